Background: an optimization exercise with open tools, aiming at small area. Do not read the settings as production practice. The RTL was checked by simulation tests, not by an equivalence proof against the original design. The runs stand in the order in which they began. Some may have run side by side, so a run need not build on the results above it, and the first need not be the original design. Some runs may be left out. An edit can pass the tests and still lose a function that they never use. Power figures rest on the tool's default switching activity, not on a simulated workload.

==> design/flow/design.v <==
module bfsk_mod ( clk, rst, msg, dout, delay_cnt, ph1, ph2);
input  wire clk;
input  wire rst;
input  wire        [95:0] msg;
output wire signed [7:0]  dout;
output wire        [15:0] delay_cnt;
output wire        [31:0] ph1;
output wire        [31:0] ph2;
reg [15:0] sin_table1 [0:4095];
initial $readmemh("sin2.hex", sin_table1);
reg [15:0] sin_table2 [0:4095];
initial $readmemh("sin2.hex", sin_table2);
reg [31:0]  count;
reg [3:0]   state_fsk;
reg [95:0]  shift_reg;
reg         data_bit;
reg [7:0]   cnt_bits;
reg [31:0]  delay_bit;
reg         tx_en;
reg [7:0]   bitpos;
reg [7:0]   DAC_r;
reg [31:0]  ph1_1k2;
reg [31:0]  ph2_2k2;
reg [31:0]  ph1_inc;
reg [31:0]  ph2_inc;
reg [15:0]  sine1;
reg [15:0]  sine2;
assign dout      = DAC_r;
assign delay_cnt = delay_bit[15:0];
assign ph1       = ph1_1k2;
assign ph2       = ph2_2k2;
always@(posedge clk) begin
  if (rst) begin
    state_fsk   <=4'd0;
    shift_reg   <=96'd0;
    data_bit    <=1'b0;
    cnt_bits    <=8'd0;
    delay_bit   <=32'd0;
    bitpos      <=8'd0;
    tx_en       <=1'b0;
    count       <=32'd0;
    DAC_r       <=8'd128;
    ph1_1k2      <=0;
    ph2_2k2      <=0;
    ph1_inc      <=0;
    ph2_inc      <=0;
  end
  else begin
    count <=count+32'd1;
    case (count)
        32'd12000: begin
            count       <=32'd0;
            state_fsk   <=4'd2;
        end
    endcase
    case(state_fsk)
        4'd0: begin  
            DAC_r       <=8'd0;
            cnt_bits    <=8'd0;
            delay_bit   <=32'd0;
            bitpos      <=8'd0;
            tx_en       <=1'b0;
            shift_reg   <=msg;
            ph1_1k2     <=0;
            ph2_2k2     <=0;
            ph1_inc     <=32'd0;
            ph2_inc     <=32'd0;
        end
        4'd1: begin
            state_fsk <=4'd2;
        end
        4'd2: begin  
            case(shift_reg[95])
                1: begin
                    ph1_1k2 <=ph1_1k2 + 32'd10737418;  
                    if(delay_bit<32'd1599) begin
                        delay_bit   <=delay_bit+1'b1;
                    end
                    else begin
                        cnt_bits  <=cnt_bits+1'b1;
                        delay_bit <=0;
                        shift_reg <= {shift_reg[94:0],1'b0};
                        if(cnt_bits >= 8'd96)
                            state_fsk<=4'd0;
                    end
                    DAC_r <=sin_table2[ph1_1k2[31-:12]][15-:8]+128;
                end
                0: begin
                    ph2_2k2 <=ph2_2k2 + 32'd21474836;  
                    if(delay_bit<32'd1599) begin
                        delay_bit <=delay_bit+1'b1;
                    end
                    else begin
                        cnt_bits  <=cnt_bits+1'b1;
                        delay_bit <=0;
                        shift_reg <={shift_reg[94:0],1'b0};
                        if(cnt_bits >= 8'd96)
                            state_fsk<=4'd0;
                    end
                    DAC_r <=sin_table2[ph2_2k2[31-:12]][15-:8]-128;
                end
            endcase
        end
        4'd15: begin
        end
        default:state_fsk<=4'd0;
    endcase
  end
end
endmodule
==> design/flow/sin2.hex <==
8000
8032
8064
8096
80c9
80fb
812d
815f
8192
81c4
81f6
8229
825b
828d
82bf
82f2
8324
8356
8388
83bb
83ed
841f
8451
8484
84b6
84e8
851a
854d
857f
85b1
85e3
8615
8648
867a
86ac
86de
8711
8743
8775
87a7
87d9
880b
883e
8870
88a2
88d4
8906
8938
896b
899d
89cf
8a01
8a33
8a65
8a97
8ac9
8afc
8b2e
8b60
8b92
8bc4
8bf6
8c28
8c5a
8c8c
8cbe
8cf0
8d22
8d54
8d86
8db8
8dea
8e1c
8e4e
8e80
8eb2
8ee4
8f16
8f48
8f7a
8fac
8fdd
900f
9041
9073
90a5
90d7
9109
913a
916c
919e
91d0
9202
9233
9265
9297
92c9
92fa
932c
935e
938f
93c1
93f3
9425
9456
9488
94b9
94eb
951d
954e
9580
95b1
95e3
9614
9646
9677
96a9
96da
970c
973d
976f
97a0
97d2
9803
9834
9866
9897
98c8
98fa
992b
995c
998e
99bf
99f0
9a21
9a52
9a84
9ab5
9ae6
9b17
9b48
9b79
9baa
9bdc
9c0d
9c3e
9c6f
9ca0
9cd1
9d02
9d33
9d64
9d95
9dc5
9df6
9e27
9e58
9e89
9eba
9eea
9f1b
9f4c
9f7d
9fad
9fde
a00f
a040
a070
a0a1
a0d1
a102
a133
a163
a194
a1c4
a1f5
a225
a256
a286
a2b6
a2e7
a317
a347
a378
a3a8
a3d8
a409
a439
a469
a499
a4c9
a4fa
a52a
a55a
a58a
a5ba
a5ea
a61a
a64a
a67a
a6aa
a6da
a70a
a739
a769
a799
a7c9
a7f9
a828
a858
a888
a8b8
a8e7
a917
a946
a976
a9a6
a9d5
aa05
aa34
aa64
aa93
aac2
aaf2
ab21
ab50
ab80
abaf
abde
ac0d
ac3d
ac6c
ac9b
acca
acf9
ad28
ad57
ad86
adb5
ade4
ae13
ae42
ae71
aea0
aecf
aefd
af2c
af5b
af89
afb8
afe7
b015
b044
b073
b0a1
b0d0
b0fe
b12c
b15b
b189
b1b8
b1e6
b214
b242
b271
b29f
b2cd
b2fb
b329
b357
b385
b3b3
b3e1
b40f
b43d
b46b
b499
b4c7
b4f5
b522
b550
b57e
b5ab
b5d9
b607
b634
b662
b68f
b6bd
b6ea
b717
b745
b772
b79f
b7cd
b7fa
b827
b854
b881
b8af
b8dc
b909
b936
b963
b98f
b9bc
b9e9
ba16
ba43
ba70
ba9c
bac9
baf6
bb22
bb4f
bb7b
bba8
bbd4
bc01
bc2d
bc59
bc86
bcb2
bcde
bd0b
bd37
bd63
bd8f
bdbb
bde7
be13
be3f
be6b
be97
bec3
beee
bf1a
bf46
bf72
bf9d
bfc9
bff4
c020
c04b
c077
c0a2
c0ce
c0f9
c124
c150
c17b
c1a6
c1d1
c1fc
c227
c252
c27d
c2a8
c2d3
c2fe
c329
c354
c37e
c3a9
c3d4
c3fe
c429
c453
c47e
c4a8
c4d3
c4fd
c527
c552
c57c
c5a6
c5d0
c5fa
c624
c64f
c679
c6a2
c6cc
c6f6
c720
c74a
c774
c79d
c7c7
c7f1
c81a
c844
c86d
c897
c8c0
c8e9
c913
c93c
c965
c98e
c9b7
c9e0
ca09
ca32
ca5b
ca84
caad
cad6
caff
cb27
cb50
cb79
cba1
cbca
cbf2
cc1b
cc43
cc6c
cc94
ccbc
cce4
cd0c
cd35
cd5d
cd85
cdad
cdd5
cdfd
ce24
ce4c
ce74
ce9c
cec3
ceeb
cf12
cf3a
cf61
cf89
cfb0
cfd8
cfff
d026
d04d
d074
d09b
d0c2
d0e9
d110
d137
d15e
d185
d1ac
d1d2
d1f9
d220
d246
d26d
d293
d2b9
d2e0
d306
d32c
d352
d379
d39f
d3c5
d3eb
d411
d437
d45c
d482
d4a8
d4ce
d4f3
d519
d53e
d564
d589
d5af
d5d4
d5f9
d61e
d644
d669
d68e
d6b3
d6d8
d6fd
d721
d746
d76b
d790
d7b4
d7d9
d7fe
d822
d846
d86b
d88f
d8b3
d8d8
d8fc
d920
d944
d968
d98c
d9b0
d9d4
d9f7
da1b
da3f
da62
da86
daaa
dacd
daf0
db14
db37
db5a
db7e
dba1
dbc4
dbe7
dc0a
dc2d
dc50
dc72
dc95
dcb8
dcda
dcfd
dd1f
dd42
dd64
dd87
dda9
ddcb
dded
de10
de32
de54
de76
de97
deb9
dedb
defd
df1e
df40
df62
df83
dfa5
dfc6
dfe7
e009
e02a
e04b
e06c
e08d
e0ae
e0cf
e0f0
e111
e131
e152
e173
e193
e1b4
e1d4
e1f5
e215
e235
e255
e276
e296
e2b6
e2d6
e2f6
e315
e335
e355
e375
e394
e3b4
e3d3
e3f3
e412
e431
e451
e470
e48f
e4ae
e4cd
e4ec
e50b
e52a
e549
e567
e586
e5a5
e5c3
e5e2
e600
e61e
e63d
e65b
e679
e697
e6b5
e6d3
e6f1
e70f
e72d
e74a
e768
e786
e7a3
e7c1
e7de
e7fb
e819
e836
e853
e870
e88d
e8aa
e8c7
e8e4
e901
e91d
e93a
e957
e973
e990
e9ac
e9c8
e9e5
ea01
ea1d
ea39
ea55
ea71
ea8d
eaa9
eac5
eae0
eafc
eb17
eb33
eb4e
eb6a
eb85
eba0
ebbb
ebd7
ebf2
ec0d
ec28
ec42
ec5d
ec78
ec93
ecad
ecc8
ece2
ecfd
ed17
ed31
ed4b
ed65
ed80
ed9a
edb3
edcd
ede7
ee01
ee1b
ee34
ee4e
ee67
ee81
ee9a
eeb3
eecc
eee6
eeff
ef18
ef31
ef49
ef62
ef7b
ef94
efac
efc5
efdd
eff6
f00e
f026
f03e
f057
f06f
f087
f09f
f0b6
f0ce
f0e6
f0fe
f115
f12d
f144
f15c
f173
f18a
f1a1
f1b8
f1cf
f1e6
f1fd
f214
f22b
f242
f258
f26f
f285
f29c
f2b2
f2c8
f2df
f2f5
f30b
f321
f337
f34d
f362
f378
f38e
f3a3
f3b9
f3ce
f3e4
f3f9
f40e
f423
f438
f44e
f462
f477
f48c
f4a1
f4b6
f4ca
f4df
f4f3
f508
f51c
f530
f544
f558
f56d
f581
f594
f5a8
f5bc
f5d0
f5e3
f5f7
f60a
f61e
f631
f644
f658
f66b
f67e
f691
f6a4
f6b6
f6c9
f6dc
f6ee
f701
f714
f726
f738
f74a
f75d
f76f
f781
f793
f7a5
f7b7
f7c8
f7da
f7ec
f7fd
f80f
f820
f831
f843
f854
f865
f876
f887
f898
f8a9
f8b9
f8ca
f8db
f8eb
f8fc
f90c
f91c
f92c
f93d
f94d
f95d
f96d
f97d
f98c
f99c
f9ac
f9bb
f9cb
f9da
f9ea
f9f9
fa08
fa17
fa26
fa35
fa44
fa53
fa62
fa70
fa7f
fa8e
fa9c
faaa
fab9
fac7
fad5
fae3
faf1
faff
fb0d
fb1b
fb29
fb36
fb44
fb51
fb5f
fb6c
fb79
fb87
fb94
fba1
fbae
fbbb
fbc8
fbd4
fbe1
fbee
fbfa
fc07
fc13
fc1f
fc2c
fc38
fc44
fc50
fc5c
fc68
fc73
fc7f
fc8b
fc96
fca2
fcad
fcb9
fcc4
fccf
fcda
fce5
fcf0
fcfb
fd06
fd11
fd1b
fd26
fd30
fd3b
fd45
fd4f
fd5a
fd64
fd6e
fd78
fd82
fd8c
fd95
fd9f
fda9
fdb2
fdbc
fdc5
fdce
fdd7
fde1
fdea
fdf3
fdfc
fe04
fe0d
fe16
fe1e
fe27
fe30
fe38
fe40
fe48
fe51
fe59
fe61
fe69
fe70
fe78
fe80
fe88
fe8f
fe97
fe9e
fea5
fead
feb4
febb
fec2
fec9
fed0
fed6
fedd
fee4
feea
fef1
fef7
fefe
ff04
ff0a
ff10
ff16
ff1c
ff22
ff28
ff2d
ff33
ff39
ff3e
ff44
ff49
ff4e
ff53
ff58
ff5d
ff62
ff67
ff6c
ff71
ff75
ff7a
ff7e
ff83
ff87
ff8b
ff90
ff94
ff98
ff9c
ffa0
ffa3
ffa7
ffab
ffae
ffb2
ffb5
ffb9
ffbc
ffbf
ffc2
ffc5
ffc8
ffcb
ffce
ffd0
ffd3
ffd6
ffd8
ffdb
ffdd
ffdf
ffe1
ffe3
ffe5
ffe7
ffe9
ffeb
ffed
ffee
fff0
fff1
fff3
fff4
fff5
fff7
fff8
fff9
fffa
fffb
fffb
fffc
fffd
fffd
fffe
fffe
fffe
ffff
ffff
ffff
ffff
ffff
ffff
ffff
fffe
fffe
fffd
fffd
fffc
fffc
fffb
fffa
fff9
fff8
fff7
fff6
fff5
fff4
fff2
fff1
ffef
ffee
ffec
ffea
ffe8
ffe6
ffe4
ffe2
ffe0
ffde
ffdc
ffd9
ffd7
ffd4
ffd2
ffcf
ffcc
ffc9
ffc7
ffc4
ffc1
ffbd
ffba
ffb7
ffb4
ffb0
ffad
ffa9
ffa5
ffa1
ff9e
ff9a
ff96
ff92
ff8e
ff89
ff85
ff81
ff7c
ff78
ff73
ff6e
ff6a
ff65
ff60
ff5b
ff56
ff51
ff4b
ff46
ff41
ff3b
ff36
ff30
ff2b
ff25
ff1f
ff19
ff13
ff0d
ff07
ff01
fefa
fef4
feee
fee7
fee0
feda
fed3
fecc
fec5
febe
feb7
feb0
fea9
fea2
fe9a
fe93
fe8b
fe84
fe7c
fe74
fe6d
fe65
fe5d
fe55
fe4d
fe44
fe3c
fe34
fe2b
fe23
fe1a
fe12
fe09
fe00
fdf7
fdee
fde5
fddc
fdd3
fdca
fdc0
fdb7
fdad
fda4
fd9a
fd90
fd87
fd7d
fd73
fd69
fd5f
fd55
fd4a
fd40
fd36
fd2b
fd21
fd16
fd0b
fd00
fcf6
fceb
fce0
fcd5
fcc9
fcbe
fcb3
fca8
fc9c
fc91
fc85
fc79
fc6e
fc62
fc56
fc4a
fc3e
fc32
fc25
fc19
fc0d
fc00
fbf4
fbe7
fbdb
fbce
fbc1
fbb4
fba7
fb9a
fb8d
fb80
fb73
fb65
fb58
fb4b
fb3d
fb2f
fb22
fb14
fb06
faf8
faea
fadc
face
fac0
fab2
faa3
fa95
fa86
fa78
fa69
fa5a
fa4c
fa3d
fa2e
fa1f
fa10
fa00
f9f1
f9e2
f9d2
f9c3
f9b3
f9a4
f994
f984
f975
f965
f955
f945
f935
f924
f914
f904
f8f3
f8e3
f8d2
f8c2
f8b1
f8a0
f88f
f87e
f86d
f85c
f84b
f83a
f829
f817
f806
f7f4
f7e3
f7d1
f7bf
f7ae
f79c
f78a
f778
f766
f754
f741
f72f
f71d
f70a
f6f8
f6e5
f6d3
f6c0
f6ad
f69a
f687
f674
f661
f64e
f63b
f627
f614
f601
f5ed
f5da
f5c6
f5b2
f59e
f58a
f577
f563
f54e
f53a
f526
f512
f4fd
f4e9
f4d4
f4c0
f4ab
f497
f482
f46d
f458
f443
f42e
f419
f404
f3ee
f3d9
f3c4
f3ae
f399
f383
f36d
f357
f342
f32c
f316
f300
f2ea
f2d3
f2bd
f2a7
f290
f27a
f263
f24d
f236
f220
f209
f1f2
f1db
f1c4
f1ad
f196
f17e
f167
f150
f138
f121
f109
f0f2
f0da
f0c2
f0aa
f093
f07b
f063
f04b
f032
f01a
f002
efe9
efd1
efb9
efa0
ef87
ef6f
ef56
ef3d
ef24
ef0b
eef2
eed9
eec0
eea7
ee8d
ee74
ee5a
ee41
ee27
ee0e
edf4
edda
edc0
eda7
ed8d
ed73
ed58
ed3e
ed24
ed0a
ecef
ecd5
ecba
eca0
ec85
ec6b
ec50
ec35
ec1a
ebff
ebe4
ebc9
ebae
eb93
eb77
eb5c
eb41
eb25
eb0a
eaee
ead2
eab7
ea9b
ea7f
ea63
ea47
ea2b
ea0f
e9f3
e9d7
e9ba
e99e
e981
e965
e948
e92c
e90f
e8f2
e8d5
e8b9
e89c
e87f
e862
e844
e827
e80a
e7ed
e7cf
e7b2
e794
e777
e759
e73b
e71e
e700
e6e2
e6c4
e6a6
e688
e66a
e64c
e62d
e60f
e5f1
e5d2
e5b4
e595
e577
e558
e539
e51a
e4fc
e4dd
e4be
e49f
e480
e460
e441
e422
e402
e3e3
e3c4
e3a4
e384
e365
e345
e325
e306
e2e6
e2c6
e2a6
e286
e266
e245
e225
e205
e1e4
e1c4
e1a4
e183
e162
e142
e121
e100
e0df
e0bf
e09e
e07d
e05b
e03a
e019
dff8
dfd7
dfb5
df94
df72
df51
df2f
df0e
deec
deca
dea8
de87
de65
de43
de21
ddfe
dddc
ddba
dd98
dd76
dd53
dd31
dd0e
dcec
dcc9
dca6
dc84
dc61
dc3e
dc1b
dbf8
dbd5
dbb2
db8f
db6c
db49
db25
db02
dadf
dabb
da98
da74
da51
da2d
da09
d9e6
d9c2
d99e
d97a
d956
d932
d90e
d8ea
d8c6
d8a1
d87d
d859
d834
d810
d7eb
d7c7
d7a2
d77d
d759
d734
d70f
d6ea
d6c5
d6a0
d67b
d656
d631
d60c
d5e7
d5c1
d59c
d576
d551
d52c
d506
d4e0
d4bb
d495
d46f
d449
d424
d3fe
d3d8
d3b2
d38c
d366
d33f
d319
d2f3
d2cd
d2a6
d280
d259
d233
d20c
d1e6
d1bf
d198
d171
d14b
d124
d0fd
d0d6
d0af
d088
d061
d03a
d012
cfeb
cfc4
cf9d
cf75
cf4e
cf26
ceff
ced7
ceaf
ce88
ce60
ce38
ce10
cde9
cdc1
cd99
cd71
cd49
cd21
ccf8
ccd0
cca8
cc80
cc57
cc2f
cc07
cbde
cbb6
cb8d
cb64
cb3c
cb13
caea
cac2
ca99
ca70
ca47
ca1e
c9f5
c9cc
c9a3
c97a
c950
c927
c8fe
c8d5
c8ab
c882
c858
c82f
c805
c7dc
c7b2
c788
c75f
c735
c70b
c6e1
c6b7
c68e
c664
c63a
c60f
c5e5
c5bb
c591
c567
c53d
c512
c4e8
c4be
c493
c469
c43e
c414
c3e9
c3be
c394
c369
c33e
c313
c2e9
c2be
c293
c268
c23d
c212
c1e7
c1bc
c190
c165
c13a
c10f
c0e3
c0b8
c08d
c061
c036
c00a
bfdf
bfb3
bf87
bf5c
bf30
bf04
bed8
bead
be81
be55
be29
bdfd
bdd1
bda5
bd79
bd4d
bd21
bcf4
bcc8
bc9c
bc70
bc43
bc17
bbea
bbbe
bb92
bb65
bb38
bb0c
badf
bab3
ba86
ba59
ba2c
ba00
b9d3
b9a6
b979
b94c
b91f
b8f2
b8c5
b898
b86b
b83e
b811
b7e3
b7b6
b789
b75b
b72e
b701
b6d3
b6a6
b678
b64b
b61d
b5f0
b5c2
b595
b567
b539
b50b
b4de
b4b0
b482
b454
b426
b3f8
b3ca
b39c
b36e
b340
b312
b2e4
b2b6
b288
b25a
b22b
b1fd
b1cf
b1a0
b172
b144
b115
b0e7
b0b8
b08a
b05b
b02d
affe
afcf
afa1
af72
af43
af15
aee6
aeb7
ae88
ae59
ae2b
adfc
adcd
ad9e
ad6f
ad40
ad11
ace2
acb3
ac83
ac54
ac25
abf6
abc7
ab97
ab68
ab39
ab09
aada
aaab
aa7b
aa4c
aa1c
a9ed
a9bd
a98e
a95e
a92f
a8ff
a8cf
a8a0
a870
a840
a811
a7e1
a7b1
a781
a751
a722
a6f2
a6c2
a692
a662
a632
a602
a5d2
a5a2
a572
a542
a512
a4e1
a4b1
a481
a451
a421
a3f0
a3c0
a390
a360
a32f
a2ff
a2cf
a29e
a26e
a23d
a20d
a1dc
a1ac
a17b
a14b
a11a
a0ea
a0b9
a088
a058
a027
9ff7
9fc6
9f95
9f64
9f34
9f03
9ed2
9ea1
9e70
9e40
9e0f
9dde
9dad
9d7c
9d4b
9d1a
9ce9
9cb8
9c87
9c56
9c25
9bf4
9bc3
9b92
9b61
9b30
9aff
9acd
9a9c
9a6b
9a3a
9a09
99d7
99a6
9975
9944
9912
98e1
98b0
987e
984d
981c
97ea
97b9
9787
9756
9725
96f3
96c2
9690
965f
962d
95fc
95ca
9599
9567
9535
9504
94d2
94a1
946f
943d
940c
93da
93a8
9377
9345
9313
92e2
92b0
927e
924c
921b
91e9
91b7
9185
9153
9122
90f0
90be
908c
905a
9028
8ff6
8fc5
8f93
8f61
8f2f
8efd
8ecb
8e99
8e67
8e35
8e03
8dd1
8d9f
8d6d
8d3b
8d09
8cd7
8ca5
8c73
8c41
8c0f
8bdd
8bab
8b79
8b47
8b15
8ae3
8ab0
8a7e
8a4c
8a1a
89e8
89b6
8984
8952
891f
88ed
88bb
8889
8857
8825
87f2
87c0
878e
875c
872a
86f7
86c5
8693
8661
862f
85fc
85ca
8598
8566
8533
8501
84cf
849d
846b
8438
8406
83d4
83a1
836f
833d
830b
82d8
82a6
8274
8242
820f
81dd
81ab
8179
8146
8114
80e2
80af
807d
804b
8019
7fe6
7fb4
7f82
7f50
7f1d
7eeb
7eb9
7e86
7e54
7e22
7df0
7dbd
7d8b
7d59
7d27
7cf4
7cc2
7c90
7c5e
7c2b
7bf9
7bc7
7b94
7b62
7b30
7afe
7acc
7a99
7a67
7a35
7a03
79d0
799e
796c
793a
7908
78d5
78a3
7871
783f
780d
77da
77a8
7776
7744
7712
76e0
76ad
767b
7649
7617
75e5
75b3
7581
754f
751c
74ea
74b8
7486
7454
7422
73f0
73be
738c
735a
7328
72f6
72c4
7292
7260
722e
71fc
71ca
7198
7166
7134
7102
70d0
709e
706c
703a
7009
6fd7
6fa5
6f73
6f41
6f0f
6edd
6eac
6e7a
6e48
6e16
6de4
6db3
6d81
6d4f
6d1d
6cec
6cba
6c88
6c57
6c25
6bf3
6bc2
6b90
6b5e
6b2d
6afb
6aca
6a98
6a66
6a35
6a03
69d2
69a0
696f
693d
690c
68da
68a9
6878
6846
6815
67e3
67b2
6781
674f
671e
66ed
66bb
668a
6659
6628
65f6
65c5
6594
6563
6532
6500
64cf
649e
646d
643c
640b
63da
63a9
6378
6347
6316
62e5
62b4
6283
6252
6221
61f0
61bf
618f
615e
612d
60fc
60cb
609b
606a
6039
6008
5fd8
5fa7
5f77
5f46
5f15
5ee5
5eb4
5e84
5e53
5e23
5df2
5dc2
5d91
5d61
5d30
5d00
5cd0
5c9f
5c6f
5c3f
5c0f
5bde
5bae
5b7e
5b4e
5b1e
5aed
5abd
5a8d
5a5d
5a2d
59fd
59cd
599d
596d
593d
590d
58dd
58ae
587e
584e
581e
57ee
57bf
578f
575f
5730
5700
56d0
56a1
5671
5642
5612
55e3
55b3
5584
5554
5525
54f6
54c6
5497
5468
5438
5409
53da
53ab
537c
534c
531d
52ee
52bf
5290
5261
5232
5203
51d4
51a6
5177
5148
5119
50ea
50bc
508d
505e
5030
5001
4fd2
4fa4
4f75
4f47
4f18
4eea
4ebb
4e8d
4e5f
4e30
4e02
4dd4
4da5
4d77
4d49
4d1b
4ced
4cbf
4c91
4c63
4c35
4c07
4bd9
4bab
4b7d
4b4f
4b21
4af4
4ac6
4a98
4a6a
4a3d
4a0f
49e2
49b4
4987
4959
492c
48fe
48d1
48a4
4876
4849
481c
47ee
47c1
4794
4767
473a
470d
46e0
46b3
4686
4659
462c
45ff
45d3
45a6
4579
454c
4520
44f3
44c7
449a
446d
4441
4415
43e8
43bc
438f
4363
4337
430b
42de
42b2
4286
425a
422e
4202
41d6
41aa
417e
4152
4127
40fb
40cf
40a3
4078
404c
4020
3ff5
3fc9
3f9e
3f72
3f47
3f1c
3ef0
3ec5
3e9a
3e6f
3e43
3e18
3ded
3dc2
3d97
3d6c
3d41
3d16
3cec
3cc1
3c96
3c6b
3c41
3c16
3beb
3bc1
3b96
3b6c
3b41
3b17
3aed
3ac2
3a98
3a6e
3a44
3a1a
39f0
39c5
399b
3971
3948
391e
38f4
38ca
38a0
3877
384d
3823
37fa
37d0
37a7
377d
3754
372a
3701
36d8
36af
3685
365c
3633
360a
35e1
35b8
358f
3566
353d
3515
34ec
34c3
349b
3472
3449
3421
33f8
33d0
33a8
337f
3357
332f
3307
32de
32b6
328e
3266
323e
3216
31ef
31c7
319f
3177
3150
3128
3100
30d9
30b1
308a
3062
303b
3014
2fed
2fc5
2f9e
2f77
2f50
2f29
2f02
2edb
2eb4
2e8e
2e67
2e40
2e19
2df3
2dcc
2da6
2d7f
2d59
2d32
2d0c
2ce6
2cc0
2c99
2c73
2c4d
2c27
2c01
2bdb
2bb6
2b90
2b6a
2b44
2b1f
2af9
2ad3
2aae
2a89
2a63
2a3e
2a18
29f3
29ce
29a9
2984
295f
293a
2915
28f0
28cb
28a6
2882
285d
2838
2814
27ef
27cb
27a6
2782
275e
2739
2715
26f1
26cd
26a9
2685
2661
263d
2619
25f6
25d2
25ae
258b
2567
2544
2520
24fd
24da
24b6
2493
2470
244d
242a
2407
23e4
23c1
239e
237b
2359
2336
2313
22f1
22ce
22ac
2289
2267
2245
2223
2201
21de
21bc
219a
2178
2157
2135
2113
20f1
20d0
20ae
208d
206b
204a
2028
2007
1fe6
1fc5
1fa4
1f82
1f61
1f40
1f20
1eff
1ede
1ebd
1e9d
1e7c
1e5b
1e3b
1e1b
1dfa
1dda
1dba
1d99
1d79
1d59
1d39
1d19
1cf9
1cda
1cba
1c9a
1c7b
1c5b
1c3b
1c1c
1bfd
1bdd
1bbe
1b9f
1b7f
1b60
1b41
1b22
1b03
1ae5
1ac6
1aa7
1a88
1a6a
1a4b
1a2d
1a0e
19f0
19d2
19b3
1995
1977
1959
193b
191d
18ff
18e1
18c4
18a6
1888
186b
184d
1830
1812
17f5
17d8
17bb
179d
1780
1763
1746
172a
170d
16f0
16d3
16b7
169a
167e
1661
1645
1628
160c
15f0
15d4
15b8
159c
1580
1564
1548
152d
1511
14f5
14da
14be
14a3
1488
146c
1451
1436
141b
1400
13e5
13ca
13af
1394
137a
135f
1345
132a
1310
12f5
12db
12c1
12a7
128c
1272
1258
123f
1225
120b
11f1
11d8
11be
11a5
118b
1172
1158
113f
1126
110d
10f4
10db
10c2
10a9
1090
1078
105f
1046
102e
1016
ffd
fe5
fcd
fb4
f9c
f84
f6c
f55
f3d
f25
f0d
ef6
ede
ec7
eaf
e98
e81
e69
e52
e3b
e24
e0d
df6
ddf
dc9
db2
d9c
d85
d6f
d58
d42
d2c
d15
cff
ce9
cd3
cbd
ca8
c92
c7c
c66
c51
c3b
c26
c11
bfb
be6
bd1
bbc
ba7
b92
b7d
b68
b54
b3f
b2b
b16
b02
aed
ad9
ac5
ab1
a9c
a88
a75
a61
a4d
a39
a25
a12
9fe
9eb
9d8
9c4
9b1
99e
98b
978
965
952
93f
92c
91a
907
8f5
8e2
8d0
8be
8ab
899
887
875
863
851
840
82e
81c
80b
7f9
7e8
7d6
7c5
7b4
7a3
792
781
770
75f
74e
73d
72d
71c
70c
6fb
6eb
6db
6ca
6ba
6aa
69a
68a
67b
66b
65b
64c
63c
62d
61d
60e
5ff
5ef
5e0
5d1
5c2
5b3
5a5
596
587
579
56a
55c
54d
53f
531
523
515
507
4f9
4eb
4dd
4d0
4c2
4b4
4a7
49a
48c
47f
472
465
458
44b
43e
431
424
418
40b
3ff
3f2
3e6
3da
3cd
3c1
3b5
3a9
39d
391
386
37a
36e
363
357
34c
341
336
32a
31f
314
309
2ff
2f4
2e9
2de
2d4
2c9
2bf
2b5
2aa
2a0
296
28c
282
278
26f
265
25b
252
248
23f
235
22c
223
21a
211
208
1ff
1f6
1ed
1e5
1dc
1d4
1cb
1c3
1bb
1b2
1aa
1a2
19a
192
18b
183
17b
174
16c
165
15d
156
14f
148
141
13a
133
12c
125
11f
118
111
10b
105
fe
f8
f2
ec
e6
e0
da
d4
cf
c9
c4
be
b9
b4
ae
a9
a4
9f
9a
95
91
8c
87
83
7e
7a
76
71
6d
69
65
61
5e
5a
56
52
4f
4b
48
45
42
3e
3b
38
36
33
30
2d
2b
28
26
23
21
1f
1d
1b
19
17
15
13
11
10
e
d
b
a
9
8
7
6
5
4
3
3
2
2
1
1
0
0
0
0
0
0
0
1
1
1
2
2
3
4
4
5
6
7
8
a
b
c
e
f
11
12
14
16
18
1a
1c
1e
20
22
24
27
29
2c
2f
31
34
37
3a
3d
40
43
46
4a
4d
51
54
58
5c
5f
63
67
6b
6f
74
78
7c
81
85
8a
8e
93
98
9d
a2
a7
ac
b1
b6
bb
c1
c6
cc
d2
d7
dd
e3
e9
ef
f5
fb
101
108
10e
115
11b
122
129
12f
136
13d
144
14b
152
15a
161
168
170
177
17f
187
18f
196
19e
1a6
1ae
1b7
1bf
1c7
1cf
1d8
1e1
1e9
1f2
1fb
203
20c
215
21e
228
231
23a
243
24d
256
260
26a
273
27d
287
291
29b
2a5
2b0
2ba
2c4
2cf
2d9
2e4
2ee
2f9
304
30f
31a
325
330
33b
346
352
35d
369
374
380
38c
397
3a3
3af
3bb
3c7
3d3
3e0
3ec
3f8
405
411
41e
42b
437
444
451
45e
46b
478
486
493
4a0
4ae
4bb
4c9
4d6
4e4
4f2
500
50e
51c
52a
538
546
555
563
571
580
58f
59d
5ac
5bb
5ca
5d9
5e8
5f7
606
615
625
634
644
653
663
673
682
692
6a2
6b2
6c2
6d3
6e3
6f3
703
714
724
735
746
756
767
778
789
79a
7ab
7bc
7ce
7df
7f0
802
813
825
837
848
85a
86c
87e
890
8a2
8b5
8c7
8d9
8eb
8fe
911
923
936
949
95b
96e
981
994
9a7
9bb
9ce
9e1
9f5
a08
a1c
a2f
a43
a57
a6b
a7e
a92
aa7
abb
acf
ae3
af7
b0c
b20
b35
b49
b5e
b73
b88
b9d
bb1
bc7
bdc
bf1
c06
c1b
c31
c46
c5c
c71
c87
c9d
cb2
cc8
cde
cf4
d0a
d20
d37
d4d
d63
d7a
d90
da7
dbd
dd4
deb
e02
e19
e30
e47
e5e
e75
e8c
ea3
ebb
ed2
eea
f01
f19
f31
f49
f60
f78
f90
fa8
fc1
fd9
ff1
1009
1022
103a
1053
106b
1084
109d
10b6
10ce
10e7
1100
1119
1133
114c
1165
117e
1198
11b1
11cb
11e4
11fe
1218
1232
124c
1265
127f
129a
12b4
12ce
12e8
1302
131d
1337
1352
136c
1387
13a2
13bd
13d7
13f2
140d
1428
1444
145f
147a
1495
14b1
14cc
14e8
1503
151f
153a
1556
1572
158e
15aa
15c6
15e2
15fe
161a
1637
1653
166f
168c
16a8
16c5
16e2
16fe
171b
1738
1755
1772
178f
17ac
17c9
17e6
1804
1821
183e
185c
1879
1897
18b5
18d2
18f0
190e
192c
194a
1968
1986
19a4
19c2
19e1
19ff
1a1d
1a3c
1a5a
1a79
1a98
1ab6
1ad5
1af4
1b13
1b32
1b51
1b70
1b8f
1bae
1bce
1bed
1c0c
1c2c
1c4b
1c6b
1c8a
1caa
1cca
1cea
1d09
1d29
1d49
1d69
1d89
1daa
1dca
1dea
1e0a
1e2b
1e4b
1e6c
1e8c
1ead
1ece
1eee
1f0f
1f30
1f51
1f72
1f93
1fb4
1fd5
1ff6
2018
2039
205a
207c
209d
20bf
20e1
2102
2124
2146
2168
2189
21ab
21cd
21ef
2212
2234
2256
2278
229b
22bd
22e0
2302
2325
2347
236a
238d
23af
23d2
23f5
2418
243b
245e
2481
24a5
24c8
24eb
250f
2532
2555
2579
259d
25c0
25e4
2608
262b
264f
2673
2697
26bb
26df
2703
2727
274c
2770
2794
27b9
27dd
2801
2826
284b
286f
2894
28b9
28de
2902
2927
294c
2971
2996
29bb
29e1
2a06
2a2b
2a50
2a76
2a9b
2ac1
2ae6
2b0c
2b31
2b57
2b7d
2ba3
2bc8
2bee
2c14
2c3a
2c60
2c86
2cad
2cd3
2cf9
2d1f
2d46
2d6c
2d92
2db9
2ddf
2e06
2e2d
2e53
2e7a
2ea1
2ec8
2eef
2f16
2f3d
2f64
2f8b
2fb2
2fd9
3000
3027
304f
3076
309e
30c5
30ed
3114
313c
3163
318b
31b3
31db
3202
322a
3252
327a
32a2
32ca
32f3
331b
3343
336b
3393
33bc
33e4
340d
3435
345e
3486
34af
34d8
3500
3529
3552
357b
35a4
35cd
35f6
361f
3648
3671
369a
36c3
36ec
3716
373f
3768
3792
37bb
37e5
380e
3838
3862
388b
38b5
38df
3909
3933
395d
3986
39b0
39db
3a05
3a2f
3a59
3a83
3aad
3ad8
3b02
3b2c
3b57
3b81
3bac
3bd6
3c01
3c2b
3c56
3c81
3cab
3cd6
3d01
3d2c
3d57
3d82
3dad
3dd8
3e03
3e2e
3e59
3e84
3eaf
3edb
3f06
3f31
3f5d
3f88
3fb4
3fdf
400b
4036
4062
408d
40b9
40e5
4111
413c
4168
4194
41c0
41ec
4218
4244
4270
429c
42c8
42f4
4321
434d
4379
43a6
43d2
43fe
442b
4457
4484
44b0
44dd
4509
4536
4563
458f
45bc
45e9
4616
4643
4670
469c
46c9
46f6
4723
4750
477e
47ab
47d8
4805
4832
4860
488d
48ba
48e8
4915
4942
4970
499d
49cb
49f8
4a26
4a54
4a81
4aaf
4add
4b0a
4b38
4b66
4b94
4bc2
4bf0
4c1e
4c4c
4c7a
4ca8
4cd6
4d04
4d32
4d60
4d8e
4dbd
4deb
4e19
4e47
4e76
4ea4
4ed3
4f01
4f2f
4f5e
4f8c
4fbb
4fea
5018
5047
5076
50a4
50d3
5102
5130
515f
518e
51bd
51ec
521b
524a
5279
52a8
52d7
5306
5335
5364
5393
53c2
53f2
5421
5450
547f
54af
54de
550d
553d
556c
559b
55cb
55fa
562a
5659
5689
56b9
56e8
5718
5747
5777
57a7
57d7
5806
5836
5866
5896
58c6
58f5
5925
5955
5985
59b5
59e5
5a15
5a45
5a75
5aa5
5ad5
5b05
5b36
5b66
5b96
5bc6
5bf6
5c27
5c57
5c87
5cb8
5ce8
5d18
5d49
5d79
5da9
5dda
5e0a
5e3b
5e6b
5e9c
5ecc
5efd
5f2e
5f5e
5f8f
5fbf
5ff0
6021
6052
6082
60b3
60e4
6115
6145
6176
61a7
61d8
6209
623a
626a
629b
62cc
62fd
632e
635f
6390
63c1
63f2
6423
6455
6486
64b7
64e8
6519
654a
657b
65ad
65de
660f
6640
6671
66a3
66d4
6705
6737
6768
6799
67cb
67fc
682d
685f
6890
68c2
68f3
6925
6956
6988
69b9
69eb
6a1c
6a4e
6a7f
6ab1
6ae2
6b14
6b46
6b77
6ba9
6bda
6c0c
6c3e
6c70
6ca1
6cd3
6d05
6d36
6d68
6d9a
6dcc
6dfd
6e2f
6e61
6e93
6ec5
6ef6
6f28
6f5a
6f8c
6fbe
6ff0
7022
7053
7085
70b7
70e9
711b
714d
717f
71b1
71e3
7215
7247
7279
72ab
72dd
730f
7341
7373
73a5
73d7
7409
743b
746d
749f
74d1
7503
7536
7568
759a
75cc
75fe
7630
7662
7694
76c7
76f9
772b
775d
778f
77c1
77f4
7826
7858
788a
78bc
78ee
7921
7953
7985
79b7
79ea
7a1c
7a4e
7a80
7ab2
7ae5
7b17
7b49
7b7b
7bae
7be0
7c12
7c44
7c77
7ca9
7cdb
7d0d
7d40
7d72
7da4
7dd6
7e09
7e3b
7e6d
7ea0
7ed2
7f04
7f36
7f69
7f9b
7fcd
8000
==> design/flow/run.sh <==
#!/bin/bash
# synth_recipe.tcl (not shown) runs the flow's synth.tcl, then flattens the netlist and writes it again
# the make line also repeats each setting of config.mk as NAME=value (left out here)
make -C /OpenROAD-flow-scripts/flow DESIGN_CONFIG=/design/flow/config.mk WORK_HOME=/design/flow/orfs CLKGATE_MAP_FILE= SYNTH_SCRIPT=/design/flow/synth_recipe.tcl finish
==> design/flow/config.mk <==
export PLATFORM = sky130hd
export DESIGN_NAME = bfsk_mod
export DESIGN_NICKNAME = bfsk_mod
export VERILOG_FILES = /design/flow/design.v
export SDC_FILE = /design/flow/constraint.sdc
export NUM_CORES = 4
export LEC_CHECK = 0
export CAP_MARGIN = 20
export CORE_MARGIN = 2
export CORE_UTILIZATION = 40
export SLEW_MARGIN = 20
export SYNTH_MEMORY_MAX_BITS = 131072
==> design/flow/constraint.sdc <==
create_clock -name core_clock -period 8.0 [get_ports {clk}]
set_input_delay 1.6000 -clock core_clock [delete_from_list [all_inputs] [get_ports {clk}]]
set_output_delay 1.6000 -clock core_clock [all_outputs]
set_load 0.01 [all_outputs]
==> flow_summary.json, run 1 <==
{
  "critPathSlowestCell": "a2111oi_0",
  "final_util_pct": 45.71,
  "finalNonFillerCells": 4534,
  "grt_antenna_before_repair": 9,
  "placed_cells": 4468,
  "hold_path_end": "delay_bit[19]",
  "yosysWarnings": 1,
  "holdBufCountCts": 0,
  "synth_area_per_cell_um2": 6.598,
  "grt_remaining_overflow": 0,
  "worst_endpoint_required_time_ns": 8.43,
  "ant_nets": 0,
  "worst-slew-pin-transition_ns": 1.218,
  "detail_route.wirelength_um": 142600,
  "path_class": "flip-flop to flip-flop",
  "groute.usage.overall_pct": 42.54,
  "first_pass_iters": 11,
  "n_fill_cell": 6485,
  "number_of_maximum_capacitance_violations": 0,
  "timing.reg2reg.setup_slack_ns": 1.85,
  "commonest_register_cell_after_synthesis": "dfxtp_1",
  "post_cts.repair.setup_buffers": 0,
  "cts.htree.levels": 1,
  "netlist-cell-type-count": 112,
  "holdCritPathClass": "flip-flop to flip-flop",
  "num_cts_buffers": 31,
  "routabilityCongestion": 1.103,
  "worst_case_clock_buffer_depth": 3,
  "initial_core_util_pct": 40.31,
  "setup_viol": 0,
  "hold_path.startpoint": "delay_bit[19]",
  "crit_path_frequent_cell": "a21oi_1",
  "cp_cell_sequence": "or3_4 > nor2_1 > a41oi_1 > o211ai_4 > inv_2 > a21oi_2 > a21oi_1 > a2111oi_0 > nor4_1 > o21ai_0 > a21oi_1 > a32oi_1",
  "ys_ff_latch": 257,
  "fraction_of_final_layout_cells_with_drive_strength_greater_than_1_pct": 8.405,
  "critical_path.reg2reg.startpoint": "state_fsk[0]",
  "largest_register_ff_count": 96,
  "holdPathStages": 1,
  "report.final.slew_viol_count": 0,
  "timing.clock.skew_ns": 0.06500,
  "design.final.nets": 3827,
  "dr.first_iter.drc_count": 6154,
  "first_global_vias": 30350,
  "final_period_minus_worst_setup_slack_ns": 6.152,
  "dpl.hpwl_um": 97000,
  "flow.area_growth_from_synthesis_pct": 13.41,
  "crit_path_start_kind": "flip-flop",
  "synth_edf_count": 0,
  "synth_top_cell_by_area": "dfxtp_1",
  "worstSkewPairLatency_ns": 0.64,
  "crit_path_max_fanout": 48,
  "timing.critical_path.arrival_ns": 6.58,
  "number_of_rows_created_at_floorplan": 91,
  "synth.yosys.seq_area_share_pct": 20.80,
  "run_status": "no timing/DRC/antenna violations",
  "port_buffers": 182,
  "yosys.cell_count.top_type": "nor2_1",
  "via_per_inst": 7.297,
  "timing.reg2reg.worst_path_depth": 12,
  "grt_pass1_wl_um": 206600,
  "floorplan.io_pins": 186,
  "mappedNetlistArea_um2": 24740,
  "largest_net_degree_at_the_start_of_global_routing": 118,
  "drt_drc_violations_left": 0,
  "yosys-top-cells-count": "nor2_1, a21oi_1, nand2_1, o21ai_0, dfxtp_1",
  "grt_setup_unrepaired": "false",
  "final.setup.tns_ns": 0,
  "fmax_mhz": 162.5,
  "post_synth_main_area_contributors": "dfxtp_1, nor2_1, a21oi_1",
  "cts_tree": "yes",
  "synthArstFlopShare_pct": 0,
  "synthesized_instance_count": 3749,
  "core_area_um2": 61370,
  "dieArea_um2": 63840,
  "clk_pin_slew_ns": 0.07,
  "tritoncts_num_sinks": 257,
  "die_width_um": 252.7,
  "clock-root-buffer": "clkbuf_16",
  "worst_setup_path_end_kind": "flip-flop",
  "vias": 33090,
  "per_cell_routed_wire_length_um": 31.45,
  "cp_slowest_stage_delay_ns": 0.87,
  "slew_headroom_pct": 18.38,
  "die_height_um": 252.7,
  "yosysTopAreaCellShare_pct": 20.80,
  "cts_repair_resize_count": 0,
  "final_cycle_utilization_of_the_critical_path_pct": 76.91,
  "hold_violations": 0
}
==> metrics by stage <==
stage / instance area (um2) / hold WS (ns) / setup WS, ns
3_3_place_gp: 27010 / 0.4419 / 1.900
6_report: 28050 / 0.4624 / 1.848
2_1_floorplan: 24740 / 0.4302 / 3.464
5_1_grt: 28030 / 0.4682 / 1.751
4_1_cts: 27990 / 0.4622 / 2.263
3_5_place_dp: 27010 / 0.4469 / 1.909
==> cell usage in the layout (no fill, tap or decap), types with 22 or more instances in the layout <==
master           count
nor2_1             628
a21oi_1            413
o21ai_0            288
nand2_1            288
dfxtp_1            256
clkdlybuf4s50_1    181
o22ai_1            141
buf_4              140
nand3_1            128
nor3_1             103
o211ai_1            82
a211oi_1            76
a31oi_1             65
nand4_1             47
a221oi_1            47
o221ai_1            41
xnor2_1             39
nor4_1              38
xor2_1              37
inv_1               35
o31ai_1             32
a311oi_1            32
clkbuf_16           31
o2111ai_1           28
and2_1              26
a22oi_1             24
and3_1              23
o311ai_0            22
==> per-layer routing <==
layer | GRT usage [%] | up-vias | part of all wire, %
li1 | - | 14090 | -
met1 | 55.15 | 15380 | 39
met2 | 59.59 | 2875 | 39
met3 | 17.87 | 726 | 16
met4 | 21.84 | 8 | 6.2
met5 | 0.1544 | - | 0.081
==> cells by family (layout without fill, tap and decap cells) <==
kind of cell    count (synthesis)  in the layout  share of synthesized area (%)
compound gates               1544           1544                          41.26
xor+xnor                       78             78                          2.822
fa+ha+maj                      15             15                         0.7587
buf+inv                       445            430                          7.972
flops                         257            257                          20.80
mux                            26             26                          1.163
other cells                     1             11                        0.01516
simple gates                 1383           1383                          25.20
==> worst max path at each step <==
stage / start / to / depth (start not counted)
3_3_place_gp: rst / flip-flop / 14
3_5_place_dp: rst / flip-flop / 14
2_1_floorplan: rst / flip-flop / 15
6_report: state_fsk[0] / flip-flop / 12
4_1_cts: state_fsk[0] / flip-flop / 14
5_1_grt: state_fsk[0] / flip-flop / 12
==> critical path: cells and delay by family, from the launching register on <==
family / cells / cell delay [ns]
AND/OR/NAND/NOR: 3 / 1.53
buffers and inverters: 1 / 0.43
flip-flops: 1 / 0.38
AO/OA/AOI/OAI: 8 / 3.60
==> area by class of cell <==
cell class                 count  area, um2  area share (%)
inverter                      48      182.7          0.6511
clock buffer                  41      843.3           3.006
multi-input combinational   3049      17760           63.29
clock inverter                14      136.4          0.4861
antenna                        8      20.02         0.07136
sequential                   257       5149           18.35
tap                          790      988.4           3.523
timing repair buffer         327       2978           10.61
Power of run 1 is not shown: the default activity estimate is doubtful for this run.
==> run 2, diff against run 1 <==
==> design/flow/design.v (replaced) <==
module bfsk_mod ( clk, rst, msg, dout, delay_cnt, ph1, ph2);
input  wire clk;
input  wire rst;
input  wire        [95:0] msg;
output wire signed [7:0]  dout;
output wire        [15:0] delay_cnt;
output wire        [31:0] ph1;
output wire        [31:0] ph2;
reg  [13:0] lf;          
reg         tx;          
reg  [95:0] shift_reg;
reg  [10:0] delay_bit;   
reg  [7:0]  DAC_r;
reg  [31:1] ph1_r;       
reg  [31:2] ph2_r;       
assign dout      = DAC_r;
assign delay_cnt = {5'd0, delay_bit};
assign ph1       = {ph1_r, 1'b0};
assign ph2       = {ph2_r, 2'b00};
wire t_wrap = ~lf[13] & lf[12] & ~lf[11] & ~lf[10] & lf[8] & lf[7] & ~lf[6] & lf[5] & ~lf[4] & lf[3] & lf[2] & lf[1] & lf[0];
wire d_last = &{delay_bit[10:9], delay_bit[5:0]};
wire f_last = ~lf[7] & ~lf[4] & lf[2] & ~lf[1] & ~lf[0];
wire lf_fb  = ~(lf[13] ^ lf[1] ^ lf[0]);
wire        bit_cur = shift_reg[95];
wire [11:0] addr = bit_cur ? ph1_r[31:20] : ph2_r[31:20];
wire [10:0] fa   = addr[11] ? ~addr[10:0] : addr[10:0];
wire        hs   = fa[10];
wire [9:0]  hc   = hs ? ~fa[9:0] : fa[9:0];
wire [10:0] hx   = {hc, hs};
reg  [6:0]  hb2;
reg  [1:0]  he2;
reg  [0:0]  hdd;
always @* begin
  case (hx[10:5])
    6'd0: hb2 = 7'd0;
    6'd1: hb2 = 7'd3;
    6'd2: hb2 = 7'd6;
    6'd3: hb2 = 7'd9;
    6'd4: hb2 = 7'd12;
    6'd5: hb2 = 7'd15;
    6'd6: hb2 = 7'd18;
    6'd7: hb2 = 7'd21;
    6'd8: hb2 = 7'd24;
    6'd9: hb2 = 7'd28;
    6'd10: hb2 = 7'd31;
    6'd11: hb2 = 7'd34;
    6'd12: hb2 = 7'd37;
    6'd13: hb2 = 7'd40;
    6'd14: hb2 = 7'd43;
    6'd15: hb2 = 7'd46;
    6'd16: hb2 = 7'd48;
    6'd17: hb2 = 7'd51;
    6'd18: hb2 = 7'd54;
    6'd19: hb2 = 7'd57;
    6'd20: hb2 = 7'd60;
    6'd21: hb2 = 7'd63;
    6'd22: hb2 = 7'd65;
    6'd23: hb2 = 7'd68;
    6'd24: hb2 = 7'd71;
    6'd25: hb2 = 7'd73;
    6'd26: hb2 = 7'd76;
    6'd27: hb2 = 7'd78;
    6'd28: hb2 = 7'd81;
    6'd29: hb2 = 7'd83;
    6'd30: hb2 = 7'd85;
    6'd31: hb2 = 7'd88;
    6'd32: hb2 = 7'd90;
    6'd33: hb2 = 7'd92;
    6'd34: hb2 = 7'd94;
    6'd35: hb2 = 7'd96;
    6'd36: hb2 = 7'd98;
    6'd37: hb2 = 7'd100;
    6'd38: hb2 = 7'd102;
    6'd39: hb2 = 7'd104;
    6'd40: hb2 = 7'd106;
    6'd41: hb2 = 7'd108;
    6'd42: hb2 = 7'd109;
    6'd43: hb2 = 7'd111;
    6'd44: hb2 = 7'd112;
    6'd45: hb2 = 7'd114;
    6'd46: hb2 = 7'd115;
    6'd47: hb2 = 7'd117;
    6'd48: hb2 = 7'd118;
    6'd49: hb2 = 7'd119;
    6'd50: hb2 = 7'd120;
    6'd51: hb2 = 7'd121;
    6'd52: hb2 = 7'd122;
    6'd53: hb2 = 7'd123;
    6'd54: hb2 = 7'd124;
    6'd55: hb2 = 7'd124;
    6'd56: hb2 = 7'd125;
    6'd57: hb2 = 7'd126;
    6'd58: hb2 = 7'd126;
    6'd59: hb2 = 7'd127;
    6'd60: hb2 = 7'd127;
    6'd61: hb2 = 7'd127;
    6'd62: hb2 = 7'd127;
    6'd63: hb2 = 7'd127;
    default: hb2 = 7'd0;
  endcase
end
always @* begin
  case (hx[10:3])
    8'd0: he2 = 2'd0;
    8'd1: he2 = 2'd0;
    8'd2: he2 = 2'd1;
    8'd3: he2 = 2'd2;
    8'd4: he2 = 2'd0;
    8'd5: he2 = 2'd0;
    8'd6: he2 = 2'd1;
    8'd7: he2 = 2'd2;
    8'd8: he2 = 2'd0;
    8'd9: he2 = 2'd1;
    8'd10: he2 = 2'd1;
    8'd11: he2 = 2'd2;
    8'd12: he2 = 2'd0;
    8'd13: he2 = 2'd1;
    8'd14: he2 = 2'd1;
    8'd15: he2 = 2'd2;
    8'd16: he2 = 2'd0;
    8'd17: he2 = 2'd1;
    8'd18: he2 = 2'd2;
    8'd19: he2 = 2'd2;
    8'd20: he2 = 2'd0;
    8'd21: he2 = 2'd1;
    8'd22: he2 = 2'd2;
    8'd23: he2 = 2'd3;
    8'd24: he2 = 2'd0;
    8'd25: he2 = 2'd1;
    8'd26: he2 = 2'd2;
    8'd27: he2 = 2'd3;
    8'd28: he2 = 2'd0;
    8'd29: he2 = 2'd1;
    8'd30: he2 = 2'd2;
    8'd31: he2 = 2'd3;
    8'd32: he2 = 2'd0;
    8'd33: he2 = 2'd1;
    8'd34: he2 = 2'd2;
    8'd35: he2 = 2'd3;
    8'd36: he2 = 2'd0;
    8'd37: he2 = 2'd0;
    8'd38: he2 = 2'd1;
    8'd39: he2 = 2'd2;
    8'd40: he2 = 2'd0;
    8'd41: he2 = 2'd0;
    8'd42: he2 = 2'd1;
    8'd43: he2 = 2'd2;
    8'd44: he2 = 2'd0;
    8'd45: he2 = 2'd0;
    8'd46: he2 = 2'd1;
    8'd47: he2 = 2'd2;
    8'd48: he2 = 2'd0;
    8'd49: he2 = 2'd0;
    8'd50: he2 = 2'd1;
    8'd51: he2 = 2'd2;
    8'd52: he2 = 2'd0;
    8'd53: he2 = 2'd0;
    8'd54: he2 = 2'd1;
    8'd55: he2 = 2'd2;
    8'd56: he2 = 2'd0;
    8'd57: he2 = 2'd0;
    8'd58: he2 = 2'd1;
    8'd59: he2 = 2'd2;
    8'd60: he2 = 2'd0;
    8'd61: he2 = 2'd0;
    8'd62: he2 = 2'd1;
    8'd63: he2 = 2'd2;
    8'd64: he2 = 2'd0;
    8'd65: he2 = 2'd1;
    8'd66: he2 = 2'd2;
    8'd67: he2 = 2'd3;
    8'd68: he2 = 2'd0;
    8'd69: he2 = 2'd1;
    8'd70: he2 = 2'd2;
    8'd71: he2 = 2'd3;
    8'd72: he2 = 2'd0;
    8'd73: he2 = 2'd1;
    8'd74: he2 = 2'd2;
    8'd75: he2 = 2'd2;
    8'd76: he2 = 2'd0;
    8'd77: he2 = 2'd1;
    8'd78: he2 = 2'd1;
    8'd79: he2 = 2'd2;
    8'd80: he2 = 2'd0;
    8'd81: he2 = 2'd1;
    8'd82: he2 = 2'd1;
    8'd83: he2 = 2'd2;
    8'd84: he2 = 2'd0;
    8'd85: he2 = 2'd0;
    8'd86: he2 = 2'd1;
    8'd87: he2 = 2'd2;
    8'd88: he2 = 2'd0;
    8'd89: he2 = 2'd1;
    8'd90: he2 = 2'd2;
    8'd91: he2 = 2'd2;
    8'd92: he2 = 2'd0;
    8'd93: he2 = 2'd1;
    8'd94: he2 = 2'd1;
    8'd95: he2 = 2'd2;
    8'd96: he2 = 2'd0;
    8'd97: he2 = 2'd0;
    8'd98: he2 = 2'd1;
    8'd99: he2 = 2'd2;
    8'd100: he2 = 2'd0;
    8'd101: he2 = 2'd1;
    8'd102: he2 = 2'd1;
    8'd103: he2 = 2'd2;
    8'd104: he2 = 2'd0;
    8'd105: he2 = 2'd0;
    8'd106: he2 = 2'd1;
    8'd107: he2 = 2'd2;
    8'd108: he2 = 2'd0;
    8'd109: he2 = 2'd1;
    8'd110: he2 = 2'd1;
    8'd111: he2 = 2'd2;
    8'd112: he2 = 2'd0;
    8'd113: he2 = 2'd0;
    8'd114: he2 = 2'd1;
    8'd115: he2 = 2'd2;
    8'd116: he2 = 2'd0;
    8'd117: he2 = 2'd1;
    8'd118: he2 = 2'd1;
    8'd119: he2 = 2'd2;
    8'd120: he2 = 2'd0;
    8'd121: he2 = 2'd1;
    8'd122: he2 = 2'd2;
    8'd123: he2 = 2'd2;
    8'd124: he2 = 2'd0;
    8'd125: he2 = 2'd0;
    8'd126: he2 = 2'd1;
    8'd127: he2 = 2'd1;
    8'd128: he2 = 2'd0;
    8'd129: he2 = 2'd1;
    8'd130: he2 = 2'd1;
    8'd131: he2 = 2'd2;
    8'd132: he2 = 2'd0;
    8'd133: he2 = 2'd1;
    8'd134: he2 = 2'd1;
    8'd135: he2 = 2'd2;
    8'd136: he2 = 2'd0;
    8'd137: he2 = 2'd1;
    8'd138: he2 = 2'd1;
    8'd139: he2 = 2'd2;
    8'd140: he2 = 2'd0;
    8'd141: he2 = 2'd1;
    8'd142: he2 = 2'd1;
    8'd143: he2 = 2'd2;
    8'd144: he2 = 2'd0;
    8'd145: he2 = 2'd1;
    8'd146: he2 = 2'd1;
    8'd147: he2 = 2'd2;
    8'd148: he2 = 2'd0;
    8'd149: he2 = 2'd1;
    8'd150: he2 = 2'd1;
    8'd151: he2 = 2'd2;
    8'd152: he2 = 2'd0;
    8'd153: he2 = 2'd1;
    8'd154: he2 = 2'd1;
    8'd155: he2 = 2'd2;
    8'd156: he2 = 2'd0;
    8'd157: he2 = 2'd1;
    8'd158: he2 = 2'd1;
    8'd159: he2 = 2'd2;
    8'd160: he2 = 2'd0;
    8'd161: he2 = 2'd0;
    8'd162: he2 = 2'd1;
    8'd163: he2 = 2'd1;
    8'd164: he2 = 2'd0;
    8'd165: he2 = 2'd0;
    8'd166: he2 = 2'd0;
    8'd167: he2 = 2'd1;
    8'd168: he2 = 2'd0;
    8'd169: he2 = 2'd1;
    8'd170: he2 = 2'd1;
    8'd171: he2 = 2'd1;
    8'd172: he2 = 2'd0;
    8'd173: he2 = 2'd0;
    8'd174: he2 = 2'd1;
    8'd175: he2 = 2'd1;
    8'd176: he2 = 2'd0;
    8'd177: he2 = 2'd1;
    8'd178: he2 = 2'd1;
    8'd179: he2 = 2'd1;
    8'd180: he2 = 2'd0;
    8'd181: he2 = 2'd0;
    8'd182: he2 = 2'd1;
    8'd183: he2 = 2'd1;
    8'd184: he2 = 2'd0;
    8'd185: he2 = 2'd1;
    8'd186: he2 = 2'd1;
    8'd187: he2 = 2'd1;
    8'd188: he2 = 2'd0;
    8'd189: he2 = 2'd0;
    8'd190: he2 = 2'd0;
    8'd191: he2 = 2'd0;
    8'd192: he2 = 2'd0;
    8'd193: he2 = 2'd0;
    8'd194: he2 = 2'd0;
    8'd195: he2 = 2'd1;
    8'd196: he2 = 2'd0;
    8'd197: he2 = 2'd0;
    8'd198: he2 = 2'd0;
    8'd199: he2 = 2'd1;
    8'd200: he2 = 2'd0;
    8'd201: he2 = 2'd0;
    8'd202: he2 = 2'd1;
    8'd203: he2 = 2'd1;
    8'd204: he2 = 2'd0;
    8'd205: he2 = 2'd0;
    8'd206: he2 = 2'd1;
    8'd207: he2 = 2'd1;
    8'd208: he2 = 2'd0;
    8'd209: he2 = 2'd0;
    8'd210: he2 = 2'd0;
    8'd211: he2 = 2'd1;
    8'd212: he2 = 2'd0;
    8'd213: he2 = 2'd0;
    8'd214: he2 = 2'd0;
    8'd215: he2 = 2'd0;
    8'd216: he2 = 2'd0;
    8'd217: he2 = 2'd0;
    8'd218: he2 = 2'd0;
    8'd219: he2 = 2'd0;
    8'd220: he2 = 2'd0;
    8'd221: he2 = 2'd1;
    8'd222: he2 = 2'd1;
    8'd223: he2 = 2'd1;
    8'd224: he2 = 2'd0;
    8'd225: he2 = 2'd0;
    8'd226: he2 = 2'd0;
    8'd227: he2 = 2'd0;
    8'd228: he2 = 2'd0;
    8'd229: he2 = 2'd0;
    8'd230: he2 = 2'd0;
    8'd231: he2 = 2'd0;
    8'd232: he2 = 2'd0;
    8'd233: he2 = 2'd0;
    8'd234: he2 = 2'd0;
    8'd235: he2 = 2'd0;
    8'd236: he2 = 2'd0;
    8'd237: he2 = 2'd0;
    8'd238: he2 = 2'd0;
    8'd239: he2 = 2'd0;
    8'd240: he2 = 2'd0;
    8'd241: he2 = 2'd0;
    8'd242: he2 = 2'd0;
    8'd243: he2 = 2'd0;
    8'd244: he2 = 2'd0;
    8'd245: he2 = 2'd0;
    8'd246: he2 = 2'd0;
    8'd247: he2 = 2'd0;
    8'd248: he2 = 2'd0;
    8'd249: he2 = 2'd0;
    8'd250: he2 = 2'd0;
    8'd251: he2 = 2'd0;
    8'd252: he2 = 2'd0;
    8'd253: he2 = 2'd0;
    8'd254: he2 = 2'd0;
    8'd255: he2 = 2'd0;
    default: he2 = 2'd0;
  endcase
end
always @* begin
  case (hx)
    11'd0: hdd = 1'd0;
    11'd1: hdd = 1'd0;
    11'd2: hdd = 1'd0;
    11'd3: hdd = 1'd0;
    11'd4: hdd = 1'd0;
    11'd5: hdd = 1'd0;
    11'd6: hdd = 1'd0;
    11'd7: hdd = 1'd0;
    11'd8: hdd = 1'd0;
    11'd9: hdd = 1'd0;
    11'd10: hdd = 1'd0;
    11'd11: hdd = 1'd1;
    11'd12: hdd = 1'd1;
    11'd13: hdd = 1'd1;
    11'd14: hdd = 1'd1;
    11'd15: hdd = 1'd1;
    11'd16: hdd = 1'd0;
    11'd17: hdd = 1'd0;
    11'd18: hdd = 1'd0;
    11'd19: hdd = 1'd0;
    11'd20: hdd = 1'd0;
    11'd21: hdd = 1'd1;
    11'd22: hdd = 1'd1;
    11'd23: hdd = 1'd1;
    11'd24: hdd = 1'd0;
    11'd25: hdd = 1'd0;
    11'd26: hdd = 1'd0;
    11'd27: hdd = 1'd0;
    11'd28: hdd = 1'd0;
    11'd29: hdd = 1'd0;
    11'd30: hdd = 1'd0;
    11'd31: hdd = 1'd1;
    11'd32: hdd = 1'd0;
    11'd33: hdd = 1'd0;
    11'd34: hdd = 1'd0;
    11'd35: hdd = 1'd0;
    11'd36: hdd = 1'd0;
    11'd37: hdd = 1'd0;
    11'd38: hdd = 1'd0;
    11'd39: hdd = 1'd0;
    11'd40: hdd = 1'd0;
    11'd41: hdd = 1'd1;
    11'd42: hdd = 1'd1;
    11'd43: hdd = 1'd1;
    11'd44: hdd = 1'd1;
    11'd45: hdd = 1'd1;
    11'd46: hdd = 1'd1;
    11'd47: hdd = 1'd1;
    11'd48: hdd = 1'd0;
    11'd49: hdd = 1'd0;
    11'd50: hdd = 1'd0;
    11'd51: hdd = 1'd1;
    11'd52: hdd = 1'd1;
    11'd53: hdd = 1'd1;
    11'd54: hdd = 1'd1;
    11'd55: hdd = 1'd1;
    11'd56: hdd = 1'd0;
    11'd57: hdd = 1'd0;
    11'd58: hdd = 1'd0;
    11'd59: hdd = 1'd0;
    11'd60: hdd = 1'd0;
    11'd61: hdd = 1'd0;
    11'd62: hdd = 1'd1;
    11'd63: hdd = 1'd1;
    11'd64: hdd = 1'd0;
    11'd65: hdd = 1'd0;
    11'd66: hdd = 1'd0;
    11'd67: hdd = 1'd0;
    11'd68: hdd = 1'd0;
    11'd69: hdd = 1'd0;
    11'd70: hdd = 1'd0;
    11'd71: hdd = 1'd0;
    11'd72: hdd = 1'd0;
    11'd73: hdd = 1'd0;
    11'd74: hdd = 1'd0;
    11'd75: hdd = 1'd0;
    11'd76: hdd = 1'd0;
    11'd77: hdd = 1'd0;
    11'd78: hdd = 1'd0;
    11'd79: hdd = 1'd0;
    11'd80: hdd = 1'd0;
    11'd81: hdd = 1'd0;
    11'd82: hdd = 1'd1;
    11'd83: hdd = 1'd1;
    11'd84: hdd = 1'd1;
    11'd85: hdd = 1'd1;
    11'd86: hdd = 1'd1;
    11'd87: hdd = 1'd1;
    11'd88: hdd = 1'd0;
    11'd89: hdd = 1'd0;
    11'd90: hdd = 1'd0;
    11'd91: hdd = 1'd0;
    11'd92: hdd = 1'd1;
    11'd93: hdd = 1'd1;
    11'd94: hdd = 1'd1;
    11'd95: hdd = 1'd1;
    11'd96: hdd = 1'd0;
    11'd97: hdd = 1'd0;
    11'd98: hdd = 1'd0;
    11'd99: hdd = 1'd0;
    11'd100: hdd = 1'd0;
    11'd101: hdd = 1'd0;
    11'd102: hdd = 1'd1;
    11'd103: hdd = 1'd1;
    11'd104: hdd = 1'd0;
    11'd105: hdd = 1'd0;
    11'd106: hdd = 1'd0;
    11'd107: hdd = 1'd0;
    11'd108: hdd = 1'd0;
    11'd109: hdd = 1'd0;
    11'd110: hdd = 1'd0;
    11'd111: hdd = 1'd0;
    11'd112: hdd = 1'd0;
    11'd113: hdd = 1'd1;
    11'd114: hdd = 1'd1;
    11'd115: hdd = 1'd1;
    11'd116: hdd = 1'd1;
    11'd117: hdd = 1'd1;
    11'd118: hdd = 1'd1;
    11'd119: hdd = 1'd1;
    11'd120: hdd = 1'd0;
    11'd121: hdd = 1'd0;
    11'd122: hdd = 1'd0;
    11'd123: hdd = 1'd1;
    11'd124: hdd = 1'd1;
    11'd125: hdd = 1'd1;
    11'd126: hdd = 1'd1;
    11'd127: hdd = 1'd1;
    11'd128: hdd = 1'd0;
    11'd129: hdd = 1'd0;
    11'd130: hdd = 1'd0;
    11'd131: hdd = 1'd0;
    11'd132: hdd = 1'd0;
    11'd133: hdd = 1'd1;
    11'd134: hdd = 1'd1;
    11'd135: hdd = 1'd1;
    11'd136: hdd = 1'd0;
    11'd137: hdd = 1'd0;
    11'd138: hdd = 1'd0;
    11'd139: hdd = 1'd0;
    11'd140: hdd = 1'd0;
    11'd141: hdd = 1'd0;
    11'd142: hdd = 1'd0;
    11'd143: hdd = 1'd1;
    11'd144: hdd = 1'd0;
    11'd145: hdd = 1'd0;
    11'd146: hdd = 1'd0;
    11'd147: hdd = 1'd0;
    11'd148: hdd = 1'd0;
    11'd149: hdd = 1'd0;
    11'd150: hdd = 1'd0;
    11'd151: hdd = 1'd0;
    11'd152: hdd = 1'd0;
    11'd153: hdd = 1'd0;
    11'd154: hdd = 1'd1;
    11'd155: hdd = 1'd1;
    11'd156: hdd = 1'd1;
    11'd157: hdd = 1'd1;
    11'd158: hdd = 1'd1;
    11'd159: hdd = 1'd1;
    11'd160: hdd = 1'd0;
    11'd161: hdd = 1'd0;
    11'd162: hdd = 1'd0;
    11'd163: hdd = 1'd0;
    11'd164: hdd = 1'd1;
    11'd165: hdd = 1'd1;
    11'd166: hdd = 1'd1;
    11'd167: hdd = 1'd1;
    11'd168: hdd = 1'd0;
    11'd169: hdd = 1'd0;
    11'd170: hdd = 1'd0;
    11'd171: hdd = 1'd0;
    11'd172: hdd = 1'd0;
    11'd173: hdd = 1'd0;
    11'd174: hdd = 1'd1;
    11'd175: hdd = 1'd1;
    11'd176: hdd = 1'd0;
    11'd177: hdd = 1'd0;
    11'd178: hdd = 1'd0;
    11'd179: hdd = 1'd0;
    11'd180: hdd = 1'd0;
    11'd181: hdd = 1'd0;
    11'd182: hdd = 1'd0;
    11'd183: hdd = 1'd0;
    11'd184: hdd = 1'd0;
    11'd185: hdd = 1'd0;
    11'd186: hdd = 1'd0;
    11'd187: hdd = 1'd0;
    11'd188: hdd = 1'd0;
    11'd189: hdd = 1'd0;
    11'd190: hdd = 1'd0;
    11'd191: hdd = 1'd0;
    11'd192: hdd = 1'd0;
    11'd193: hdd = 1'd0;
    11'd194: hdd = 1'd0;
    11'd195: hdd = 1'd1;
    11'd196: hdd = 1'd1;
    11'd197: hdd = 1'd1;
    11'd198: hdd = 1'd1;
    11'd199: hdd = 1'd1;
    11'd200: hdd = 1'd0;
    11'd201: hdd = 1'd0;
    11'd202: hdd = 1'd0;
    11'd203: hdd = 1'd0;
    11'd204: hdd = 1'd0;
    11'd205: hdd = 1'd1;
    11'd206: hdd = 1'd1;
    11'd207: hdd = 1'd1;
    11'd208: hdd = 1'd0;
    11'd209: hdd = 1'd0;
    11'd210: hdd = 1'd0;
    11'd211: hdd = 1'd0;
    11'd212: hdd = 1'd0;
    11'd213: hdd = 1'd0;
    11'd214: hdd = 1'd0;
    11'd215: hdd = 1'd1;
    11'd216: hdd = 1'd0;
    11'd217: hdd = 1'd0;
    11'd218: hdd = 1'd0;
    11'd219: hdd = 1'd0;
    11'd220: hdd = 1'd0;
    11'd221: hdd = 1'd0;
    11'd222: hdd = 1'd0;
    11'd223: hdd = 1'd0;
    11'd224: hdd = 1'd0;
    11'd225: hdd = 1'd0;
    11'd226: hdd = 1'd1;
    11'd227: hdd = 1'd1;
    11'd228: hdd = 1'd1;
    11'd229: hdd = 1'd1;
    11'd230: hdd = 1'd1;
    11'd231: hdd = 1'd1;
    11'd232: hdd = 1'd0;
    11'd233: hdd = 1'd0;
    11'd234: hdd = 1'd0;
    11'd235: hdd = 1'd0;
    11'd236: hdd = 1'd1;
    11'd237: hdd = 1'd1;
    11'd238: hdd = 1'd1;
    11'd239: hdd = 1'd1;
    11'd240: hdd = 1'd0;
    11'd241: hdd = 1'd0;
    11'd242: hdd = 1'd0;
    11'd243: hdd = 1'd0;
    11'd244: hdd = 1'd0;
    11'd245: hdd = 1'd0;
    11'd246: hdd = 1'd1;
    11'd247: hdd = 1'd1;
    11'd248: hdd = 1'd0;
    11'd249: hdd = 1'd0;
    11'd250: hdd = 1'd0;
    11'd251: hdd = 1'd0;
    11'd252: hdd = 1'd0;
    11'd253: hdd = 1'd0;
    11'd254: hdd = 1'd0;
    11'd255: hdd = 1'd0;
    11'd256: hdd = 1'd0;
    11'd257: hdd = 1'd1;
    11'd258: hdd = 1'd1;
    11'd259: hdd = 1'd1;
    11'd260: hdd = 1'd1;
    11'd261: hdd = 1'd1;
    11'd262: hdd = 1'd1;
    11'd263: hdd = 1'd1;
    11'd264: hdd = 1'd0;
    11'd265: hdd = 1'd0;
    11'd266: hdd = 1'd0;
    11'd267: hdd = 1'd1;
    11'd268: hdd = 1'd1;
    11'd269: hdd = 1'd1;
    11'd270: hdd = 1'd1;
    11'd271: hdd = 1'd1;
    11'd272: hdd = 1'd0;
    11'd273: hdd = 1'd0;
    11'd274: hdd = 1'd0;
    11'd275: hdd = 1'd0;
    11'd276: hdd = 1'd0;
    11'd277: hdd = 1'd0;
    11'd278: hdd = 1'd1;
    11'd279: hdd = 1'd1;
    11'd280: hdd = 1'd0;
    11'd281: hdd = 1'd0;
    11'd282: hdd = 1'd0;
    11'd283: hdd = 1'd0;
    11'd284: hdd = 1'd0;
    11'd285: hdd = 1'd0;
    11'd286: hdd = 1'd0;
    11'd287: hdd = 1'd0;
    11'd288: hdd = 1'd0;
    11'd289: hdd = 1'd0;
    11'd290: hdd = 1'd0;
    11'd291: hdd = 1'd0;
    11'd292: hdd = 1'd0;
    11'd293: hdd = 1'd0;
    11'd294: hdd = 1'd0;
    11'd295: hdd = 1'd0;
    11'd296: hdd = 1'd0;
    11'd297: hdd = 1'd0;
    11'd298: hdd = 1'd1;
    11'd299: hdd = 1'd1;
    11'd300: hdd = 1'd1;
    11'd301: hdd = 1'd1;
    11'd302: hdd = 1'd1;
    11'd303: hdd = 1'd1;
    11'd304: hdd = 1'd0;
    11'd305: hdd = 1'd0;
    11'd306: hdd = 1'd0;
    11'd307: hdd = 1'd0;
    11'd308: hdd = 1'd0;
    11'd309: hdd = 1'd1;
    11'd310: hdd = 1'd1;
    11'd311: hdd = 1'd1;
    11'd312: hdd = 1'd0;
    11'd313: hdd = 1'd0;
    11'd314: hdd = 1'd0;
    11'd315: hdd = 1'd0;
    11'd316: hdd = 1'd0;
    11'd317: hdd = 1'd0;
    11'd318: hdd = 1'd0;
    11'd319: hdd = 1'd1;
    11'd320: hdd = 1'd0;
    11'd321: hdd = 1'd0;
    11'd322: hdd = 1'd0;
    11'd323: hdd = 1'd0;
    11'd324: hdd = 1'd0;
    11'd325: hdd = 1'd0;
    11'd326: hdd = 1'd0;
    11'd327: hdd = 1'd0;
    11'd328: hdd = 1'd0;
    11'd329: hdd = 1'd0;
    11'd330: hdd = 1'd1;
    11'd331: hdd = 1'd1;
    11'd332: hdd = 1'd1;
    11'd333: hdd = 1'd1;
    11'd334: hdd = 1'd1;
    11'd335: hdd = 1'd1;
    11'd336: hdd = 1'd0;
    11'd337: hdd = 1'd0;
    11'd338: hdd = 1'd0;
    11'd339: hdd = 1'd0;
    11'd340: hdd = 1'd1;
    11'd341: hdd = 1'd1;
    11'd342: hdd = 1'd1;
    11'd343: hdd = 1'd1;
    11'd344: hdd = 1'd0;
    11'd345: hdd = 1'd0;
    11'd346: hdd = 1'd0;
    11'd347: hdd = 1'd0;
    11'd348: hdd = 1'd0;
    11'd349: hdd = 1'd0;
    11'd350: hdd = 1'd0;
    11'd351: hdd = 1'd1;
    11'd352: hdd = 1'd0;
    11'd353: hdd = 1'd0;
    11'd354: hdd = 1'd0;
    11'd355: hdd = 1'd0;
    11'd356: hdd = 1'd0;
    11'd357: hdd = 1'd0;
    11'd358: hdd = 1'd0;
    11'd359: hdd = 1'd0;
    11'd360: hdd = 1'd0;
    11'd361: hdd = 1'd0;
    11'd362: hdd = 1'd1;
    11'd363: hdd = 1'd1;
    11'd364: hdd = 1'd1;
    11'd365: hdd = 1'd1;
    11'd366: hdd = 1'd1;
    11'd367: hdd = 1'd1;
    11'd368: hdd = 1'd0;
    11'd369: hdd = 1'd0;
    11'd370: hdd = 1'd0;
    11'd371: hdd = 1'd0;
    11'd372: hdd = 1'd1;
    11'd373: hdd = 1'd1;
    11'd374: hdd = 1'd1;
    11'd375: hdd = 1'd1;
    11'd376: hdd = 1'd0;
    11'd377: hdd = 1'd0;
    11'd378: hdd = 1'd0;
    11'd379: hdd = 1'd0;
    11'd380: hdd = 1'd0;
    11'd381: hdd = 1'd0;
    11'd382: hdd = 1'd0;
    11'd383: hdd = 1'd1;
    11'd384: hdd = 1'd0;
    11'd385: hdd = 1'd0;
    11'd386: hdd = 1'd0;
    11'd387: hdd = 1'd0;
    11'd388: hdd = 1'd0;
    11'd389: hdd = 1'd0;
    11'd390: hdd = 1'd0;
    11'd391: hdd = 1'd0;
    11'd392: hdd = 1'd0;
    11'd393: hdd = 1'd1;
    11'd394: hdd = 1'd1;
    11'd395: hdd = 1'd1;
    11'd396: hdd = 1'd1;
    11'd397: hdd = 1'd1;
    11'd398: hdd = 1'd1;
    11'd399: hdd = 1'd1;
    11'd400: hdd = 1'd0;
    11'd401: hdd = 1'd0;
    11'd402: hdd = 1'd0;
    11'd403: hdd = 1'd0;
    11'd404: hdd = 1'd1;
    11'd405: hdd = 1'd1;
    11'd406: hdd = 1'd1;
    11'd407: hdd = 1'd1;
    11'd408: hdd = 1'd0;
    11'd409: hdd = 1'd0;
    11'd410: hdd = 1'd0;
    11'd411: hdd = 1'd0;
    11'd412: hdd = 1'd0;
    11'd413: hdd = 1'd0;
    11'd414: hdd = 1'd0;
    11'd415: hdd = 1'd1;
    11'd416: hdd = 1'd0;
    11'd417: hdd = 1'd0;
    11'd418: hdd = 1'd0;
    11'd419: hdd = 1'd0;
    11'd420: hdd = 1'd0;
    11'd421: hdd = 1'd0;
    11'd422: hdd = 1'd0;
    11'd423: hdd = 1'd0;
    11'd424: hdd = 1'd0;
    11'd425: hdd = 1'd0;
    11'd426: hdd = 1'd1;
    11'd427: hdd = 1'd1;
    11'd428: hdd = 1'd1;
    11'd429: hdd = 1'd1;
    11'd430: hdd = 1'd1;
    11'd431: hdd = 1'd1;
    11'd432: hdd = 1'd0;
    11'd433: hdd = 1'd0;
    11'd434: hdd = 1'd0;
    11'd435: hdd = 1'd0;
    11'd436: hdd = 1'd1;
    11'd437: hdd = 1'd1;
    11'd438: hdd = 1'd1;
    11'd439: hdd = 1'd1;
    11'd440: hdd = 1'd0;
    11'd441: hdd = 1'd0;
    11'd442: hdd = 1'd0;
    11'd443: hdd = 1'd0;
    11'd444: hdd = 1'd0;
    11'd445: hdd = 1'd0;
    11'd446: hdd = 1'd0;
    11'd447: hdd = 1'd1;
    11'd448: hdd = 1'd0;
    11'd449: hdd = 1'd0;
    11'd450: hdd = 1'd0;
    11'd451: hdd = 1'd0;
    11'd452: hdd = 1'd0;
    11'd453: hdd = 1'd0;
    11'd454: hdd = 1'd0;
    11'd455: hdd = 1'd0;
    11'd456: hdd = 1'd0;
    11'd457: hdd = 1'd0;
    11'd458: hdd = 1'd1;
    11'd459: hdd = 1'd1;
    11'd460: hdd = 1'd1;
    11'd461: hdd = 1'd1;
    11'd462: hdd = 1'd1;
    11'd463: hdd = 1'd1;
    11'd464: hdd = 1'd0;
    11'd465: hdd = 1'd0;
    11'd466: hdd = 1'd0;
    11'd467: hdd = 1'd0;
    11'd468: hdd = 1'd0;
    11'd469: hdd = 1'd1;
    11'd470: hdd = 1'd1;
    11'd471: hdd = 1'd1;
    11'd472: hdd = 1'd0;
    11'd473: hdd = 1'd0;
    11'd474: hdd = 1'd0;
    11'd475: hdd = 1'd0;
    11'd476: hdd = 1'd0;
    11'd477: hdd = 1'd0;
    11'd478: hdd = 1'd0;
    11'd479: hdd = 1'd0;
    11'd480: hdd = 1'd0;
    11'd481: hdd = 1'd0;
    11'd482: hdd = 1'd0;
    11'd483: hdd = 1'd0;
    11'd484: hdd = 1'd0;
    11'd485: hdd = 1'd0;
    11'd486: hdd = 1'd0;
    11'd487: hdd = 1'd0;
    11'd488: hdd = 1'd0;
    11'd489: hdd = 1'd0;
    11'd490: hdd = 1'd0;
    11'd491: hdd = 1'd1;
    11'd492: hdd = 1'd1;
    11'd493: hdd = 1'd1;
    11'd494: hdd = 1'd1;
    11'd495: hdd = 1'd1;
    11'd496: hdd = 1'd0;
    11'd497: hdd = 1'd0;
    11'd498: hdd = 1'd0;
    11'd499: hdd = 1'd0;
    11'd500: hdd = 1'd0;
    11'd501: hdd = 1'd0;
    11'd502: hdd = 1'd1;
    11'd503: hdd = 1'd1;
    11'd504: hdd = 1'd0;
    11'd505: hdd = 1'd0;
    11'd506: hdd = 1'd0;
    11'd507: hdd = 1'd0;
    11'd508: hdd = 1'd0;
    11'd509: hdd = 1'd0;
    11'd510: hdd = 1'd0;
    11'd511: hdd = 1'd0;
    11'd512: hdd = 1'd0;
    11'd513: hdd = 1'd1;
    11'd514: hdd = 1'd1;
    11'd515: hdd = 1'd1;
    11'd516: hdd = 1'd1;
    11'd517: hdd = 1'd1;
    11'd518: hdd = 1'd1;
    11'd519: hdd = 1'd1;
    11'd520: hdd = 1'd0;
    11'd521: hdd = 1'd0;
    11'd522: hdd = 1'd0;
    11'd523: hdd = 1'd0;
    11'd524: hdd = 1'd1;
    11'd525: hdd = 1'd1;
    11'd526: hdd = 1'd1;
    11'd527: hdd = 1'd1;
    11'd528: hdd = 1'd0;
    11'd529: hdd = 1'd0;
    11'd530: hdd = 1'd0;
    11'd531: hdd = 1'd0;
    11'd532: hdd = 1'd0;
    11'd533: hdd = 1'd0;
    11'd534: hdd = 1'd0;
    11'd535: hdd = 1'd1;
    11'd536: hdd = 1'd0;
    11'd537: hdd = 1'd0;
    11'd538: hdd = 1'd0;
    11'd539: hdd = 1'd0;
    11'd540: hdd = 1'd0;
    11'd541: hdd = 1'd0;
    11'd542: hdd = 1'd0;
    11'd543: hdd = 1'd0;
    11'd544: hdd = 1'd0;
    11'd545: hdd = 1'd0;
    11'd546: hdd = 1'd1;
    11'd547: hdd = 1'd1;
    11'd548: hdd = 1'd1;
    11'd549: hdd = 1'd1;
    11'd550: hdd = 1'd1;
    11'd551: hdd = 1'd1;
    11'd552: hdd = 1'd0;
    11'd553: hdd = 1'd0;
    11'd554: hdd = 1'd0;
    11'd555: hdd = 1'd0;
    11'd556: hdd = 1'd0;
    11'd557: hdd = 1'd1;
    11'd558: hdd = 1'd1;
    11'd559: hdd = 1'd1;
    11'd560: hdd = 1'd0;
    11'd561: hdd = 1'd0;
    11'd562: hdd = 1'd0;
    11'd563: hdd = 1'd0;
    11'd564: hdd = 1'd0;
    11'd565: hdd = 1'd0;
    11'd566: hdd = 1'd0;
    11'd567: hdd = 1'd0;
    11'd568: hdd = 1'd0;
    11'd569: hdd = 1'd0;
    11'd570: hdd = 1'd0;
    11'd571: hdd = 1'd0;
    11'd572: hdd = 1'd0;
    11'd573: hdd = 1'd0;
    11'd574: hdd = 1'd0;
    11'd575: hdd = 1'd0;
    11'd576: hdd = 1'd0;
    11'd577: hdd = 1'd0;
    11'd578: hdd = 1'd0;
    11'd579: hdd = 1'd1;
    11'd580: hdd = 1'd1;
    11'd581: hdd = 1'd1;
    11'd582: hdd = 1'd1;
    11'd583: hdd = 1'd1;
    11'd584: hdd = 1'd0;
    11'd585: hdd = 1'd0;
    11'd586: hdd = 1'd0;
    11'd587: hdd = 1'd0;
    11'd588: hdd = 1'd0;
    11'd589: hdd = 1'd0;
    11'd590: hdd = 1'd0;
    11'd591: hdd = 1'd1;
    11'd592: hdd = 1'd0;
    11'd593: hdd = 1'd0;
    11'd594: hdd = 1'd0;
    11'd595: hdd = 1'd0;
    11'd596: hdd = 1'd0;
    11'd597: hdd = 1'd0;
    11'd598: hdd = 1'd0;
    11'd599: hdd = 1'd0;
    11'd600: hdd = 1'd0;
    11'd601: hdd = 1'd0;
    11'd602: hdd = 1'd1;
    11'd603: hdd = 1'd1;
    11'd604: hdd = 1'd1;
    11'd605: hdd = 1'd1;
    11'd606: hdd = 1'd1;
    11'd607: hdd = 1'd1;
    11'd608: hdd = 1'd0;
    11'd609: hdd = 1'd0;
    11'd610: hdd = 1'd0;
    11'd611: hdd = 1'd0;
    11'd612: hdd = 1'd0;
    11'd613: hdd = 1'd1;
    11'd614: hdd = 1'd1;
    11'd615: hdd = 1'd1;
    11'd616: hdd = 1'd0;
    11'd617: hdd = 1'd0;
    11'd618: hdd = 1'd0;
    11'd619: hdd = 1'd0;
    11'd620: hdd = 1'd0;
    11'd621: hdd = 1'd0;
    11'd622: hdd = 1'd0;
    11'd623: hdd = 1'd0;
    11'd624: hdd = 1'd0;
    11'd625: hdd = 1'd1;
    11'd626: hdd = 1'd1;
    11'd627: hdd = 1'd1;
    11'd628: hdd = 1'd1;
    11'd629: hdd = 1'd1;
    11'd630: hdd = 1'd1;
    11'd631: hdd = 1'd1;
    11'd632: hdd = 1'd0;
    11'd633: hdd = 1'd0;
    11'd634: hdd = 1'd0;
    11'd635: hdd = 1'd0;
    11'd636: hdd = 1'd1;
    11'd637: hdd = 1'd1;
    11'd638: hdd = 1'd1;
    11'd639: hdd = 1'd1;
    11'd640: hdd = 1'd0;
    11'd641: hdd = 1'd0;
    11'd642: hdd = 1'd0;
    11'd643: hdd = 1'd0;
    11'd644: hdd = 1'd0;
    11'd645: hdd = 1'd0;
    11'd646: hdd = 1'd0;
    11'd647: hdd = 1'd0;
    11'd648: hdd = 1'd0;
    11'd649: hdd = 1'd0;
    11'd650: hdd = 1'd0;
    11'd651: hdd = 1'd0;
    11'd652: hdd = 1'd0;
    11'd653: hdd = 1'd0;
    11'd654: hdd = 1'd0;
    11'd655: hdd = 1'd0;
    11'd656: hdd = 1'd0;
    11'd657: hdd = 1'd0;
    11'd658: hdd = 1'd0;
    11'd659: hdd = 1'd0;
    11'd660: hdd = 1'd1;
    11'd661: hdd = 1'd1;
    11'd662: hdd = 1'd1;
    11'd663: hdd = 1'd1;
    11'd664: hdd = 1'd0;
    11'd665: hdd = 1'd0;
    11'd666: hdd = 1'd0;
    11'd667: hdd = 1'd0;
    11'd668: hdd = 1'd0;
    11'd669: hdd = 1'd0;
    11'd670: hdd = 1'd0;
    11'd671: hdd = 1'd1;
    11'd672: hdd = 1'd0;
    11'd673: hdd = 1'd0;
    11'd674: hdd = 1'd0;
    11'd675: hdd = 1'd0;
    11'd676: hdd = 1'd0;
    11'd677: hdd = 1'd0;
    11'd678: hdd = 1'd0;
    11'd679: hdd = 1'd0;
    11'd680: hdd = 1'd0;
    11'd681: hdd = 1'd0;
    11'd682: hdd = 1'd0;
    11'd683: hdd = 1'd1;
    11'd684: hdd = 1'd1;
    11'd685: hdd = 1'd1;
    11'd686: hdd = 1'd1;
    11'd687: hdd = 1'd1;
    11'd688: hdd = 1'd0;
    11'd689: hdd = 1'd0;
    11'd690: hdd = 1'd0;
    11'd691: hdd = 1'd0;
    11'd692: hdd = 1'd0;
    11'd693: hdd = 1'd0;
    11'd694: hdd = 1'd0;
    11'd695: hdd = 1'd1;
    11'd696: hdd = 1'd0;
    11'd697: hdd = 1'd0;
    11'd698: hdd = 1'd0;
    11'd699: hdd = 1'd0;
    11'd700: hdd = 1'd0;
    11'd701: hdd = 1'd0;
    11'd702: hdd = 1'd0;
    11'd703: hdd = 1'd0;
    11'd704: hdd = 1'd0;
    11'd705: hdd = 1'd0;
    11'd706: hdd = 1'd0;
    11'd707: hdd = 1'd1;
    11'd708: hdd = 1'd1;
    11'd709: hdd = 1'd1;
    11'd710: hdd = 1'd1;
    11'd711: hdd = 1'd1;
    11'd712: hdd = 1'd0;
    11'd713: hdd = 1'd0;
    11'd714: hdd = 1'd0;
    11'd715: hdd = 1'd0;
    11'd716: hdd = 1'd0;
    11'd717: hdd = 1'd0;
    11'd718: hdd = 1'd0;
    11'd719: hdd = 1'd1;
    11'd720: hdd = 1'd0;
    11'd721: hdd = 1'd0;
    11'd722: hdd = 1'd0;
    11'd723: hdd = 1'd0;
    11'd724: hdd = 1'd0;
    11'd725: hdd = 1'd0;
    11'd726: hdd = 1'd0;
    11'd727: hdd = 1'd0;
    11'd728: hdd = 1'd0;
    11'd729: hdd = 1'd0;
    11'd730: hdd = 1'd0;
    11'd731: hdd = 1'd1;
    11'd732: hdd = 1'd1;
    11'd733: hdd = 1'd1;
    11'd734: hdd = 1'd1;
    11'd735: hdd = 1'd1;
    11'd736: hdd = 1'd0;
    11'd737: hdd = 1'd0;
    11'd738: hdd = 1'd0;
    11'd739: hdd = 1'd0;
    11'd740: hdd = 1'd0;
    11'd741: hdd = 1'd0;
    11'd742: hdd = 1'd0;
    11'd743: hdd = 1'd1;
    11'd744: hdd = 1'd0;
    11'd745: hdd = 1'd0;
    11'd746: hdd = 1'd0;
    11'd747: hdd = 1'd0;
    11'd748: hdd = 1'd0;
    11'd749: hdd = 1'd0;
    11'd750: hdd = 1'd0;
    11'd751: hdd = 1'd0;
    11'd752: hdd = 1'd0;
    11'd753: hdd = 1'd0;
    11'd754: hdd = 1'd0;
    11'd755: hdd = 1'd1;
    11'd756: hdd = 1'd1;
    11'd757: hdd = 1'd1;
    11'd758: hdd = 1'd1;
    11'd759: hdd = 1'd1;
    11'd760: hdd = 1'd0;
    11'd761: hdd = 1'd0;
    11'd762: hdd = 1'd0;
    11'd763: hdd = 1'd0;
    11'd764: hdd = 1'd0;
    11'd765: hdd = 1'd0;
    11'd766: hdd = 1'd0;
    11'd767: hdd = 1'd1;
    11'd768: hdd = 1'd0;
    11'd769: hdd = 1'd0;
    11'd770: hdd = 1'd0;
    11'd771: hdd = 1'd0;
    11'd772: hdd = 1'd0;
    11'd773: hdd = 1'd0;
    11'd774: hdd = 1'd0;
    11'd775: hdd = 1'd0;
    11'd776: hdd = 1'd0;
    11'd777: hdd = 1'd0;
    11'd778: hdd = 1'd0;
    11'd779: hdd = 1'd1;
    11'd780: hdd = 1'd1;
    11'd781: hdd = 1'd1;
    11'd782: hdd = 1'd1;
    11'd783: hdd = 1'd1;
    11'd784: hdd = 1'd0;
    11'd785: hdd = 1'd0;
    11'd786: hdd = 1'd0;
    11'd787: hdd = 1'd0;
    11'd788: hdd = 1'd0;
    11'd789: hdd = 1'd0;
    11'd790: hdd = 1'd0;
    11'd791: hdd = 1'd0;
    11'd792: hdd = 1'd0;
    11'd793: hdd = 1'd0;
    11'd794: hdd = 1'd0;
    11'd795: hdd = 1'd0;
    11'd796: hdd = 1'd0;
    11'd797: hdd = 1'd0;
    11'd798: hdd = 1'd0;
    11'd799: hdd = 1'd0;
    11'd800: hdd = 1'd0;
    11'd801: hdd = 1'd0;
    11'd802: hdd = 1'd0;
    11'd803: hdd = 1'd0;
    11'd804: hdd = 1'd1;
    11'd805: hdd = 1'd1;
    11'd806: hdd = 1'd1;
    11'd807: hdd = 1'd1;
    11'd808: hdd = 1'd0;
    11'd809: hdd = 1'd0;
    11'd810: hdd = 1'd0;
    11'd811: hdd = 1'd0;
    11'd812: hdd = 1'd0;
    11'd813: hdd = 1'd0;
    11'd814: hdd = 1'd0;
    11'd815: hdd = 1'd0;
    11'd816: hdd = 1'd0;
    11'd817: hdd = 1'd1;
    11'd818: hdd = 1'd1;
    11'd819: hdd = 1'd1;
    11'd820: hdd = 1'd1;
    11'd821: hdd = 1'd1;
    11'd822: hdd = 1'd1;
    11'd823: hdd = 1'd1;
    11'd824: hdd = 1'd0;
    11'd825: hdd = 1'd0;
    11'd826: hdd = 1'd0;
    11'd827: hdd = 1'd0;
    11'd828: hdd = 1'd0;
    11'd829: hdd = 1'd1;
    11'd830: hdd = 1'd1;
    11'd831: hdd = 1'd1;
    11'd832: hdd = 1'd0;
    11'd833: hdd = 1'd0;
    11'd834: hdd = 1'd0;
    11'd835: hdd = 1'd0;
    11'd836: hdd = 1'd0;
    11'd837: hdd = 1'd0;
    11'd838: hdd = 1'd0;
    11'd839: hdd = 1'd0;
    11'd840: hdd = 1'd0;
    11'd841: hdd = 1'd0;
    11'd842: hdd = 1'd1;
    11'd843: hdd = 1'd1;
    11'd844: hdd = 1'd1;
    11'd845: hdd = 1'd1;
    11'd846: hdd = 1'd1;
    11'd847: hdd = 1'd1;
    11'd848: hdd = 1'd0;
    11'd849: hdd = 1'd0;
    11'd850: hdd = 1'd0;
    11'd851: hdd = 1'd0;
    11'd852: hdd = 1'd0;
    11'd853: hdd = 1'd0;
    11'd854: hdd = 1'd0;
    11'd855: hdd = 1'd1;
    11'd856: hdd = 1'd0;
    11'd857: hdd = 1'd0;
    11'd858: hdd = 1'd0;
    11'd859: hdd = 1'd0;
    11'd860: hdd = 1'd0;
    11'd861: hdd = 1'd0;
    11'd862: hdd = 1'd0;
    11'd863: hdd = 1'd0;
    11'd864: hdd = 1'd0;
    11'd865: hdd = 1'd0;
    11'd866: hdd = 1'd0;
    11'd867: hdd = 1'd0;
    11'd868: hdd = 1'd1;
    11'd869: hdd = 1'd1;
    11'd870: hdd = 1'd1;
    11'd871: hdd = 1'd1;
    11'd872: hdd = 1'd0;
    11'd873: hdd = 1'd0;
    11'd874: hdd = 1'd0;
    11'd875: hdd = 1'd0;
    11'd876: hdd = 1'd0;
    11'd877: hdd = 1'd0;
    11'd878: hdd = 1'd0;
    11'd879: hdd = 1'd0;
    11'd880: hdd = 1'd0;
    11'd881: hdd = 1'd1;
    11'd882: hdd = 1'd1;
    11'd883: hdd = 1'd1;
    11'd884: hdd = 1'd1;
    11'd885: hdd = 1'd1;
    11'd886: hdd = 1'd1;
    11'd887: hdd = 1'd1;
    11'd888: hdd = 1'd0;
    11'd889: hdd = 1'd0;
    11'd890: hdd = 1'd0;
    11'd891: hdd = 1'd0;
    11'd892: hdd = 1'd0;
    11'd893: hdd = 1'd0;
    11'd894: hdd = 1'd1;
    11'd895: hdd = 1'd1;
    11'd896: hdd = 1'd0;
    11'd897: hdd = 1'd0;
    11'd898: hdd = 1'd0;
    11'd899: hdd = 1'd0;
    11'd900: hdd = 1'd0;
    11'd901: hdd = 1'd0;
    11'd902: hdd = 1'd0;
    11'd903: hdd = 1'd0;
    11'd904: hdd = 1'd0;
    11'd905: hdd = 1'd0;
    11'd906: hdd = 1'd0;
    11'd907: hdd = 1'd1;
    11'd908: hdd = 1'd1;
    11'd909: hdd = 1'd1;
    11'd910: hdd = 1'd1;
    11'd911: hdd = 1'd1;
    11'd912: hdd = 1'd0;
    11'd913: hdd = 1'd0;
    11'd914: hdd = 1'd0;
    11'd915: hdd = 1'd0;
    11'd916: hdd = 1'd0;
    11'd917: hdd = 1'd0;
    11'd918: hdd = 1'd0;
    11'd919: hdd = 1'd0;
    11'd920: hdd = 1'd0;
    11'd921: hdd = 1'd0;
    11'd922: hdd = 1'd0;
    11'd923: hdd = 1'd0;
    11'd924: hdd = 1'd0;
    11'd925: hdd = 1'd0;
    11'd926: hdd = 1'd0;
    11'd927: hdd = 1'd0;
    11'd928: hdd = 1'd0;
    11'd929: hdd = 1'd0;
    11'd930: hdd = 1'd0;
    11'd931: hdd = 1'd0;
    11'd932: hdd = 1'd0;
    11'd933: hdd = 1'd0;
    11'd934: hdd = 1'd1;
    11'd935: hdd = 1'd1;
    11'd936: hdd = 1'd0;
    11'd937: hdd = 1'd0;
    11'd938: hdd = 1'd0;
    11'd939: hdd = 1'd0;
    11'd940: hdd = 1'd0;
    11'd941: hdd = 1'd0;
    11'd942: hdd = 1'd0;
    11'd943: hdd = 1'd0;
    11'd944: hdd = 1'd0;
    11'd945: hdd = 1'd0;
    11'd946: hdd = 1'd0;
    11'd947: hdd = 1'd1;
    11'd948: hdd = 1'd1;
    11'd949: hdd = 1'd1;
    11'd950: hdd = 1'd1;
    11'd951: hdd = 1'd1;
    11'd952: hdd = 1'd0;
    11'd953: hdd = 1'd0;
    11'd954: hdd = 1'd0;
    11'd955: hdd = 1'd0;
    11'd956: hdd = 1'd0;
    11'd957: hdd = 1'd0;
    11'd958: hdd = 1'd0;
    11'd959: hdd = 1'd0;
    11'd960: hdd = 1'd0;
    11'd961: hdd = 1'd1;
    11'd962: hdd = 1'd1;
    11'd963: hdd = 1'd1;
    11'd964: hdd = 1'd1;
    11'd965: hdd = 1'd1;
    11'd966: hdd = 1'd1;
    11'd967: hdd = 1'd1;
    11'd968: hdd = 1'd0;
    11'd969: hdd = 1'd0;
    11'd970: hdd = 1'd0;
    11'd971: hdd = 1'd0;
    11'd972: hdd = 1'd0;
    11'd973: hdd = 1'd0;
    11'd974: hdd = 1'd0;
    11'd975: hdd = 1'd1;
    11'd976: hdd = 1'd0;
    11'd977: hdd = 1'd0;
    11'd978: hdd = 1'd0;
    11'd979: hdd = 1'd0;
    11'd980: hdd = 1'd0;
    11'd981: hdd = 1'd0;
    11'd982: hdd = 1'd0;
    11'd983: hdd = 1'd0;
    11'd984: hdd = 1'd0;
    11'd985: hdd = 1'd0;
    11'd986: hdd = 1'd0;
    11'd987: hdd = 1'd0;
    11'd988: hdd = 1'd0;
    11'd989: hdd = 1'd1;
    11'd990: hdd = 1'd1;
    11'd991: hdd = 1'd1;
    11'd992: hdd = 1'd0;
    11'd993: hdd = 1'd0;
    11'd994: hdd = 1'd0;
    11'd995: hdd = 1'd0;
    11'd996: hdd = 1'd0;
    11'd997: hdd = 1'd0;
    11'd998: hdd = 1'd0;
    11'd999: hdd = 1'd0;
    11'd1000: hdd = 1'd0;
    11'd1001: hdd = 1'd0;
    11'd1002: hdd = 1'd0;
    11'd1003: hdd = 1'd1;
    11'd1004: hdd = 1'd1;
    11'd1005: hdd = 1'd1;
    11'd1006: hdd = 1'd1;
    11'd1007: hdd = 1'd1;
    11'd1008: hdd = 1'd0;
    11'd1009: hdd = 1'd0;
    11'd1010: hdd = 1'd0;
    11'd1011: hdd = 1'd0;
    11'd1012: hdd = 1'd0;
    11'd1013: hdd = 1'd0;
    11'd1014: hdd = 1'd0;
    11'd1015: hdd = 1'd0;
    11'd1016: hdd = 1'd0;
    11'd1017: hdd = 1'd1;
    11'd1018: hdd = 1'd1;
    11'd1019: hdd = 1'd1;
    11'd1020: hdd = 1'd1;
    11'd1021: hdd = 1'd1;
    11'd1022: hdd = 1'd1;
    11'd1023: hdd = 1'd1;
    11'd1024: hdd = 1'd0;
    11'd1025: hdd = 1'd0;
    11'd1026: hdd = 1'd0;
    11'd1027: hdd = 1'd0;
    11'd1028: hdd = 1'd0;
    11'd1029: hdd = 1'd0;
    11'd1030: hdd = 1'd0;
    11'd1031: hdd = 1'd1;
    11'd1032: hdd = 1'd0;
    11'd1033: hdd = 1'd0;
    11'd1034: hdd = 1'd0;
    11'd1035: hdd = 1'd0;
    11'd1036: hdd = 1'd0;
    11'd1037: hdd = 1'd0;
    11'd1038: hdd = 1'd0;
    11'd1039: hdd = 1'd0;
    11'd1040: hdd = 1'd0;
    11'd1041: hdd = 1'd0;
    11'd1042: hdd = 1'd0;
    11'd1043: hdd = 1'd0;
    11'd1044: hdd = 1'd0;
    11'd1045: hdd = 1'd0;
    11'd1046: hdd = 1'd1;
    11'd1047: hdd = 1'd1;
    11'd1048: hdd = 1'd0;
    11'd1049: hdd = 1'd0;
    11'd1050: hdd = 1'd0;
    11'd1051: hdd = 1'd0;
    11'd1052: hdd = 1'd0;
    11'd1053: hdd = 1'd0;
    11'd1054: hdd = 1'd0;
    11'd1055: hdd = 1'd0;
    11'd1056: hdd = 1'd0;
    11'd1057: hdd = 1'd0;
    11'd1058: hdd = 1'd0;
    11'd1059: hdd = 1'd0;
    11'd1060: hdd = 1'd0;
    11'd1061: hdd = 1'd1;
    11'd1062: hdd = 1'd1;
    11'd1063: hdd = 1'd1;
    11'd1064: hdd = 1'd0;
    11'd1065: hdd = 1'd0;
    11'd1066: hdd = 1'd0;
    11'd1067: hdd = 1'd0;
    11'd1068: hdd = 1'd0;
    11'd1069: hdd = 1'd0;
    11'd1070: hdd = 1'd0;
    11'd1071: hdd = 1'd0;
    11'd1072: hdd = 1'd0;
    11'd1073: hdd = 1'd0;
    11'd1074: hdd = 1'd0;
    11'd1075: hdd = 1'd0;
    11'd1076: hdd = 1'd1;
    11'd1077: hdd = 1'd1;
    11'd1078: hdd = 1'd1;
    11'd1079: hdd = 1'd1;
    11'd1080: hdd = 1'd0;
    11'd1081: hdd = 1'd0;
    11'd1082: hdd = 1'd0;
    11'd1083: hdd = 1'd0;
    11'd1084: hdd = 1'd0;
    11'd1085: hdd = 1'd0;
    11'd1086: hdd = 1'd0;
    11'd1087: hdd = 1'd0;
    11'd1088: hdd = 1'd0;
    11'd1089: hdd = 1'd0;
    11'd1090: hdd = 1'd0;
    11'd1091: hdd = 1'd1;
    11'd1092: hdd = 1'd1;
    11'd1093: hdd = 1'd1;
    11'd1094: hdd = 1'd1;
    11'd1095: hdd = 1'd1;
    11'd1096: hdd = 1'd0;
    11'd1097: hdd = 1'd0;
    11'd1098: hdd = 1'd0;
    11'd1099: hdd = 1'd0;
    11'd1100: hdd = 1'd0;
    11'd1101: hdd = 1'd0;
    11'd1102: hdd = 1'd0;
    11'd1103: hdd = 1'd0;
    11'd1104: hdd = 1'd0;
    11'd1105: hdd = 1'd0;
    11'd1106: hdd = 1'd1;
    11'd1107: hdd = 1'd1;
    11'd1108: hdd = 1'd1;
    11'd1109: hdd = 1'd1;
    11'd1110: hdd = 1'd1;
    11'd1111: hdd = 1'd1;
    11'd1112: hdd = 1'd0;
    11'd1113: hdd = 1'd0;
    11'd1114: hdd = 1'd0;
    11'd1115: hdd = 1'd0;
    11'd1116: hdd = 1'd0;
    11'd1117: hdd = 1'd0;
    11'd1118: hdd = 1'd0;
    11'd1119: hdd = 1'd0;
    11'd1120: hdd = 1'd0;
    11'd1121: hdd = 1'd1;
    11'd1122: hdd = 1'd1;
    11'd1123: hdd = 1'd1;
    11'd1124: hdd = 1'd1;
    11'd1125: hdd = 1'd1;
    11'd1126: hdd = 1'd1;
    11'd1127: hdd = 1'd1;
    11'd1128: hdd = 1'd0;
    11'd1129: hdd = 1'd0;
    11'd1130: hdd = 1'd0;
    11'd1131: hdd = 1'd0;
    11'd1132: hdd = 1'd0;
    11'd1133: hdd = 1'd0;
    11'd1134: hdd = 1'd0;
    11'd1135: hdd = 1'd0;
    11'd1136: hdd = 1'd0;
    11'd1137: hdd = 1'd1;
    11'd1138: hdd = 1'd1;
    11'd1139: hdd = 1'd1;
    11'd1140: hdd = 1'd1;
    11'd1141: hdd = 1'd1;
    11'd1142: hdd = 1'd1;
    11'd1143: hdd = 1'd1;
    11'd1144: hdd = 1'd0;
    11'd1145: hdd = 1'd0;
    11'd1146: hdd = 1'd0;
    11'd1147: hdd = 1'd0;
    11'd1148: hdd = 1'd0;
    11'd1149: hdd = 1'd0;
    11'd1150: hdd = 1'd0;
    11'd1151: hdd = 1'd0;
    11'd1152: hdd = 1'd0;
    11'd1153: hdd = 1'd1;
    11'd1154: hdd = 1'd1;
    11'd1155: hdd = 1'd1;
    11'd1156: hdd = 1'd1;
    11'd1157: hdd = 1'd1;
    11'd1158: hdd = 1'd1;
    11'd1159: hdd = 1'd1;
    11'd1160: hdd = 1'd0;
    11'd1161: hdd = 1'd0;
    11'd1162: hdd = 1'd0;
    11'd1163: hdd = 1'd0;
    11'd1164: hdd = 1'd0;
    11'd1165: hdd = 1'd0;
    11'd1166: hdd = 1'd0;
    11'd1167: hdd = 1'd0;
    11'd1168: hdd = 1'd0;
    11'd1169: hdd = 1'd1;
    11'd1170: hdd = 1'd1;
    11'd1171: hdd = 1'd1;
    11'd1172: hdd = 1'd1;
    11'd1173: hdd = 1'd1;
    11'd1174: hdd = 1'd1;
    11'd1175: hdd = 1'd1;
    11'd1176: hdd = 1'd0;
    11'd1177: hdd = 1'd0;
    11'd1178: hdd = 1'd0;
    11'd1179: hdd = 1'd0;
    11'd1180: hdd = 1'd0;
    11'd1181: hdd = 1'd0;
    11'd1182: hdd = 1'd0;
    11'd1183: hdd = 1'd0;
    11'd1184: hdd = 1'd0;
    11'd1185: hdd = 1'd0;
    11'd1186: hdd = 1'd1;
    11'd1187: hdd = 1'd1;
    11'd1188: hdd = 1'd1;
    11'd1189: hdd = 1'd1;
    11'd1190: hdd = 1'd1;
    11'd1191: hdd = 1'd1;
    11'd1192: hdd = 1'd0;
    11'd1193: hdd = 1'd0;
    11'd1194: hdd = 1'd0;
    11'd1195: hdd = 1'd0;
    11'd1196: hdd = 1'd0;
    11'd1197: hdd = 1'd0;
    11'd1198: hdd = 1'd0;
    11'd1199: hdd = 1'd0;
    11'd1200: hdd = 1'd0;
    11'd1201: hdd = 1'd0;
    11'd1202: hdd = 1'd1;
    11'd1203: hdd = 1'd1;
    11'd1204: hdd = 1'd1;
    11'd1205: hdd = 1'd1;
    11'd1206: hdd = 1'd1;
    11'd1207: hdd = 1'd1;
    11'd1208: hdd = 1'd0;
    11'd1209: hdd = 1'd0;
    11'd1210: hdd = 1'd0;
    11'd1211: hdd = 1'd0;
    11'd1212: hdd = 1'd0;
    11'd1213: hdd = 1'd0;
    11'd1214: hdd = 1'd0;
    11'd1215: hdd = 1'd0;
    11'd1216: hdd = 1'd0;
    11'd1217: hdd = 1'd0;
    11'd1218: hdd = 1'd0;
    11'd1219: hdd = 1'd1;
    11'd1220: hdd = 1'd1;
    11'd1221: hdd = 1'd1;
    11'd1222: hdd = 1'd1;
    11'd1223: hdd = 1'd1;
    11'd1224: hdd = 1'd0;
    11'd1225: hdd = 1'd0;
    11'd1226: hdd = 1'd0;
    11'd1227: hdd = 1'd0;
    11'd1228: hdd = 1'd0;
    11'd1229: hdd = 1'd0;
    11'd1230: hdd = 1'd0;
    11'd1231: hdd = 1'd0;
    11'd1232: hdd = 1'd0;
    11'd1233: hdd = 1'd0;
    11'd1234: hdd = 1'd0;
    11'd1235: hdd = 1'd0;
    11'd1236: hdd = 1'd0;
    11'd1237: hdd = 1'd1;
    11'd1238: hdd = 1'd1;
    11'd1239: hdd = 1'd1;
    11'd1240: hdd = 1'd0;
    11'd1241: hdd = 1'd0;
    11'd1242: hdd = 1'd0;
    11'd1243: hdd = 1'd0;
    11'd1244: hdd = 1'd0;
    11'd1245: hdd = 1'd0;
    11'd1246: hdd = 1'd0;
    11'd1247: hdd = 1'd0;
    11'd1248: hdd = 1'd0;
    11'd1249: hdd = 1'd0;
    11'd1250: hdd = 1'd0;
    11'd1251: hdd = 1'd0;
    11'd1252: hdd = 1'd0;
    11'd1253: hdd = 1'd0;
    11'd1254: hdd = 1'd1;
    11'd1255: hdd = 1'd1;
    11'd1256: hdd = 1'd0;
    11'd1257: hdd = 1'd0;
    11'd1258: hdd = 1'd0;
    11'd1259: hdd = 1'd0;
    11'd1260: hdd = 1'd0;
    11'd1261: hdd = 1'd0;
    11'd1262: hdd = 1'd0;
    11'd1263: hdd = 1'd0;
    11'd1264: hdd = 1'd0;
    11'd1265: hdd = 1'd0;
    11'd1266: hdd = 1'd0;
    11'd1267: hdd = 1'd0;
    11'd1268: hdd = 1'd0;
    11'd1269: hdd = 1'd0;
    11'd1270: hdd = 1'd0;
    11'd1271: hdd = 1'd0;
    11'd1272: hdd = 1'd0;
    11'd1273: hdd = 1'd0;
    11'd1274: hdd = 1'd0;
    11'd1275: hdd = 1'd0;
    11'd1276: hdd = 1'd0;
    11'd1277: hdd = 1'd0;
    11'd1278: hdd = 1'd0;
    11'd1279: hdd = 1'd0;
    11'd1280: hdd = 1'd0;
    11'd1281: hdd = 1'd0;
    11'd1282: hdd = 1'd0;
    11'd1283: hdd = 1'd0;
    11'd1284: hdd = 1'd0;
    11'd1285: hdd = 1'd0;
    11'd1286: hdd = 1'd0;
    11'd1287: hdd = 1'd0;
    11'd1288: hdd = 1'd0;
    11'd1289: hdd = 1'd0;
    11'd1290: hdd = 1'd0;
    11'd1291: hdd = 1'd1;
    11'd1292: hdd = 1'd1;
    11'd1293: hdd = 1'd1;
    11'd1294: hdd = 1'd1;
    11'd1295: hdd = 1'd1;
    11'd1296: hdd = 1'd0;
    11'd1297: hdd = 1'd0;
    11'd1298: hdd = 1'd0;
    11'd1299: hdd = 1'd0;
    11'd1300: hdd = 1'd0;
    11'd1301: hdd = 1'd0;
    11'd1302: hdd = 1'd0;
    11'd1303: hdd = 1'd0;
    11'd1304: hdd = 1'd0;
    11'd1305: hdd = 1'd0;
    11'd1306: hdd = 1'd0;
    11'd1307: hdd = 1'd0;
    11'd1308: hdd = 1'd0;
    11'd1309: hdd = 1'd0;
    11'd1310: hdd = 1'd1;
    11'd1311: hdd = 1'd1;
    11'd1312: hdd = 1'd0;
    11'd1313: hdd = 1'd0;
    11'd1314: hdd = 1'd0;
    11'd1315: hdd = 1'd0;
    11'd1316: hdd = 1'd0;
    11'd1317: hdd = 1'd0;
    11'd1318: hdd = 1'd0;
    11'd1319: hdd = 1'd0;
    11'd1320: hdd = 1'd0;
    11'd1321: hdd = 1'd0;
    11'd1322: hdd = 1'd0;
    11'd1323: hdd = 1'd0;
    11'd1324: hdd = 1'd0;
    11'd1325: hdd = 1'd0;
    11'd1326: hdd = 1'd0;
    11'd1327: hdd = 1'd0;
    11'd1328: hdd = 1'd0;
    11'd1329: hdd = 1'd1;
    11'd1330: hdd = 1'd1;
    11'd1331: hdd = 1'd1;
    11'd1332: hdd = 1'd1;
    11'd1333: hdd = 1'd1;
    11'd1334: hdd = 1'd1;
    11'd1335: hdd = 1'd1;
    11'd1336: hdd = 1'd0;
    11'd1337: hdd = 1'd0;
    11'd1338: hdd = 1'd0;
    11'd1339: hdd = 1'd0;
    11'd1340: hdd = 1'd0;
    11'd1341: hdd = 1'd0;
    11'd1342: hdd = 1'd0;
    11'd1343: hdd = 1'd0;
    11'd1344: hdd = 1'd0;
    11'd1345: hdd = 1'd0;
    11'd1346: hdd = 1'd0;
    11'd1347: hdd = 1'd0;
    11'd1348: hdd = 1'd1;
    11'd1349: hdd = 1'd1;
    11'd1350: hdd = 1'd1;
    11'd1351: hdd = 1'd1;
    11'd1352: hdd = 1'd0;
    11'd1353: hdd = 1'd0;
    11'd1354: hdd = 1'd0;
    11'd1355: hdd = 1'd0;
    11'd1356: hdd = 1'd0;
    11'd1357: hdd = 1'd0;
    11'd1358: hdd = 1'd0;
    11'd1359: hdd = 1'd0;
    11'd1360: hdd = 1'd0;
    11'd1361: hdd = 1'd0;
    11'd1362: hdd = 1'd0;
    11'd1363: hdd = 1'd0;
    11'd1364: hdd = 1'd0;
    11'd1365: hdd = 1'd0;
    11'd1366: hdd = 1'd0;
    11'd1367: hdd = 1'd0;
    11'd1368: hdd = 1'd0;
    11'd1369: hdd = 1'd1;
    11'd1370: hdd = 1'd1;
    11'd1371: hdd = 1'd1;
    11'd1372: hdd = 1'd1;
    11'd1373: hdd = 1'd1;
    11'd1374: hdd = 1'd1;
    11'd1375: hdd = 1'd1;
    11'd1376: hdd = 1'd0;
    11'd1377: hdd = 1'd0;
    11'd1378: hdd = 1'd0;
    11'd1379: hdd = 1'd0;
    11'd1380: hdd = 1'd0;
    11'd1381: hdd = 1'd0;
    11'd1382: hdd = 1'd0;
    11'd1383: hdd = 1'd0;
    11'd1384: hdd = 1'd0;
    11'd1385: hdd = 1'd0;
    11'd1386: hdd = 1'd0;
    11'd1387: hdd = 1'd0;
    11'd1388: hdd = 1'd0;
    11'd1389: hdd = 1'd1;
    11'd1390: hdd = 1'd1;
    11'd1391: hdd = 1'd1;
    11'd1392: hdd = 1'd0;
    11'd1393: hdd = 1'd0;
    11'd1394: hdd = 1'd0;
    11'd1395: hdd = 1'd0;
    11'd1396: hdd = 1'd0;
    11'd1397: hdd = 1'd0;
    11'd1398: hdd = 1'd0;
    11'd1399: hdd = 1'd0;
    11'd1400: hdd = 1'd0;
    11'd1401: hdd = 1'd0;
    11'd1402: hdd = 1'd0;
    11'd1403: hdd = 1'd0;
    11'd1404: hdd = 1'd0;
    11'd1405: hdd = 1'd0;
    11'd1406: hdd = 1'd0;
    11'd1407: hdd = 1'd0;
    11'd1408: hdd = 1'd0;
    11'd1409: hdd = 1'd0;
    11'd1410: hdd = 1'd0;
    11'd1411: hdd = 1'd1;
    11'd1412: hdd = 1'd1;
    11'd1413: hdd = 1'd1;
    11'd1414: hdd = 1'd1;
    11'd1415: hdd = 1'd1;
    11'd1416: hdd = 1'd0;
    11'd1417: hdd = 1'd0;
    11'd1418: hdd = 1'd0;
    11'd1419: hdd = 1'd0;
    11'd1420: hdd = 1'd0;
    11'd1421: hdd = 1'd0;
    11'd1422: hdd = 1'd0;
    11'd1423: hdd = 1'd0;
    11'd1424: hdd = 1'd0;
    11'd1425: hdd = 1'd0;
    11'd1426: hdd = 1'd0;
    11'd1427: hdd = 1'd0;
    11'd1428: hdd = 1'd0;
    11'd1429: hdd = 1'd0;
    11'd1430: hdd = 1'd0;
    11'd1431: hdd = 1'd0;
    11'd1432: hdd = 1'd0;
    11'd1433: hdd = 1'd1;
    11'd1434: hdd = 1'd1;
    11'd1435: hdd = 1'd1;
    11'd1436: hdd = 1'd1;
    11'd1437: hdd = 1'd1;
    11'd1438: hdd = 1'd1;
    11'd1439: hdd = 1'd1;
    11'd1440: hdd = 1'd0;
    11'd1441: hdd = 1'd0;
    11'd1442: hdd = 1'd0;
    11'd1443: hdd = 1'd0;
    11'd1444: hdd = 1'd0;
    11'd1445: hdd = 1'd0;
    11'd1446: hdd = 1'd0;
    11'd1447: hdd = 1'd0;
    11'd1448: hdd = 1'd0;
    11'd1449: hdd = 1'd0;
    11'd1450: hdd = 1'd0;
    11'd1451: hdd = 1'd0;
    11'd1452: hdd = 1'd0;
    11'd1453: hdd = 1'd0;
    11'd1454: hdd = 1'd0;
    11'd1455: hdd = 1'd1;
    11'd1456: hdd = 1'd0;
    11'd1457: hdd = 1'd0;
    11'd1458: hdd = 1'd0;
    11'd1459: hdd = 1'd0;
    11'd1460: hdd = 1'd0;
    11'd1461: hdd = 1'd0;
    11'd1462: hdd = 1'd0;
    11'd1463: hdd = 1'd0;
    11'd1464: hdd = 1'd0;
    11'd1465: hdd = 1'd0;
    11'd1466: hdd = 1'd0;
    11'd1467: hdd = 1'd0;
    11'd1468: hdd = 1'd0;
    11'd1469: hdd = 1'd0;
    11'd1470: hdd = 1'd0;
    11'd1471: hdd = 1'd0;
    11'd1472: hdd = 1'd0;
    11'd1473: hdd = 1'd0;
    11'd1474: hdd = 1'd0;
    11'd1475: hdd = 1'd0;
    11'd1476: hdd = 1'd0;
    11'd1477: hdd = 1'd0;
    11'd1478: hdd = 1'd0;
    11'd1479: hdd = 1'd1;
    11'd1480: hdd = 1'd0;
    11'd1481: hdd = 1'd0;
    11'd1482: hdd = 1'd0;
    11'd1483: hdd = 1'd0;
    11'd1484: hdd = 1'd0;
    11'd1485: hdd = 1'd0;
    11'd1486: hdd = 1'd0;
    11'd1487: hdd = 1'd0;
    11'd1488: hdd = 1'd0;
    11'd1489: hdd = 1'd0;
    11'd1490: hdd = 1'd0;
    11'd1491: hdd = 1'd0;
    11'd1492: hdd = 1'd0;
    11'd1493: hdd = 1'd0;
    11'd1494: hdd = 1'd0;
    11'd1495: hdd = 1'd0;
    11'd1496: hdd = 1'd0;
    11'd1497: hdd = 1'd0;
    11'd1498: hdd = 1'd0;
    11'd1499: hdd = 1'd0;
    11'd1500: hdd = 1'd0;
    11'd1501: hdd = 1'd0;
    11'd1502: hdd = 1'd0;
    11'd1503: hdd = 1'd0;
    11'd1504: hdd = 1'd0;
    11'd1505: hdd = 1'd0;
    11'd1506: hdd = 1'd0;
    11'd1507: hdd = 1'd0;
    11'd1508: hdd = 1'd0;
    11'd1509: hdd = 1'd0;
    11'd1510: hdd = 1'd0;
    11'd1511: hdd = 1'd0;
    11'd1512: hdd = 1'd0;
    11'd1513: hdd = 1'd0;
    11'd1514: hdd = 1'd0;
    11'd1515: hdd = 1'd0;
    11'd1516: hdd = 1'd0;
    11'd1517: hdd = 1'd0;
    11'd1518: hdd = 1'd0;
    11'd1519: hdd = 1'd0;
    11'd1520: hdd = 1'd0;
    11'd1521: hdd = 1'd0;
    11'd1522: hdd = 1'd0;
    11'd1523: hdd = 1'd0;
    11'd1524: hdd = 1'd0;
    11'd1525: hdd = 1'd0;
    11'd1526: hdd = 1'd0;
    11'd1527: hdd = 1'd0;
    11'd1528: hdd = 1'd0;
    11'd1529: hdd = 1'd1;
    11'd1530: hdd = 1'd1;
    11'd1531: hdd = 1'd1;
    11'd1532: hdd = 1'd1;
    11'd1533: hdd = 1'd1;
    11'd1534: hdd = 1'd1;
    11'd1535: hdd = 1'd1;
    11'd1536: hdd = 1'd0;
    11'd1537: hdd = 1'd0;
    11'd1538: hdd = 1'd0;
    11'd1539: hdd = 1'd0;
    11'd1540: hdd = 1'd0;
    11'd1541: hdd = 1'd0;
    11'd1542: hdd = 1'd0;
    11'd1543: hdd = 1'd0;
    11'd1544: hdd = 1'd0;
    11'd1545: hdd = 1'd0;
    11'd1546: hdd = 1'd0;
    11'd1547: hdd = 1'd0;
    11'd1548: hdd = 1'd0;
    11'd1549: hdd = 1'd0;
    11'd1550: hdd = 1'd0;
    11'd1551: hdd = 1'd0;
    11'd1552: hdd = 1'd0;
    11'd1553: hdd = 1'd0;
    11'd1554: hdd = 1'd0;
    11'd1555: hdd = 1'd0;
    11'd1556: hdd = 1'd1;
    11'd1557: hdd = 1'd1;
    11'd1558: hdd = 1'd1;
    11'd1559: hdd = 1'd1;
    11'd1560: hdd = 1'd0;
    11'd1561: hdd = 1'd0;
    11'd1562: hdd = 1'd0;
    11'd1563: hdd = 1'd0;
    11'd1564: hdd = 1'd0;
    11'd1565: hdd = 1'd0;
    11'd1566: hdd = 1'd0;
    11'd1567: hdd = 1'd0;
    11'd1568: hdd = 1'd0;
    11'd1569: hdd = 1'd0;
    11'd1570: hdd = 1'd0;
    11'd1571: hdd = 1'd0;
    11'd1572: hdd = 1'd0;
    11'd1573: hdd = 1'd0;
    11'd1574: hdd = 1'd0;
    11'd1575: hdd = 1'd0;
    11'd1576: hdd = 1'd0;
    11'd1577: hdd = 1'd0;
    11'd1578: hdd = 1'd0;
    11'd1579: hdd = 1'd0;
    11'd1580: hdd = 1'd0;
    11'd1581: hdd = 1'd0;
    11'd1582: hdd = 1'd0;
    11'd1583: hdd = 1'd0;
    11'd1584: hdd = 1'd0;
    11'd1585: hdd = 1'd1;
    11'd1586: hdd = 1'd1;
    11'd1587: hdd = 1'd1;
    11'd1588: hdd = 1'd1;
    11'd1589: hdd = 1'd1;
    11'd1590: hdd = 1'd1;
    11'd1591: hdd = 1'd1;
    11'd1592: hdd = 1'd0;
    11'd1593: hdd = 1'd0;
    11'd1594: hdd = 1'd0;
    11'd1595: hdd = 1'd0;
    11'd1596: hdd = 1'd0;
    11'd1597: hdd = 1'd0;
    11'd1598: hdd = 1'd0;
    11'd1599: hdd = 1'd0;
    11'd1600: hdd = 1'd0;
    11'd1601: hdd = 1'd0;
    11'd1602: hdd = 1'd0;
    11'd1603: hdd = 1'd0;
    11'd1604: hdd = 1'd0;
    11'd1605: hdd = 1'd0;
    11'd1606: hdd = 1'd0;
    11'd1607: hdd = 1'd0;
    11'd1608: hdd = 1'd0;
    11'd1609: hdd = 1'd0;
    11'd1610: hdd = 1'd0;
    11'd1611: hdd = 1'd0;
    11'd1612: hdd = 1'd0;
    11'd1613: hdd = 1'd0;
    11'd1614: hdd = 1'd0;
    11'd1615: hdd = 1'd1;
    11'd1616: hdd = 1'd0;
    11'd1617: hdd = 1'd0;
    11'd1618: hdd = 1'd0;
    11'd1619: hdd = 1'd0;
    11'd1620: hdd = 1'd0;
    11'd1621: hdd = 1'd0;
    11'd1622: hdd = 1'd0;
    11'd1623: hdd = 1'd0;
    11'd1624: hdd = 1'd0;
    11'd1625: hdd = 1'd0;
    11'd1626: hdd = 1'd0;
    11'd1627: hdd = 1'd0;
    11'd1628: hdd = 1'd0;
    11'd1629: hdd = 1'd0;
    11'd1630: hdd = 1'd0;
    11'd1631: hdd = 1'd0;
    11'd1632: hdd = 1'd0;
    11'd1633: hdd = 1'd0;
    11'd1634: hdd = 1'd0;
    11'd1635: hdd = 1'd0;
    11'd1636: hdd = 1'd0;
    11'd1637: hdd = 1'd0;
    11'd1638: hdd = 1'd0;
    11'd1639: hdd = 1'd0;
    11'd1640: hdd = 1'd0;
    11'd1641: hdd = 1'd0;
    11'd1642: hdd = 1'd0;
    11'd1643: hdd = 1'd0;
    11'd1644: hdd = 1'd0;
    11'd1645: hdd = 1'd0;
    11'd1646: hdd = 1'd0;
    11'd1647: hdd = 1'd1;
    11'd1648: hdd = 1'd0;
    11'd1649: hdd = 1'd0;
    11'd1650: hdd = 1'd0;
    11'd1651: hdd = 1'd0;
    11'd1652: hdd = 1'd0;
    11'd1653: hdd = 1'd0;
    11'd1654: hdd = 1'd0;
    11'd1655: hdd = 1'd0;
    11'd1656: hdd = 1'd0;
    11'd1657: hdd = 1'd0;
    11'd1658: hdd = 1'd0;
    11'd1659: hdd = 1'd0;
    11'd1660: hdd = 1'd0;
    11'd1661: hdd = 1'd0;
    11'd1662: hdd = 1'd0;
    11'd1663: hdd = 1'd0;
    11'd1664: hdd = 1'd0;
    11'd1665: hdd = 1'd0;
    11'd1666: hdd = 1'd0;
    11'd1667: hdd = 1'd0;
    11'd1668: hdd = 1'd0;
    11'd1669: hdd = 1'd0;
    11'd1670: hdd = 1'd0;
    11'd1671: hdd = 1'd0;
    11'd1672: hdd = 1'd0;
    11'd1673: hdd = 1'd0;
    11'd1674: hdd = 1'd0;
    11'd1675: hdd = 1'd0;
    11'd1676: hdd = 1'd0;
    11'd1677: hdd = 1'd0;
    11'd1678: hdd = 1'd0;
    11'd1679: hdd = 1'd0;
    11'd1680: hdd = 1'd0;
    11'd1681: hdd = 1'd0;
    11'd1682: hdd = 1'd0;
    11'd1683: hdd = 1'd1;
    11'd1684: hdd = 1'd1;
    11'd1685: hdd = 1'd1;
    11'd1686: hdd = 1'd1;
    11'd1687: hdd = 1'd1;
    11'd1688: hdd = 1'd0;
    11'd1689: hdd = 1'd0;
    11'd1690: hdd = 1'd0;
    11'd1691: hdd = 1'd0;
    11'd1692: hdd = 1'd0;
    11'd1693: hdd = 1'd0;
    11'd1694: hdd = 1'd0;
    11'd1695: hdd = 1'd0;
    11'd1696: hdd = 1'd0;
    11'd1697: hdd = 1'd0;
    11'd1698: hdd = 1'd0;
    11'd1699: hdd = 1'd0;
    11'd1700: hdd = 1'd0;
    11'd1701: hdd = 1'd0;
    11'd1702: hdd = 1'd0;
    11'd1703: hdd = 1'd0;
    11'd1704: hdd = 1'd0;
    11'd1705: hdd = 1'd0;
    11'd1706: hdd = 1'd0;
    11'd1707: hdd = 1'd0;
    11'd1708: hdd = 1'd0;
    11'd1709: hdd = 1'd0;
    11'd1710: hdd = 1'd0;
    11'd1711: hdd = 1'd0;
    11'd1712: hdd = 1'd0;
    11'd1713: hdd = 1'd0;
    11'd1714: hdd = 1'd0;
    11'd1715: hdd = 1'd0;
    11'd1716: hdd = 1'd0;
    11'd1717: hdd = 1'd0;
    11'd1718: hdd = 1'd0;
    11'd1719: hdd = 1'd0;
    11'd1720: hdd = 1'd0;
    11'd1721: hdd = 1'd1;
    11'd1722: hdd = 1'd1;
    11'd1723: hdd = 1'd1;
    11'd1724: hdd = 1'd1;
    11'd1725: hdd = 1'd1;
    11'd1726: hdd = 1'd1;
    11'd1727: hdd = 1'd1;
    11'd1728: hdd = 1'd0;
    11'd1729: hdd = 1'd0;
    11'd1730: hdd = 1'd0;
    11'd1731: hdd = 1'd0;
    11'd1732: hdd = 1'd0;
    11'd1733: hdd = 1'd0;
    11'd1734: hdd = 1'd0;
    11'd1735: hdd = 1'd0;
    11'd1736: hdd = 1'd0;
    11'd1737: hdd = 1'd0;
    11'd1738: hdd = 1'd0;
    11'd1739: hdd = 1'd0;
    11'd1740: hdd = 1'd0;
    11'd1741: hdd = 1'd0;
    11'd1742: hdd = 1'd0;
    11'd1743: hdd = 1'd0;
    11'd1744: hdd = 1'd0;
    11'd1745: hdd = 1'd0;
    11'd1746: hdd = 1'd0;
    11'd1747: hdd = 1'd0;
    11'd1748: hdd = 1'd0;
    11'd1749: hdd = 1'd0;
    11'd1750: hdd = 1'd0;
    11'd1751: hdd = 1'd0;
    11'd1752: hdd = 1'd0;
    11'd1753: hdd = 1'd0;
    11'd1754: hdd = 1'd0;
    11'd1755: hdd = 1'd0;
    11'd1756: hdd = 1'd0;
    11'd1757: hdd = 1'd0;
    11'd1758: hdd = 1'd0;
    11'd1759: hdd = 1'd0;
    11'd1760: hdd = 1'd0;
    11'd1761: hdd = 1'd0;
    11'd1762: hdd = 1'd0;
    11'd1763: hdd = 1'd0;
    11'd1764: hdd = 1'd0;
    11'd1765: hdd = 1'd1;
    11'd1766: hdd = 1'd1;
    11'd1767: hdd = 1'd1;
    11'd1768: hdd = 1'd0;
    11'd1769: hdd = 1'd0;
    11'd1770: hdd = 1'd0;
    11'd1771: hdd = 1'd0;
    11'd1772: hdd = 1'd0;
    11'd1773: hdd = 1'd0;
    11'd1774: hdd = 1'd0;
    11'd1775: hdd = 1'd0;
    11'd1776: hdd = 1'd0;
    11'd1777: hdd = 1'd0;
    11'd1778: hdd = 1'd0;
    11'd1779: hdd = 1'd0;
    11'd1780: hdd = 1'd0;
    11'd1781: hdd = 1'd0;
    11'd1782: hdd = 1'd0;
    11'd1783: hdd = 1'd0;
    11'd1784: hdd = 1'd0;
    11'd1785: hdd = 1'd0;
    11'd1786: hdd = 1'd0;
    11'd1787: hdd = 1'd0;
    11'd1788: hdd = 1'd0;
    11'd1789: hdd = 1'd0;
    11'd1790: hdd = 1'd0;
    11'd1791: hdd = 1'd0;
    11'd1792: hdd = 1'd0;
    11'd1793: hdd = 1'd0;
    11'd1794: hdd = 1'd0;
    11'd1795: hdd = 1'd0;
    11'd1796: hdd = 1'd0;
    11'd1797: hdd = 1'd0;
    11'd1798: hdd = 1'd0;
    11'd1799: hdd = 1'd0;
    11'd1800: hdd = 1'd0;
    11'd1801: hdd = 1'd0;
    11'd1802: hdd = 1'd0;
    11'd1803: hdd = 1'd0;
    11'd1804: hdd = 1'd0;
    11'd1805: hdd = 1'd0;
    11'd1806: hdd = 1'd0;
    11'd1807: hdd = 1'd0;
    11'd1808: hdd = 1'd0;
    11'd1809: hdd = 1'd0;
    11'd1810: hdd = 1'd0;
    11'd1811: hdd = 1'd0;
    11'd1812: hdd = 1'd0;
    11'd1813: hdd = 1'd0;
    11'd1814: hdd = 1'd0;
    11'd1815: hdd = 1'd0;
    11'd1816: hdd = 1'd0;
    11'd1817: hdd = 1'd1;
    11'd1818: hdd = 1'd1;
    11'd1819: hdd = 1'd1;
    11'd1820: hdd = 1'd1;
    11'd1821: hdd = 1'd1;
    11'd1822: hdd = 1'd1;
    11'd1823: hdd = 1'd1;
    11'd1824: hdd = 1'd0;
    11'd1825: hdd = 1'd0;
    11'd1826: hdd = 1'd0;
    11'd1827: hdd = 1'd0;
    11'd1828: hdd = 1'd0;
    11'd1829: hdd = 1'd0;
    11'd1830: hdd = 1'd0;
    11'd1831: hdd = 1'd0;
    11'd1832: hdd = 1'd0;
    11'd1833: hdd = 1'd0;
    11'd1834: hdd = 1'd0;
    11'd1835: hdd = 1'd0;
    11'd1836: hdd = 1'd0;
    11'd1837: hdd = 1'd0;
    11'd1838: hdd = 1'd0;
    11'd1839: hdd = 1'd0;
    11'd1840: hdd = 1'd0;
    11'd1841: hdd = 1'd0;
    11'd1842: hdd = 1'd0;
    11'd1843: hdd = 1'd0;
    11'd1844: hdd = 1'd0;
    11'd1845: hdd = 1'd0;
    11'd1846: hdd = 1'd0;
    11'd1847: hdd = 1'd0;
    11'd1848: hdd = 1'd0;
    11'd1849: hdd = 1'd0;
    11'd1850: hdd = 1'd0;
    11'd1851: hdd = 1'd0;
    11'd1852: hdd = 1'd0;
    11'd1853: hdd = 1'd0;
    11'd1854: hdd = 1'd0;
    11'd1855: hdd = 1'd0;
    11'd1856: hdd = 1'd0;
    11'd1857: hdd = 1'd0;
    11'd1858: hdd = 1'd0;
    11'd1859: hdd = 1'd0;
    11'd1860: hdd = 1'd0;
    11'd1861: hdd = 1'd0;
    11'd1862: hdd = 1'd0;
    11'd1863: hdd = 1'd0;
    11'd1864: hdd = 1'd0;
    11'd1865: hdd = 1'd0;
    11'd1866: hdd = 1'd0;
    11'd1867: hdd = 1'd0;
    11'd1868: hdd = 1'd0;
    11'd1869: hdd = 1'd0;
    11'd1870: hdd = 1'd0;
    11'd1871: hdd = 1'd0;
    11'd1872: hdd = 1'd0;
    11'd1873: hdd = 1'd0;
    11'd1874: hdd = 1'd0;
    11'd1875: hdd = 1'd0;
    11'd1876: hdd = 1'd0;
    11'd1877: hdd = 1'd0;
    11'd1878: hdd = 1'd0;
    11'd1879: hdd = 1'd0;
    11'd1880: hdd = 1'd0;
    11'd1881: hdd = 1'd0;
    11'd1882: hdd = 1'd0;
    11'd1883: hdd = 1'd0;
    11'd1884: hdd = 1'd0;
    11'd1885: hdd = 1'd1;
    11'd1886: hdd = 1'd1;
    11'd1887: hdd = 1'd1;
    11'd1888: hdd = 1'd0;
    11'd1889: hdd = 1'd0;
    11'd1890: hdd = 1'd0;
    11'd1891: hdd = 1'd0;
    11'd1892: hdd = 1'd0;
    11'd1893: hdd = 1'd0;
    11'd1894: hdd = 1'd0;
    11'd1895: hdd = 1'd0;
    11'd1896: hdd = 1'd0;
    11'd1897: hdd = 1'd0;
    11'd1898: hdd = 1'd0;
    11'd1899: hdd = 1'd0;
    11'd1900: hdd = 1'd0;
    11'd1901: hdd = 1'd0;
    11'd1902: hdd = 1'd0;
    11'd1903: hdd = 1'd0;
    11'd1904: hdd = 1'd0;
    11'd1905: hdd = 1'd0;
    11'd1906: hdd = 1'd0;
    11'd1907: hdd = 1'd0;
    11'd1908: hdd = 1'd0;
    11'd1909: hdd = 1'd0;
    11'd1910: hdd = 1'd0;
    11'd1911: hdd = 1'd0;
    11'd1912: hdd = 1'd0;
    11'd1913: hdd = 1'd0;
    11'd1914: hdd = 1'd0;
    11'd1915: hdd = 1'd0;
    11'd1916: hdd = 1'd0;
    11'd1917: hdd = 1'd0;
    11'd1918: hdd = 1'd0;
    11'd1919: hdd = 1'd0;
    11'd1920: hdd = 1'd0;
    11'd1921: hdd = 1'd0;
    11'd1922: hdd = 1'd0;
    11'd1923: hdd = 1'd0;
    11'd1924: hdd = 1'd0;
    11'd1925: hdd = 1'd0;
    11'd1926: hdd = 1'd0;
    11'd1927: hdd = 1'd0;
    11'd1928: hdd = 1'd0;
    11'd1929: hdd = 1'd0;
    11'd1930: hdd = 1'd0;
    11'd1931: hdd = 1'd0;
    11'd1932: hdd = 1'd0;
    11'd1933: hdd = 1'd0;
    11'd1934: hdd = 1'd0;
    11'd1935: hdd = 1'd0;
    11'd1936: hdd = 1'd0;
    11'd1937: hdd = 1'd0;
    11'd1938: hdd = 1'd0;
    11'd1939: hdd = 1'd0;
    11'd1940: hdd = 1'd0;
    11'd1941: hdd = 1'd0;
    11'd1942: hdd = 1'd0;
    11'd1943: hdd = 1'd0;
    11'd1944: hdd = 1'd0;
    11'd1945: hdd = 1'd0;
    11'd1946: hdd = 1'd0;
    11'd1947: hdd = 1'd0;
    11'd1948: hdd = 1'd0;
    11'd1949: hdd = 1'd0;
    11'd1950: hdd = 1'd0;
    11'd1951: hdd = 1'd0;
    11'd1952: hdd = 1'd0;
    11'd1953: hdd = 1'd0;
    11'd1954: hdd = 1'd0;
    11'd1955: hdd = 1'd0;
    11'd1956: hdd = 1'd0;
    11'd1957: hdd = 1'd0;
    11'd1958: hdd = 1'd0;
    11'd1959: hdd = 1'd0;
    11'd1960: hdd = 1'd0;
    11'd1961: hdd = 1'd0;
    11'd1962: hdd = 1'd0;
    11'd1963: hdd = 1'd0;
    11'd1964: hdd = 1'd0;
    11'd1965: hdd = 1'd0;
    11'd1966: hdd = 1'd0;
    11'd1967: hdd = 1'd0;
    11'd1968: hdd = 1'd0;
    11'd1969: hdd = 1'd0;
    11'd1970: hdd = 1'd0;
    11'd1971: hdd = 1'd0;
    11'd1972: hdd = 1'd0;
    11'd1973: hdd = 1'd0;
    11'd1974: hdd = 1'd0;
    11'd1975: hdd = 1'd0;
    11'd1976: hdd = 1'd0;
    11'd1977: hdd = 1'd0;
    11'd1978: hdd = 1'd0;
    11'd1979: hdd = 1'd0;
    11'd1980: hdd = 1'd0;
    11'd1981: hdd = 1'd0;
    11'd1982: hdd = 1'd0;
    11'd1983: hdd = 1'd0;
    11'd1984: hdd = 1'd0;
    11'd1985: hdd = 1'd0;
    11'd1986: hdd = 1'd0;
    11'd1987: hdd = 1'd0;
    11'd1988: hdd = 1'd0;
    11'd1989: hdd = 1'd0;
    11'd1990: hdd = 1'd0;
    11'd1991: hdd = 1'd0;
    11'd1992: hdd = 1'd0;
    11'd1993: hdd = 1'd0;
    11'd1994: hdd = 1'd0;
    11'd1995: hdd = 1'd0;
    11'd1996: hdd = 1'd0;
    11'd1997: hdd = 1'd0;
    11'd1998: hdd = 1'd0;
    11'd1999: hdd = 1'd0;
    11'd2000: hdd = 1'd0;
    11'd2001: hdd = 1'd0;
    11'd2002: hdd = 1'd0;
    11'd2003: hdd = 1'd0;
    11'd2004: hdd = 1'd0;
    11'd2005: hdd = 1'd0;
    11'd2006: hdd = 1'd0;
    11'd2007: hdd = 1'd0;
    11'd2008: hdd = 1'd0;
    11'd2009: hdd = 1'd0;
    11'd2010: hdd = 1'd0;
    11'd2011: hdd = 1'd0;
    11'd2012: hdd = 1'd0;
    11'd2013: hdd = 1'd0;
    11'd2014: hdd = 1'd0;
    11'd2015: hdd = 1'd0;
    11'd2016: hdd = 1'd0;
    11'd2017: hdd = 1'd0;
    11'd2018: hdd = 1'd0;
    11'd2019: hdd = 1'd0;
    11'd2020: hdd = 1'd0;
    11'd2021: hdd = 1'd0;
    11'd2022: hdd = 1'd0;
    11'd2023: hdd = 1'd0;
    11'd2024: hdd = 1'd0;
    11'd2025: hdd = 1'd0;
    11'd2026: hdd = 1'd0;
    11'd2027: hdd = 1'd0;
    11'd2028: hdd = 1'd0;
    11'd2029: hdd = 1'd0;
    11'd2030: hdd = 1'd0;
    11'd2031: hdd = 1'd0;
    11'd2032: hdd = 1'd0;
    11'd2033: hdd = 1'd0;
    11'd2034: hdd = 1'd0;
    11'd2035: hdd = 1'd0;
    11'd2036: hdd = 1'd0;
    11'd2037: hdd = 1'd0;
    11'd2038: hdd = 1'd0;
    11'd2039: hdd = 1'd0;
    11'd2040: hdd = 1'd0;
    11'd2041: hdd = 1'd0;
    11'd2042: hdd = 1'd0;
    11'd2043: hdd = 1'd0;
    11'd2044: hdd = 1'd0;
    11'd2045: hdd = 1'd0;
    11'd2046: hdd = 1'd0;
    11'd2047: hdd = 1'd0;
    default: hdd = 1'd0;
  endcase
end
wire [6:0] hq     = hb2 + he2 + hdd;
wire [7:0] sample = (&addr) ? 8'h00 : (addr[11] ? ~{1'b0, hq} : {1'b0, hq});
always @(posedge clk) begin
  if (rst) begin
    lf        <= 14'd0;
    tx        <= 1'b0;
    delay_bit <= 11'd0;
    DAC_r     <= 8'h80;
    ph1_r     <= 31'd0;
    ph2_r     <= 30'd0;
  end else begin
    lf <= t_wrap ? 14'd0 : {lf[12:0], lf_fb};
    if (!tx) begin
      tx        <= t_wrap;
      DAC_r     <= 8'd0;
      delay_bit <= 11'd0;
      ph1_r     <= 31'd0;
      ph2_r     <= 30'd0;
    end else begin
      DAC_r     <= sample;
      delay_bit <= d_last ? 11'd0 : delay_bit + 11'd1;
      if (d_last && f_last) tx <= 1'b0;
      if (bit_cur) ph1_r <= ph1_r + 31'd5368709;    
      else         ph2_r <= ph2_r + 30'd5368709;    
    end
  end
end
wire sr_load  = ~tx;
wire sr_shift = tx & d_last;
wire sr_hold  = tx & ~d_last;
always @(posedge clk)
  shift_reg <= ({96{sr_load}}  & msg)
             | ({96{sr_shift}} & {shift_reg[94:0], 1'b0})
             | ({96{sr_hold}}  & shift_reg);
endmodule
==> design/flow/flow/run.sh (new file) <==
#!/bin/bash
# Own flow: the standard layout, with synthesis mapping the logic through
# an area-oriented ABC script (flow/abc_area.script) in place of ORFS's.
set -euo pipefail
W=$PWD
export OWN_FLOW_DIR=$W/flow
sed "s|SYNTH_SCRIPT=[^ ]*|SYNTH_SCRIPT=$W/flow/synth.tcl|" standard.sh > $W/standard_own.sh
bash $W/standard_own.sh > $W/flow_make.log 2>&1
==> design/flow/flow/abc_area.script (new file) <==
strash
dc2
dch
amap
topo
==> design/flow/flow/synth.tcl (new file) <==
# Same synthesis as synth_recipe.tcl, but every abc call uses flow/abc_area.script.
proc abc {args} {
  set i [lsearch -exact $args -script]
  if { $i >= 0 } {
    lset args [expr { $i + 1 }] $::env(OWN_FLOW_DIR)/abc_area.script
  }
  puts "own abc: $args"
  yosys abc {*}$args
}
source $::env(OWN_FLOW_DIR)/../synth_recipe.tcl
==> design/flow/standard.sh (new file) <==
#!/bin/bash
# synth_recipe.tcl (not shown) runs the flow's synth.tcl, then flattens the netlist and writes it again
# the make line also repeats each setting of config.mk as NAME=value (left out here)
make -C /OpenROAD-flow-scripts/flow DESIGN_CONFIG=/design/flow/config.mk WORK_HOME=/design/flow/orfs CLKGATE_MAP_FILE= SYNTH_SCRIPT=/design/flow/synth_recipe.tcl "${@:-finish}"
removed: design/flow/sin2.hex
removed: design/flow/run.sh
==> run 2 against run 1 <==
- count of clock-buffer cells in the layout fell by 22
- sequential cell count fell by 66
- design area fell by 58%
- via count down 72%
- critical path depth up 15
- highest routed layer is now met4
- first-iteration DRC count down 80%
- critical path type unchanged
- utilization rose by 8.2 points
- hold slack worse by 0.039 ns
- die area decreased by 63%
- non-clock buffer count decreased by 133
- still clean on timing, DRC and antenna
- global-route usage fell by 20 points
==> flow_summary.json, run 2 <==
{
  "dieArea_um2": 23750,
  "placed_cells": 1599,
  "via_per_inst": 5.691,
  "critical_path.reg2reg.startpoint": "shift_reg[95]",
  "drt_drc_violations_left": 0,
  "dr.first_iter.drc_count": 1204,
  "die_width_um": 154.1,
  "critPathTopFamily": "buffers and inverters",
  "grt_antenna_before_repair": 1,
  "finalInstanceArea_um2": 11830,
  "flow.area_growth_from_synthesis_pct": 31.23,
  "hold_violations": 0,
  "post_synth_main_area_contributors": "dfxtp_1, a222oi_1, nor2_1",
  "cellPowerDensity_nw_per_um2": 185.0,
  "cp-startpoint": "shift_reg[95]",
  "worst_setup_path_end_kind": "flip-flop",
  "leakagePower_nw": 4.146,
  "netlist-cell-type-count": 44,
  "report.final.slew_viol_count": 0,
  "ir_drop_uv": 113.6,
  "clk_pin_slew_ns": 0.07,
  "setup_viol": 0,
  "timing.critical_path.arrival_ns": 7.28,
  "grt_pass1_wl_um": 43960,
  "cts.htree.levels": 4,
  "finalNonFillerCells": 1632,
  "largest_register_ff_count": 96,
  "design.final.nets": 1452,
  "tritoncts_num_sinks": 191,
  "number_of_rows_created_at_floorplan": 54,
  "num_cts_buffers": 17,
  "synth_edf_count": 0,
  "final_cycle_utilization_of_the_critical_path_pct": 86.76,
  "detail_route.wirelength_um": 28070,
  "multiInputGateArea_um2": 4477,
  "n_fill_cell": 2097,
  "run_status": "no timing/DRC/antenna violations",
  "synth_top_cell_by_area": "dfxtp_1",
  "floorplan.io_pins": 186,
  "dpl.hpwl_um": 19810,
  "clock-root-buffer": "clkbuf_16",
  "largest_net_degree_at_the_start_of_global_routing": 98,
  "final_common_cell": "nor2_1",
  "die_height_um": 154.1,
  "per_cell_routed_wire_length_um": 17.20,
  "first_global_vias": 8341,
  "yosys-top-cells-count": "nor2_1, dfxtp_1, clkinv_1, a222oi_1, o21ai_0",
  "core_area_um2": 21960,
  "synth.yosys.seq_area_share_pct": 42.41,
  "timing.clock.skew_ns": 0.01793,
  "groute.usage.overall_pct": 22.87,
  "fraction_of_final_layout_cells_with_drive_strength_greater_than_1_pct": 3.923,
  "synth_area_per_cell_um2": 8.006,
  "holdBufCountCts": 0,
  "path_class": "flip-flop to flip-flop",
  "synthesized_instance_count": 1126,
  "critPathSlowestCell": "dfxtp_1",
  "yosys.cell_count.top_type": "nor2_1",
  "commonest_register_cell_after_synthesis": "dfxtp_1",
  "routabilityCongestion": 0.9772,
  "yosysTopAreaCellShare_pct": 42.41,
  "final-seq-area_um2": 3824,
  "worstSkewPairLatency_ns": 0.43,
  "cts_repair_resize_count": 0,
  "crit_path_start_kind": "flip-flop",
  "post_cts.repair.setup_buffers": 0,
  "postPlaceCellArea_um2": 11250,
  "ant_nets": 0,
  "vias": 9288,
  "synthArstFlopShare_pct": 0,
  "grt_setup_unrepaired": "false",
  "crit_path_frequent_cell": "nor2_1",
  "final_period_minus_worst_setup_slack_ns": 6.941,
  "crit_path_max_fanout": 31,
  "grt_remaining_overflow": 0,
  "port_buffers": 177,
  "first_pass_iters": 7,
  "worst-slew-pin-transition_ns": 1.052,
  "ys_ff_latch": 191,
  "worst_endpoint_required_time_ns": 8.34,
  "yosysWarnings": 1,
  "fmax_mhz": 144.1,
  "number_of_maximum_capacitance_violations": 0,
  "worst_case_clock_buffer_depth": 2,
  "final_cell_mix": "nor2_1, dfxtp_1, clkinv_1",
  "final.setup.tns_ns": 0,
  "initial_core_util_pct": 41.05,
  "path_buf_inv": 6,
  "hold_path.startpoint": "lf[10]",
  "slew_headroom_pct": 28.03,
  "cts_tree": "yes",
  "cp_slowest_stage_delay_ns": 0.65,
  "holdCritPathClass": "flip-flop to flip-flop",
  "mappedNetlistArea_um2": 9015
}
-- run 2: metal layers --
layer	vias to the layer above	global-route usage, %	wire [um]
met5	-	0	0
met4	0	8.589	808
met3	53	5.045	1906
met2	346	36.58	12840
met1	4290	30.26	12510
li1	4599	-	-
-- run 2: cell type report --
cell class / instances / share of cell area [%]
tap: 280 / 2.961
clock buffer: 19 / 3.659
multi-input combinational: 747 / 37.84
sequential: 191 / 32.32
timing repair buffer: 194 / 16.05
inverter: 187 / 5.944
clock inverter: 13 / 1.195
antenna: 1 / 0.02115
-- run 2: kinds of logic after synthesis --
family	after synthesis	synth area share, %
DFF	191	42.42
buffers and inverters	195	8.452
adders and majority gates	16	2.387
and+or+nand+nor	382	18.27
AOI/OAI and AO/OA	341	28.44
other	1	0.04160
-- run 2: worst paths after layout --
check	end	slack, ns	cells past startpoint
worst max-delay path	DAC_r[6]	1.06	27
worst min register to register	lf[11]	0.42	2
worst max register to register	DAC_r[6]	1.06	27
worst min-delay path	lf[11]	0.42	2
-- run 2: metrics by stage --
stage                     setup slack (ns)  power (mW)  hold slack, ns  util [%]
after floorplan                     0.4019       1.242          0.4030         -
after global placement               1.260       1.392          0.4137     51.21
after detailed placement             1.161       1.382          0.4162     51.21
after CTS                            1.136       2.207          0.4255     53.83
after global routing                0.3828       2.294          0.4570     53.87
final                                1.059       2.189          0.4236     53.87
-- run 2: where the power goes --
| group | leakage (nW) | internal (mW) | switching, mW | total [mW] |
|---|---|---|---|---|
| Clock | 0.278 | 0.417 | 0.403 | 0.819 |
| Sequential | 1.58 | 0.986 | 0.0171 | 1.00 |
| Combinational | 2.29 | 0.156 | 0.210 | 0.366 |
-- run 2: worst reg2reg max path: stages, from the launching register on --
cell	delay, ns
dfxtp_1	0.65
buf_4	0.42
o22ai_1	0.16
ha_1	0.35
nor2_1	0.06
a21oi_1	0.63
clkinv_1	0.40
o22ai_2	0.25
buf_4	0.29
clkinv_1	0.41
nor2_1	0.37
clkinv_1	0.23
nor2_1	0.14
nor3_1	0.05
a2111oi_0	0.38
nor2_1	0.08
nor3_1	0.20
a31oi_1	0.06
o32ai_1	0.13
nand2b_1	0.16
fa_1	0.21
clkinv_1	0.09
fa_1	0.40
nor3_1	0.26
nand2_1	0.10
nor2_1	0.13
nor2_1	0.06
a211oi_1	0.21
==> run 3, diff against run 2 <==
==> design/flow/flow/run.sh (replaced) <==
#!/bin/bash
# Own flow: the standard layout (standard.sh) with three changes:
#  - synthesis maps the logic with an area-oriented ABC script
#    (flow/synth.tcl, flow/abc_area.script); the registers are the same;
#  - port buffers are buf_1 cells instead of the delay cell buffer_ports picks;
#  - CTS does not add dummy loads.
set -euo pipefail
W=$PWD
export OWN_FLOW_DIR=$W/flow
export BUFFER_PORTS_ARGS="-buffer_cell sky130_fd_sc_hd__buf_1"
export CTS_ARGS="-sink_clustering_enable -repair_clock_nets -dont_use_dummy_load"
sed "s|SYNTH_SCRIPT=[^ ]*|SYNTH_SCRIPT=$W/flow/synth.tcl|" standard.sh > $W/standard_own.sh
bash $W/standard_own.sh > $W/flow_make.log 2>&1
--- a/design/flow/config.mk
+++ b/design/flow/config.mk
@@ -7,6 +7,6 @@
 export LEC_CHECK = 0
 export CAP_MARGIN = 20
 export CORE_MARGIN = 2
-export CORE_UTILIZATION = 40
+export CORE_UTILIZATION = 60
 export SLEW_MARGIN = 20
 export SYNTH_MEMORY_MAX_BITS = 131072
==> run 3 against run 2 <==
- still clean
- register-to-register slack lost 0.099 ns
- hold slack lost 0.0079 ns
- utilization grew 18 points
- synthesized cell count is the same
- via count grew 2.3%
- combinational power shrank about 10%
- non-clock buffer count is the same
- first-iteration DRC count grew 6.9%
- critical path type unchanged
==> flow_summary.json, run 3 <==
{
  "holdPathStages": 2,
  "worst_case_clock_buffer_depth": 2,
  "drt_drc_violations_left": 0,
  "final_cell_mix": "nor2_1, dfxtp_1, clkinv_1",
  "flow.area_growth_from_synthesis_pct": 15.85,
  "whs_ns": 0.4158,
  "worst-slew-pin-transition_ns": 0.9663,
  "cellPowerDensity_nw_per_um2": 193.0,
  "fmax_mhz": 142.0,
  "first_global_vias": 8691,
  "first_pass_iters": 7,
  "run_status": "no timing/DRC/antenna violations",
  "number_of_rows_created_at_floorplan": 44,
  "ir_drop_uv": 151.9,
  "grt_setup_unrepaired": "false",
  "cts_tree": "yes",
  "cts.htree.levels": 4,
  "yosysWarnings": 1,
  "synth_top_cell_by_area": "dfxtp_1",
  "critPathSlowestCell": "a21oi_1",
  "crit_path_max_fanout": 24,
  "final.setup.tns_ns": 0,
  "crit_path_frequent_cell": "nor2_1",
  "synthArstFlopShare_pct": 0,
  "die_width_um": 126.6,
  "grt_pass1_wl_um": 41220,
  "design_power_total_mw": 2.016,
  "final_common_cell": "nor2_1",
  "routabilityCongestion": 1.016,
  "groute.usage.overall_pct": 30.93,
  "postPlaceCellArea_um2": 10020,
  "finalInstanceArea_um2": 10440,
  "design.final.nets": 1452,
  "cp_slowest_stage_delay_ns": 0.64,
  "holdCritPathClass": "flip-flop to flip-flop",
  "cts_repair_resize_count": 0,
  "worstSkewPairLatency_ns": 0.43,
  "via_per_inst": 6.253,
  "clock-root-buffer": "clkbuf_16",
  "leakagePower_nw": 3.634,
  "initial_core_util_pct": 61.79,
  "fraction_of_final_layout_cells_with_drive_strength_greater_than_1_pct": 2.919,
  "dieArea_um2": 16020,
  "die_height_um": 126.6,
  "floorplan.io_pins": 186,
  "worst_endpoint_required_time_ns": 8.33,
  "post_cts.repair.setup_buffers": 0,
  "mappedNetlistArea_um2": 9015,
  "dpl.hpwl_um": 17400,
  "setup_viol": 0,
  "core_area_um2": 14590,
  "antenna-diode-count": 0,
  "synth_edf_count": 0,
  "netlist-cell-type-count": 44,
  "grt_remaining_overflow": 0,
  "grt_antenna_before_repair": 0,
  "worst_setup_path_end_kind": "flip-flop",
  "dr.first_iter.drc_count": 1287,
  "setup_slack_ns": 0.9594,
  "report.final.slew_viol_count": 0,
  "yosysTopAreaCellShare_pct": 42.41,
  "timing.reg2reg.worst_path_depth": 30,
  "final_cycle_utilization_of_the_critical_path_pct": 88.01,
  "post_synth_main_area_contributors": "dfxtp_1, a222oi_1, nor2_1",
  "port_buffers": 177,
  "per_cell_routed_wire_length_um": 16.77,
  "synth_area_per_cell_um2": 8.006,
  "commonest_register_cell_after_synthesis": "dfxtp_1",
  "num_cts_buffers": 17,
  "timing.critical_path.arrival_ns": 7.37,
  "number_of_maximum_capacitance_violations": 0,
  "largest_net_degree_at_the_start_of_global_routing": 98,
  "largest_register_ff_count": 96,
  "vias": 9505,
  "timing.clock.skew_ns": 0.02398,
  "ys_ff_latch": 191,
  "final_period_minus_worst_setup_slack_ns": 7.041,
  "synthesized_instance_count": 1126,
  "hold_violations": 0,
  "yosys.cell_count.top_type": "nor2_1",
  "path_class": "flip-flop to flip-flop",
  "slew_headroom_pct": 35.58,
  "pre_cts_slack_ns": 1.166,
  "synth.yosys.seq_area_share_pct": 42.41,
  "clk_pin_slew_ns": 0.06,
  "tritoncts_num_sinks": 191,
  "yosys-top-cells-count": "nor2_1, dfxtp_1, clkinv_1, a222oi_1, o21ai_0",
  "ant_nets": 0,
  "holdBufCountCts": 0,
  "detail_route.wirelength_um": 25500,
  "crit_path_start_kind": "flip-flop"
}
[run 3: final timing paths]
path | startpoint | end | slack, ns
max | shift_reg[95] | DAC_r[6] | 0.96
min | lf[5] | lf[6] | 0.42
max reg2reg | shift_reg[95] | DAC_r[6] | 0.96
min reg2reg | lf[5] | lf[6] | 0.42
[run 3: cells by family (layout without fill, tap and decap cells)]
kind of cell / after synthesis / in the layout / synth area share (%)
other cells: 1 / 8 / 0.04160
buf+inv: 195 / 398 / 8.452
flops: 191 / 191 / 42.42
compound gates: 341 / 341 / 28.44
simple gates: 382 / 382 / 18.27
fa+ha+maj: 16 / 16 / 2.387
[run 3: cell type report]
| cell class | instances | area [um2] |
|---|---|---|
| flip-flops and latches | 191 | 3824 |
| multi-input cells | 747 | 4469 |
| inverters | 187 | 703.2 |
| repair buffers | 194 | 792.0 |
| clock buffers | 17 | 425.4 |
| fillers | 1165 | 4145 |
| well taps | 184 | 230.2 |
[run 3: per-stage QoR]
step,utilization (%),std cells
floorplan,-,1133
global placement,68.67,1503
detailed placement,68.67,1503
CTS,71.59,1520
global route,71.59,1520
finish,71.59,1520
[run 3: worst max-delay path, delay by kind of cell (launching register included)]
family / cells / cell delay [ns]
compound gates: 7 / 1.86
fa+ha+maj: 3 / 0.98
flops: 1 / 0.32
buf+inv: 9 / 2.13
simple gates: 11 / 1.64
[run 3: routing by layer]
layer	GRT usage (%)	vias to the layer above	part of all wire, %
met5	0	-	0
met4	10.41	0	2.4
met3	7.339	68	10
met2	49.26	509	45
met1	41.52	4347	43
li1	-	4581	-
[run 3: power by group]
group          switching [mW]  internal, mW  total [mW]
registers              0.0173         0.987        1.00
clock network           0.312         0.370       0.682
logic                   0.213         0.116       0.329
total                   0.543          1.47        2.02
==> run 4, diff against run 3 <==
==> design/flow/design.v (replaced) <==
module bfsk_mod ( clk, rst, msg, dout, delay_cnt, ph1, ph2);
input  wire clk;
input  wire rst;
input  wire        [95:0] msg;
output wire signed [7:0]  dout;
output wire        [15:0] delay_cnt;
output wire        [31:0] ph1;
output wire        [31:0] ph2;
reg  [13:0] lf;          
reg         tx;          
reg  [95:0] shift_reg;
reg  [10:0] delay_bit;   
reg  [7:0]  DAC_r;
reg  [31:1] ph1_r;       
reg  [31:2] ph2_r;       
assign dout      = DAC_r;
assign delay_cnt = {5'd0, delay_bit};
assign ph1       = {ph1_r, 1'b0};
assign ph2       = {ph2_r, 2'b00};
wire t_wrap = ~lf[13] & lf[12] & ~lf[11] & ~lf[10] & lf[8] & lf[7] & ~lf[6] & lf[5] & ~lf[4] & lf[3] & lf[2] & lf[1] & lf[0];
wire d_last = &{delay_bit[10:9], delay_bit[5:0]};
wire f_last = ~lf[7] & ~lf[4] & lf[2] & ~lf[1] & ~lf[0];
wire lf_fb  = ~(lf[13] ^ lf[1] ^ lf[0]);
wire        bit_cur = shift_reg[95];
wire [11:0] addr = bit_cur ? ph1_r[31:20] : ph2_r[31:20];
wire [7:0] sample;
wire rom_n21, rom_n22, rom_n23, rom_n24, rom_n25, rom_n26, rom_n27, rom_n28;
wire rom_n29, rom_n30, rom_n31, rom_n32, rom_n33, rom_n34, rom_n35, rom_n36;
wire rom_n37, rom_n38, rom_n39, rom_n40, rom_n41, rom_n42, rom_n43, rom_n44;
wire rom_n45, rom_n46, rom_n47, rom_n48, rom_n49, rom_n50, rom_n51, rom_n52;
wire rom_n53, rom_n54, rom_n55, rom_n56, rom_n57, rom_n58, rom_n59, rom_n60;
wire rom_n61, rom_n62, rom_n63, rom_n64, rom_n65, rom_n66, rom_n67, rom_n68;
wire rom_n69, rom_n70, rom_n71, rom_n72, rom_n73, rom_n74, rom_n75, rom_n76;
wire rom_n77, rom_n78, rom_n79, rom_n80, rom_n81, rom_n82, rom_n83, rom_n84;
wire rom_n85, rom_n86, rom_n87, rom_n88, rom_n89, rom_n90, rom_n91, rom_n92;
wire rom_n93, rom_n94, rom_n95, rom_n96, rom_n97, rom_n98, rom_n99, rom_n100;
wire rom_n101, rom_n102, rom_n103, rom_n104, rom_n105, rom_n106, rom_n107, rom_n108;
wire rom_n109, rom_n110, rom_n111, rom_n112, rom_n113, rom_n114, rom_n115, rom_n116;
wire rom_n117, rom_n118, rom_n119, rom_n120, rom_n121, rom_n122, rom_n123, rom_n124;
wire rom_n125, rom_n126, rom_n127, rom_n128, rom_n129, rom_n130, rom_n131, rom_n132;
wire rom_n133, rom_n134, rom_n135, rom_n136, rom_n137, rom_n138, rom_n139, rom_n140;
wire rom_n141, rom_n142, rom_n143, rom_n144, rom_n145, rom_n146, rom_n147, rom_n148;
wire rom_n149, rom_n150, rom_n151, rom_n152, rom_n153, rom_n154, rom_n155, rom_n156;
wire rom_n157, rom_n158, rom_n159, rom_n160, rom_n161, rom_n162, rom_n163, rom_n164;
wire rom_n165, rom_n166, rom_n167, rom_n168, rom_n169, rom_n170, rom_n171, rom_n172;
wire rom_n173, rom_n174, rom_n175, rom_n176, rom_n177, rom_n178, rom_n179, rom_n180;
wire rom_n181, rom_n182, rom_n183, rom_n184, rom_n185, rom_n186, rom_n187, rom_n188;
wire rom_n189, rom_n190, rom_n191, rom_n192, rom_n193, rom_n194, rom_n195, rom_n196;
wire rom_n197, rom_n198, rom_n199, rom_n200, rom_n201, rom_n202, rom_n203, rom_n204;
wire rom_n205, rom_n206, rom_n207, rom_n208, rom_n209, rom_n210, rom_n211, rom_n212;
wire rom_n213, rom_n214, rom_n215, rom_n216, rom_n217, rom_n218, rom_n219, rom_n220;
wire rom_n221, rom_n222, rom_n223, rom_n224, rom_n225, rom_n226, rom_n227, rom_n228;
wire rom_n229, rom_n230, rom_n231, rom_n232, rom_n233, rom_n234, rom_n235, rom_n236;
wire rom_n237, rom_n238, rom_n239, rom_n240, rom_n241, rom_n242, rom_n243, rom_n244;
wire rom_n245, rom_n246, rom_n247, rom_n248, rom_n249, rom_n250, rom_n251, rom_n252;
wire rom_n253, rom_n254, rom_n255, rom_n256, rom_n257, rom_n258, rom_n259, rom_n260;
wire rom_n261, rom_n262, rom_n263, rom_n264, rom_n265, rom_n266, rom_n267, rom_n268;
wire rom_n269, rom_n270, rom_n271, rom_n272, rom_n273, rom_n274, rom_n275, rom_n276;
wire rom_n277, rom_n278, rom_n279, rom_n280, rom_n281, rom_n282, rom_n283, rom_n284;
wire rom_n285, rom_n286, rom_n287, rom_n288, rom_n289, rom_n290, rom_n291, rom_n292;
wire rom_n293, rom_n294, rom_n295, rom_n296, rom_n297, rom_n298, rom_n299, rom_n300;
wire rom_n301, rom_n302, rom_n303, rom_n304, rom_n305, rom_n306, rom_n307, rom_n308;
wire rom_n309, rom_n310, rom_n311, rom_n312, rom_n313, rom_n314, rom_n315, rom_n316;
wire rom_n317, rom_n318, rom_n319, rom_n320, rom_n321, rom_n322, rom_n323, rom_n324;
wire rom_n325, rom_n326, rom_n327, rom_n328, rom_n329, rom_n330, rom_n331, rom_n332;
wire rom_n333, rom_n334, rom_n335, rom_n336, rom_n337, rom_n338, rom_n339, rom_n340;
wire rom_n341, rom_n342, rom_n343, rom_n344, rom_n345, rom_n346, rom_n347, rom_n348;
wire rom_n349, rom_n350, rom_n351, rom_n352, rom_n353, rom_n354, rom_n355, rom_n356;
wire rom_n357, rom_n358, rom_n359, rom_n360, rom_n361, rom_n362, rom_n363, rom_n364;
wire rom_n365, rom_n366, rom_n367, rom_n368, rom_n369, rom_n370, rom_n371, rom_n372;
wire rom_n373, rom_n374, rom_n375, rom_n376, rom_n377, rom_n378, rom_n379, rom_n380;
wire rom_n381, rom_n382, rom_n383, rom_n384, rom_n385, rom_n386, rom_n387, rom_n389;
wire rom_n391, rom_n392, rom_n393, rom_n394, rom_n395, rom_n396, rom_n397, rom_n398;
wire rom_n399, rom_n400, rom_n401, rom_n402, rom_n403, rom_n404, rom_n405, rom_n406;
wire rom_n407, rom_n408, rom_n409, rom_n410, rom_n411, rom_n412, rom_n413, rom_n414;
wire rom_n415, rom_n416, rom_n417, rom_n418, rom_n419, rom_n420, rom_n421, rom_n422;
wire rom_n423, rom_n424, rom_n425, rom_n426, rom_n427, rom_n428, rom_n429, rom_n430;
wire rom_n431, rom_n432, rom_n434, rom_n435, rom_n436, rom_n437, rom_n438, rom_n439;
wire rom_n440, rom_n441, rom_n442, rom_n443, rom_n444, rom_n445, rom_n446, rom_n447;
wire rom_n448, rom_n449, rom_n450, rom_n451, rom_n452, rom_n453, rom_n454, rom_n455;
wire rom_n456, rom_n457, rom_n458, rom_n459, rom_n461, rom_n462, rom_n463, rom_n464;
wire rom_n465, rom_n466, rom_n467, rom_n468, rom_n469, rom_n470, rom_n471, rom_n472;
wire rom_n473, rom_n474, rom_n475, rom_n476, rom_n477, rom_n478, rom_n479, rom_n480;
wire rom_n481, rom_n482, rom_n484, rom_n485, rom_n486, rom_n487, rom_n488, rom_n489;
wire rom_n490, rom_n491, rom_n492, rom_n493, rom_n494, rom_n495, rom_n496, rom_n497;
wire rom_n498, rom_n499, rom_n500, rom_n501, rom_n503, rom_n504, rom_n505, rom_n506;
wire rom_n507, rom_n508, rom_n509, rom_n510, rom_n511, rom_n512, rom_n514, rom_n515;
wire rom_n516, rom_n517, rom_n518, rom_n519, rom_n520;
assign rom_n21 = ~addr[4]& ~addr[10];
assign rom_n22 = addr[4]& addr[10];
assign rom_n23 = ~rom_n21 & ~rom_n22;
assign rom_n24 = ~addr[5]& ~addr[10];
assign rom_n25 = addr[5]& addr[10];
assign rom_n26 = ~rom_n24 & ~rom_n25;
assign rom_n27 = rom_n23 & ~rom_n26;
assign rom_n28 = ~addr[2]& ~addr[10];
assign rom_n29 = addr[2]& addr[10];
assign rom_n30 = ~rom_n28 & ~rom_n29;
assign rom_n31 = ~addr[6]& ~addr[10];
assign rom_n32 = addr[6]& addr[10];
assign rom_n33 = ~rom_n31 & ~rom_n32;
assign rom_n34 = ~rom_n23 & ~rom_n26;
assign rom_n35 = rom_n33 & ~rom_n34;
assign rom_n36 = rom_n30 & rom_n35;
assign rom_n37 = ~addr[3]& ~addr[10];
assign rom_n38 = addr[3]& addr[10];
assign rom_n39 = ~rom_n37 & ~rom_n38;
assign rom_n40 = ~rom_n33 & rom_n39;
assign rom_n41 = ~rom_n30 & rom_n40;
assign rom_n42 = ~rom_n36 & ~rom_n41;
assign rom_n43 = rom_n27 & ~rom_n42;
assign rom_n44 = ~rom_n26 & ~rom_n33;
assign rom_n45 = ~rom_n30 & rom_n39;
assign rom_n46 = rom_n30 & ~rom_n39;
assign rom_n47 = ~rom_n45 & ~rom_n46;
assign rom_n48 = ~rom_n44 & rom_n47;
assign rom_n49 = ~rom_n23 & rom_n26;
assign rom_n50 = ~rom_n46 & rom_n49;
assign rom_n51 = addr[7]& addr[10];
assign rom_n52 = ~addr[7]& ~addr[10];
assign rom_n53 = ~rom_n51 & ~rom_n52;
assign rom_n54 = ~rom_n26 & ~rom_n30;
assign rom_n55 = ~rom_n33 & rom_n54;
assign rom_n56 = ~rom_n53 & ~rom_n55;
assign rom_n57 = ~rom_n50 & rom_n56;
assign rom_n58 = ~rom_n48 & rom_n57;
assign rom_n59 = ~rom_n43 & rom_n58;
assign rom_n60 = ~addr[8]& ~addr[10];
assign rom_n61 = addr[8]& addr[10];
assign rom_n62 = ~rom_n60 & ~rom_n61;
assign rom_n63 = rom_n26 & rom_n33;
assign rom_n64 = ~rom_n23 & ~rom_n39;
assign rom_n65 = ~rom_n47 & ~rom_n64;
assign rom_n66 = ~rom_n63 & ~rom_n65;
assign rom_n67 = rom_n30 & rom_n64;
assign rom_n68 = rom_n23 & rom_n39;
assign rom_n69 = rom_n63 & ~rom_n68;
assign rom_n70 = ~rom_n67 & rom_n69;
assign rom_n71 = rom_n53 & ~rom_n70;
assign rom_n72 = ~rom_n66 & rom_n71;
assign rom_n73 = rom_n62 & ~rom_n72;
assign rom_n74 = ~rom_n59 & rom_n73;
assign rom_n75 = ~rom_n44 & rom_n46;
assign rom_n76 = ~rom_n53 & ~rom_n62;
assign rom_n77 = ~rom_n75 & rom_n76;
assign rom_n78 = rom_n42 & rom_n77;
assign rom_n79 = ~rom_n23 & rom_n44;
assign rom_n80 = rom_n45 & ~rom_n79;
assign rom_n81 = rom_n30 & rom_n79;
assign rom_n82 = rom_n53 & ~rom_n62;
assign rom_n83 = ~rom_n81 & rom_n82;
assign rom_n84 = ~rom_n80 & rom_n83;
assign rom_n85 = addr[10]& ~addr[11];
assign rom_n86 = ~addr[10]& addr[11];
assign rom_n87 = ~rom_n85 & ~rom_n86;
assign rom_n88 = addr[9]& ~rom_n87;
assign rom_n89 = ~addr[9]& rom_n87;
assign rom_n90 = ~rom_n88 & ~rom_n89;
assign rom_n91 = ~addr[11]& ~rom_n90;
assign rom_n92 = addr[11]& rom_n90;
assign rom_n93 = ~rom_n91 & ~rom_n92;
assign rom_n94 = ~rom_n84 & ~rom_n93;
assign rom_n95 = ~rom_n78 & rom_n94;
assign rom_n96 = ~rom_n74 & rom_n95;
assign rom_n97 = rom_n39 & ~rom_n43;
assign rom_n98 = rom_n30 & rom_n49;
assign rom_n99 = ~rom_n33 & rom_n53;
assign rom_n100 = ~rom_n98 & rom_n99;
assign rom_n101 = ~rom_n97 & rom_n100;
assign rom_n102 = rom_n47 & ~rom_n53;
assign rom_n103 = rom_n33 & rom_n53;
assign rom_n104 = rom_n23 & rom_n26;
assign rom_n105 = ~rom_n39 & ~rom_n67;
assign rom_n106 = ~rom_n104 & ~rom_n105;
assign rom_n107 = rom_n103 & ~rom_n106;
assign rom_n108 = ~rom_n102 & ~rom_n107;
assign rom_n109 = ~rom_n101 & rom_n108;
assign rom_n110 = ~rom_n62 & ~rom_n109;
assign rom_n111 = rom_n40 & ~rom_n54;
assign rom_n112 = rom_n62 & ~rom_n111;
assign rom_n113 = ~rom_n34 & ~rom_n104;
assign rom_n114 = rom_n33 & ~rom_n113;
assign rom_n115 = ~rom_n30 & ~rom_n68;
assign rom_n116 = ~rom_n64 & ~rom_n115;
assign rom_n117 = rom_n114 & rom_n116;
assign rom_n118 = rom_n112 & ~rom_n117;
assign rom_n119 = rom_n53 & rom_n62;
assign rom_n120 = rom_n93 & ~rom_n119;
assign rom_n121 = ~rom_n118 & rom_n120;
assign rom_n122 = ~rom_n110 & rom_n121;
assign rom_n123 = ~rom_n96 & ~rom_n122;
assign rom_n124 = rom_n26 & rom_n53;
assign rom_n125 = ~rom_n23 & ~rom_n53;
assign rom_n126 = ~rom_n53 & rom_n63;
assign rom_n127 = ~rom_n125 & ~rom_n126;
assign rom_n128 = ~rom_n124 & rom_n127;
assign rom_n129 = rom_n33 & rom_n49;
assign rom_n130 = ~rom_n128 & ~rom_n129;
assign rom_n131 = rom_n62 & ~rom_n130;
assign rom_n132 = ~rom_n62 & ~rom_n125;
assign rom_n133 = rom_n23 & rom_n53;
assign rom_n134 = ~rom_n79 & ~rom_n133;
assign rom_n135 = rom_n132 & rom_n134;
assign rom_n136 = ~rom_n131 & ~rom_n135;
assign rom_n137 = ~rom_n93 & ~rom_n136;
assign rom_n138 = rom_n99 & rom_n113;
assign rom_n139 = rom_n127 & ~rom_n138;
assign rom_n140 = rom_n62 & ~rom_n139;
assign rom_n141 = ~rom_n62 & ~rom_n124;
assign rom_n142 = rom_n93 & ~rom_n141;
assign rom_n143 = ~rom_n140 & rom_n142;
assign rom_n144 = ~rom_n137 & ~rom_n143;
assign rom_n145 = rom_n123 & rom_n144;
assign rom_n146 = ~rom_n123 & ~rom_n144;
assign rom_n147 = ~rom_n145 & ~rom_n146;
assign rom_n148 = ~addr[1]& ~addr[10];
assign rom_n149 = addr[1]& addr[10];
assign rom_n150 = ~rom_n148 & ~rom_n149;
assign rom_n151 = ~addr[0]& ~addr[10];
assign rom_n152 = addr[0]& addr[10];
assign rom_n153 = ~rom_n151 & ~rom_n152;
assign rom_n154 = ~rom_n87 & rom_n153;
assign rom_n155 = ~rom_n150 & ~rom_n154;
assign rom_n156 = ~rom_n30 & rom_n150;
assign rom_n157 = rom_n150 & rom_n154;
assign rom_n158 = rom_n30 & rom_n157;
assign rom_n159 = ~rom_n156 & ~rom_n158;
assign rom_n160 = rom_n39 & ~rom_n159;
assign rom_n161 = rom_n34 & ~rom_n160;
assign rom_n162 = ~rom_n155 & ~rom_n161;
assign rom_n163 = ~rom_n30 & ~rom_n155;
assign rom_n164 = ~rom_n157 & ~rom_n163;
assign rom_n165 = rom_n154 & rom_n156;
assign rom_n166 = ~rom_n39 & ~rom_n165;
assign rom_n167 = ~rom_n164 & ~rom_n166;
assign rom_n168 = rom_n104 & ~rom_n167;
assign rom_n169 = rom_n39 & ~rom_n165;
assign rom_n170 = rom_n30 & ~rom_n155;
assign rom_n171 = ~rom_n39 & ~rom_n170;
assign rom_n172 = ~rom_n169 & ~rom_n171;
assign rom_n173 = rom_n27 & ~rom_n172;
assign rom_n174 = ~rom_n168 & ~rom_n173;
assign rom_n175 = rom_n162 & rom_n174;
assign rom_n176 = rom_n33 & ~rom_n175;
assign rom_n177 = rom_n87 & ~rom_n153;
assign rom_n178 = ~rom_n150 & rom_n177;
assign rom_n179 = ~rom_n30 & ~rom_n178;
assign rom_n180 = ~rom_n150 & ~rom_n179;
assign rom_n181 = rom_n150 & ~rom_n177;
assign rom_n182 = ~rom_n30 & rom_n181;
assign rom_n183 = ~rom_n39 & ~rom_n182;
assign rom_n184 = ~rom_n180 & ~rom_n183;
assign rom_n185 = rom_n104 & ~rom_n184;
assign rom_n186 = rom_n64 & ~rom_n180;
assign rom_n187 = rom_n23 & ~rom_n39;
assign rom_n188 = rom_n30 & rom_n187;
assign rom_n189 = rom_n181 & rom_n188;
assign rom_n190 = ~rom_n26 & ~rom_n189;
assign rom_n191 = ~rom_n23 & rom_n165;
assign rom_n192 = ~rom_n150 & ~rom_n153;
assign rom_n193 = ~rom_n30 & ~rom_n192;
assign rom_n194 = rom_n187 & rom_n193;
assign rom_n195 = ~rom_n191 & ~rom_n194;
assign rom_n196 = rom_n190 & rom_n195;
assign rom_n197 = ~rom_n186 & rom_n196;
assign rom_n198 = ~rom_n185 & ~rom_n197;
assign rom_n199 = ~rom_n33 & ~rom_n198;
assign rom_n200 = rom_n30 & ~rom_n192;
assign rom_n201 = rom_n39 & ~rom_n200;
assign rom_n202 = ~rom_n39 & rom_n164;
assign rom_n203 = ~rom_n201 & ~rom_n202;
assign rom_n204 = rom_n49 & ~rom_n203;
assign rom_n205 = ~rom_n199 & ~rom_n204;
assign rom_n206 = ~rom_n176 & rom_n205;
assign rom_n207 = ~rom_n53 & ~rom_n206;
assign rom_n208 = rom_n30 & ~rom_n153;
assign rom_n209 = ~rom_n180 & ~rom_n208;
assign rom_n210 = ~rom_n39 & ~rom_n156;
assign rom_n211 = rom_n209 & ~rom_n210;
assign rom_n212 = rom_n30 & rom_n39;
assign rom_n213 = rom_n181 & rom_n212;
assign rom_n214 = ~rom_n26 & rom_n213;
assign rom_n215 = rom_n23 & ~rom_n214;
assign rom_n216 = ~rom_n211 & rom_n215;
assign rom_n217 = ~rom_n39 & rom_n170;
assign rom_n218 = rom_n34 & ~rom_n217;
assign rom_n219 = ~rom_n39 & ~rom_n200;
assign rom_n220 = ~rom_n169 & ~rom_n219;
assign rom_n221 = rom_n49 & ~rom_n220;
assign rom_n222 = ~rom_n218 & ~rom_n221;
assign rom_n223 = ~rom_n216 & rom_n222;
assign rom_n224 = rom_n99 & ~rom_n223;
assign rom_n225 = rom_n49 & ~rom_n213;
assign rom_n226 = ~rom_n158 & ~rom_n179;
assign rom_n227 = ~rom_n39 & ~rom_n226;
assign rom_n228 = rom_n225 & ~rom_n227;
assign rom_n229 = rom_n30 & ~rom_n178;
assign rom_n230 = rom_n39 & ~rom_n229;
assign rom_n231 = ~rom_n171 & ~rom_n230;
assign rom_n232 = rom_n104 & ~rom_n231;
assign rom_n233 = rom_n153 & rom_n156;
assign rom_n234 = ~rom_n39 & ~rom_n233;
assign rom_n235 = rom_n163 & ~rom_n234;
assign rom_n236 = rom_n27 & ~rom_n235;
assign rom_n237 = ~rom_n218 & ~rom_n236;
assign rom_n238 = ~rom_n232 & rom_n237;
assign rom_n239 = ~rom_n228 & rom_n238;
assign rom_n240 = rom_n103 & ~rom_n239;
assign rom_n241 = rom_n62 & ~rom_n240;
assign rom_n242 = ~rom_n224 & rom_n241;
assign rom_n243 = ~rom_n207 & rom_n242;
assign rom_n244 = ~rom_n154 & ~rom_n184;
assign rom_n245 = ~rom_n234 & ~rom_n244;
assign rom_n246 = rom_n104 & ~rom_n245;
assign rom_n247 = rom_n46 & ~rom_n178;
assign rom_n248 = rom_n39 & ~rom_n155;
assign rom_n249 = rom_n209 & rom_n248;
assign rom_n250 = ~rom_n247 & ~rom_n249;
assign rom_n251 = rom_n27 & rom_n250;
assign rom_n252 = rom_n39 & ~rom_n182;
assign rom_n253 = ~rom_n158 & rom_n252;
assign rom_n254 = ~rom_n171 & ~rom_n253;
assign rom_n255 = rom_n34 & ~rom_n254;
assign rom_n256 = ~rom_n33 & ~rom_n49;
assign rom_n257 = ~rom_n150 & ~rom_n193;
assign rom_n258 = rom_n40 & ~rom_n257;
assign rom_n259 = ~rom_n256 & ~rom_n258;
assign rom_n260 = ~rom_n255 & ~rom_n259;
assign rom_n261 = ~rom_n251 & rom_n260;
assign rom_n262 = ~rom_n246 & rom_n261;
assign rom_n263 = ~rom_n158 & rom_n183;
assign rom_n264 = ~rom_n23 & ~rom_n201;
assign rom_n265 = ~rom_n263 & rom_n264;
assign rom_n266 = rom_n150 & rom_n187;
assign rom_n267 = ~rom_n208 & rom_n266;
assign rom_n268 = ~rom_n26 & ~rom_n267;
assign rom_n269 = ~rom_n265 & rom_n268;
assign rom_n270 = ~rom_n39 & ~rom_n163;
assign rom_n271 = ~rom_n181 & rom_n270;
assign rom_n272 = ~rom_n169 & ~rom_n271;
assign rom_n273 = rom_n49 & ~rom_n272;
assign rom_n274 = ~rom_n39 & rom_n257;
assign rom_n275 = rom_n39 & ~rom_n233;
assign rom_n276 = rom_n104 & rom_n275;
assign rom_n277 = rom_n33 & ~rom_n276;
assign rom_n278 = ~rom_n274 & rom_n277;
assign rom_n279 = ~rom_n273 & rom_n278;
assign rom_n280 = ~rom_n269 & rom_n279;
assign rom_n281 = ~rom_n53 & ~rom_n280;
assign rom_n282 = ~rom_n262 & rom_n281;
assign rom_n283 = rom_n161 & ~rom_n247;
assign rom_n284 = ~rom_n219 & ~rom_n252;
assign rom_n285 = ~rom_n160 & ~rom_n284;
assign rom_n286 = rom_n27 & rom_n285;
assign rom_n287 = rom_n49 & ~rom_n284;
assign rom_n288 = rom_n104 & rom_n171;
assign rom_n289 = ~rom_n276 & ~rom_n288;
assign rom_n290 = ~rom_n287 & rom_n289;
assign rom_n291 = ~rom_n286 & rom_n290;
assign rom_n292 = ~rom_n283 & rom_n291;
assign rom_n293 = rom_n103 & ~rom_n292;
assign rom_n294 = rom_n26 & rom_n285;
assign rom_n295 = ~rom_n219 & ~rom_n253;
assign rom_n296 = rom_n27 & ~rom_n295;
assign rom_n297 = rom_n34 & ~rom_n179;
assign rom_n298 = rom_n171 & rom_n297;
assign rom_n299 = rom_n34 & rom_n275;
assign rom_n300 = ~rom_n298 & ~rom_n299;
assign rom_n301 = ~rom_n296 & rom_n300;
assign rom_n302 = ~rom_n294 & rom_n301;
assign rom_n303 = rom_n99 & ~rom_n302;
assign rom_n304 = ~rom_n62 & ~rom_n303;
assign rom_n305 = ~rom_n293 & rom_n304;
assign rom_n306 = ~rom_n282 & rom_n305;
assign rom_n307 = ~rom_n243 & ~rom_n306;
assign rom_n308 = ~rom_n93 & ~rom_n307;
assign rom_n309 = rom_n68 & rom_n229;
assign rom_n310 = ~rom_n23 & ~rom_n270;
assign rom_n311 = rom_n193 & rom_n310;
assign rom_n312 = rom_n248 & rom_n311;
assign rom_n313 = ~rom_n309 & ~rom_n312;
assign rom_n314 = ~rom_n26 & ~rom_n313;
assign rom_n315 = rom_n181 & rom_n288;
assign rom_n316 = rom_n33 & ~rom_n315;
assign rom_n317 = ~rom_n314 & rom_n316;
assign rom_n318 = ~rom_n39 & rom_n158;
assign rom_n319 = rom_n26 & rom_n318;
assign rom_n320 = rom_n39 & rom_n156;
assign rom_n321 = ~rom_n68 & ~rom_n320;
assign rom_n322 = rom_n54 & ~rom_n178;
assign rom_n323 = ~rom_n34 & ~rom_n322;
assign rom_n324 = ~rom_n321 & ~rom_n323;
assign rom_n325 = ~rom_n33 & ~rom_n324;
assign rom_n326 = ~rom_n319 & rom_n325;
assign rom_n327 = ~rom_n53 & ~rom_n326;
assign rom_n328 = ~rom_n317 & rom_n327;
assign rom_n329 = ~rom_n23 & ~rom_n210;
assign rom_n330 = ~rom_n230 & rom_n329;
assign rom_n331 = rom_n30 & rom_n99;
assign rom_n332 = ~rom_n225 & rom_n331;
assign rom_n333 = rom_n330 & rom_n332;
assign rom_n334 = ~rom_n328 & ~rom_n333;
assign rom_n335 = rom_n62 & ~rom_n334;
assign rom_n336 = rom_n170 & ~rom_n250;
assign rom_n337 = ~rom_n23 & ~rom_n336;
assign rom_n338 = ~rom_n187 & ~rom_n323;
assign rom_n339 = ~rom_n337 & rom_n338;
assign rom_n340 = ~rom_n189 & ~rom_n330;
assign rom_n341 = rom_n26 & ~rom_n340;
assign rom_n342 = rom_n99 & ~rom_n341;
assign rom_n343 = ~rom_n339 & rom_n342;
assign rom_n344 = rom_n23 & rom_n179;
assign rom_n345 = ~rom_n311 & ~rom_n344;
assign rom_n346 = ~rom_n33 & ~rom_n299;
assign rom_n347 = rom_n34 & rom_n166;
assign rom_n348 = rom_n27 & ~rom_n320;
assign rom_n349 = ~rom_n182 & rom_n348;
assign rom_n350 = ~rom_n347 & ~rom_n349;
assign rom_n351 = rom_n346 & rom_n350;
assign rom_n352 = ~rom_n345 & rom_n351;
assign rom_n353 = ~rom_n252 & rom_n310;
assign rom_n354 = rom_n187 & rom_n233;
assign rom_n355 = rom_n26 & ~rom_n354;
assign rom_n356 = ~rom_n353 & rom_n355;
assign rom_n357 = rom_n27 & ~rom_n193;
assign rom_n358 = rom_n33 & ~rom_n357;
assign rom_n359 = ~rom_n297 & rom_n358;
assign rom_n360 = ~rom_n356 & rom_n359;
assign rom_n361 = ~rom_n53 & ~rom_n360;
assign rom_n362 = ~rom_n352 & rom_n361;
assign rom_n363 = ~rom_n230 & ~rom_n270;
assign rom_n364 = rom_n34 & ~rom_n363;
assign rom_n365 = rom_n27 & ~rom_n318;
assign rom_n366 = rom_n64 & rom_n165;
assign rom_n367 = rom_n26 & ~rom_n366;
assign rom_n368 = ~rom_n309 & rom_n367;
assign rom_n369 = ~rom_n365 & ~rom_n368;
assign rom_n370 = ~rom_n364 & rom_n369;
assign rom_n371 = rom_n103 & ~rom_n370;
assign rom_n372 = ~rom_n62 & ~rom_n371;
assign rom_n373 = ~rom_n362 & rom_n372;
assign rom_n374 = ~rom_n343 & rom_n373;
assign rom_n375 = ~rom_n335 & ~rom_n374;
assign rom_n376 = rom_n93 & ~rom_n375;
assign rom_n377 = ~rom_n308 & ~rom_n376;
assign rom_n378 = rom_n147 & rom_n377;
assign rom_n379 = ~rom_n147 & ~rom_n377;
assign rom_n380 = ~rom_n378 & ~rom_n379;
assign rom_n381 = addr[9]& rom_n32;
assign rom_n382 = rom_n34 & rom_n381;
assign rom_n383 = rom_n76 & rom_n192;
assign rom_n384 = rom_n382 & rom_n383;
assign rom_n385 = rom_n105 & rom_n384;
assign rom_n386 = ~addr[11]& ~rom_n385;
assign rom_n387 = ~rom_n380 & rom_n386;
assign sample[7] = addr[11]& ~rom_n385;
assign rom_n389 = rom_n380 & sample[7];
assign sample[0] = rom_n387 | rom_n389;
assign rom_n391 = rom_n53 & ~rom_n138;
assign rom_n392 = ~rom_n114 & rom_n391;
assign rom_n393 = rom_n132 & ~rom_n392;
assign rom_n394 = ~rom_n26 & ~rom_n99;
assign rom_n395 = ~rom_n27 & rom_n62;
assign rom_n396 = ~rom_n124 & rom_n395;
assign rom_n397 = ~rom_n394 & rom_n396;
assign rom_n398 = rom_n93 & ~rom_n397;
assign rom_n399 = ~rom_n393 & rom_n398;
assign rom_n400 = ~rom_n53 & rom_n113;
assign rom_n401 = ~rom_n392 & ~rom_n400;
assign rom_n402 = ~rom_n63 & ~rom_n401;
assign rom_n403 = rom_n62 & ~rom_n402;
assign rom_n404 = rom_n141 & ~rom_n400;
assign rom_n405 = ~rom_n93 & ~rom_n404;
assign rom_n406 = ~rom_n403 & rom_n405;
assign rom_n407 = ~rom_n399 & ~rom_n406;
assign rom_n408 = rom_n76 & rom_n212;
assign rom_n409 = rom_n72 & rom_n112;
assign rom_n410 = rom_n33 & ~rom_n82;
assign rom_n411 = ~rom_n76 & ~rom_n124;
assign rom_n412 = ~rom_n410 & ~rom_n411;
assign rom_n413 = rom_n62 & rom_n104;
assign rom_n414 = ~rom_n133 & ~rom_n413;
assign rom_n415 = ~rom_n412 & rom_n414;
assign rom_n416 = ~rom_n30 & ~rom_n415;
assign rom_n417 = rom_n33 & rom_n54;
assign rom_n418 = ~rom_n76 & rom_n417;
assign rom_n419 = rom_n39 & ~rom_n418;
assign rom_n420 = ~rom_n93 & rom_n419;
assign rom_n421 = ~rom_n416 & rom_n420;
assign rom_n422 = ~rom_n409 & rom_n421;
assign rom_n423 = ~rom_n408 & ~rom_n422;
assign rom_n424 = ~rom_n407 & ~rom_n423;
assign rom_n425 = rom_n407 & rom_n423;
assign rom_n426 = ~rom_n424 & ~rom_n425;
assign rom_n427 = ~rom_n145 & ~rom_n378;
assign rom_n428 = ~rom_n426 & rom_n427;
assign rom_n429 = rom_n426 & ~rom_n427;
assign rom_n430 = ~rom_n428 & ~rom_n429;
assign rom_n431 = rom_n386 & ~rom_n430;
assign rom_n432 = sample[7]& rom_n430;
assign sample[1] = rom_n431 | rom_n432;
assign rom_n434 = ~rom_n53 & ~rom_n113;
assign rom_n435 = ~rom_n104 & rom_n391;
assign rom_n436 = ~rom_n434 & ~rom_n435;
assign rom_n437 = ~rom_n62 & ~rom_n436;
assign rom_n438 = ~rom_n53 & ~rom_n63;
assign rom_n439 = ~rom_n44 & rom_n62;
assign rom_n440 = rom_n438 & rom_n439;
assign rom_n441 = rom_n93 & ~rom_n440;
assign rom_n442 = ~rom_n437 & rom_n441;
assign rom_n443 = ~rom_n62 & rom_n392;
assign rom_n444 = ~rom_n27 & ~rom_n114;
assign rom_n445 = rom_n119 & ~rom_n444;
assign rom_n446 = ~rom_n129 & ~rom_n256;
assign rom_n447 = ~rom_n53 & ~rom_n446;
assign rom_n448 = ~rom_n93 & ~rom_n447;
assign rom_n449 = ~rom_n445 & rom_n448;
assign rom_n450 = ~rom_n443 & rom_n449;
assign rom_n451 = ~rom_n442 & ~rom_n450;
assign rom_n452 = ~rom_n425 & rom_n427;
assign rom_n453 = ~rom_n424 & ~rom_n452;
assign rom_n454 = addr[11]& ~rom_n453;
assign rom_n455 = ~addr[11]& rom_n453;
assign rom_n456 = ~rom_n454 & ~rom_n455;
assign rom_n457 = ~rom_n451 & rom_n456;
assign rom_n458 = rom_n451 & ~rom_n456;
assign rom_n459 = ~rom_n385 & ~rom_n458;
assign sample[2] = ~rom_n457 & rom_n459;
assign rom_n461 = rom_n62 & rom_n435;
assign rom_n462 = ~rom_n33 & ~rom_n104;
assign rom_n463 = ~rom_n63 & ~rom_n462;
assign rom_n464 = ~rom_n53 & ~rom_n463;
assign rom_n465 = rom_n82 & ~rom_n462;
assign rom_n466 = ~rom_n35 & rom_n465;
assign rom_n467 = ~rom_n464 & ~rom_n466;
assign rom_n468 = ~rom_n461 & rom_n467;
assign rom_n469 = ~rom_n93 & ~rom_n468;
assign rom_n470 = rom_n76 & ~rom_n129;
assign rom_n471 = ~rom_n463 & rom_n470;
assign rom_n472 = ~rom_n99 & ~rom_n439;
assign rom_n473 = rom_n93 & rom_n472;
assign rom_n474 = ~rom_n471 & rom_n473;
assign rom_n475 = ~rom_n469 & ~rom_n474;
assign rom_n476 = ~rom_n451 & ~rom_n453;
assign rom_n477 = addr[11]& ~rom_n476;
assign rom_n478 = ~addr[11]& rom_n476;
assign rom_n479 = ~rom_n477 & ~rom_n478;
assign rom_n480 = ~rom_n475 & rom_n479;
assign rom_n481 = rom_n475 & ~rom_n479;
assign rom_n482 = ~rom_n385 & ~rom_n481;
assign sample[3] = ~rom_n480 & rom_n482;
assign rom_n484 = rom_n62 & rom_n438;
assign rom_n485 = ~rom_n62 & ~rom_n438;
assign rom_n486 = ~rom_n484 & ~rom_n485;
assign rom_n487 = ~rom_n93 & rom_n486;
assign rom_n488 = rom_n76 & rom_n462;
assign rom_n489 = ~rom_n62 & ~rom_n488;
assign rom_n490 = rom_n93 & rom_n489;
assign rom_n491 = ~rom_n487 & ~rom_n490;
assign rom_n492 = ~rom_n103 & ~rom_n491;
assign rom_n493 = ~rom_n93 & rom_n465;
assign rom_n494 = ~rom_n492 & ~rom_n493;
assign rom_n495 = rom_n475 & rom_n476;
assign rom_n496 = addr[11]& ~rom_n495;
assign rom_n497 = ~addr[11]& rom_n495;
assign rom_n498 = ~rom_n496 & ~rom_n497;
assign rom_n499 = ~rom_n494 & rom_n498;
assign rom_n500 = rom_n494 & ~rom_n498;
assign rom_n501 = ~rom_n385 & ~rom_n500;
assign sample[4] = ~rom_n499 & rom_n501;
assign rom_n503 = ~rom_n465 & ~rom_n484;
assign rom_n504 = ~rom_n93 & rom_n503;
assign rom_n505 = ~rom_n488 & ~rom_n504;
assign rom_n506 = rom_n494 & rom_n495;
assign rom_n507 = addr[11]& ~rom_n506;
assign rom_n508 = ~addr[11]& rom_n506;
assign rom_n509 = ~rom_n507 & ~rom_n508;
assign rom_n510 = ~rom_n505 & rom_n509;
assign rom_n511 = rom_n505 & ~rom_n509;
assign rom_n512 = ~rom_n385 & ~rom_n511;
assign sample[5] = ~rom_n510 & rom_n512;
assign rom_n514 = rom_n505 & rom_n506;
assign rom_n515 = rom_n62 & rom_n504;
assign rom_n516 = ~rom_n506 & rom_n515;
assign rom_n517 = ~rom_n514 & ~rom_n516;
assign rom_n518 = addr[11]& ~rom_n517;
assign rom_n519 = ~rom_n90 & rom_n517;
assign rom_n520 = ~rom_n385 & ~rom_n519;
assign sample[6] = ~rom_n518 & rom_n520;
always @(posedge clk) begin
  if (rst) begin
    lf        <= 14'd0;
    tx        <= 1'b0;
    delay_bit <= 11'd0;
    DAC_r     <= 8'h80;
    ph1_r     <= 31'd0;
    ph2_r     <= 30'd0;
  end else begin
    lf <= t_wrap ? 14'd0 : {lf[12:0], lf_fb};
    if (!tx) begin
      tx        <= t_wrap;
      DAC_r     <= 8'd0;
      delay_bit <= 11'd0;
      ph1_r     <= 31'd0;
      ph2_r     <= 30'd0;
    end else begin
      DAC_r     <= sample;
      delay_bit <= d_last ? 11'd0 : delay_bit + 11'd1;
      if (d_last && f_last) tx <= 1'b0;
      if (bit_cur) ph1_r <= ph1_r + 31'd5368709;    
      else         ph2_r <= ph2_r + 30'd5368709;    
    end
  end
end
wire sr_load  = ~tx;
wire sr_shift = tx & d_last;
wire sr_hold  = tx & ~d_last;
always @(posedge clk)
  shift_reg <= ({96{sr_load}}  & msg)
             | ({96{sr_shift}} & {shift_reg[94:0], 1'b0})
             | ({96{sr_hold}}  & shift_reg);
endmodule
==> design/flow/flow/run.sh (replaced) <==
#!/bin/bash
# Own flow: the standard layout (standard.sh) with three changes:
#  - synthesis maps the logic with an area-oriented ABC script
#    (flow/synth.tcl, flow/abc_area.script); the registers are the same;
#  - port buffers are buf_1 cells instead of the delay cell buffer_ports picks;
#  - CTS builds the tree from clkbuf_8 cells and adds no dummy loads.
set -euo pipefail
W=$PWD
export OWN_FLOW_DIR=$W/flow
export BUFFER_PORTS_ARGS="-buffer_cell sky130_fd_sc_hd__buf_1"
export CTS_ARGS="-sink_clustering_enable -repair_clock_nets -dont_use_dummy_load -buf_list sky130_fd_sc_hd__clkbuf_8"
sed "s|SYNTH_SCRIPT=[^ ]*|SYNTH_SCRIPT=$W/flow/synth.tcl|" standard.sh > $W/standard_own.sh
bash $W/standard_own.sh > $W/flow_make.log 2>&1
==> design/flow/flow/abc_area.script (replaced) <==
strash
dc2
&get -n
&deepsyn -T 300
&put
dch
amap
topo
--- a/design/flow/config.mk
+++ b/design/flow/config.mk
@@ -7,6 +7,6 @@
 export LEC_CHECK = 0
 export CAP_MARGIN = 20
 export CORE_MARGIN = 2
-export CORE_UTILIZATION = 60
+export CORE_UTILIZATION = 55
 export SLEW_MARGIN = 20
 export SYNTH_MEMORY_MAX_BITS = 131072
==> run 4 against run 3 <==
- utilization down 7.5 points
- synthesized cell count fell by 8.3%
- critical path depth down 4
- critical path type unchanged
- largest power group unchanged
==> flow_summary.json, run 4 <==
{
  "crit_path_frequent_cell": "clkinv_1",
  "placed_cells": 1407,
  "setup_viol": 0,
  "final_period_minus_worst_setup_slack_ns": 6.376,
  "synth.yosys.seq_area_share_pct": 44.68,
  "synth_edf_count": 0,
  "clock-root-buffer": "clkbuf_8",
  "first_pass_iters": 9,
  "synth_top_cell_by_area": "dfxtp_1",
  "run_status": "no timing/DRC/antenna violations",
  "hold_violations": 0,
  "ir_drop_uv": 150.1,
  "design.final.nets": 1352,
  "largest_net_degree_at_the_start_of_global_routing": 98,
  "fmax_mhz": 156.8,
  "final_common_cell": "nor2_1",
  "flow.area_growth_from_synthesis_pct": 13.93,
  "timing.critical_path.arrival_ns": 6.72,
  "path_class": "flip-flop to flip-flop",
  "die_height_um": 128.7,
  "dr.first_iter.drc_count": 995,
  "wl_met2_um": 10290,
  "timing.reg2reg.worst_path_depth": 26,
  "mappedNetlistArea_um2": 8557,
  "comb_power_share_pct": 11.1,
  "crit_path_max_fanout": 32,
  "worst-slew-pin-transition_ns": 1.027,
  "holdPathStages": 2,
  "worstSkewPairLatency_ns": 0.47,
  "dpl.hpwl_um": 16600,
  "cp_slowest_stage_delay_ns": 0.58,
  "dieArea_um2": 16570,
  "grt_pass1_wl_um": 37230,
  "final_cell_mix": "nor2_1, dfxtp_1, buf_1",
  "ys_ff_latch": 191,
  "initial_core_util_pct": 56.29,
  "number_of_maximum_capacitance_violations": 0,
  "commonest_register_cell_after_synthesis": "dfxtp_1",
  "cts_tree": "yes",
  "drt_drc_violations_left": 0,
  "cts.htree.levels": 4,
  "yosysWarnings": 1,
  "port_buffers": 177,
  "detail_route.wirelength_um": 23270,
  "routabilityCongestion": 0.9967,
  "core_area_um2": 15200,
  "number_of_rows_created_at_floorplan": 45,
  "yosysTopAreaCellShare_pct": 44.68,
  "sequentialPowerShare_pct": 60.0,
  "wirelength_met1_um": 9900,
  "fraction_of_final_layout_cells_with_drive_strength_greater_than_1_pct": 2.508,
  "report.final.slew_viol_count": 0,
  "met3_length_um": 2132,
  "worst_setup_path_end_kind": "flip-flop",
  "largest_register_ff_count": 96,
  "finalNonFillerCells": 1424,
  "ant_nets": 0,
  "final.setup.tns_ns": 0,
  "cellPowerDensity_nw_per_um2": 169.7,
  "holdBufCountCts": 0,
  "antenna-diode-count": 0,
  "die_width_um": 128.7,
  "grt_remaining_overflow": 0,
  "timing.clock.skew_ns": 0.03560,
  "power.switching_mw": 0.4174,
  "worst_endpoint_required_time_ns": 8.34,
  "crit_path_start_kind": "flip-flop",
  "critPathSlowestCell": "o22ai_1",
  "yosys-top-cells-count": "nor2_1, dfxtp_1, clkinv_1, a222oi_1, o21ai_0",
  "leakagePower_nw": 3.400,
  "netlist-cell-type-count": 45,
  "first_global_vias": 7641,
  "p_clk_share_pct": 28.8,
  "holdCritPathClass": "flip-flop to flip-flop",
  "grt_setup_unrepaired": "false",
  "switch_share_pct": 25.23,
  "n_fill_cell": 1405,
  "groute.usage.overall_pct": 27.97,
  "p_int_mw": 1.237,
  "tritoncts_num_sinks": 191,
  "floorplan.io_pins": 186,
  "grt_antenna_before_repair": 0,
  "highest_signal_layer_in_the_routed_design": "met4",
  "post_synth_main_area_contributors": "dfxtp_1, a222oi_1, nor2_1",
  "synth_area_per_cell_um2": 8.292,
  "multiInputGateArea_um2": 4053,
  "final_cycle_utilization_of_the_critical_path_pct": 79.70,
  "worst_case_clock_buffer_depth": 2,
  "synthesized_instance_count": 1032,
  "clk_pin_slew_ns": 0.09,
  "post_cts.repair.setup_buffers": 0,
  "slew_headroom_pct": 31.53,
  "per_cell_routed_wire_length_um": 16.34,
  "via_per_inst": 6.040,
  "cts_repair_resize_count": 0,
  "num_cts_buffers": 17,
  "yosys.cell_count.top_type": "nor2_1",
  "final-seq-area_um2": 3824,
  "vias": 8601,
  "synthArstFlopShare_pct": 0
}
-- run 4: changes by cell type after synthesis, moves of 6 or more --
cell / change
nand3_1: -9
a22oi_1: -6
a21oi_1: -7
clkinv_1: -12
or2_0: -7
nor2_1: -30
nor3_1: -24
o31ai_1: +8
nor4_1: -7
a211oi_1: -13
nand2_1: +10
-- run 4: path summary, 6_finish.rpt --
kind	startpoint	slack [ns]	endpoint
min	lf[10]	0.41	lf[11]
max	shift_reg[95]	1.62	DAC_r[6]
min reg2reg	lf[10]	0.41	lf[11]
max reg2reg	shift_reg[95]	1.62	DAC_r[6]
-- run 4: per-stage QoR --
| step | setup WS, ns | hold WS [ns] | util, % | total power [mW] | area (um2) |
|---|---|---|---|---|---|
| floorplan | 1.751 | 0.4031 | - | 1.137 | 8583 |
| global placement | 1.915 | 0.4161 | 62.59 | 1.194 | 9515 |
| detailed placement | 1.796 | 0.4232 | 62.59 | 1.194 | 9515 |
| CTS | 1.720 | 0.4171 | 64.13 | 1.661 | 9749 |
| global route | 0.8890 | 0.4366 | 64.13 | 1.727 | 9749 |
| finish | 1.624 | 0.4090 | 64.13 | 1.654 | 9749 |
-- run 4: critical path: cells and delay by family, from the launching register on --
kind            cells  cell delay, ns
compound gates     12            2.69
fa+ha+maj           2            0.54
buf+inv             6            1.42
flops               1            0.32
simple gates        6            1.27
-- run 4: kinds of logic (layout without fill, tap and decap cells) --
kind of cell / count (synthesis) / count (layout) / share of synthesized area, %
flops: 191 / 191 / 44.68
simple gates: 314 / 314 / 15.37
other cells: 1 / 8 / 0.04382
compound gates: 327 / 327 / 29.01
buf+inv: 183 / 380 / 8.378
fa+ha+maj: 16 / 16 / 2.515
-- run 4: final cells by class --
class / count / area share, %
clock buffer: 17 / 2.400
inverter: 175 / 6.738
multi-input combinational: 665 / 41.57
sequential: 191 / 39.22
tap: 188 / 2.413
timing repair buffer: 188 / 7.662
-- run 4: power groups by stage --
stage / Combinational (mW) / Sequential, mW / Clock [mW]
after global routing: 0.204 / 0.996 / 0.526
after detailed placement: 0.179 / 1.01 / 0
after global placement: 0.180 / 1.01 / 0
final: 0.184 / 0.993 / 0.477
after floorplan: 0.125 / 1.01 / 0
after CTS: 0.180 / 0.993 / 0.488
-- run 4: layer usage --
| layer | track usage [%] | up-vias |
|---|---|---|
| met4 | 13.36 | 0 |
| met1 | 36.19 | 3902 |
| met5 | 0 | - |
| met3 | 8.565 | 85 |
| met2 | 42.79 | 393 |
| li1 | - | 4221 |
==> run 5, diff against run 4 <==
==> design/flow/flow/run.sh (replaced) <==
#!/bin/bash
# Own flow: the standard layout (standard.sh) with three changes:
#  - synthesis maps the logic with an area-oriented ABC script
#    (flow/synth.tcl, flow/abc_area.script); the registers are the same;
#  - port buffers are buf_1 cells instead of the delay cell buffer_ports picks;
#  - CTS adds no dummy loads.
set -euo pipefail
W=$PWD
export OWN_FLOW_DIR=$W/flow
export BUFFER_PORTS_ARGS="-buffer_cell sky130_fd_sc_hd__buf_1"
export CTS_ARGS="-sink_clustering_enable -repair_clock_nets -dont_use_dummy_load"
sed "s|SYNTH_SCRIPT=[^ ]*|SYNTH_SCRIPT=$W/flow/synth.tcl|" standard.sh > $W/standard_own.sh
bash $W/standard_own.sh > $W/flow_make.log 2>&1
==> run 5 against run 4 <==
- hold slack better by 0.0096 ns
- maximum frequency is 0.29% lower
- design area is 2.0% higher
- sequential power hardly changed
- routed wire length is 1.7% higher
- via count hardly changed
- combinational power hardly changed
- cell count stayed put
- clock skew is 0.013 ns lower
- sequential cell count stayed put
- first-iteration DRC count is 5.0% higher
- critical path type unchanged
- count of clock-buffer cells in the layout stayed put
==> flow_summary.json, run 5 <==
{
  "run_status": "no timing/DRC/antenna violations",
  "number_of_rows_created_at_floorplan": 45,
  "antenna-diode-count": 0,
  "port_buffers": 177,
  "first_pass_iters": 9,
  "p_clk_share_pct": 36.7,
  "final-seq-area_um2": 3824,
  "floorplan.io_pins": 186,
  "flow.area_growth_from_synthesis_pct": 16.17,
  "synth_edf_count": 0,
  "clk_pin_slew_ns": 0.07,
  "worst_setup_path_end_kind": "flip-flop",
  "timing.reg2reg.setup_slack_ns": 1.61,
  "final.setup.tns_ns": 0,
  "number_of_maximum_capacitance_violations": 0,
  "holdPathStages": 2,
  "hold_violations": 0,
  "holdCritPathClass": "flip-flop to flip-flop",
  "worst_endpoint_required_time_ns": 8.32,
  "grt_remaining_overflow": 0,
  "setup_viol": 0,
  "switch_share_pct": 23.83,
  "via_per_inst": 6.039,
  "drt_drc_violations_left": 0,
  "ir_drop_uv": 171.7,
  "cp_slowest_stage_delay_ns": 0.57,
  "synth_area_per_cell_um2": 8.292,
  "worstSkewPairLatency_ns": 0.43,
  "timing.clock.skew_ns": 0.02306,
  "rr_endpoint": "DAC_r[6]",
  "final_cell_mix": "nor2_1, dfxtp_1, buf_1",
  "hold_path_end": "lf[11]",
  "grt_pass1_wl_um": 37630,
  "worst_case_clock_buffer_depth": 2,
  "p_int_mw": 1.419,
  "fraction_of_final_layout_cells_with_drive_strength_greater_than_1_pct": 2.508,
  "post_synth_main_area_contributors": "dfxtp_1, a222oi_1, nor2_1",
  "core_area_um2": 15200,
  "routabilityCongestion": 0.9967,
  "grt_setup_unrepaired": "false",
  "multiInputGateArea_um2": 4053,
  "commonest_register_cell_after_synthesis": "dfxtp_1",
  "largest_net_degree_at_the_start_of_global_routing": 98,
  "synthesized_instance_count": 1032,
  "critPathSlowestCell": "o22ai_1",
  "cellPowerDensity_nw_per_um2": 187.4,
  "postPlaceCellArea_um2": 9515,
  "design.final.nets": 1352,
  "dieArea_um2": 16570,
  "die_height_um": 128.7,
  "detail_route.wirelength_um": 23680,
  "cp-startpoint": "shift_reg[95]",
  "yosysWarnings": 1,
  "mappedNetlistArea_um2": 8557,
  "hold_path.startpoint": "lf[10]",
  "fmax_mhz": 156.4,
  "timing.critical_path.arrival_ns": 6.71,
  "power.switching_mw": 0.4439,
  "cts_tree": "yes",
  "cts.htree.levels": 4,
  "dpl.hpwl_um": 16600,
  "per_cell_routed_wire_length_um": 16.63,
  "n_fill_cell": 1379,
  "slew_headroom_pct": 31.29,
  "cts_repair_resize_count": 0,
  "yosys.cell_count.top_type": "nor2_1",
  "synth.yosys.seq_area_share_pct": 44.68,
  "grt_antenna_before_repair": 0,
  "largest_register_ff_count": 96,
  "crit_path_max_fanout": 32,
  "first_global_vias": 7686,
  "ys_ff_latch": 191,
  "worst-slew-pin-transition_ns": 1.031,
  "clock-root-buffer": "clkbuf_16",
  "report.final.slew_viol_count": 0,
  "post_cts.repair.setup_buffers": 0,
  "crit_path_start_kind": "flip-flop",
  "tritoncts_num_sinks": 191,
  "final_cycle_utilization_of_the_critical_path_pct": 79.93,
  "yosys-top-cells-count": "nor2_1, dfxtp_1, clkinv_1, a222oi_1, o21ai_0",
  "comb_power_share_pct": 9.9,
  "sequentialPowerShare_pct": 53.4,
  "path_class": "flip-flop to flip-flop",
  "ant_nets": 0,
  "synthArstFlopShare_pct": 0,
  "num_cts_buffers": 17,
  "groute.usage.overall_pct": 28.38,
  "leakagePower_nw": 3.487,
  "critPathTopFamily": "compound AO/OA/AOI/OAI gates",
  "holdBufCountCts": 0,
  "netlist-cell-type-count": 45,
  "initial_core_util_pct": 56.29,
  "timing.reg2reg.worst_path_depth": 26,
  "die_width_um": 128.7,
  "final_common_cell": "nor2_1",
  "yosysTopAreaCellShare_pct": 44.68,
  "dr.first_iter.drc_count": 1045,
  "path_buf_inv": 6,
  "finalInstanceArea_um2": 9941,
  "synth_top_cell_by_area": "dfxtp_1",
  "critical_path.reg2reg.startpoint": "shift_reg[95]",
  "vias": 8599,
  "final_period_minus_worst_setup_slack_ns": 6.394,
  "crit_path_frequent_cell": "clkinv_1"
}
[run 5: worst max path at each step]
| stage | to | cells past startpoint |
|---|---|---|
| global route | DAC_r[6] | 26 |
| detailed placement | DAC_r[6] | 26 |
| CTS | DAC_r[6] | 26 |
| floorplan | DAC_r[6] | 22 |
| global placement | DAC_r[6] | 26 |
| finish | DAC_r[6] | 26 |
[run 5: stage by stage]
step / hold WS (ns) / std cells / setup slack [ns] / power, mW / util [%]
6_report: 0.4185 / 1424 / 1.606 / 1.863 / 65.39
5_1_grt: 0.4406 / 1424 / 0.9212 / 1.936 / 65.39
4_1_cts: 0.4207 / 1424 / 1.780 / 1.872 / 65.39
3_5_place_dp: 0.4232 / 1407 / 1.796 / 1.194 / 62.59
3_3_place_gp: 0.4161 / 1407 / 1.915 / 1.194 / 62.59
2_1_floorplan: 0.4031 / 1039 / 1.751 / 1.137 / -
[run 5: cell type report]
| type | instances | area share (%) |
|---|---|---|
| inverters | 175 | 6.608 |
| multi-input cells | 665 | 40.77 |
| flip-flops and latches | 191 | 38.46 |
| repair buffers | 188 | 7.514 |
| well taps | 188 | 2.366 |
| clock buffers | 17 | 4.279 |
[run 5: power by group through the flow]
| stage | combinational (mW) | sequential [mW] | clock (mW) |
|---|---|---|---|
| finish | 0.184 | 0.994 | 0.685 |
| global route | 0.205 | 0.997 | 0.734 |
| CTS | 0.180 | 0.994 | 0.698 |
| detailed placement | 0.179 | 1.01 | 0 |
| global placement | 0.180 | 1.01 | 0 |
| floorplan | 0.125 | 1.01 | 0 |
[run 5: metal layers]
metal,global-route usage [%],up-vias,wire length (um)
met5,0,-,0
met4,13.55,0,785
met3,8.482,62,2169
met2,43.67,416,10620
met1,36.67,3893,10100
li1,-,4228,-
[run 5: cell families (layout without fill, tap and decap cells)]
kind of cell	after synthesis	count (layout)	synth area share (%)
compound gates	327	327	29.01
buf+inv	183	380	8.378
other cells	1	8	0.04382
simple gates	314	314	15.37
fa+ha+maj	16	16	2.515
flops	191	191	44.68
[run 5: worst reg2reg max path: cells and delay by family, from the launching register on]
kind	cells	cell delay [ns]
AOI/OAI and AO/OA	12	2.75
adders and majority gates	2	0.55
buffers and inverters	6	1.45
DFF	1	0.31
and+or+nand+nor	6	1.24
==> run 6, diff against run 5 <==
==> design/flow/design.v (replaced) <==
module bfsk_mod ( clk, rst, msg, dout, delay_cnt, ph1, ph2);
input  wire clk;
input  wire rst;
input  wire        [95:0] msg;
output wire signed [7:0]  dout;
output wire        [15:0] delay_cnt;
output wire        [31:0] ph1;
output wire        [31:0] ph2;
reg  [13:0] lf;          
reg         tx;          
reg  [95:0] shift_reg;
reg  [10:0] delay_bit;   
reg  [7:0]  DAC_r;
reg  [31:1] ph1_r;       
reg  [31:2] ph2_r;       
assign dout      = DAC_r;
assign delay_cnt = {5'd0, delay_bit};
assign ph1       = {ph1_r, 1'b0};
assign ph2       = {ph2_r, 2'b00};
wire t_wrap = ~lf[13] & lf[12] & ~lf[11] & ~lf[10] & lf[8] & lf[7] & ~lf[6] & lf[5] & ~lf[4] & lf[3] & lf[2] & lf[1] & lf[0];
wire d_last = &{delay_bit[10:9], delay_bit[5:0]};
wire f_last = ~lf[7] & ~lf[4] & lf[2] & ~lf[1] & ~lf[0];
wire lf_fb  = ~(lf[13] ^ lf[1] ^ lf[0]);
wire        bit_cur = shift_reg[95];
wire [11:0] addr = bit_cur ? ph1_r[31:20] : ph2_r[31:20];
wire [7:0] sample;
wire rom_n21, rom_n22, rom_n23, rom_n24, rom_n25, rom_n26, rom_n27, rom_n28;
wire rom_n29, rom_n30, rom_n31, rom_n32, rom_n33, rom_n34, rom_n35, rom_n36;
wire rom_n37, rom_n38, rom_n39, rom_n40, rom_n41, rom_n42, rom_n43, rom_n44;
wire rom_n45, rom_n46, rom_n47, rom_n48, rom_n49, rom_n50, rom_n51, rom_n52;
wire rom_n53, rom_n54, rom_n55, rom_n56, rom_n57, rom_n58, rom_n59, rom_n60;
wire rom_n61, rom_n62, rom_n63, rom_n64, rom_n65, rom_n66, rom_n67, rom_n68;
wire rom_n69, rom_n70, rom_n71, rom_n72, rom_n73, rom_n74, rom_n75, rom_n76;
wire rom_n77, rom_n78, rom_n79, rom_n80, rom_n81, rom_n82, rom_n83, rom_n84;
wire rom_n85, rom_n86, rom_n87, rom_n88, rom_n89, rom_n90, rom_n91, rom_n92;
wire rom_n93, rom_n94, rom_n95, rom_n96, rom_n97, rom_n98, rom_n99, rom_n100;
wire rom_n101, rom_n102, rom_n103, rom_n104, rom_n105, rom_n106, rom_n107, rom_n108;
wire rom_n109, rom_n110, rom_n111, rom_n112, rom_n113, rom_n114, rom_n115, rom_n116;
wire rom_n117, rom_n118, rom_n119, rom_n120, rom_n121, rom_n122, rom_n123, rom_n124;
wire rom_n125, rom_n126, rom_n127, rom_n128, rom_n129, rom_n130, rom_n131, rom_n132;
wire rom_n133, rom_n134, rom_n135, rom_n136, rom_n137, rom_n138, rom_n139, rom_n140;
wire rom_n141, rom_n142, rom_n143, rom_n144, rom_n145, rom_n146, rom_n147, rom_n148;
wire rom_n149, rom_n150, rom_n151, rom_n152, rom_n153, rom_n154, rom_n155, rom_n156;
wire rom_n157, rom_n158, rom_n159, rom_n160, rom_n161, rom_n162, rom_n163, rom_n164;
wire rom_n165, rom_n166, rom_n167, rom_n168, rom_n169, rom_n170, rom_n171, rom_n172;
wire rom_n173, rom_n174, rom_n175, rom_n176, rom_n177, rom_n178, rom_n179, rom_n180;
wire rom_n181, rom_n182, rom_n183, rom_n184, rom_n185, rom_n186, rom_n187, rom_n188;
wire rom_n189, rom_n190, rom_n191, rom_n192, rom_n193, rom_n194, rom_n195, rom_n196;
wire rom_n197, rom_n198, rom_n199, rom_n200, rom_n201, rom_n202, rom_n203, rom_n204;
wire rom_n205, rom_n206, rom_n207, rom_n208, rom_n209, rom_n210, rom_n211, rom_n212;
wire rom_n213, rom_n214, rom_n215, rom_n216, rom_n217, rom_n218, rom_n219, rom_n220;
wire rom_n221, rom_n222, rom_n223, rom_n224, rom_n225, rom_n226, rom_n227, rom_n228;
wire rom_n229, rom_n230, rom_n231, rom_n232, rom_n233, rom_n234, rom_n235, rom_n236;
wire rom_n237, rom_n238, rom_n239, rom_n240, rom_n241, rom_n242, rom_n243, rom_n244;
wire rom_n245, rom_n246, rom_n247, rom_n248, rom_n249, rom_n250, rom_n251, rom_n252;
wire rom_n253, rom_n254, rom_n255, rom_n256, rom_n257, rom_n258, rom_n259, rom_n260;
wire rom_n261, rom_n262, rom_n263, rom_n264, rom_n265, rom_n266, rom_n267, rom_n268;
wire rom_n269, rom_n270, rom_n271, rom_n272, rom_n273, rom_n274, rom_n275, rom_n276;
wire rom_n277, rom_n278, rom_n279, rom_n280, rom_n281, rom_n282, rom_n283, rom_n284;
wire rom_n285, rom_n286, rom_n287, rom_n288, rom_n289, rom_n290, rom_n291, rom_n292;
wire rom_n293, rom_n294, rom_n295, rom_n296, rom_n297, rom_n298, rom_n299, rom_n300;
wire rom_n301, rom_n302, rom_n303, rom_n304, rom_n305, rom_n306, rom_n307, rom_n308;
wire rom_n309, rom_n310, rom_n311, rom_n312, rom_n313, rom_n314, rom_n315, rom_n317;
wire rom_n318, rom_n319, rom_n320, rom_n321, rom_n322, rom_n323, rom_n324, rom_n325;
wire rom_n326, rom_n327, rom_n328, rom_n329, rom_n330, rom_n331, rom_n332, rom_n333;
wire rom_n334, rom_n335, rom_n336, rom_n337, rom_n338, rom_n340, rom_n341, rom_n342;
wire rom_n343, rom_n344, rom_n345, rom_n346, rom_n347, rom_n348, rom_n349, rom_n350;
wire rom_n351, rom_n352, rom_n353, rom_n354, rom_n355, rom_n356, rom_n357, rom_n359;
wire rom_n360, rom_n361, rom_n362, rom_n363, rom_n364, rom_n365, rom_n366, rom_n367;
wire rom_n368, rom_n369, rom_n370, rom_n371, rom_n372, rom_n373, rom_n374, rom_n375;
wire rom_n376, rom_n377, rom_n379, rom_n380, rom_n381, rom_n382, rom_n383, rom_n384;
wire rom_n385, rom_n386, rom_n387, rom_n388, rom_n389, rom_n390, rom_n392, rom_n393;
wire rom_n394, rom_n395, rom_n396, rom_n397, rom_n398, rom_n399, rom_n400, rom_n401;
wire rom_n402, rom_n404, rom_n405, rom_n406, rom_n407;
assign rom_n21 = addr[8]& ~addr[10];
assign rom_n22 = ~addr[8]& addr[10];
assign rom_n23 = ~rom_n21 & ~rom_n22;
assign rom_n24 = addr[5]& ~addr[10];
assign rom_n25 = ~addr[5]& addr[10];
assign rom_n26 = ~rom_n24 & ~rom_n25;
assign rom_n27 = addr[4]& ~addr[10];
assign rom_n28 = ~addr[4]& addr[10];
assign rom_n29 = ~rom_n27 & ~rom_n28;
assign rom_n30 = ~rom_n26 & rom_n29;
assign rom_n31 = ~rom_n23 & ~rom_n30;
assign rom_n32 = addr[7]& ~addr[10];
assign rom_n33 = ~addr[7]& addr[10];
assign rom_n34 = ~rom_n32 & ~rom_n33;
assign rom_n35 = addr[6]& ~addr[10];
assign rom_n36 = ~addr[6]& addr[10];
assign rom_n37 = ~rom_n35 & ~rom_n36;
assign rom_n38 = rom_n26 & rom_n29;
assign rom_n39 = ~rom_n37 & ~rom_n38;
assign rom_n40 = rom_n29 & rom_n37;
assign rom_n41 = ~rom_n39 & ~rom_n40;
assign rom_n42 = rom_n34 & ~rom_n41;
assign rom_n43 = ~rom_n34 & ~rom_n38;
assign rom_n44 = ~rom_n26 & ~rom_n29;
assign rom_n45 = rom_n39 & ~rom_n44;
assign rom_n46 = rom_n43 & ~rom_n45;
assign rom_n47 = ~rom_n34 & ~rom_n37;
assign rom_n48 = rom_n26 & ~rom_n34;
assign rom_n49 = ~rom_n47 & ~rom_n48;
assign rom_n50 = ~rom_n46 & ~rom_n49;
assign rom_n51 = ~rom_n42 & ~rom_n50;
assign rom_n52 = ~rom_n29 & ~rom_n51;
assign rom_n53 = rom_n31 & ~rom_n52;
assign rom_n54 = rom_n40 & ~rom_n48;
assign rom_n55 = rom_n26 & ~rom_n43;
assign rom_n56 = ~rom_n54 & rom_n55;
assign rom_n57 = ~rom_n26 & ~rom_n37;
assign rom_n58 = ~rom_n34 & rom_n57;
assign rom_n59 = ~rom_n38 & ~rom_n44;
assign rom_n60 = rom_n34 & rom_n59;
assign rom_n61 = rom_n26 & rom_n37;
assign rom_n62 = rom_n29 & rom_n57;
assign rom_n63 = ~rom_n61 & ~rom_n62;
assign rom_n64 = rom_n60 & rom_n63;
assign rom_n65 = ~rom_n58 & ~rom_n64;
assign rom_n66 = ~rom_n56 & rom_n65;
assign rom_n67 = ~rom_n53 & rom_n66;
assign rom_n68 = addr[9]& ~addr[10];
assign rom_n69 = ~addr[9]& addr[10];
assign rom_n70 = ~rom_n68 & ~rom_n69;
assign rom_n71 = rom_n23 & ~rom_n58;
assign rom_n72 = rom_n29 & ~rom_n34;
assign rom_n73 = ~rom_n47 & ~rom_n72;
assign rom_n74 = ~rom_n62 & ~rom_n73;
assign rom_n75 = ~rom_n23 & ~rom_n74;
assign rom_n76 = ~rom_n60 & rom_n75;
assign rom_n77 = ~rom_n71 & ~rom_n76;
assign rom_n78 = rom_n70 & ~rom_n77;
assign rom_n79 = ~rom_n67 & rom_n78;
assign rom_n80 = ~rom_n23 & ~rom_n70;
assign rom_n81 = rom_n34 & ~rom_n61;
assign rom_n82 = ~rom_n39 & rom_n81;
assign rom_n83 = rom_n80 & ~rom_n82;
assign rom_n84 = rom_n23 & ~rom_n70;
assign rom_n85 = rom_n51 & rom_n84;
assign rom_n86 = ~rom_n83 & ~rom_n85;
assign rom_n87 = ~rom_n79 & rom_n86;
assign rom_n88 = addr[4]& addr[5];
assign rom_n89 = addr[7]& addr[9];
assign rom_n90 = rom_n88 & rom_n89;
assign rom_n91 = addr[0]& addr[1];
assign rom_n92 = addr[2]& addr[3];
assign rom_n93 = rom_n91 & rom_n92;
assign rom_n94 = rom_n90 & rom_n93;
assign rom_n95 = rom_n87 & rom_n94;
assign rom_n96 = addr[1]& ~addr[10];
assign rom_n97 = ~addr[1]& addr[10];
assign rom_n98 = ~rom_n96 & ~rom_n97;
assign rom_n99 = ~rom_n63 & ~rom_n70;
assign rom_n100 = ~rom_n56 & ~rom_n81;
assign rom_n101 = rom_n23 & rom_n37;
assign rom_n102 = ~rom_n100 & rom_n101;
assign rom_n103 = rom_n26 & rom_n34;
assign rom_n104 = rom_n31 & ~rom_n103;
assign rom_n105 = rom_n70 & ~rom_n104;
assign rom_n106 = ~rom_n102 & rom_n105;
assign rom_n107 = ~rom_n99 & ~rom_n106;
assign rom_n108 = ~rom_n98 & rom_n107;
assign rom_n109 = addr[0]& ~addr[10];
assign rom_n110 = ~addr[0]& addr[10];
assign rom_n111 = ~rom_n109 & ~rom_n110;
assign rom_n112 = ~rom_n70 & ~rom_n81;
assign rom_n113 = rom_n37 & ~rom_n59;
assign rom_n114 = rom_n34 & ~rom_n113;
assign rom_n115 = ~rom_n37 & rom_n44;
assign rom_n116 = rom_n43 & ~rom_n115;
assign rom_n117 = rom_n29 & ~rom_n37;
assign rom_n118 = rom_n81 & ~rom_n117;
assign rom_n119 = ~rom_n116 & ~rom_n118;
assign rom_n120 = rom_n23 & ~rom_n119;
assign rom_n121 = rom_n114 & rom_n120;
assign rom_n122 = ~rom_n23 & rom_n38;
assign rom_n123 = rom_n23 & ~rom_n34;
assign rom_n124 = rom_n63 & rom_n123;
assign rom_n125 = ~rom_n122 & ~rom_n124;
assign rom_n126 = ~rom_n121 & rom_n125;
assign rom_n127 = ~rom_n112 & ~rom_n126;
assign rom_n128 = ~addr[10]& ~addr[11];
assign rom_n129 = addr[10]& addr[11];
assign rom_n130 = ~rom_n128 & ~rom_n129;
assign rom_n131 = rom_n112 & rom_n126;
assign rom_n132 = ~rom_n130 & ~rom_n131;
assign rom_n133 = ~rom_n127 & rom_n132;
assign rom_n134 = ~rom_n111 & ~rom_n133;
assign rom_n135 = ~rom_n60 & ~rom_n63;
assign rom_n136 = ~rom_n64 & ~rom_n135;
assign rom_n137 = rom_n84 & ~rom_n136;
assign rom_n138 = ~rom_n61 & rom_n72;
assign rom_n139 = ~rom_n66 & ~rom_n138;
assign rom_n140 = rom_n23 & ~rom_n139;
assign rom_n141 = ~rom_n53 & rom_n70;
assign rom_n142 = ~rom_n140 & rom_n141;
assign rom_n143 = ~rom_n137 & ~rom_n142;
assign rom_n144 = ~rom_n134 & ~rom_n143;
assign rom_n145 = ~addr[0]& ~addr[11];
assign rom_n146 = addr[0]& addr[11];
assign rom_n147 = ~rom_n145 & ~rom_n146;
assign rom_n148 = rom_n133 & ~rom_n147;
assign rom_n149 = ~rom_n144 & ~rom_n148;
assign rom_n150 = ~rom_n108 & ~rom_n149;
assign rom_n151 = rom_n98 & ~rom_n107;
assign rom_n152 = addr[2]& ~addr[10];
assign rom_n153 = ~addr[2]& addr[10];
assign rom_n154 = ~rom_n152 & ~rom_n153;
assign rom_n155 = rom_n34 & ~rom_n115;
assign rom_n156 = rom_n84 & ~rom_n155;
assign rom_n157 = rom_n34 & rom_n37;
assign rom_n158 = ~rom_n43 & ~rom_n47;
assign rom_n159 = ~rom_n157 & rom_n158;
assign rom_n160 = rom_n23 & ~rom_n159;
assign rom_n161 = rom_n70 & ~rom_n160;
assign rom_n162 = rom_n43 & ~rom_n57;
assign rom_n163 = rom_n31 & rom_n81;
assign rom_n164 = ~rom_n162 & ~rom_n163;
assign rom_n165 = rom_n161 & rom_n164;
assign rom_n166 = ~rom_n156 & ~rom_n165;
assign rom_n167 = rom_n154 & ~rom_n166;
assign rom_n168 = ~rom_n151 & ~rom_n167;
assign rom_n169 = ~rom_n150 & rom_n168;
assign rom_n170 = addr[3]& ~addr[10];
assign rom_n171 = ~addr[3]& addr[10];
assign rom_n172 = ~rom_n170 & ~rom_n171;
assign rom_n173 = ~rom_n23 & ~rom_n62;
assign rom_n174 = ~rom_n44 & rom_n157;
assign rom_n175 = rom_n173 & ~rom_n174;
assign rom_n176 = rom_n161 & ~rom_n175;
assign rom_n177 = ~rom_n172 & rom_n176;
assign rom_n178 = ~rom_n154 & rom_n166;
assign rom_n179 = ~rom_n177 & ~rom_n178;
assign rom_n180 = ~rom_n169 & rom_n179;
assign rom_n181 = rom_n66 & ~rom_n115;
assign rom_n182 = ~rom_n45 & ~rom_n113;
assign rom_n183 = ~rom_n34 & rom_n182;
assign rom_n184 = rom_n23 & ~rom_n183;
assign rom_n185 = ~rom_n181 & rom_n184;
assign rom_n186 = ~rom_n64 & rom_n71;
assign rom_n187 = rom_n34 & ~rom_n57;
assign rom_n188 = ~rom_n29 & rom_n187;
assign rom_n189 = ~rom_n47 & ~rom_n188;
assign rom_n190 = ~rom_n23 & ~rom_n48;
assign rom_n191 = rom_n189 & rom_n190;
assign rom_n192 = ~rom_n186 & ~rom_n191;
assign rom_n193 = rom_n147 & rom_n192;
assign rom_n194 = ~rom_n29 & rom_n34;
assign rom_n195 = rom_n26 & ~rom_n194;
assign rom_n196 = ~rom_n23 & rom_n37;
assign rom_n197 = ~rom_n195 & rom_n196;
assign rom_n198 = ~rom_n130 & ~rom_n197;
assign rom_n199 = ~rom_n193 & rom_n198;
assign rom_n200 = ~rom_n185 & rom_n199;
assign rom_n201 = rom_n23 & rom_n187;
assign rom_n202 = rom_n37 & ~rom_n44;
assign rom_n203 = rom_n201 & ~rom_n202;
assign rom_n204 = ~rom_n77 & ~rom_n203;
assign rom_n205 = rom_n98 & rom_n204;
assign rom_n206 = rom_n111 & ~rom_n192;
assign rom_n207 = ~rom_n205 & ~rom_n206;
assign rom_n208 = ~rom_n200 & rom_n207;
assign rom_n209 = rom_n26 & ~rom_n41;
assign rom_n210 = rom_n75 & ~rom_n209;
assign rom_n211 = rom_n123 & ~rom_n202;
assign rom_n212 = ~rom_n201 & ~rom_n211;
assign rom_n213 = ~rom_n160 & rom_n212;
assign rom_n214 = ~rom_n57 & ~rom_n213;
assign rom_n215 = ~rom_n210 & ~rom_n214;
assign rom_n216 = ~rom_n154 & rom_n215;
assign rom_n217 = ~rom_n98 & ~rom_n204;
assign rom_n218 = ~rom_n216 & ~rom_n217;
assign rom_n219 = ~rom_n208 & rom_n218;
assign rom_n220 = rom_n154 & ~rom_n215;
assign rom_n221 = rom_n77 & ~rom_n210;
assign rom_n222 = rom_n70 & ~rom_n172;
assign rom_n223 = ~rom_n221 & rom_n222;
assign rom_n224 = ~rom_n220 & rom_n223;
assign rom_n225 = ~rom_n219 & rom_n224;
assign rom_n226 = ~rom_n40 & rom_n116;
assign rom_n227 = rom_n71 & ~rom_n226;
assign rom_n228 = ~rom_n70 & ~rom_n227;
assign rom_n229 = rom_n172 & ~rom_n176;
assign rom_n230 = ~rom_n228 & ~rom_n229;
assign rom_n231 = ~rom_n225 & rom_n230;
assign rom_n232 = ~rom_n180 & rom_n231;
assign rom_n233 = ~rom_n57 & ~rom_n191;
assign rom_n234 = rom_n173 & ~rom_n233;
assign rom_n235 = rom_n23 & ~rom_n194;
assign rom_n236 = ~rom_n138 & rom_n235;
assign rom_n237 = rom_n70 & ~rom_n236;
assign rom_n238 = ~rom_n234 & rom_n237;
assign rom_n239 = ~rom_n44 & ~rom_n209;
assign rom_n240 = ~rom_n34 & ~rom_n239;
assign rom_n241 = rom_n189 & ~rom_n240;
assign rom_n242 = rom_n80 & ~rom_n241;
assign rom_n243 = ~rom_n26 & ~rom_n34;
assign rom_n244 = rom_n84 & rom_n243;
assign rom_n245 = ~rom_n242 & ~rom_n244;
assign rom_n246 = ~rom_n238 & rom_n245;
assign rom_n247 = rom_n232 & ~rom_n246;
assign rom_n248 = ~rom_n232 & rom_n246;
assign rom_n249 = ~rom_n247 & ~rom_n248;
assign rom_n250 = ~rom_n44 & rom_n160;
assign rom_n251 = rom_n104 & ~rom_n164;
assign rom_n252 = rom_n175 & ~rom_n251;
assign rom_n253 = rom_n70 & ~rom_n211;
assign rom_n254 = ~rom_n252 & rom_n253;
assign rom_n255 = ~rom_n250 & rom_n254;
assign rom_n256 = rom_n84 & ~rom_n240;
assign rom_n257 = ~rom_n34 & rom_n40;
assign rom_n258 = ~rom_n118 & ~rom_n257;
assign rom_n259 = ~rom_n45 & ~rom_n49;
assign rom_n260 = rom_n81 & ~rom_n115;
assign rom_n261 = ~rom_n259 & ~rom_n260;
assign rom_n262 = rom_n44 & rom_n261;
assign rom_n263 = ~rom_n258 & ~rom_n262;
assign rom_n264 = rom_n80 & ~rom_n263;
assign rom_n265 = ~rom_n256 & ~rom_n264;
assign rom_n266 = ~rom_n255 & rom_n265;
assign rom_n267 = rom_n154 & rom_n266;
assign rom_n268 = rom_n70 & ~rom_n203;
assign rom_n269 = ~rom_n251 & rom_n268;
assign rom_n270 = rom_n84 & ~rom_n261;
assign rom_n271 = ~rom_n44 & rom_n80;
assign rom_n272 = ~rom_n54 & rom_n271;
assign rom_n273 = ~rom_n270 & ~rom_n272;
assign rom_n274 = ~rom_n269 & rom_n273;
assign rom_n275 = ~rom_n98 & ~rom_n274;
assign rom_n276 = ~rom_n87 & ~rom_n111;
assign rom_n277 = rom_n53 & rom_n114;
assign rom_n278 = ~rom_n120 & ~rom_n162;
assign rom_n279 = ~rom_n277 & rom_n278;
assign rom_n280 = rom_n70 & ~rom_n279;
assign rom_n281 = rom_n160 & ~rom_n257;
assign rom_n282 = rom_n31 & ~rom_n113;
assign rom_n283 = ~rom_n23 & ~rom_n103;
assign rom_n284 = ~rom_n70 & ~rom_n283;
assign rom_n285 = ~rom_n236 & rom_n284;
assign rom_n286 = ~rom_n282 & rom_n285;
assign rom_n287 = ~rom_n281 & rom_n286;
assign rom_n288 = ~rom_n130 & ~rom_n287;
assign rom_n289 = ~rom_n280 & rom_n288;
assign rom_n290 = ~rom_n276 & rom_n289;
assign rom_n291 = rom_n87 & rom_n111;
assign rom_n292 = rom_n98 & rom_n274;
assign rom_n293 = ~rom_n291 & ~rom_n292;
assign rom_n294 = ~rom_n290 & rom_n293;
assign rom_n295 = ~rom_n275 & ~rom_n294;
assign rom_n296 = ~rom_n267 & ~rom_n295;
assign rom_n297 = ~rom_n154 & ~rom_n266;
assign rom_n298 = ~rom_n257 & rom_n283;
assign rom_n299 = rom_n23 & ~rom_n182;
assign rom_n300 = ~rom_n298 & ~rom_n299;
assign rom_n301 = rom_n228 & rom_n300;
assign rom_n302 = ~rom_n172 & ~rom_n301;
assign rom_n303 = ~rom_n297 & ~rom_n302;
assign rom_n304 = ~rom_n296 & rom_n303;
assign rom_n305 = ~rom_n70 & rom_n283;
assign rom_n306 = rom_n258 & rom_n305;
assign rom_n307 = rom_n172 & rom_n301;
assign rom_n308 = ~rom_n306 & ~rom_n307;
assign rom_n309 = ~rom_n304 & rom_n308;
assign rom_n310 = rom_n249 & rom_n309;
assign rom_n311 = ~rom_n249 & ~rom_n309;
assign rom_n312 = ~rom_n310 & ~rom_n311;
assign rom_n313 = addr[11]& ~rom_n312;
assign rom_n314 = ~addr[11]& rom_n312;
assign rom_n315 = ~rom_n313 & ~rom_n314;
assign sample[0] = ~rom_n95 & ~rom_n315;
assign rom_n317 = ~rom_n225 & ~rom_n247;
assign rom_n318 = rom_n34 & ~rom_n59;
assign rom_n319 = rom_n173 & ~rom_n318;
assign rom_n320 = ~rom_n183 & rom_n319;
assign rom_n321 = rom_n23 & ~rom_n195;
assign rom_n322 = ~rom_n318 & rom_n321;
assign rom_n323 = rom_n70 & ~rom_n322;
assign rom_n324 = ~rom_n320 & rom_n323;
assign rom_n325 = rom_n158 & rom_n305;
assign rom_n326 = ~rom_n183 & ~rom_n194;
assign rom_n327 = rom_n84 & ~rom_n326;
assign rom_n328 = ~rom_n325 & ~rom_n327;
assign rom_n329 = ~rom_n324 & rom_n328;
assign rom_n330 = ~rom_n317 & rom_n329;
assign rom_n331 = rom_n317 & ~rom_n329;
assign rom_n332 = ~rom_n330 & ~rom_n331;
assign rom_n333 = rom_n310 & rom_n332;
assign rom_n334 = ~rom_n310 & ~rom_n332;
assign rom_n335 = ~rom_n333 & ~rom_n334;
assign rom_n336 = addr[11]& ~rom_n335;
assign rom_n337 = ~addr[11]& rom_n335;
assign rom_n338 = ~rom_n336 & ~rom_n337;
assign sample[1] = ~rom_n95 & ~rom_n338;
assign rom_n340 = ~rom_n34 & ~rom_n282;
assign rom_n341 = ~rom_n299 & rom_n340;
assign rom_n342 = rom_n63 & rom_n114;
assign rom_n343 = rom_n70 & ~rom_n342;
assign rom_n344 = ~rom_n341 & rom_n343;
assign rom_n345 = ~rom_n57 & rom_n80;
assign rom_n346 = rom_n81 & rom_n345;
assign rom_n347 = ~rom_n60 & rom_n84;
assign rom_n348 = ~rom_n46 & rom_n347;
assign rom_n349 = ~rom_n346 & ~rom_n348;
assign rom_n350 = ~rom_n344 & rom_n349;
assign rom_n351 = ~rom_n330 & ~rom_n333;
assign rom_n352 = rom_n350 & ~rom_n351;
assign rom_n353 = ~rom_n350 & rom_n351;
assign rom_n354 = ~rom_n352 & ~rom_n353;
assign rom_n355 = addr[11]& ~rom_n354;
assign rom_n356 = ~addr[11]& rom_n354;
assign rom_n357 = ~rom_n355 & ~rom_n356;
assign sample[2] = ~rom_n95 & ~rom_n357;
assign rom_n359 = addr[11]& ~rom_n352;
assign rom_n360 = ~addr[11]& rom_n352;
assign rom_n361 = ~rom_n359 & ~rom_n360;
assign rom_n362 = ~rom_n23 & rom_n50;
assign rom_n363 = ~rom_n39 & rom_n211;
assign rom_n364 = ~rom_n57 & ~rom_n202;
assign rom_n365 = rom_n34 & ~rom_n364;
assign rom_n366 = ~rom_n363 & ~rom_n365;
assign rom_n367 = ~rom_n362 & rom_n366;
assign rom_n368 = rom_n70 & ~rom_n367;
assign rom_n369 = rom_n26 & ~rom_n84;
assign rom_n370 = rom_n157 & rom_n369;
assign rom_n371 = rom_n84 & ~rom_n202;
assign rom_n372 = ~rom_n262 & rom_n371;
assign rom_n373 = ~rom_n370 & ~rom_n372;
assign rom_n374 = ~rom_n368 & rom_n373;
assign rom_n375 = rom_n361 & rom_n374;
assign rom_n376 = ~rom_n361 & ~rom_n374;
assign rom_n377 = ~rom_n375 & ~rom_n376;
assign sample[3] = ~rom_n95 & ~rom_n377;
assign rom_n379 = rom_n352 & rom_n377;
assign rom_n380 = ~rom_n359 & ~rom_n379;
assign rom_n381 = rom_n70 & ~rom_n212;
assign rom_n382 = ~rom_n23 & ~rom_n187;
assign rom_n383 = rom_n70 & ~rom_n382;
assign rom_n384 = ~rom_n47 & ~rom_n80;
assign rom_n385 = ~rom_n174 & rom_n384;
assign rom_n386 = ~rom_n383 & rom_n385;
assign rom_n387 = ~rom_n381 & ~rom_n386;
assign rom_n388 = ~rom_n380 & ~rom_n387;
assign rom_n389 = rom_n380 & rom_n387;
assign rom_n390 = ~rom_n388 & ~rom_n389;
assign sample[4] = ~rom_n95 & ~rom_n390;
assign rom_n392 = ~rom_n23 & rom_n187;
assign rom_n393 = ~rom_n174 & ~rom_n253;
assign rom_n394 = ~rom_n392 & ~rom_n393;
assign rom_n395 = rom_n374 & rom_n387;
assign rom_n396 = rom_n352 & rom_n395;
assign rom_n397 = ~rom_n394 & rom_n396;
assign rom_n398 = rom_n394 & ~rom_n396;
assign rom_n399 = ~rom_n397 & ~rom_n398;
assign rom_n400 = addr[11]& ~rom_n399;
assign rom_n401 = ~addr[11]& rom_n399;
assign rom_n402 = ~rom_n400 & ~rom_n401;
assign sample[5] = ~rom_n95 & ~rom_n402;
assign rom_n404 = rom_n383 & ~rom_n397;
assign rom_n405 = ~addr[11]& ~rom_n404;
assign rom_n406 = addr[11]& rom_n404;
assign rom_n407 = ~rom_n405 & ~rom_n406;
assign sample[6] = ~rom_n95 & ~rom_n407;
assign sample[7] = addr[11]& ~rom_n95;
always @(posedge clk) begin
  if (rst) begin
    lf        <= 14'd0;
    tx        <= 1'b0;
    delay_bit <= 11'd0;
    DAC_r     <= 8'h80;
    ph1_r     <= 31'd0;
    ph2_r     <= 30'd0;
  end else begin
    lf <= t_wrap ? 14'd0 : {lf[12:0], lf_fb};
    if (!tx) begin
      tx        <= t_wrap;
      DAC_r     <= 8'd0;
      delay_bit <= 11'd0;
      ph1_r     <= 31'd0;
      ph2_r     <= 30'd0;
    end else begin
      DAC_r     <= sample;
      delay_bit <= d_last ? 11'd0 : delay_bit + 11'd1;
      if (d_last && f_last) tx <= 1'b0;
      if (bit_cur) ph1_r <= ph1_r + 31'd5368709;    
      else         ph2_r <= ph2_r + 30'd5368709;    
    end
  end
end
wire sr_load  = ~tx;
wire sr_shift = tx & d_last;
wire sr_hold  = tx & ~d_last;
always @(posedge clk)
  shift_reg <= ({96{sr_load}}  & msg)
             | ({96{sr_shift}} & {shift_reg[94:0], 1'b0})
             | ({96{sr_hold}}  & shift_reg);
endmodule
==> design/flow/flow/run.sh (replaced) <==
#!/bin/bash
# Own flow: the standard layout (standard.sh) with three changes:
#  - synthesis maps the logic with an area-oriented ABC script
#    (flow/synth.tcl, flow/abc_area.script); the registers are the same;
#  - port buffers are buf_1 cells instead of the delay cell buffer_ports picks;
#  - CTS builds the tree from clkbuf_8 cells and adds no dummy loads.
set -euo pipefail
W=$PWD
export OWN_FLOW_DIR=$W/flow
export BUFFER_PORTS_ARGS="-buffer_cell sky130_fd_sc_hd__buf_1"
export CTS_ARGS="-sink_clustering_enable -repair_clock_nets -dont_use_dummy_load -buf_list sky130_fd_sc_hd__clkbuf_8"
sed "s|SYNTH_SCRIPT=[^ ]*|SYNTH_SCRIPT=$W/flow/synth.tcl|" standard.sh > $W/standard_own.sh
bash $W/standard_own.sh > $W/flow_make.log 2>&1
==> run 6 against run 5 <==
- critical path type unchanged
- global-route usage fell by 1.4 points
- non-clock buffer count rose by 1
- combinational power rose by 19%
- critical path depth rose by 1
- synthesized cell count fell by 4.7%
- sequential power barely moved
- clock skew rose by 0.0042 ns
- power fell by 9.6%
- die area fell by 4.0%
- maximum frequency fell by 4.8%
- register-to-register slack got worse by 0.32 ns
- design area fell by 5.5%
- critical endpoint unchanged
==> flow_summary.json, run 6 <==
{
  "yosysTopAreaCellShare_pct": 46.59,
  "fraction_of_synthesized_cell_area_in_xor_and_xnor_cells_pct": 0,
  "yosys-mux-area-fraction_pct": 0,
  "setup_viol": 0,
  "largest_net_degree_at_the_start_of_global_routing": 97,
  "groute.usage.overall_pct": 26.98,
  "num_cts_buffers": 17,
  "final_cycle_utilization_of_the_critical_path_pct": 83.95,
  "slew_headroom_pct": 29.55,
  "run_status": "no timing/DRC/antenna violations",
  "dpl.hpwl_um": 15410,
  "grt_antenna_before_repair": 0,
  "fraction_of_final_layout_cells_with_drive_strength_greater_than_1_pct": 2.694,
  "crit_path_start_kind": "flip-flop",
  "post_cts.repair.setup_buffers": 0,
  "synthesized_instance_count": 983,
  "largest_register_ff_count": 96,
  "finalNonFillerCells": 1372,
  "yosysWarnings": 1,
  "worst_setup_path_end_kind": "flip-flop",
  "whs_ns": 0.4101,
  "grt_setup_unrepaired": "false",
  "timing.critical_path.depth": 27,
  "holdCritPathClass": "flip-flop to flip-flop",
  "timing.critical_path.arrival_ns": 7.03,
  "placed_cells": 1355,
  "synth_area_per_cell_um2": 8.349,
  "cellPowerDensity_nw_per_um2": 179.3,
  "first_global_vias": 7246,
  "rr_endpoint": "DAC_r[6]",
  "synth_edf_count": 0,
  "critical_path.reg2reg.startpoint": "shift_reg[95]",
  "commonest_register_cell_after_synthesis": "dfxtp_1",
  "n_fill_cell": 1334,
  "worst-slew-pin-transition_ns": 1.046,
  "dieArea_um2": 15910,
  "cts_repair_resize_count": 0,
  "design.final.nets": 1296,
  "yosys.cell_count.top_type": "nor2_1",
  "initial_core_util_pct": 56.47,
  "timing.clock.skew_ns": 0.02727,
  "dr.first_iter.drc_count": 1074,
  "final_period_minus_worst_setup_slack_ns": 6.716,
  "ys_ff_latch": 191,
  "report.final.slew_viol_count": 0,
  "flow.area_growth_from_synthesis_pct": 14.50,
  "crit_path_frequent_cell": "nor2_1",
  "synth_compound_area_share_pct": 27.34,
  "cts_tree": "yes",
  "holdBufCountCts": 0,
  "cts.htree.levels": 4,
  "cp_slowest_stage_delay_ns": 0.80,
  "synth_fa_ha_area_share_pct": 1.311,
  "worst_case_clock_buffer_depth": 2,
  "pre_cts_slack_ns": 1.422,
  "design_power_total_mw": 1.685,
  "grt_pass1_wl_um": 35640,
  "detail_route.wirelength_um": 21920,
  "setup_slack_ns": 1.284,
  "ant_nets": 0,
  "finalInstanceArea_um2": 9397,
  "endpoint": "DAC_r[6]",
  "path_class": "flip-flop to flip-flop",
  "tritoncts_num_sinks": 191,
  "ir_drop_uv": 153.6,
  "mappedNetlistArea_um2": 8207,
  "synth_top_cell_by_area": "dfxtp_1",
  "vias": 8168,
  "worstSkewPairLatency_ns": 0.44,
  "final_util_pct": 64.65,
  "grt_remaining_overflow": 0,
  "drt_drc_violations_left": 0,
  "core_area_um2": 14530,
  "number_of_maximum_capacitance_violations": 0,
  "floorplan.io_pins": 186,
  "number_of_rows_created_at_floorplan": 44,
  "clock-root-buffer": "clkbuf_8",
  "die_height_um": 126.2,
  "final_common_cell": "nor2_1",
  "via_per_inst": 5.953,
  "path_buf_inv": 3,
  "per_cell_routed_wire_length_um": 15.98,
  "die_width_um": 126.2,
  "critPathTopFamily": "compound AO/OA/AOI/OAI gates",
  "post_synth_main_area_contributors": "dfxtp_1, a222oi_1, nor2_1",
  "timing.reg2reg.setup_slack_ns": 1.28,
  "fmax_mhz": 148.9,
  "port_buffers": 177,
  "yosys.area_share.simple_pct": 16.94,
  "final.setup.tns_ns": 0,
  "routabilityCongestion": 1.029,
  "holdPathStages": 2,
  "hold_violations": 0,
  "hold_path.startpoint": "lf[4]",
  "worst_endpoint_required_time_ns": 8.31,
  "synth_top_family_by_area": "compound AO/OA/AOI/OAI gates",
  "first_pass_iters": 10,
  "netlist-cell-type-count": 40,
  "cp-startpoint": "shift_reg[95]",
  "timing.reg2reg.worst_path_depth": 27,
  "antenna-diode-count": 0,
  "final_cell_mix": "nor2_1, dfxtp_1, buf_1",
  "synthArstFlopShare_pct": 0,
  "synth.yosys.seq_area_share_pct": 46.59,
  "postPlaceCellArea_um2": 9163,
  "leakagePower_nw": 3.177,
  "yosys-top-cells-count": "nor2_1, dfxtp_1, clkinv_1, a222oi_1, nand2_1",
  "crit_path_max_fanout": 16,
  "critPathSlowestCell": "o22ai_1",
  "clk_pin_slew_ns": 0.09
}
[run 6: cells by family (layout without fill, tap and decap cells)]
family          after synthesis  count (layout)
simple gates                329             329
flops                       191             191
other cells                   1               8
compound gates              292             292
buf+inv                     162             360
fa+ha+maj                     8               8
[run 6: worst reg2reg max path, cell delays in order, from the launching register on]
cell      delay, ns
dfxtp_1        0.62
clkinv_1       0.17
o22ai_1        0.80
nor2_1         0.11
a21oi_1        0.51
clkinv_1       0.29
nor2_1         0.41
nor2_1         0.19
nor2_1         0.23
nor2_1         0.06
o21ai_0        0.23
clkinv_1       0.14
o21a_1         0.20
o32ai_1        0.31
a21oi_1        0.12
a222oi_1       0.28
nor3_1         0.09
ha_1           0.31
ha_1           0.22
fa_1           0.42
ha_1           0.20
nand2_1        0.09
nor2_1         0.07
ha_1           0.19
nor2_1         0.13
nor2_1         0.05
a21oi_1        0.11
nor2_1         0.05
[run 6: worst min path at each step]
stage and to:
5_1_grt lf[5], 3_5_place_dp lf[6], 6_report lf[5], 3_3_place_gp lf[6]
4_1_cts lf[5], 2_1_floorplan lf[4]
[run 6: cell type report]
| type | instances | area, um2 | share of cell area [%] |
|---|---|---|---|
| Sequential cell | 191 | 3824 | 40.69 |
| Multi-Input combinational cell | 637 | 3776 | 40.19 |
| Timing Repair Buffer | 189 | 754.5 | 8.029 |
| Inverter | 154 | 578.1 | 6.152 |
| Clock buffer | 17 | 234.0 | 2.490 |
| Tap cell | 184 | 230.2 | 2.450 |
[run 6: power by group]
group | internal, mW | switching (mW)
Clock | 0.189 | 0.282
Combinational | 0.0876 | 0.132
Sequential | 0.978 | 0.0166
Total | 1.25 | 0.430
[run 6: layer usage]
metal	global-route usage [%]	vias to the layer above	share of wire (%)
met4	8.533	0	2.2
met3	7.477	47	9.1
met1	37.79	3673	44
met2	40.61	393	44
met5	0	-	0
li1	-	4055	-
==> run 7, diff against run 6 <==
==> design/flow/config.mk (replaced) <==
export PLATFORM = sky130hd
export DESIGN_NAME = bfsk_mod
export DESIGN_NICKNAME = bfsk_mod
export VERILOG_FILES = /design/flow/design.v
export SDC_FILE = /design/flow/constraint.sdc
export NUM_CORES = 4
export LEC_CHECK = 0
export CAP_MARGIN = 10
export CORE_MARGIN = 2
export CORE_UTILIZATION = 60
export SLEW_MARGIN = 10
export SYNTH_MEMORY_MAX_BITS = 131072
==> run 7 against run 6 <==
- count of clock-buffer cells in the layout is the same
- synthesized cell count is the same
- combinational power is essentially flat
- power grew 0.65%
- critical path depth grew 2
- routed wire length grew 1.6%
- via count grew 2.8%
- still clean
- non-clock buffer count is the same
- setup slack lost 0.18 ns
- sequential cell count is the same
- hold slack gained 0.0080 ns
==> flow_summary.json, run 7 <==
{
  "holdCritPathClass": "flip-flop to flip-flop",
  "ys_ff_latch": 191,
  "largest_register_ff_count": 96,
  "grt_pass1_wl_um": 36200,
  "final.setup.tns_ns": 0,
  "timing.clock.skew_ns": 0.03198,
  "crit_path_frequent_cell": "nor2_1",
  "synth_top_cell_by_area": "dfxtp_1",
  "fraction_of_final_layout_cells_with_drive_strength_greater_than_1_pct": 2.694,
  "grt_remaining_overflow": 0,
  "met3_length_um": 2100,
  "vias": 8394,
  "per_cell_routed_wire_length_um": 16.33,
  "report.final.slew_viol_count": 0,
  "slew_headroom_pct": 25.42,
  "holdPathStages": 2,
  "grt_setup_unrepaired": "false",
  "first_global_vias": 7584,
  "mappedNetlistArea_um2": 8207,
  "run_status": "no timing/DRC/antenna violations",
  "crit_path_max_fanout": 17,
  "post_cts.repair.setup_buffers": 0,
  "final_util_pct": 70.60,
  "via_per_inst": 6.154,
  "largest_net_degree_at_the_start_of_global_routing": 96,
  "yosys-top-cells-count": "nor2_1, dfxtp_1, clkinv_1, a222oi_1, nand2_1",
  "timing.reg2reg.worst_path_depth": 29,
  "initial_core_util_pct": 61.73,
  "routabilityCongestion": 1.004,
  "post_synth_main_area_contributors": "dfxtp_1, a222oi_1, nor2_1",
  "ir_drop_uv": 150.6,
  "synthArstFlopShare_pct": 0,
  "die_width_um": 121.0,
  "setup_viol": 0,
  "wirelength_met1_um": 9216,
  "critPathSlowestCell": "o22ai_1",
  "finalInstanceArea_um2": 9387,
  "worst_case_clock_buffer_depth": 2,
  "cp_slowest_stage_delay_ns": 0.81,
  "worst_endpoint_required_time_ns": 8.32,
  "synth_area_per_cell_um2": 8.349,
  "fmax_mhz": 145.1,
  "die_height_um": 121.0,
  "setup_slack_ns": 1.107,
  "synth_fa_ha_area_share_pct": 1.311,
  "final_common_cell": "nor2_1",
  "grt_antenna_before_repair": 0,
  "highest_signal_layer_in_the_routed_design": "met4",
  "whs_ns": 0.4181,
  "dpl.hpwl_um": 15610,
  "final_cell_mix": "nor2_1, dfxtp_1, buf_1",
  "synth_top_family_by_area": "compound AO/OA/AOI/OAI gates",
  "commonest_register_cell_after_synthesis": "dfxtp_1",
  "antenna-diode-count": 0,
  "synth_edf_count": 0,
  "crit_path_start_kind": "flip-flop",
  "ant_nets": 0,
  "path_class": "flip-flop to flip-flop",
  "yosys-mux-area-fraction_pct": 0,
  "yosys.cell_count.top_type": "nor2_1",
  "port_buffers": 177,
  "final_period_minus_worst_setup_slack_ns": 6.893,
  "cts_tree": "yes",
  "leakagePower_nw": 3.177,
  "postPlaceCellArea_um2": 9153,
  "flow.area_growth_from_synthesis_pct": 14.38,
  "synthesized_instance_count": 983,
  "worst_setup_path_end_kind": "flip-flop",
  "netlist-cell-type-count": 40,
  "clk_pin_slew_ns": 0.08,
  "n_fill_cell": 1104,
  "design_power_total_mw": 1.696,
  "holdBufCountCts": 0,
  "number_of_rows_created_at_floorplan": 42,
  "core_area_um2": 13300,
  "drt_drc_violations_left": 0,
  "yosys.area_share.simple_pct": 16.94,
  "wl_met2_um": 10360,
  "worst-slew-pin-transition_ns": 1.107,
  "number_of_maximum_capacitance_violations": 0,
  "cts.htree.levels": 4,
  "clock-root-buffer": "clkbuf_8",
  "cts_repair_resize_count": 0,
  "floorplan.io_pins": 186,
  "groute.usage.overall_pct": 30.42,
  "final_cycle_utilization_of_the_critical_path_pct": 86.16,
  "yosysWarnings": 1,
  "timing.reg2reg.setup_slack_ns": 1.11,
  "dieArea_um2": 14630,
  "first_pass_iters": 13,
  "fraction_of_synthesized_cell_area_in_xor_and_xnor_cells_pct": 0,
  "synth.yosys.seq_area_share_pct": 46.59,
  "tritoncts_num_sinks": 191,
  "hold_violations": 0,
  "worstSkewPairLatency_ns": 0.46,
  "placed_cells": 1347,
  "detail_route.wirelength_um": 22280,
  "cellPowerDensity_nw_per_um2": 180.6,
  "timing.critical_path.arrival_ns": 7.21,
  "design.final.nets": 1296,
  "num_cts_buffers": 17,
  "finalNonFillerCells": 1364,
  "yosysTopAreaCellShare_pct": 46.59,
  "pre_cts_slack_ns": 1.327,
  "dr.first_iter.drc_count": 1204,
  "synth_compound_area_share_pct": 27.34
}
-- run 7: critical path, delay by kind of cell (launching register included) --
kind | cells | cell delay [ns]
simple gates | 12 | 1.67
buf+inv | 5 | 1.36
flops | 1 | 0.66
compound gates | 7 | 1.75
fa+ha+maj | 5 | 1.34
-- run 7: final cells by class --
type	count	area (um2)	share of cell area, %
clock buffers	17	234.0	2.493
repair buffers	189	754.5	8.038
flip-flops and latches	191	3824	40.74
inverters	154	578.1	6.158
multi-input cells	637	3776	40.23
well taps	176	220.2	2.346
-- run 7: cell families after synthesis --
family,count (synthesis)
compound gates,292
other cells,1
flops,191
buf+inv,162
simple gates,329
fa+ha+maj,8
-- run 7: metal layers --
metal,vias up,global-route usage (%)
li1,4029,-
met3,59,8.224
met1,3880,39.85
met2,426,48.24
met4,0,11.12
met5,-,0
-- run 7: final timing paths --
| path | start | to |
|---|---|---|
| setup / recovery | shift_reg[95] | DAC_r[6] |
| hold reg to reg | lf[10] | lf[11] |
| setup reg to reg | shift_reg[95] | DAC_r[6] |
| hold / removal | lf[10] | lf[11] |
-- run 7: where the power goes --
group          internal (mW)  switching [mW]  leakage [nW]
logic                 0.0879           0.133          1.48
clock network          0.188           0.291         0.122
registers              0.978          0.0173          1.58
total                   1.25           0.441          3.18

==> what the ideal ports hide <==
The results above use ideal ports. As a check the final layouts listed here were re-extracted and re-timed, cells and wires unchanged. Step 1: set_driving_cell puts a clkbuf_16 on clk and a buf_2 on each other input, an assumption about the parent block. Step 2 times the ports against the registers' clock, not the clock port: input delays grow and output delays shrink by t, the midpoint of the rising clock arrivals with the driver on. Slacks: ideal / step 1 / step 2; pairs: ideal / step 1.
run | t, ns | setup slack, ns | worst setup path after step 2
run 1 | 0.667 | 1.848 / 1.848 / 1.679 | input to register
run 2 | 0.469 | 1.059 / 1.059 / 1.059 | register to register
run 3 | 0.459 | 0.959 / 0.959 / 0.959 | register to register
run 4 | 0.490 | 1.624 / 1.624 / 1.624 | register to register
run 5 | 0.462 | 1.606 / 1.606 / 1.606 | register to register
run 6 | 0.466 | 1.284 / 1.284 / 1.284 | register to register
run 7 | 0.487 | 1.107 / 1.107 / 1.107 | register to register
After both steps every run listed still meets setup and hold. For run 1, which loses most, drivers alone change the setup slack by 0.000 ns; drivers and shift together by -0.169 ns.
